Source: an optimization exercise on an open RTL-to-GDS flow (aim: a short achievable clock period and few clock cycles). Production flows keep margins and buffers that such runs may drop.
In this exercise RTL edits were held to simulation tests only and were not proved equivalent to the original.
The runs stand in the order in which they began. Some may have run side by side, so a run need not build on the results above it, and the first need not be the original design.
Not every run is shown, and edits may drop behaviour that the tests do not exercise.
Power is estimated from default activity; no workload was simulated.

## flow/design.v

```verilog
module Registrador (
    input  wire        Clk,
    input  wire        Reset,
    input  wire        Load,
    input  wire [31:0] Entrada,
    output reg  [31:0] Saida
);
    always @(posedge Clk or posedge Reset) begin
        if (Reset)
            Saida <= 32'd0;
        else if (Load)
            Saida <= Entrada;
    end
endmodule
module Instr_Reg (
    input  wire        Clk,
    input  wire        Reset,
    input  wire        Load_ir,
    input  wire [31:0] Entrada,
    output reg  [5:0]  Instr31_26,
    output reg  [4:0]  Instr25_21,
    output reg  [4:0]  Instr20_16,
    output reg  [15:0] Instr15_0
);
    always @(posedge Clk or posedge Reset) begin
        if (Reset) begin
            Instr31_26 <= 6'd0;
            Instr25_21 <= 5'd0;
            Instr20_16 <= 5'd0;
            Instr15_0  <= 16'd0;
        end else if (Load_ir) begin
            Instr31_26 <= Entrada[31:26];
            Instr25_21 <= Entrada[25:21];
            Instr20_16 <= Entrada[20:16];
            Instr15_0  <= Entrada[15:0];
        end
    end
endmodule
module Banco_reg (
    input  wire        Clk,
    input  wire        Reset,
    input  wire        RegWrite,
    input  wire [4:0]  ReadReg1,
    input  wire [4:0]  ReadReg2,
    input  wire [4:0]  WriteReg,
    input  wire [31:0] WriteData,
    output wire [31:0] ReadData1,
    output wire [31:0] ReadData2
);
    reg [31:0] Cluster [0:31];
    integer i;
    assign ReadData1 = Cluster[ReadReg1];
    assign ReadData2 = Cluster[ReadReg2];
    always @(posedge Clk or posedge Reset) begin
        if (Reset) begin
            for (i = 0; i < 32; i = i + 1)
                Cluster[i] <= 32'd0;
        end else if (RegWrite) begin
            Cluster[WriteReg] <= WriteData;
        end
    end
endmodule
module RegDesloc (
    input  wire        Clk,
    input  wire        Reset,
    input  wire [2:0]  Shift,
    input  wire [4:0]  N,
    input  wire [31:0] Entrada,
    output wire [31:0] Saida
);
    reg [31:0] temp;
    reg [4:0]  n_shift;
    assign Saida = temp;
    always @(posedge Clk) begin
        if (Shift == 3'b001)
            n_shift <= N;
    end
    always @(posedge Clk or posedge Reset) begin
        if (Reset) begin
            temp <= 32'd0;
        end else begin
            case (Shift)
                3'b001: temp <= Entrada;
                3'b010: temp <= temp << n_shift;
                3'b011: temp <= temp >> n_shift;
                3'b100: temp <= $signed(temp) >>> n_shift;
                3'b101: temp <= (temp >> n_shift) | (temp << (6'd32 - {1'b0, n_shift}));
                3'b110: temp <= (temp << n_shift) | (temp >> (6'd32 - {1'b0, n_shift}));
                default: temp <= temp;
            endcase
        end
    end
endmodule
module ula32 (
    input  wire [31:0] A,
    input  wire [31:0] B,
    input  wire [2:0]  Seletor,
    output wire [31:0] S,
    output wire        Overflow,
    output wire        Negativo,
    output wire        z,
    output wire        Igual,
    output wire        Maior,
    output wire        Menor
);
    reg  [31:0] s_temp;
    reg  [31:0] novo_B;
    wire [31:0] soma_temp;
    wire [31:0] carry_temp;
    wire        overflow_temp;
    wire        igual_temp;
    always @(*) begin
        case (Seletor)
            3'b001:  novo_B = B;
            3'b100:  novo_B = 32'd1;
            default: novo_B = ~B;
        endcase
    end
    genvar k;
    assign soma_temp[0]  = A[0] ^ novo_B[0] ^ Seletor[1];
    assign carry_temp[0] = (Seletor[1] & (A[0] | novo_B[0])) | (A[0] & novo_B[0]);
    generate
        for (k = 1; k < 32; k = k + 1) begin : g_add
            assign soma_temp[k]  = A[k] ^ novo_B[k] ^ carry_temp[k-1];
            assign carry_temp[k] = (carry_temp[k-1] & (A[k] | novo_B[k])) | (A[k] & novo_B[k]);
        end
    endgenerate
    always @(*) begin
        case (Seletor)
            3'b000:  s_temp = A;
            3'b001:  s_temp = soma_temp;
            3'b010:  s_temp = soma_temp;
            3'b011:  s_temp = A & B;
            3'b110:  s_temp = A ^ B;
            3'b101:  s_temp = ~A;
            3'b100:  s_temp = soma_temp;
            default: s_temp = 32'd0;
        endcase
    end
    assign S             = s_temp;
    assign Negativo      = s_temp[31];
    assign z             = (s_temp == 32'd0);
    assign overflow_temp = carry_temp[31] ^ carry_temp[30];
    assign Overflow      = overflow_temp;
    assign igual_temp    = (soma_temp == 32'd0) ? ~overflow_temp : 1'b0;
    assign Igual         = igual_temp;
    assign Maior         = ((~soma_temp[31] & ~overflow_temp) | (overflow_temp & ~A[31])) & ~igual_temp;
    assign Menor         = (soma_temp[31] & ~overflow_temp) | (overflow_temp & A[31]);
endmodule
module LS_Control (input [31:0] b,
                  input [1:0] control,
                  input control2,
                  input [31:0] mdr,
                  input clock,
                  input reset,
                  output reg [31:0] out);
  always @(posedge clock)
    begin
      if(reset)
        out <= 32'b0;
      else begin
        if (control2 == 1'b1) begin
          if(control == 2'b01) begin
            out <=  {b[7:0], mdr[23:0]};  
          end    
          else if (control == 2'b10) begin
            out <= {b[15:0] , mdr[15:0]};  
          end
          else if(control == 2'b11) begin
            out <= b;  
          end
        end    
        else begin
          if(control == 2'b01) begin
            out <=  {24'b0, mdr[7:0]};
          end
          else if (control == 2'b10) begin
            out <= {16'b0, mdr[15:0]};
          end
          else if(control == 2'b11) begin
            out <= mdr;
          end
        end
      end
    end
endmodule
module mult_div (
    input wire clk,
    input wire [1:0] mult_div_control,  
    input wire reset,
    input wire [31:0] a,
    input wire [31:0] b,
    output reg [31:0] high,
    output reg [31:0] low,
    output reg div_zero
);
    reg signed [63:0] Out;
    integer counter_mult;
    reg [31:0] Q1;
    reg Qres;
    reg mult_end;
    reg [31:0] aux_a;
    reg [31:0] aux_b;
    reg [31:0] comp_b;
    reg sign_a;
    reg sign_b;
    reg div_start;
    reg div_end;
    reg [31:0] aux_result;
    reg [31:0] aux_remainder;
    reg [32:0] aux_diff;
    integer counter_div;
    always @(posedge clk)
    begin
        if (mult_div_control == 2'b00 || mult_div_control == 2'b11)
        begin
          Qres = 1'd0;
          Out = 64'd0;
          Q1 = 32'd0;
          counter_mult = 0;
          mult_end = 0;
          sign_a = 1'b0;  
          sign_b = 1'b0;  
          div_start = 1'b0;
          div_zero <= 1'b0;
          div_end = 1'b0;
          aux_result = 32'b0;
          aux_remainder = 32'b0;
          aux_diff = 33'b0;
          counter_div = 31;
          high <= 32'b0;
          low <= 32'b0;
        end
        else if (mult_div_control == 2'b01)  
        begin
            if (reset)
            begin
                Out = 64'd0;
                Q1 = 32'd0;
                Qres = 0;
                counter_mult = 0;
                mult_end = 0;
            end
            if (!mult_end) 
            begin
                case({a[counter_mult], Qres})
                    2'b01: Out[63:32] = Out[63:32] + b;
                    2'b10:
                    begin
                        Q1 = - b;
                        Out[63:32] = Out[63:32] + Q1;
                    end
                endcase
                Out = Out >>> 1;
                Qres = a[counter_mult];
                counter_mult = counter_mult + 1;
                if (counter_mult == 32)
                begin
                    if (b == 32'h8000_0000)								
                        begin
                        Out = - Out;
                    end
                    high <= Out[63:32];
                    low <= Out[31:0];
                    mult_end = 1;     
                end
            end
        end
      else if (mult_div_control == 2'b10)  
        begin
            if (reset)
            begin
                high <= 32'b0;
                low <= 32'b0;
                div_zero <= 1'b0;
                div_start = 1'b0;
                div_end = 1'b1;
                sign_a = 1'b0;
                sign_b = 1'b0;
                aux_result = 32'b0;
                aux_remainder = 32'b0;
                aux_diff = 32'b0;
                counter_div = 0;
            end
            if (!div_end)
            begin
                if (!div_start)
                begin
                    if (b == 32'b0)
                    begin
                        div_zero <= 1'b1;
                        div_end = 1'b1;
                    end
                    else
                    begin  
                        if (a[31])
                        begin
                            aux_a = (~a + 1'b1);
                            sign_a = 1'b1;
                        end
                        else
                        begin
                            aux_a = a; 
                        end
                        if (b[31])
                        begin
                            aux_b = (~b + 1'b1);
                            sign_b = 1'b1;
                        end
                        else
                        begin
                            aux_b = b; 
                        end
                    end
                    div_start = 1'b1;
                end
                if (div_start)
                begin
                    aux_remainder = aux_remainder << 1;  
                    aux_remainder[0] = aux_a[counter_div];
                    comp_b = (~aux_b + 1'b1);
                    aux_diff = aux_remainder + comp_b;  
                    if (aux_diff[32])  
                    begin
                        aux_remainder = aux_diff[31:0];
                    end
                    aux_result[counter_div] = aux_diff[32];  
                    counter_div = counter_div - 1;
                    if (counter_div == -1)
                    begin
                        if (sign_a ^ sign_b)
                        begin
                            high <= (~aux_result + 1'b1);
                        end
                        else
                        begin
                            high <= aux_result;
                        end
                        if (sign_a)
                        begin
                            low <= (~aux_remainder + 1'b1);
                        end
                        else
                        begin
                            low <= aux_remainder;
                        end
                        div_end = 1'b1;
                    end
                end
            end
        end
    end
endmodule
module mux_2to1(input wire [31:0] a,
                input wire [31:0] b,
                input wire sel,
                output reg [31:0] out
                );
  always@(*) begin
    case (sel)
      1'b0: out = a;
      1'b1: out = b;
    endcase
  end
endmodule
module mux_alusrb(input wire [31:0] reg_B,
                     input wire [31:0] instruction_15_11,
                     input wire [31:0] c,
                     input wire [1:0] sel,
                     output reg [31:0] out
                     );
  always@(*) begin
    case (sel)
      2'b00: out = reg_B; 
      2'b01: out = instruction_15_11; 
      2'b10: out = c;
      2'b11: out = 32'b100;  
    endcase
  end
endmodule
module mux_condcontrol(input wire zero,
                      input wire gt,
                      input wire [1:0] sel,
                      output reg out
                      );
  always@(*) begin
    case (sel)
      2'b00: out = ~zero;
      2'b01: out = zero;
      2'b10: out = ~gt;
      2'b11: out = gt;
    endcase
  end
endmodule
module mux_iord(input wire [31:0] PC,
                     input wire [31:0] b,
                     input wire [2:0] sel,
                     output reg [31:0] out
                     );
  always@(*) begin
    case (sel)
      3'b000: out = PC;
      3'b001: out = b;
      3'b010: out = 32'b11111101;  
      3'b011: out = 32'b11111110;  
      3'b100: out = 32'b11111111;  
      3'b101: out = 32'b0;  
      3'b110: out = 32'b0;
      3'b111: out = 32'b0;
    endcase
  end
endmodule
module mux_memtoreg(input wire [31:0] a,
                     input wire [31:0] b,
                     input wire [31:0] c,
                     input wire [31:0] d,
                     input wire [31:0] e,
                     input wire [31:0] f,
                     input wire [31:0] g,
                     input wire [2:0] sel,
                     output reg [31:0] out
                     );
  always@(*) begin
    case (sel)
      3'b000: out = a;
      3'b001: out = b;
      3'b010: out = c;
      3'b011: out = d;
      3'b100: out = e;
      3'b101: out = f;
      3'b110: out = g;
      3'b111: out = 32'd227;  
    endcase
  end
endmodule
module mux_numbershift(input wire [31:0] reg_B,
                 input wire [4:0] instruction_15_0,
                 input wire sel,
                 output reg [4:0] out
                 );
  always@(*) begin
    case (sel)
      1'b0: out = reg_B[4:0];
      1'b1: out = instruction_15_0;
    endcase
  end
endmodule
module mux_pcsource(input wire [31:0] aluResult,
                     input wire [3:0] PC_sig,
                     input wire [27:0] output_shift_left_2,
                     input wire [31:0] memData,
		                 input wire [31:0] aluOut,
                     input wire [31:0] epc,
                     input wire [2:0] sel,
                     output reg [31:0] out
                     );
  always@(*) begin
    case (sel)
      3'b000: out = aluResult;
      3'b001: out = {PC_sig, output_shift_left_2};
      3'b010: out = memData;
      3'b011: out = aluOut;
      3'b100: out = epc;
      3'b101: out = 32'b0;
      3'b110: out = 32'b0;
      3'b111: out = 32'b0;
    endcase
  end
endmodule
module mux_regdest(input wire [4:0] instruction_20_16,
                 input wire [4:0] instruction_15_11,
                 input wire [1:0] sel,
                 output reg [4:0] out
                 );
  always@(*) begin
    case (sel)
      2'b00: out = instruction_20_16;
      2'b01: out = instruction_15_11;
      2'b10: out = 5'b11101;  
      2'b11: out = 5'b11111;  
    endcase
  end
endmodule
module mux_regreadone(input wire [4:0]instrucion_25_21,
                 input wire [1:0] sel,
                 output reg [4:0] out
                 );
  always@(*) begin
    case (sel)
      2'b00: out = instrucion_25_21;
      2'b01: out = 5'b11101;  
      2'b10: out = 5'b11111;  
      2'b11: out = 5'b0;
    endcase
  end
endmodule
module shift_left_16 (
  input wire [15:0] data_in,  
  output wire [31:0] data_out  
);
  assign data_out = {data_in, 16'b0};  
endmodule
module shift_left_2 (
  input wire [31:0] data_in,  
  output wire [31:0] data_out  
);
  assign data_out = data_in << 2;  
endmodule
module shift_left_2_PC (
  input wire [25:0] data_in,  
  output wire [27:0] data_out  
);
  assign data_out = {data_in, {2{1'b0}}};  
endmodule
module sign_extend_16 (
    input wire [15:0] Data_in,
    output wire [31:0] Data_out
);
  assign Data_out = (Data_in[15]) ? {{16{1'b1}}, Data_in} : {16'b0, Data_in};
endmodule
module zero_extender_1 (
    input wire Data_in,
    output wire [31:0] Data_out
);
    assign Data_out = {31'b0, Data_in};
endmodule
module control_unit2 (
    input wire clk,
    input wire reset,
    output reg PCWrite,
    output reg PCWriteCond,
    output reg MemControl,
    output reg IRWrite,
    output reg RegWrite,
    output reg LoadA,
    output reg LoadB,
    output reg ALUSrA,
    output reg LoadALUOUT,
    output reg LoadMDR,
    output reg LoadHi,
    output reg LoadLo,
    output reg LoadEPC,
    output reg NumberShift,
    output reg InputShift,
    output reg LTout,
    output reg LSControl,
    input wire Of,
    input wire Ng,
    input wire Zr,
    input wire Eq,
    input wire Gt,
    input wire Lt,
    input wire DivZero,
    output reg [1:0] RegDST,
    output reg [1:0] ALUSrB,
    output reg [1:0] RegReadOne,
    output reg [1:0] CondControl,
    output reg [1:0] LSControlSignal,
    output reg [1:0] MultDiv,
    output reg[2:0] IordD,
    output reg[2:0] ALUOp,
    output reg[2:0] PCSource,
    output reg[2:0] MemToReg,
    output reg[2:0] ShiftControl,
    input wire [5:0] OPCode,
    input wire [5:0] Funct,
    output reg rst_out,
    input wire ext_reset
);
    reg [5:0] Counter;
    reg [5:0] State;
    parameter ST_COMMON = 6'd0;
    parameter ST_ADD = 6'd1;
    parameter ST_ADDI = 6'd2;
    parameter ST_ADDIU = 6'd3;
    parameter ST_AND = 6'd4;
    parameter ST_SUB = 6'd5;
    parameter ST_DIV = 6'd6;
    parameter ST_MULT = 6'd7;
    parameter ST_MFHI = 6'd8;
    parameter ST_MFLO = 6'd9;
    parameter ST_JR = 6'd10;
    parameter ST_RTE = 6'd11;
    parameter ST_BNE = 6'd12;
    parameter ST_BEQ = 6'd13;
    parameter ST_BLE = 6'd14;
    parameter ST_BGT = 6'd15;
    parameter ST_SLT = 6'd16;
    parameter ST_SLTI= 6'd17;
    parameter ST_LUI = 6'd18;
    parameter ST_J = 6'd19;
    parameter ST_JAL = 6'd20;
    parameter ST_SLL = 6'd21;
    parameter ST_SLLV = 6'd22;
    parameter ST_SRL = 6'd23;
    parameter ST_SRA = 6'd24;
    parameter ST_SRAV = 6'd25;
    parameter ST_SW = 6'd26;
    parameter ST_OF = 6'd27;
    parameter ST_DIVZ = 6'd28;
    parameter ST_LW = 6'd29;
    parameter ST_LH = 6'd30;
    parameter ST_LB = 6'd31;
    parameter ST_SB = 6'd34;
    parameter ST_SH = 6'd35;
    parameter ST_POP = 6'd36;
    parameter ST_PUSH = 6'd37;
    parameter ST_BREAK = 6'd32;  
    parameter ST_RESET = 6'd33;  
    parameter ST_OPN = 6'd38;
    parameter RESET = 6'b111111;
    parameter Type_R = 6'd0;
        parameter ADD = 6'h20;
        parameter SUB = 6'h22;
        parameter AND = 6'h24;
        parameter DIV = 6'h1a;
        parameter MULT = 6'h18;
        parameter JR = 6'h8;
        parameter MFHI = 6'h10;
        parameter MFLO = 6'h12;
        parameter SLL = 6'h0;
        parameter SLLV = 6'h4;
        parameter SLT = 6'h2a;
        parameter SRA = 6'h3;
        parameter SRAV = 6'h7;
        parameter SRL = 6'h2;
        parameter BREAK = 6'hd;
        parameter RTE = 6'h13;
        parameter PUSH = 6'h5;
        parameter POP = 6'h6;
    parameter ADDI = 6'h8;
    parameter ADDIU = 6'h9;
    parameter BEQ = 6'h4;
    parameter BNE = 6'h5;
    parameter BLE = 6'h6;
    parameter BGT = 6'h7;
    parameter LB = 6'h20;
    parameter LH = 6'h21;
    parameter LUI = 6'hf;
    parameter LW = 6'h23;
    parameter SB = 6'h28;
    parameter SH = 6'h29;
    parameter SLTI = 6'ha;
    parameter SW = 6'h2b;
    parameter J = 6'h2;
    parameter JAL = 6'h3;
    always @(posedge clk) begin
        if (reset == 1'b1) begin
            if (State != ST_RESET || ext_reset == 1'b1) begin
                State <= ST_RESET;
                PCWrite <= 1'b0;
                PCWriteCond <= 1'b0;
                MemControl <= 1'b0;
                IRWrite <= 1'b0;
                RegWrite <= 1'b1; 
                LoadA <= 1'b0;
                LoadB <= 1'b0;
                ALUSrA <= 1'b0;
                LoadALUOUT <= 1'b0;
                LoadMDR <= 1'b0;
                MultDiv <= 2'b00;
                LoadHi <= 1'b0;
                LoadLo <= 1'b0;
                LoadEPC <= 1'b0;
                InputShift <= 1'b0;
                NumberShift <= 1'b0;
                LTout <= 1'b0;
                LSControl <= 1'b0;
                RegDST <= 2'b10; 
                ALUSrB <= 2'b00;
                RegReadOne <= 2'b00;
                CondControl <= 2'b00;
                LSControlSignal <= 2'b00;
                IordD <= 3'b000;
                ALUOp <= 3'b000;
                PCSource <= 3'b000;
                MemToReg <= 3'b111; 
                ShiftControl <= 3'b000;
                rst_out <= 1'b1;
                Counter <= 6'd0;
            end
            else begin
                State <= ST_COMMON;
                PCWrite <= 1'b0;
                PCWriteCond <= 1'b0;
                MemControl <= 1'b0;
                IRWrite <= 1'b0;
                RegWrite <= 1'b1; 
                LoadA <= 1'b0;
                LoadB <= 1'b0;
                ALUSrA <= 1'b0;
                LoadALUOUT <= 1'b0;
                LoadMDR <= 1'b0;
                MultDiv <= 2'b00;
                LoadHi <= 1'b0;
                LoadLo <= 1'b0;
                LoadEPC <= 1'b0;
                InputShift <= 1'b0;
                NumberShift <= 1'b0;
                LTout <= 1'b0;
                LSControl <= 1'b0;
                RegDST <= 2'b10; 
                ALUSrB <= 2'b00;
                RegReadOne <= 2'b00;
                CondControl <= 2'b00;
                LSControlSignal <= 2'b00;
                IordD <= 3'b000;
                ALUOp <= 3'b000;
                PCSource <= 3'b000;
                MemToReg <= 3'b111; 
                ShiftControl <= 3'b000;
                rst_out <= 1'b0;
                Counter <= 6'd0;
            end
        end
        else begin
            case(State)
                ST_COMMON: begin
                    if (Counter == 6'd0 || Counter == 6'd1 || Counter == 6'd2) begin
                        State <= ST_COMMON;
                        PCWrite <= 1'b0;
                        PCWriteCond <= 1'b0;
                        MemControl <= 1'b0;
                        IRWrite <= 1'b0;
                        RegWrite <= 1'b0;
                        LoadA <= 1'b0;
                        LoadB <= 1'b0;
                        ALUSrA <= 1'b0;
                        LoadALUOUT <= 1'b0;
                        LoadMDR <= 1'b0;
                        MultDiv <= 2'b00;
                        LoadHi <= 1'b0;
                        LoadLo <= 1'b0;
                        LoadEPC <= 1'b0;
                        InputShift <= 1'b0;
                        NumberShift <= 1'b0;
                        LTout <= 1'b0;
                        LSControl <= 1'b0;
                        RegDST <= 2'b00;
                        ALUSrB <= 2'b11;
                        RegReadOne <= 2'b00;
                        CondControl <= 2'b00;
                        LSControlSignal <= 2'b00;
                        IordD <= 3'b000;
                        ALUOp <= 3'b001;
                        PCSource <= 3'b000;
                        MemToReg <= 3'b000;
                        ShiftControl <= 3'b000;
                        rst_out <= 1'b0;
                        Counter <= Counter + 1;
                    end
                    else if (Counter == 6'd3) begin
                        State <= ST_COMMON;
                        PCWrite <= 1'b1; 
                        PCWriteCond <= 1'b0;
                        MemControl <= 1'b0;
                        IRWrite <= 1'b1;  
                        RegWrite <= 1'b0;
                        LoadA <= 1'b0;
                        LoadB <= 1'b0;
                        ALUSrA <= 1'b0;
                        LoadALUOUT <= 1'b0; 
                        LoadMDR <= 1'b0;
                        MultDiv <= 2'b00;
                        LoadHi <= 1'b0;
                        LoadLo <= 1'b0;
                        LoadEPC <= 1'b0;
                        InputShift <= 1'b0;
                        NumberShift <= 1'b0;
                        LTout <= 1'b0;
                        LSControl <= 1'b0;
                        RegDST <= 2'b00;
                        ALUSrB <= 2'b11;  
                        RegReadOne <= 2'b00;
                        CondControl <= 2'b00;
                        LSControlSignal <= 2'b00;
                        IordD <= 3'b000;
                        ALUOp <= 3'b001;  
                        PCSource <= 3'b000;
                        MemToReg <= 3'b000;
                        ShiftControl <= 3'b000;
                        rst_out <= 1'b0;
                        Counter <= Counter + 1;
                    end
                    else if(Counter == 6'd4) begin
                        State <= ST_COMMON;
                        PCWrite <= 1'b0; 
                        PCWriteCond <= 1'b0;
                        MemControl <= 1'b0;
                        IRWrite <= 1'b0;
                        RegWrite <= 1'b0;
                        LoadA <= 1'b1;
                        LoadB <= 1'b1;
                        ALUSrA <= 1'b0;  
                        LoadALUOUT <= 1'b1;
                        LoadMDR <= 1'b0;
                        MultDiv <= 2'b00;
                        LoadHi <= 1'b0;
                        LoadLo <= 1'b0;
                        LoadEPC <= 1'b0;
                        InputShift <= 1'b0;
                        NumberShift <= 1'b0;
                        LTout <= 1'b0;
                        LSControl <= 1'b0;
                        RegDST <= 2'b00;
                        ALUSrB <= 2'b10;  
                        RegReadOne <= 2'b00;
                        CondControl <= 2'b00;
                        LSControlSignal <= 2'b00;
                        IordD <= 3'b000;
                        ALUOp <= 3'b001;  
                        PCSource <= 3'b000;
                        MemToReg <= 3'b000;
                        ShiftControl <= 3'b000;
                        rst_out <= 1'b0;
                        Counter <= Counter + 1;
                    end
                    else if(Counter == 6'd5) begin
                        case(OPCode)
                            Type_R: begin
                                case(Funct)
                                    ADD: begin
                                        State <= ST_ADD;
                                    end
                                    AND: begin
                                        State <= ST_AND;
                                    end
                                    SUB: begin
                                        State <= ST_SUB;
                                    end
                                    DIV: begin
                                        State <= ST_DIV;
                                    end
                                    MULT: begin
                                        State <= ST_MULT;
                                    end
                                    MFHI: begin
                                        State <= ST_MFHI;
                                    end
                                    MFLO: begin
                                        State <= ST_MFLO;
                                    end
                                    JR: begin
                                        State <= ST_JR;
                                    end
                                    RTE: begin
                                        State <= ST_RTE;
                                    end
                                    BREAK: begin
                                        State <= ST_BREAK;
                                    end
                                    SLL: begin
                                        State <= ST_SLL;
                                    end
                                    SLLV: begin
                                        State <= ST_SLLV;
                                    end
                                    SRL: begin
                                        State <= ST_SRL;
                                    end
                                    SRA: begin
                                        State <= ST_SRA;
                                    end
                                    SRAV: begin
                                        State <= ST_SRAV;
                                    end
                                    SLT: begin
                                        State <= ST_SLT;
                                    end
                                    PUSH: begin
                                        State <= ST_PUSH;
                                    end
                                    POP: begin
                                        State <= ST_POP;
                                    end
                                endcase
                            end
                            ADDI: begin
                                State <= ST_ADDI;
                            end
                            ADDIU: begin
                                State <= ST_ADDIU;
                            end
                            RESET: begin
                                State <= ST_RESET;
                            end
                            BNE: begin
                                State <= ST_BNE;
                            end
                            BEQ: begin
                                State <= ST_BEQ;
                            end
                            BLE: begin
                                State <= ST_BLE;
                            end
                            BGT: begin
                                State <= ST_BGT;
                            end
                            SLTI: begin
                                State <= ST_SLTI;
                            end
                            LUI: begin
                                State <= ST_LUI;
                            end
                            J: begin
                                State <= ST_J;
                            end
                            JAL: begin
                                State <= ST_JAL;
                            end
                            SW: begin
                                State <= ST_SW;
                            end
                            LW: begin
                                State <= ST_LW;
                            end
                            LB: begin
                                State <= ST_LB;
                            end
                            LH: begin
                                State <= ST_LH;
                            end
                            SB: begin
                                State <= ST_SB;
                            end
                            SH: begin
                                State <= ST_SH;
                            end
                            default:
                                State <= ST_OPN;
                        endcase
                        PCWrite <= 1'b0;   
                        PCWriteCond <= 1'b0;
                        MemControl <= 1'b0;
                        IRWrite <= 1'b0;   
                        RegWrite <= 1'b0;
                        LoadA <= 1'b0;   
                        LoadB <= 1'b0;   
                        ALUSrA <= 1'b0;
                        LoadALUOUT <= 1'b0;
                        LoadMDR <= 1'b0;
                        MultDiv <= 2'b00;
                        LoadHi <= 1'b0;
                        LoadLo <= 1'b0;
                        LoadEPC <= 1'b0;
                        InputShift <= 1'b0;
                        NumberShift <= 1'b0;
                        LTout <= 1'b0;
                        LSControl <= 1'b0;
                        RegDST <= 2'b00;
                        ALUSrB <= 2'b00;   
                        RegReadOne <= 2'b00;
                        CondControl <= 2'b00;
                        LSControlSignal <= 2'b00;
                        IordD <= 3'b000;
                        ALUOp <= 3'b000;   
                        PCSource <= 3'b000;
                        MemToReg <= 3'b000;
                        ShiftControl <= 3'b000;
                        rst_out <= 1'b0;
                        Counter <= 6'd0;
                    end
                end
                ST_ADD: begin
                    if(Counter == 6'd0) begin
                        State <= ST_ADD;
                        PCWrite <= 1'b0;   
                        PCWriteCond <= 1'b0;
                        MemControl <= 1'b0;
                        IRWrite <= 1'b0;   
                        RegWrite <= 1'b0;
                        LoadA <= 1'b0;   
                        LoadB <= 1'b0;   
                        ALUSrA <= 1'b1;
                        LoadALUOUT <= 1'b1;
                        LoadMDR <= 1'b0;
                        MultDiv <= 2'b00;
                        LoadHi <= 1'b0;
                        LoadLo <= 1'b0;
                        LoadEPC <= 1'b0;
                        InputShift <= 1'b0;
                        NumberShift <= 1'b0;
                        LTout <= 1'b0;
                        LSControl <= 1'b0;
                        RegDST <= 2'b01;   
                        ALUSrB <= 2'b00;   
                        RegReadOne <= 2'b00;
                        CondControl <= 2'b00;
                        LSControlSignal <= 2'b00;
                        IordD <= 3'b000;
                        ALUOp <= 3'b001;   
                        PCSource <= 3'b000;
                        MemToReg <= 3'b000;
                        ShiftControl <= 3'b000;
                        rst_out <= 1'b0;
                        Counter <= Counter + 1;
                    end
                    else if(Counter == 6'd1) begin
                        State <= ST_COMMON;
                        PCWrite <= 1'b0;  
                        PCWriteCond <= 1'b0;
                        MemControl <= 1'b0;
                        IRWrite <= 1'b0;   
                        RegWrite <= 1'b1;
                        LoadA <= 1'b0;   
                        LoadB <= 1'b0;   
                        ALUSrA <= 1'b1;
                        LoadALUOUT <= 1'b1;
                        LoadMDR <= 1'b0;
                        MultDiv <= 2'b00;
                        LoadHi <= 1'b0;
                        LoadLo <= 1'b0;
                        LoadEPC <= 1'b0;
                        InputShift <= 1'b0;
                        NumberShift <= 1'b0;
                        LTout <= 1'b0;
                        LSControl <= 1'b0;
                        RegDST <= 2'b01;  
                        ALUSrB <= 2'b00;   
                        RegReadOne <= 2'b00;
                        CondControl <= 2'b00;
                        LSControlSignal <= 2'b00;
                        IordD <= 3'b000;
                        ALUOp <= 3'b001;  
                        PCSource <= 3'b000;
                        MemToReg <= 3'b000;
                        ShiftControl <= 3'b000;
                        rst_out <= 1'b0;
                        Counter <= 6'd0;
                        if (Of == 1'b1) 
                        begin
                            State <= ST_OF;
                        end
                    end
                end
                ST_ADDI: begin
                    if(Counter == 6'd0) begin
                        State <= ST_ADDI;
                        PCWrite <= 1'b0;   
                        PCWriteCond <= 1'b0;
                        MemControl <= 1'b0;
                        IRWrite <= 1'b0;   
                        RegWrite <= 1'b1;
                        LoadA <= 1'b0;   
                        LoadB <= 1'b0;   
                        ALUSrA <= 1'b1;
                        LoadALUOUT <= 1'b1;
                        LoadMDR <= 1'b0;
                        MultDiv <= 2'b00;
                        LoadHi <= 1'b0;
                        LoadLo <= 1'b0;
                        LoadEPC <= 1'b0;
                        InputShift <= 1'b0;
                        NumberShift <= 1'b0;
                        LTout <= 1'b0;
                        LSControl <= 1'b0;
                        RegDST <= 2'b00;   
                        ALUSrB <= 2'b01;   
                        RegReadOne <= 2'b00;
                        CondControl <= 2'b00;
                        LSControlSignal <= 2'b00;
                        IordD <= 3'b000;
                        ALUOp <= 3'b001;   
                        PCSource <= 3'b000;
                        MemToReg <= 3'b000;
                        ShiftControl <= 3'b000;
                        rst_out <= 1'b0;
                        Counter <= Counter + 1;
                    end
                    else if(Counter == 6'd1) begin
                        State <= ST_COMMON;
                        PCWrite <= 1'b0;   
                        PCWriteCond <= 1'b0;
                        MemControl <= 1'b0;
                        IRWrite <= 1'b0;   
                        RegWrite <= 1'b1;
                        LoadA <= 1'b0;   
                        LoadB <= 1'b0;   
                        ALUSrA <= 1'b1;
                        LoadALUOUT <= 1'b1;
                        LoadMDR <= 1'b0;
                        MultDiv <= 2'b00;
                        LoadHi <= 1'b0;
                        LoadLo <= 1'b0;
                        LoadEPC <= 1'b0;
                        InputShift <= 1'b0;
                        NumberShift <= 1'b0;
                        LTout <= 1'b0;
                        LSControl <= 1'b0;
                        RegDST <= 2'b00;   
                        ALUSrB <= 2'b01;   
                        RegReadOne <= 2'b00;
                        CondControl <= 2'b00;
                        LSControlSignal <= 2'b00;
                        IordD <= 3'b000;
                        ALUOp <= 3'b001;   
                        PCSource <= 3'b000;
                        MemToReg <= 3'b000;
                        ShiftControl <= 3'b000;
                        rst_out <= 1'b0;
                        Counter <= 3'b000;
                        if (Of == 1'b1) 
                        begin
                            State <= ST_OF;
                        end
                    end
                end
                ST_OPN: begin
                    if(Counter == 6'd0) 
                    begin
                        State <= ST_OPN;
                        PCWrite <= 1'b0;
                        PCWriteCond <= 1'b0;
                        MemControl <= 1'b0;
                        IRWrite <= 1'b0;
                        RegWrite <= 1'b0;
                        LoadA <= 1'b0;
                        LoadB <= 1'b0;
                        ALUSrA <= 1'b0; 
                        LoadALUOUT <= 1'b0;
                        LoadMDR <= 1'b0;
                        MultDiv <= 2'b00;
                        LoadHi <= 1'b0;
                        LoadLo <= 1'b0;
                        LoadEPC <= 1'b1; 
                        InputShift <= 1'b0;
                        NumberShift <= 1'b0;
                        LTout <= 1'b0;
                        LSControl <= 1'b0;
                        RegDST <= 2'b00;
                        ALUSrB <= 2'b11; 
                        RegReadOne <= 2'b00;
                        CondControl <= 2'b00;
                        LSControlSignal <= 2'b00;
                        IordD <= 3'b000;
                        ALUOp <= 3'b010; 
                        PCSource <= 3'b000;
                        MemToReg <= 3'b000;
                        ShiftControl <= 3'b000;
                        rst_out <= 1'b0;
                        Counter <= Counter + 1;
                    end else if (Counter == 6'd1  || Counter == 6'd2) 
                    begin
                        State <= ST_OPN;
                        PCWrite <= 1'b0;
                        PCWriteCond <= 1'b0;
                        MemControl <= 1'b0; 
                        IRWrite <= 1'b0;
                        RegWrite <= 1'b0;
                        LoadA <= 1'b0;
                        LoadB <= 1'b0;
                        ALUSrA <= 1'b0;
                        LoadALUOUT <= 1'b0;
                        LoadMDR <= 1'b0;
                        MultDiv <= 2'b00;
                        LoadHi <= 1'b0;
                        LoadLo <= 1'b0;
                        LoadEPC <= 1'b0;
                        InputShift <= 1'b0;
                        NumberShift <= 1'b0;
                        LTout <= 1'b0;
                        LSControl <= 1'b0;
                        RegDST <= 2'b00;
                        ALUSrB <= 2'b00;
                        RegReadOne <= 2'b00;
                        CondControl <= 2'b00;
                        LSControlSignal <= 2'b00;
                        IordD <= 3'b011; 
                        ALUOp <= 3'b000;
                        PCSource <= 3'b000;
                        MemToReg <= 3'b000;
                        ShiftControl <= 3'b000;
                        rst_out <= 1'b0;
                        Counter <= Counter + 1;
                    end else if (Counter == 6'd3)
                    begin
                        State <= ST_COMMON;
                        PCWrite <= 1'b1; 
                        PCWriteCond <= 1'b0;
                        MemControl <= 1'b0;
                        IRWrite <= 1'b0;
                        RegWrite <= 1'b0;
                        LoadA <= 1'b0;
                        LoadB <= 1'b0;
                        ALUSrA <= 1'b0;
                        LoadALUOUT <= 1'b0;
                        LoadMDR <= 1'b0;
                        MultDiv <= 2'b00;
                        LoadHi <= 1'b0;
                        LoadLo <= 1'b0;
                        LoadEPC <= 1'b0;
                        InputShift <= 1'b0;
                        NumberShift <= 1'b0;
                        LTout <= 1'b0;
                        LSControl <= 1'b0;
                        RegDST <= 2'b00;
                        ALUSrB <= 2'b00;
                        RegReadOne <= 2'b00;
                        CondControl <= 2'b00;
                        LSControlSignal <= 2'b00;
                        IordD <= 3'b000;
                        ALUOp <= 3'b000;
                        PCSource <= 3'b010; 
                        MemToReg <= 3'b000;
                        ShiftControl <= 3'b000;
                        rst_out <= 1'b0;
                        Counter <= 6'd0;
                    end
                end
                ST_OF: begin
                    if(Counter == 6'd0) 
                    begin
                        State <= ST_OF;
                        PCWrite <= 1'b0;
                        PCWriteCond <= 1'b0;
                        MemControl <= 1'b0;
                        IRWrite <= 1'b0;
                        RegWrite <= 1'b0;
                        LoadA <= 1'b0;
                        LoadB <= 1'b0;
                        ALUSrA <= 1'b0; 
                        LoadALUOUT <= 1'b0;
                        LoadMDR <= 1'b0;
                        MultDiv <= 2'b00;
                        LoadHi <= 1'b0;
                        LoadLo <= 1'b0;
                        LoadEPC <= 1'b1; 
                        InputShift <= 1'b0;
                        NumberShift <= 1'b0;
                        LTout <= 1'b0;
                        LSControl <= 1'b0;
                        RegDST <= 2'b00;
                        ALUSrB <= 2'b11; 
                        RegReadOne <= 2'b00;
                        CondControl <= 2'b00;
                        LSControlSignal <= 2'b00;
                        IordD <= 3'b000;
                        ALUOp <= 3'b010; 
                        PCSource <= 3'b000;
                        MemToReg <= 3'b000;
                        ShiftControl <= 3'b000;
                        rst_out <= 1'b0;
                        Counter <= Counter + 1;
                    end else if (Counter == 6'd1  || Counter == 6'd2) 
                    begin
                        State <= ST_OF;
                        PCWrite <= 1'b0;
                        PCWriteCond <= 1'b0;
                        MemControl <= 1'b0; 
                        IRWrite <= 1'b0;
                        RegWrite <= 1'b0;
                        LoadA <= 1'b0;
                        LoadB <= 1'b0;
                        ALUSrA <= 1'b0;
                        LoadALUOUT <= 1'b0;
                        LoadMDR <= 1'b0;
                        MultDiv <= 2'b00;
                        LoadHi <= 1'b0;
                        LoadLo <= 1'b0;
                        LoadEPC <= 1'b0;
                        InputShift <= 1'b0;
                        NumberShift <= 1'b0;
                        LTout <= 1'b0;
                        LSControl <= 1'b0;
                        RegDST <= 2'b00;
                        ALUSrB <= 2'b00;
                        RegReadOne <= 2'b00;
                        CondControl <= 2'b00;
                        LSControlSignal <= 2'b00;
                        IordD <= 3'b011; 
                        ALUOp <= 3'b000;
                        PCSource <= 3'b000;
                        MemToReg <= 3'b000;
                        ShiftControl <= 3'b000;
                        rst_out <= 1'b0;
                        Counter <= Counter + 1;
                    end else if (Counter == 6'd3)
                    begin
                        State <= ST_COMMON;
                        PCWrite <= 1'b1; 
                        PCWriteCond <= 1'b0;
                        MemControl <= 1'b0;
                        IRWrite <= 1'b0;
                        RegWrite <= 1'b0;
                        LoadA <= 1'b0;
                        LoadB <= 1'b0;
                        ALUSrA <= 1'b0;
                        LoadALUOUT <= 1'b0;
                        LoadMDR <= 1'b0;
                        MultDiv <= 2'b00;
                        LoadHi <= 1'b0;
                        LoadLo <= 1'b0;
                        LoadEPC <= 1'b0;
                        InputShift <= 1'b0;
                        NumberShift <= 1'b0;
                        LTout <= 1'b0;
                        LSControl <= 1'b0;
                        RegDST <= 2'b00;
                        ALUSrB <= 2'b00;
                        RegReadOne <= 2'b00;
                        CondControl <= 2'b00;
                        LSControlSignal <= 2'b00;
                        IordD <= 3'b000;
                        ALUOp <= 3'b000;
                        PCSource <= 3'b010; 
                        MemToReg <= 3'b000;
                        ShiftControl <= 3'b000;
                        rst_out <= 1'b0;
                        Counter <= 6'd0;
                    end
                end
                ST_ADDIU: begin
                    if(Counter == 6'd0) begin
                        State <= ST_ADDIU;
                        PCWrite <= 1'b0;   
                        PCWriteCond <= 1'b0;
                        MemControl <= 1'b0;
                        IRWrite <= 1'b0;   
                        RegWrite <= 1'b1;
                        LoadA <= 1'b0;   
                        LoadB <= 1'b0;   
                        ALUSrA <= 1'b1;
                        LoadALUOUT <= 1'b1;
                        LoadMDR <= 1'b0;
                        MultDiv <= 2'b00;
                        LoadHi <= 1'b0;
                        LoadLo <= 1'b0;
                        LoadEPC <= 1'b0;
                        InputShift <= 1'b0;
                        NumberShift <= 1'b0;
                        LTout <= 1'b0;
                        LSControl <= 1'b0;
                        RegDST <= 2'b00;   
                        ALUSrB <= 2'b01;   
                        RegReadOne <= 2'b00;
                        CondControl <= 2'b00;
                        LSControlSignal <= 2'b00;
                        IordD <= 3'b000;
                        ALUOp <= 3'b001;   
                        PCSource <= 3'b000;
                        MemToReg <= 3'b000;
                        ShiftControl <= 3'b000;
                        rst_out <= 1'b0;
                        Counter <= Counter + 1;
                    end
                    else if(Counter == 6'd1) begin
                        State <= ST_COMMON;
                        PCWrite <= 1'b0;   
                        PCWriteCond <= 1'b0;
                        MemControl <= 1'b0;
                        IRWrite <= 1'b0;   
                        RegWrite <= 1'b1;
                        LoadA <= 1'b0;   
                        LoadB <= 1'b0;   
                        ALUSrA <= 1'b1;
                        LoadALUOUT <= 1'b1;
                        LoadMDR <= 1'b0;
                        MultDiv <= 2'b00;
                        LoadHi <= 1'b0;
                        LoadLo <= 1'b0;
                        LoadEPC <= 1'b0;
                        InputShift <= 1'b0;
                        NumberShift <= 1'b0;
                        LTout <= 1'b0;
                        LSControl <= 1'b0;
                        RegDST <= 2'b00;   
                        ALUSrB <= 2'b01;   
                        RegReadOne <= 2'b00;
                        CondControl <= 2'b00;
                        LSControlSignal <= 2'b00;
                        IordD <= 3'b000;
                        ALUOp <= 3'b001;   
                        PCSource <= 3'b000;
                        MemToReg <= 3'b000;
                        ShiftControl <= 3'b000;
                        rst_out <= 1'b0;
                        Counter <= 3'b000;
                    end
                end
                ST_AND: begin
                    if(Counter == 6'd0) begin
                        State <= ST_AND;
                        PCWrite <= 1'b0;   
                        PCWriteCond <= 1'b0;
                        MemControl <= 1'b0;
                        IRWrite <= 1'b0;   
                        RegWrite <= 1'b1;
                        LoadA <= 1'b0;   
                        LoadB <= 1'b0;  
                        ALUSrA <= 1'b1;
                        LoadALUOUT <= 1'b1;
                        LoadMDR <= 1'b0;
                        MultDiv <= 2'b00;
                        LoadHi <= 1'b0;
                        LoadLo <= 1'b0;
                        LoadEPC <= 1'b0;
                        InputShift <= 1'b0;
                        NumberShift <= 1'b0;
                        LTout <= 1'b0;
                        LSControl <= 1'b0;
                        RegDST <= 2'b01;  
                        ALUSrB <= 2'b00;   
                        RegReadOne <= 2'b00;
                        CondControl <= 2'b00;
                        LSControlSignal <= 2'b00;
                        IordD <= 3'b000;
                        ALUOp <= 3'b011;
                        PCSource <= 3'b000;
                        MemToReg <= 3'b000;
                        ShiftControl <= 3'b000;
                        rst_out <= 1'b0;
                        Counter <= Counter + 1;
                    end
                    else if(Counter == 6'd1) begin
                        State <= ST_COMMON;
                        PCWrite <= 1'b0;   
                        PCWriteCond <= 1'b0;
                        MemControl <= 1'b0;
                        IRWrite <= 1'b0;   
                        RegWrite <= 1'b1;
                        LoadA <= 1'b0;   
                        LoadB <= 1'b0;   
                        ALUSrA <= 1'b1;
                        LoadALUOUT <= 1'b1;
                        LoadMDR <= 1'b0;
                        MultDiv <= 2'b00;
                        LoadHi <= 1'b0;
                        LoadLo <= 1'b0;
                        LoadEPC <= 1'b0;
                        InputShift <= 1'b0;
                        NumberShift <= 1'b0;
                        LTout <= 1'b0;
                        LSControl <= 1'b0;
                        RegDST <= 2'b01;  
                        ALUSrB <= 2'b00;   
                        RegReadOne <= 2'b00;
                        CondControl <= 2'b00;
                        LSControlSignal <= 2'b00;
                        IordD <= 3'b000;
                        ALUOp <= 3'b011;
                        PCSource <= 3'b000;
                        MemToReg <= 3'b000;  
                        ShiftControl <= 3'b000;
                        rst_out <= 1'b0;
                        Counter <= 6'd0;
                    end
                end
                ST_SUB: begin
                    if(Counter == 6'd0) begin
                        State <= ST_SUB;
                        PCWrite <= 1'b0;   
                        PCWriteCond <= 1'b0;
                        MemControl <= 1'b0;
                        IRWrite <= 1'b0;   
                        RegWrite <= 1'b1;
                        LoadA <= 1'b0;   
                        LoadB <= 1'b0;   
                        ALUSrA <= 1'b1;
                        LoadALUOUT <= 1'b1;
                        LoadMDR <= 1'b0;
                        MultDiv <= 2'b00;
                        LoadHi <= 1'b0;
                        LoadLo <= 1'b0;
                        LoadEPC <= 1'b0;
                        InputShift <= 1'b0;
                        NumberShift <= 1'b0;
                        LTout <= 1'b0;
                        LSControl <= 1'b0;
                        RegDST <= 2'b01;   
                        ALUSrB <= 2'b00;
                        RegReadOne <= 2'b00;
                        CondControl <= 2'b00;
                        LSControlSignal <= 2'b00;
                        IordD <= 3'b000;
                        ALUOp <= 3'b010;
                        PCSource <= 3'b000;
                        MemToReg <= 3'b000;
                        ShiftControl <= 3'b000;  
                        rst_out <= 1'b0;
                        Counter <= Counter + 1;
                    end
                    else if(Counter == 6'd1) begin
                        State <= ST_COMMON;
                        PCWrite <= 1'b0;   
                        PCWriteCond <= 1'b0;
                        MemControl <= 1'b0;
                        IRWrite <= 1'b0;   
                        RegWrite <= 1'b1;
                        LoadA <= 1'b0;   
                        LoadB <= 1'b0;   
                        ALUSrA <= 1'b1;
                        LoadALUOUT <= 1'b1;
                        LoadMDR <= 1'b0;
                        MultDiv <= 2'b00;
                        LoadHi <= 1'b0;
                        LoadLo <= 1'b0;
                        LoadEPC <= 1'b0;
                        InputShift <= 1'b0;
                        NumberShift <= 1'b0;
                        LTout <= 1'b0;
                        LSControl <= 1'b0;
                        RegDST <= 2'b01;  
                        ALUSrB <= 2'b00;   
                        RegReadOne <= 2'b00;
                        CondControl <= 2'b00;
                        LSControlSignal <= 2'b00;
                        IordD <= 3'b000;
                        ALUOp <= 3'b010;  
                        PCSource <= 3'b000;
                        MemToReg <= 3'b000;
                        ShiftControl <= 3'b000;
                        rst_out <= 1'b0;
                        Counter <= 6'd0;
                        if (Of == 1'b1) 
                        begin
                            State <= ST_OF;
                        end
                    end
                end
                ST_DIV: begin
                    if(Counter < 6'd33) begin
                        State <= ST_DIV;
                        PCWrite <= 1'b0;  
                        PCWriteCond <= 1'b0;
                        MemControl <= 1'b0;
                        IRWrite <= 1'b0;   
                        RegWrite <= 1'b0;
                        LoadA <= 1'b0;  
                        LoadB <= 1'b0;  
                        ALUSrA <= 1'b0;
                        LoadALUOUT <= 1'b0;
                        LoadMDR <= 1'b0;
                        MultDiv <= 2'b10;
                        LoadHi <= 1'b0;
                        LoadLo <= 1'b0;
                        LoadEPC <= 1'b0;
                        InputShift <= 1'b0;
                        NumberShift <= 1'b0;
                        LTout <= 1'b0;
                        LSControl <= 1'b0;
                        RegDST <= 2'b00;   
                        ALUSrB <= 2'b00;   
                        RegReadOne <= 2'b00;
                        CondControl <= 2'b00;
                        LSControlSignal <= 2'b00;
                        IordD <= 3'b000;
                        ALUOp <= 3'b000; 
                        PCSource <= 3'b000;
                        MemToReg <= 3'b000;  
                        ShiftControl <= 3'b000;
                        rst_out <= 1'b0;
                        Counter <= Counter + 1;
                    end
                    else if(Counter == 6'd33) begin
                        State <= ST_COMMON;
                        PCWrite <= 1'b0;  
                        PCWriteCond <= 1'b0;
                        MemControl <= 1'b0;
                        IRWrite <= 1'b0;   
                        RegWrite <= 1'b0;
                        LoadA <= 1'b0;   
                        LoadB <= 1'b0;  
                        ALUSrA <= 1'b0;
                        LoadALUOUT <= 1'b0;
                        LoadMDR <= 1'b0;
                        MultDiv <= 2'b10;
                        LoadHi <= 1'b1; 
                        LoadLo <=  1'b1;
                        LoadEPC <= 1'b0;
                        InputShift <= 1'b0;
                        NumberShift <= 1'b0;
                        LTout <= 1'b0;
                        LSControl <= 1'b0;
                        RegDST <= 2'b00;   
                        ALUSrB <= 2'b00;   
                        RegReadOne <= 2'b00;
                        CondControl <= 2'b00;
                        LSControlSignal <= 2'b00;
                        IordD <= 3'b000;
                        ALUOp <= 3'b000;
                        PCSource <= 3'b000;
                        MemToReg <= 3'b000; 
                        ShiftControl <= 3'b000;  
                        rst_out <= 1'b0;
                        Counter <= 6'd0;
                        if (DivZero == 1'b1)
                        begin
                            State <= ST_DIVZ;
                        end
                    end
                end
                ST_DIVZ: begin
                    if(Counter == 6'd0) 
                    begin
                        State <= ST_DIVZ;
                        PCWrite <= 1'b0;
                        PCWriteCond <= 1'b0;
                        MemControl <= 1'b0;
                        IRWrite <= 1'b0;
                        RegWrite <= 1'b0;
                        LoadA <= 1'b0;
                        LoadB <= 1'b0;
                        ALUSrA <= 1'b0; 
                        LoadALUOUT <= 1'b0;
                        LoadMDR <= 1'b0;
                        MultDiv <= 2'b00;
                        LoadHi <= 1'b0;
                        LoadLo <= 1'b0;
                        LoadEPC <= 1'b1; 
                        InputShift <= 1'b0;
                        NumberShift <= 1'b0;
                        LTout <= 1'b0;
                        LSControl <= 1'b0;
                        RegDST <= 2'b00;
                        ALUSrB <= 2'b11; 
                        RegReadOne <= 2'b00;
                        CondControl <= 2'b00;
                        LSControlSignal <= 2'b00;
                        IordD <= 3'b000;
                        ALUOp <= 3'b010; 
                        PCSource <= 3'b000;
                        MemToReg <= 3'b000;
                        ShiftControl <= 3'b000;
                        rst_out <= 1'b0;
                        Counter <= Counter + 1;
                    end else if (Counter == 6'd1  || Counter == 6'd2) 
                    begin
                        State <= ST_DIVZ;
                        PCWrite <= 1'b0;
                        PCWriteCond <= 1'b0;
                        MemControl <= 1'b0; 
                        IRWrite <= 1'b0;
                        RegWrite <= 1'b0;
                        LoadA <= 1'b0;
                        LoadB <= 1'b0;
                        ALUSrA <= 1'b0;
                        LoadALUOUT <= 1'b0;
                        LoadMDR <= 1'b0;
                        MultDiv <= 2'b00;
                        LoadHi <= 1'b0;
                        LoadLo <= 1'b0;
                        LoadEPC <= 1'b0;
                        InputShift <= 1'b0;
                        NumberShift <= 1'b0;
                        LTout <= 1'b0;
                        LSControl <= 1'b0;
                        RegDST <= 2'b00;
                        ALUSrB <= 2'b00;
                        RegReadOne <= 2'b00;
                        CondControl <= 2'b00;
                        LSControlSignal <= 2'b00;
                        IordD <= 3'b100; 
                        ALUOp <= 3'b000;
                        PCSource <= 3'b000;
                        MemToReg <= 3'b000;
                        ShiftControl <= 3'b000;
                        rst_out <= 1'b0;
                        Counter <= Counter + 1;
                    end else if (Counter == 6'd3)
                    begin
                        State <= ST_COMMON;
                        PCWrite <= 1'b1; 
                        PCWriteCond <= 1'b0;
                        MemControl <= 1'b0;
                        IRWrite <= 1'b0;
                        RegWrite <= 1'b0;
                        LoadA <= 1'b0;
                        LoadB <= 1'b0;
                        ALUSrA <= 1'b0;
                        LoadALUOUT <= 1'b0;
                        LoadMDR <= 1'b0;
                        MultDiv <= 2'b00;
                        LoadHi <= 1'b0;
                        LoadLo <= 1'b0;
                        LoadEPC <= 1'b0;
                        InputShift <= 1'b0;
                        NumberShift <= 1'b0;
                        LTout <= 1'b0;
                        LSControl <= 1'b0;
                        RegDST <= 2'b00;
                        ALUSrB <= 2'b00;
                        RegReadOne <= 2'b00;
                        CondControl <= 2'b00;
                        LSControlSignal <= 2'b00;
                        IordD <= 3'b000;
                        ALUOp <= 3'b000;
                        PCSource <= 3'b010; 
                        MemToReg <= 3'b000;
                        ShiftControl <= 3'b000;
                        rst_out <= 1'b0;
                        Counter <= 6'd0;
                    end
                end
                ST_MULT: begin
                    if(Counter < 6'd33) begin
                        State <= ST_MULT;
                        PCWrite <= 1'b0;  
                        PCWriteCond <= 1'b0;
                        MemControl <= 1'b0;
                        IRWrite <= 1'b0;   
                        RegWrite <= 1'b0;
                        LoadA <= 1'b0;   
                        LoadB <= 1'b0;   
                        ALUSrA <= 1'b0;
                        LoadALUOUT <= 1'b0;
                        LoadMDR <= 1'b0;
                        MultDiv <= 2'b01;
                        LoadHi <= 1'b0;
                        LoadLo <= 1'b0;
                        LoadEPC <= 1'b0;
                        InputShift <= 1'b0;
                        NumberShift <= 1'b0;
                        LTout <= 1'b0;
                        LSControl <= 1'b0;
                        RegDST <= 2'b00;   
                        ALUSrB <= 2'b00;  
                        RegReadOne <= 2'b00;
                        CondControl <= 2'b00;
                        LSControlSignal <= 2'b00;
                        IordD <= 3'b000;
                        ALUOp <= 3'b000;
                        PCSource <= 3'b000;
                        MemToReg <= 3'b000;  
                        ShiftControl <= 3'b000;
                        rst_out <= 1'b0;
                        Counter <= Counter + 1;
                    end
                    else if(Counter == 6'd33) begin
                        State <= ST_COMMON;
                        PCWrite <= 1'b0;  
                        PCWriteCond <= 1'b0;
                        MemControl <= 1'b0;
                        IRWrite <= 1'b0;   
                        RegWrite <= 1'b0;
                        LoadA <= 1'b0;   
                        LoadB <= 1'b0;   
                        ALUSrA <= 1'b0;
                        LoadALUOUT <= 1'b0;
                        LoadMDR <= 1'b0;
                        MultDiv <= 2'b01;
                        LoadHi <= 1'b1; 
                        LoadLo <=  1'b1;
                        LoadEPC <= 1'b0;
                        InputShift <= 1'b0;
                        NumberShift <= 1'b0;
                        LTout <= 1'b0;
                        LSControl <= 1'b0;
                        RegDST <= 2'b00;   
                        ALUSrB <= 2'b00;   
                        RegReadOne <= 2'b00;
                        CondControl <= 2'b00;
                        LSControlSignal <= 2'b00;
                        IordD <= 3'b000;
                        ALUOp <= 3'b000;
                        PCSource <= 3'b000;
                        MemToReg <= 3'b000;   
                        ShiftControl <= 3'b000;
                        rst_out <= 1'b0;
                        Counter <= 6'd0;
                    end
                end
                ST_MFHI: begin
                    if(Counter == 6'd0) begin
                        State <= ST_MFHI;
                        PCWrite <= 1'b0; 
                        PCWriteCond <= 1'b0;
                        MemControl <= 1'b0;
                        IRWrite <= 1'b0;   
                        RegWrite <= 1'b0;
                        LoadA <= 1'b0;   
                        LoadB <= 1'b0; 
                        ALUSrA <= 1'b0;
                        LoadALUOUT <= 1'b0;
                        LoadMDR <= 1'b0;
                        MultDiv <= 2'b00;
                        LoadHi <= 1'b0;
                        LoadLo <= 1'b0;
                        LoadEPC <= 1'b0;
                        InputShift <= 1'b0;
                        NumberShift <= 1'b0;
                        LTout <= 1'b0;
                        LSControl <= 1'b0;
                        RegDST <= 2'b01;  
                        ALUSrB <= 2'b00;   
                        RegReadOne <= 2'b00;
                        CondControl <= 2'b00;
                        LSControlSignal <= 2'b00;
                        IordD <= 3'b000;
                        ALUOp <= 3'b000;
                        PCSource <= 3'b000;   
                        MemToReg <= 3'b010;
                        ShiftControl <= 3'b000;
                        rst_out <= 1'b0;
                        Counter <= Counter + 1;
                    end
                    else if(Counter == 6'd1) begin
                        State <= ST_COMMON;
                        PCWrite <= 1'b1;   
                        PCWriteCond <= 1'b0;
                        MemControl <= 1'b0;
                        IRWrite <= 1'b0;   
                        RegWrite <= 1'b1;
                        LoadA <= 1'b0;   
                        LoadB <= 1'b0;  
                        ALUSrA <= 1'b0;
                        LoadALUOUT <= 1'b0;
                        LoadMDR <= 1'b0;
                        MultDiv <= 2'b00;
                        LoadHi <= 1'b0;
                        LoadLo <=  1'b0;
                        LoadEPC <= 1'b0;
                        InputShift <= 1'b0;
                        NumberShift <= 1'b0;
                        LTout <= 1'b0;
                        LSControl <= 1'b0;
                        RegDST <= 2'b01;   
                        ALUSrB <= 2'b00;   
                        RegReadOne <= 2'b00;
                        CondControl <= 2'b00;
                        LSControlSignal <= 2'b00;
                        IordD <= 3'b000;
                        ALUOp <= 3'b000;
                        PCSource <= 3'b000;  
                        MemToReg <= 3'b010;
                        ShiftControl <= 3'b000;
                        rst_out <= 1'b0;
                        Counter <= 6'd0;
                    end
                end
                ST_MFLO: begin
                    if(Counter == 6'd0) begin
                        State <= ST_MFLO;
                        PCWrite <= 1'b0;   
                        PCWriteCond <= 1'b0;
                        MemControl <= 1'b0;
                        IRWrite <= 1'b0;   
                        RegWrite <= 1'b0;
                        LoadA <= 1'b0;   
                        LoadB <= 1'b0;   
                        ALUSrA <= 1'b0;
                        LoadALUOUT <= 1'b0;
                        LoadMDR <= 1'b0;
                        MultDiv <= 2'b00;
                        LoadHi <= 1'b0;
                        LoadLo <= 1'b0;
                        LoadEPC <= 1'b0;
                        InputShift <= 1'b0;
                        NumberShift <= 1'b0;
                        LTout <= 1'b0;
                        LSControl <= 1'b0;
                        RegDST <= 2'b01;  
                        ALUSrB <= 2'b00;  
                        RegReadOne <= 2'b00;
                        CondControl <= 2'b00;
                        LSControlSignal <= 2'b00;
                        IordD <= 3'b000;
                        ALUOp <= 3'b000;
                        PCSource <= 3'b000;  
                        MemToReg <= 3'b011;
                        ShiftControl <= 3'b000;
                        rst_out <= 1'b0;
                        Counter <= Counter + 1;
                    end
                    else if(Counter == 6'd1) begin
                        State <= ST_COMMON;
                        PCWrite <= 1'b1;   
                        PCWriteCond <= 1'b0;
                        MemControl <= 1'b0;
                        IRWrite <= 1'b0;   
                        RegWrite <= 1'b1;
                        LoadA <= 1'b0;   
                        LoadB <= 1'b0;   
                        ALUSrA <= 1'b0;
                        LoadALUOUT <= 1'b0;
                        LoadMDR <= 1'b0;
                        MultDiv <= 2'b00;
                        LoadHi <= 1'b0; 
                        LoadLo <=  1'b0; 
                        LoadEPC <= 1'b0;
                        InputShift <= 1'b0;
                        NumberShift <= 1'b0;
                        LTout <= 1'b0;
                        LSControl <= 1'b0;
                        RegDST <= 2'b01;  
                        ALUSrB <= 2'b00;   
                        RegReadOne <= 2'b00;
                        CondControl <= 2'b00;
                        LSControlSignal <= 2'b00;
                        IordD <= 3'b000;
                        ALUOp <= 3'b000;
                        PCSource <= 3'b000;  
                        MemToReg <= 3'b011;
                        ShiftControl <= 3'b000;
                        rst_out <= 1'b0;
                        Counter <= 6'd0;
                    end
                end
                ST_JR: begin
                    if(Counter == 6'd0) begin
                        State <= ST_JR; 
                        PCWrite <= 1'b1;
                        PCWriteCond <= 1'b0;
                        MemControl <= 1'b0;
                        IRWrite <= 1'b0;
                        RegWrite <= 1'b0;
                        LoadA <= 1'b0;
                        LoadB <= 1'b0;
                        ALUSrA <= 1'b1;
                        LoadALUOUT <= 1'b1;
                        LoadMDR <= 1'b0;
                        MultDiv <= 2'b00;
                        LoadHi <= 1'b0; 
                        LoadLo <=  1'b0; 
                        LoadEPC <= 1'b0;
                        InputShift <= 1'b0;
                        NumberShift <= 1'b0;
                        LTout <= 1'b0;
                        LSControl <= 1'b0;
                        RegDST <= 2'b00;
                        ALUSrB <= 2'b00;
                        RegReadOne <= 2'b00;
                        CondControl <= 2'b00;
                        LSControlSignal <= 2'b00;
                        IordD <= 3'b000;
                        ALUOp <= 3'b000;
                        PCSource <= 3'b000;
                        MemToReg <= 3'b000;
                        ShiftControl <= 3'b000;
                        rst_out <= 1'b0;
                        Counter <= Counter + 1;
                    end
                    else if(Counter == 1'd1) begin
                        State <= ST_COMMON;
                        PCWrite <= 1'b1;
                        PCWriteCond <= 1'b0;
                        MemControl <= 1'b0;
                        IRWrite <= 1'b0;
                        RegWrite <= 1'b0;
                        LoadA <= 1'b0;
                        LoadB <= 1'b0;
                        ALUSrA <= 1'b0;
                        LoadALUOUT <= 1'b1;
                        LoadMDR <= 1'b0;
                        MultDiv <= 2'b00;
                        LoadHi <= 1'b0; 
                        LoadLo <=  1'b0; 
                        LoadEPC <= 1'b0;
                        InputShift <= 1'b0;
                        NumberShift <= 1'b0;
                        LTout <= 1'b0;
                        LSControl <= 1'b0;
                        RegDST <= 2'b00;
                        ALUSrB <= 2'b00;
                        RegReadOne <= 2'b00;
                        CondControl <= 2'b00;
                        LSControlSignal <= 2'b00;
                        IordD <= 3'b000;
                        ALUOp <= 3'b000;
                        PCSource <= 3'b011;
                        MemToReg <= 3'b000;
                        ShiftControl <= 3'b000;
                        rst_out <= 1'b0;
                        Counter <= 6'd0;
                    end
                end
                ST_RTE: begin
                    if(Counter == 6'd0) begin
                        State <= ST_RTE;
                        PCWrite <= 1'b1;
                        PCWriteCond <= 1'b0;
                        MemControl <= 1'b0;
                        IRWrite <= 1'b0;
                        RegWrite <= 1'b0;
                        LoadA <= 1'b0;
                        LoadB <= 1'b0;
                        ALUSrA <= 1'b0;
                        LoadALUOUT <= 1'b0;
                        LoadMDR <= 1'b0;
                        MultDiv <= 2'b00;
                        LoadHi <= 1'b0;
                        LoadLo <= 1'b0;
                        LoadEPC <= 1'b0;
                        InputShift <= 1'b0;
                        NumberShift <= 1'b0;
                        LTout <= 1'b0;
                        LSControl <= 1'b0;
                        RegDST <= 2'b00;
                        ALUSrB <= 2'b00;
                        RegReadOne <= 2'b00;
                        CondControl <= 2'b00;
                        LSControlSignal <= 2'b00;
                        IordD <= 3'b000;
                        ALUOp <= 3'b000;
                        PCSource <= 3'b100;
                        MemToReg <= 3'b000;
                        ShiftControl <= 3'b000;
                        rst_out <= 1'b0;
                        Counter <= Counter + 1;
                    end
                    else if(Counter == 6'd1) begin
                        State <= ST_COMMON;
                        PCWrite <= 1'b1;
                        PCWriteCond <= 1'b0;
                        MemControl <= 1'b0;
                        IRWrite <= 1'b0;
                        RegWrite <= 1'b0;
                        LoadA <= 1'b0;
                        LoadB <= 1'b0;
                        ALUSrA <= 1'b0;
                        LoadALUOUT <= 1'b0;
                        LoadMDR <= 1'b0;
                        MultDiv <= 2'b00;
                        LoadHi <= 1'b0;
                        LoadLo <= 1'b0;
                        LoadEPC <= 1'b0;
                        InputShift <= 1'b0;
                        NumberShift <= 1'b0;
                        LTout <= 1'b0;
                        LSControl <= 1'b0;
                        RegDST <= 2'b00;
                        ALUSrB <= 2'b00;
                        RegReadOne <= 2'b00;
                        CondControl <= 2'b00;
                        LSControlSignal <= 2'b00;
                        IordD <= 3'b000;
                        ALUOp <= 3'b000;
                        PCSource <= 3'b100;
                        MemToReg <= 3'b000;
                        ShiftControl <= 3'b000;
                        rst_out <= 1'b0;
                        Counter <= 6'd0;
                    end
                end
                ST_BNE: begin
                    State <= ST_COMMON;
                    PCWrite <= 1'b0;
                    PCWriteCond <= 1'b1;
                    MemControl <= 1'b0;
                    IRWrite <= 1'b0;
                    RegWrite <= 1'b0;  
                    LoadA <= 1'b0;
                    LoadB <= 1'b0;
                    ALUSrA <= 1'b1;
                    LoadALUOUT <= 1'b0;
                    LoadMDR <= 1'b0;
                    MultDiv <= 2'b00;
                    LoadHi <= 1'b0; 
                    LoadLo <=  1'b0; 
                    LoadEPC <= 1'b0;
                    InputShift <= 1'b0;
                    NumberShift <= 1'b0;
                    LTout <= 1'b0;
                    LSControl <= 1'b0;
                    RegDST <= 2'b01;
                    ALUSrB <= 2'b00;
                    RegReadOne <= 2'b00;
                    CondControl <= 2'b00;
                    LSControlSignal <= 2'b00;
                    IordD <= 3'b000;
                    ALUOp <= 3'b111;
                    PCSource <= 3'b011;
                    MemToReg <= 3'b011;
                    ShiftControl <= 3'b000;
                    rst_out <= 1'b0;
                    Counter <= 6'd0;
                end
                ST_BEQ: begin
                    State <= ST_COMMON;
                    PCWrite <= 1'b0;
                    PCWriteCond <= 1'b1;
                    MemControl <= 1'b0;
                    IRWrite <= 1'b0;
                    RegWrite <= 1'b0;  
                    LoadA <= 1'b0;
                    LoadB <= 1'b0;
                    ALUSrA <= 1'b1;
                    LoadALUOUT <= 1'b0;
                    LoadMDR <= 1'b0;
                    MultDiv <= 2'b00;
                    LoadHi <= 1'b0; 
                    LoadLo <=  1'b0; 
                    LoadEPC <= 1'b0;
                    InputShift <= 1'b0;
                    NumberShift <= 1'b0;
                    LTout <= 1'b0;
                    LSControl <= 1'b0;
                    RegDST <= 2'b01;
                    ALUSrB <= 2'b00;
                    RegReadOne <= 2'b00;
                    CondControl <= 2'b01;
                    LSControlSignal <= 2'b00;
                    IordD <= 3'b000;
                    ALUOp <= 3'b111;
                    PCSource <= 3'b011;
                    MemToReg <= 3'b011;
                    ShiftControl <= 3'b000;
                    rst_out <= 1'b0;
                    Counter <= 6'd0;
                end
                ST_BLE: begin
                    State <= ST_COMMON;
                    PCWrite <= 1'b0;
                    PCWriteCond <= 1'b1;
                    MemControl <= 1'b0;
                    IRWrite <= 1'b0;
                    RegWrite <= 1'b0;  
                    LoadA <= 1'b0;
                    LoadB <= 1'b0;
                    ALUSrA <= 1'b1;
                    LoadALUOUT <= 1'b0;
                    LoadMDR <= 1'b0;
                    MultDiv <= 2'b00;
                    LoadHi <= 1'b0; 
                    LoadLo <=  1'b0; 
                    LoadEPC <= 1'b0;
                    InputShift <= 1'b0;
                    NumberShift <= 1'b0;
                    LTout <= 1'b0;
                    LSControl <= 1'b0;
                    RegDST <= 2'b01;
                    ALUSrB <= 2'b00;
                    RegReadOne <= 2'b00;
                    CondControl <= 2'b10;
                    LSControlSignal <= 2'b00;
                    IordD <= 3'b000;
                    ALUOp <= 3'b111;
                    PCSource <= 3'b011;
                    MemToReg <= 3'b011;
                    ShiftControl <= 3'b000;
                    rst_out <= 1'b0;
                    Counter <= 6'd0;
                end
                ST_BGT: begin
                    State <= ST_COMMON;
                    PCWrite <= 1'b0;
                    PCWriteCond <= 1'b1;
                    MemControl <= 1'b0;
                    IRWrite <= 1'b0;
                    RegWrite <= 1'b0;  
                    LoadA <= 1'b0;
                    LoadB <= 1'b0;
                    ALUSrA <= 1'b1;
                    LoadALUOUT <= 1'b0;
                    LoadMDR <= 1'b0;
                    MultDiv <= 2'b00;
                    LoadHi <= 1'b0; 
                    LoadLo <=  1'b0; 
                    LoadEPC <= 1'b0;
                    InputShift <= 1'b0;
                    NumberShift <= 1'b0;
                    LTout <= 1'b0;
                    LSControl <= 1'b0;
                    RegDST <= 2'b01;
                    ALUSrB <= 2'b00;
                    RegReadOne <= 2'b00;
                    CondControl <= 2'b11;
                    LSControlSignal <= 2'b00;
                    IordD <= 3'b000;
                    ALUOp <= 3'b111;
                    PCSource <= 3'b011;
                    MemToReg <= 3'b011;
                    ShiftControl <= 3'b000;
                    rst_out <= 1'b0;
                    Counter <= 6'd0;
                end
                ST_SLTI: begin
                    State <= ST_COMMON;
                    PCWrite <= 1'b0;
                    PCWriteCond <= 1'b0;
                    MemControl <= 1'b0;
                    IRWrite <= 1'b0;
                    RegWrite <= 1'b1;
                    LoadA <= 1'b0;
                    LoadB <= 1'b0;
                    ALUSrA <= 1'b1;
                    LoadALUOUT <= 1'b0;
                    LoadMDR <= 1'b0;
                    MultDiv <= 2'b00;
                    LoadHi <= 1'b0;
                    LoadLo <= 1'b0;
                    LoadEPC <= 1'b0;
                    InputShift <= 1'b0;
                    NumberShift <= 1'b0;
                    LTout <= 1'b1;
                    LSControl <= 1'b0;
                    RegDST <= 2'b00;
                    ALUSrB <= 2'b01;
                    RegReadOne <= 2'b00;
                    CondControl <= 2'b00;
                    LSControlSignal <= 2'b00;
                    IordD <= 3'b000;
                    ALUOp <= 3'b111;
                    PCSource <= 3'b000;
                    MemToReg <= 3'b000;
                    ShiftControl <= 3'b000;
                    rst_out <= 1'b0;
                    Counter <= 6'd0;
                end
                ST_LUI: begin
                    State <= ST_COMMON;
                    PCWrite <= 1'b0;
                    PCWriteCond <= 1'b0;
                    MemControl <= 1'b0;
                    IRWrite <= 1'b0;
                    RegWrite <= 1'b1;
                    LoadA <= 1'b0;
                    LoadB <= 1'b0;
                    ALUSrA <= 1'b0;
                    LoadALUOUT <= 1'b0;
                    LoadMDR <= 1'b0;
                    MultDiv <= 2'b00;
                    LoadHi <= 1'b0;
                    LoadLo <= 1'b0;
                    LoadEPC <= 1'b0;
                    InputShift <= 1'b0;
                    NumberShift <= 1'b0;
                    LTout <= 1'b0;
                    LSControl <= 1'b0;
                    RegDST <= 2'b00;
                    ALUSrB <= 2'b00;
                    RegReadOne <= 2'b00;
                    CondControl <= 2'b00;
                    LSControlSignal <= 2'b00;
                    IordD <= 3'b000;
                    ALUOp <= 3'b000;
                    PCSource <= 3'b000;
                    MemToReg <= 3'b110;
                    ShiftControl <= 3'b000;
                    rst_out <= 1'b0;
                    Counter <= 6'd0;
                end
                ST_J: begin
                    if(Counter == 6'd0) begin
                        State <= ST_J;
                        PCWrite <= 1'b1;  
                        PCWriteCond <= 1'b0;
                        MemControl <= 1'b0;
                        IRWrite <= 1'b0;
                        RegWrite <= 1'b0;
                        LoadA <= 1'b0;
                        LoadB <= 1'b0;
                        ALUSrA <= 1'b0;
                        LoadALUOUT <= 1'b0;
                        LoadMDR <= 1'b0;
                        MultDiv <= 2'b00;
                        LoadHi <= 1'b0;
                        LoadLo <= 1'b0;
                        LoadEPC <= 1'b0;
                        InputShift <= 1'b0;
                        NumberShift <= 1'b0;
                        LTout <= 1'b0;
                        LSControl <= 1'b0;
                        RegDST <= 2'b00;
                        ALUSrB <= 2'b00;
                        RegReadOne <= 2'b00;
                        CondControl <= 2'b00;
                        LSControlSignal <= 2'b00;
                        IordD <= 3'b000;
                        ALUOp <= 3'b000;
                        PCSource <= 3'b001;  
                        MemToReg <= 3'b000;
                        ShiftControl <= 3'b000;
                        rst_out <= 1'b0;
                        Counter <= Counter + 1;
                    end
                    else if(Counter == 6'd1) begin
                        State <= ST_COMMON;
                        PCWrite <= 1'b1;  
                        PCWriteCond <= 1'b0;
                        MemControl <= 1'b0;
                        IRWrite <= 1'b0;
                        RegWrite <= 1'b0;
                        LoadA <= 1'b0;
                        LoadB <= 1'b0;
                        ALUSrA <= 1'b0;
                        LoadALUOUT <= 1'b0;
                        LoadMDR <= 1'b0;
                        MultDiv <= 2'b00;
                        LoadHi <= 1'b0;
                        LoadLo <= 1'b0;
                        LoadEPC <= 1'b0;
                        InputShift <= 1'b0;
                        NumberShift <= 1'b0;
                        LTout <= 1'b0;
                        LSControl <= 1'b0;
                        RegDST <= 2'b00;
                        ALUSrB <= 2'b00;
                        RegReadOne <= 2'b00;
                        CondControl <= 2'b00;
                        LSControlSignal <= 2'b00;
                        IordD <= 3'b000;
                        ALUOp <= 3'b000;
                        PCSource <= 3'b001;  
                        MemToReg <= 3'b000;
                        ShiftControl <= 3'b000;
                        rst_out <= 1'b0;
                        Counter <= 6'd0;
                    end
                end
                ST_JAL: begin
                    if(Counter == 6'd0) begin
                        State <= ST_JAL;
                        PCWrite <= 1'b0;
                        PCWriteCond <= 1'b0;
                        MemControl <= 1'b0;
                        IRWrite <= 1'b0;
                        RegWrite <= 1'b0;
                        LoadA <= 1'b0;
                        LoadB <= 1'b0;
                        ALUSrA <= 1'b0;
                        LoadALUOUT <= 1'b1;
                        LoadMDR <= 1'b0;
                        MultDiv <= 2'b00;
                        LoadHi <= 1'b0;
                        LoadLo <= 1'b0;
                        LoadEPC <= 1'b0;
                        InputShift <= 1'b0;
                        NumberShift <= 1'b0;
                        LTout <= 1'b0;
                        LSControl <= 1'b0;
                        RegDST <= 2'b00;
                        ALUSrB <= 2'b00;
                        RegReadOne <= 2'b00;
                        CondControl <= 2'b00;
                        LSControlSignal <= 2'b00;
                        IordD <= 3'b000;
                        ALUOp <= 3'b000;
                        PCSource <= 3'b000;
                        MemToReg <= 3'b000;
                        ShiftControl <= 3'b000;
                        rst_out <= 1'b0;
                        Counter <= Counter + 1;
                    end
                    else if(Counter == 6'd1) begin
                        State <= ST_J;
                        PCWrite <= 1'b0;
                        PCWriteCond <= 1'b0;
                        MemControl <= 1'b0;
                        IRWrite <= 1'b0;
                        RegWrite <= 1'b1;
                        LoadA <= 1'b0;
                        LoadB <= 1'b0;
                        ALUSrA <= 1'b0;
                        LoadALUOUT <= 1'b0;
                        LoadMDR <= 1'b0;
                        MultDiv <= 2'b00;
                        LoadHi <= 1'b0;
                        LoadLo <= 1'b0;
                        LoadEPC <= 1'b0;
                        InputShift <= 1'b0;
                        NumberShift <= 1'b0;
                        LTout <= 1'b0;
                        LSControl <= 1'b0;
                        RegDST <= 2'b11;
                        ALUSrB <= 2'b00;
                        RegReadOne <= 2'b00;
                        CondControl <= 2'b00;
                        LSControlSignal <= 2'b00;
                        IordD <= 3'b000;
                        ALUOp <= 3'b000;
                        PCSource <= 3'b000;
                        MemToReg <= 3'b000;
                        ShiftControl <= 3'b000;
                        rst_out <= 1'b0;
                        Counter <= 6'd0;
                    end
                end
                ST_SLL: begin
                    if(Counter == 6'd0) begin
                        State <= ST_SLL;
                        PCWrite <= 1'b0;
                        PCWriteCond <= 1'b0;
                        MemControl <= 1'b0;
                        IRWrite <= 1'b0;
                        RegWrite <= 1'b0;
                        LoadA <= 1'b0;
                        LoadB <= 1'b0;
                        ALUSrA <= 1'b0;
                        LoadHi <= 1'b0;
                        LoadLo <=  1'b0;
                        LoadEPC <= 1'b0;
                        InputShift <= 1'b1;    
                        NumberShift <= 1'b1;    
                        LTout <= 1'b0;
                        LSControl <= 1'b0;
                        RegDST <= 2'b01;
                        ALUSrB <= 2'b00;
                        RegReadOne <= 2'b00;
                        CondControl <= 2'b00;
                        LSControlSignal <= 2'b00;
                        IordD <= 3'b000;
                        ALUOp <= 3'b000;
                        MemToReg <= 3'b000;
                        ShiftControl <= 3'b001;    
                        rst_out <= 1'b0;
                        Counter <= Counter + 1;
                    end
                    else if(Counter == 6'd1) begin
                        State <= ST_SLL;
                        PCWrite <= 1'b0;
                        PCWriteCond <= 1'b0;
                        MemControl <= 1'b0;
                        IRWrite <= 1'b0;
                        RegWrite <= 1'b0;
                        LoadA <= 1'b0;
                        LoadB <= 1'b0;
                        ALUSrA <= 1'b0;
                        LoadHi <= 1'b0;
                        LoadLo <=  1'b0;
                        LoadEPC <= 1'b0;
                        InputShift <= 1'b0;    
                        NumberShift <= 1'b0;    
                        LTout <= 1'b0;
                        LSControl <= 1'b0;
                        RegDST <= 2'b00;
                        ALUSrB <= 2'b00;
                        RegReadOne <= 2'b00;
                        CondControl <= 2'b00;
                        LSControlSignal <= 2'b00;
                        IordD <= 3'b000;
                        ALUOp <= 3'b000;
                        MemToReg <= 3'b000;
                        ShiftControl <= 3'b010;    
                        rst_out <= 1'b0;
                        Counter <= Counter + 1;
                    end
                    else if(Counter == 6'd2) begin
                        State <= ST_COMMON;
                        PCWrite <= 1'b0;
                        PCWriteCond <= 1'b0;
                        MemControl <= 1'b0;
                        IRWrite <= 1'b0;
                        RegWrite <= 1'b1;
                        LoadA <= 1'b0;
                        LoadB <= 1'b0;
                        ALUSrA <= 1'b0;
                        LoadHi <= 1'b0;
                        LoadLo <=  1'b0;
                        LoadEPC <= 1'b0;
                        InputShift <= 1'b0;
                        NumberShift <= 1'b0;
                        LTout <= 1'b0;
                        LSControl <= 1'b0;
                        RegDST <= 2'b01;    
                        ALUSrB <= 2'b00;
                        RegReadOne <= 2'b00;
                        CondControl <= 2'b00;
                        LSControlSignal <= 2'b00;
                        IordD <= 3'b000;
                        ALUOp <= 3'b000;
                        MemToReg <= 3'b100;    
                        ShiftControl <= 3'b000;    
                        rst_out <= 1'b0;
                        Counter <= 6'd0;    
                    end
                end
                ST_SRL: begin
                    if(Counter == 6'd0) begin
                        State <= ST_SRL;
                        PCWrite <= 1'b0;
                        PCWriteCond <= 1'b0;
                        MemControl <= 1'b0;
                        IRWrite <= 1'b0;
                        RegWrite <= 1'b0;
                        LoadA <= 1'b0;
                        LoadB <= 1'b0;
                        ALUSrA <= 1'b0;
                        LoadHi <= 1'b0;
                        LoadLo <=  1'b0;
                        LoadEPC <= 1'b0;
                        InputShift <= 1'b1;    
                        NumberShift <= 1'b1;    
                        LTout <= 1'b0;
                        LSControl <= 1'b0;
                        RegDST <= 2'b01;
                        ALUSrB <= 2'b00;
                        RegReadOne <= 2'b00;
                        CondControl <= 2'b00;
                        LSControlSignal <= 2'b00;
                        IordD <= 3'b000;
                        ALUOp <= 3'b000;
                        MemToReg <= 3'b000;
                        ShiftControl <= 3'b001;    
                        rst_out <= 1'b0;
                        Counter <= Counter + 1;
                    end
                    else if(Counter == 6'd1) begin
                        State <= ST_SRL;
                        PCWrite <= 1'b0;
                        PCWriteCond <= 1'b0;
                        MemControl <= 1'b0;
                        IRWrite <= 1'b0;
                        RegWrite <= 1'b0;
                        LoadA <= 1'b0;
                        LoadB <= 1'b0;
                        ALUSrA <= 1'b0;
                        LoadHi <= 1'b0;
                        LoadLo <=  1'b0;
                        LoadEPC <= 1'b0;
                        InputShift <= 1'b0;    
                        NumberShift <= 1'b0;    
                        LTout <= 1'b0;
                        LSControl <= 1'b0;
                        RegDST <= 2'b00;
                        ALUSrB <= 2'b00;
                        RegReadOne <= 2'b00;
                        CondControl <= 2'b00;
                        LSControlSignal <= 2'b00;
                        IordD <= 3'b000;
                        ALUOp <= 3'b000;
                        MemToReg <= 3'b000;
                        ShiftControl <= 3'b011;    
                        rst_out <= 1'b0;
                        Counter <= Counter + 1;
                    end
                    else if(Counter == 6'd2) begin
                        State <= ST_COMMON;
                        PCWrite <= 1'b0;
                        PCWriteCond <= 1'b0;
                        MemControl <= 1'b0;
                        IRWrite <= 1'b0;
                        RegWrite <= 1'b1;
                        LoadA <= 1'b0;
                        LoadB <= 1'b0;
                        ALUSrA <= 1'b0;
                        LoadHi <= 1'b0;
                        LoadLo <=  1'b0;
                        LoadEPC <= 1'b0;
                        InputShift <= 1'b0;
                        NumberShift <= 1'b0;
                        LTout <= 1'b0;
                        LSControl <= 1'b0;
                        RegDST <= 2'b01;    
                        ALUSrB <= 2'b00;
                        RegReadOne <= 2'b00;
                        CondControl <= 2'b00;
                        LSControlSignal <= 2'b00;
                        IordD <= 3'b000;
                        ALUOp <= 3'b000;
                        MemToReg <= 3'b100;    
                        ShiftControl <= 3'b000;    
                        rst_out <= 1'b0;
                        Counter <= 6'd0;    
                    end
                end
                ST_SRA: begin
                    if(Counter == 6'd0) begin
                        State <= ST_SRA;
                        PCWrite <= 1'b0;
                        PCWriteCond <= 1'b0;
                        MemControl <= 1'b0;
                        IRWrite <= 1'b0;
                        RegWrite <= 1'b0;
                        LoadA <= 1'b0;
                        LoadB <= 1'b0;
                        ALUSrA <= 1'b0;
                        LoadHi <= 1'b0;
                        LoadLo <=  1'b0;
                        LoadEPC <= 1'b0;
                        InputShift <= 1'b1;    
                        NumberShift <= 1'b1;    
                        LTout <= 1'b0;
                        LSControl <= 1'b0;
                        RegDST <= 2'b01;
                        ALUSrB <= 2'b00;
                        RegReadOne <= 2'b00;
                        CondControl <= 2'b00;
                        LSControlSignal <= 2'b00;
                        IordD <= 3'b000;
                        ALUOp <= 3'b000;
                        MemToReg <= 3'b000;
                        ShiftControl <= 3'b001;    
                        rst_out <= 1'b0;
                        Counter <= Counter + 1;
                    end
                    else if(Counter == 6'd1) begin
                        State <= ST_SRA;
                        PCWrite <= 1'b0;
                        PCWriteCond <= 1'b0;
                        MemControl <= 1'b0;
                        IRWrite <= 1'b0;
                        RegWrite <= 1'b0;
                        LoadA <= 1'b0;
                        LoadB <= 1'b0;
                        ALUSrA <= 1'b0;
                        LoadHi <= 1'b0;
                        LoadLo <=  1'b0;
                        LoadEPC <= 1'b0;
                        InputShift <= 1'b0;
                        NumberShift <= 1'b0;
                        LTout <= 1'b0;
                        LSControl <= 1'b0;
                        RegDST <= 2'b00;
                        ALUSrB <= 2'b00;
                        RegReadOne <= 2'b00;
                        CondControl <= 2'b00;
                        LSControlSignal <= 2'b00;
                        IordD <= 3'b000;
                        ALUOp <= 3'b000;
                        MemToReg <= 3'b000;
                        ShiftControl <= 3'b100;    
                        rst_out <= 1'b0;
                        Counter <= Counter + 1;
                    end
                    else if(Counter == 6'd2) begin
                        State <= ST_COMMON;
                        PCWrite <= 1'b0;
                        PCWriteCond <= 1'b0;
                        MemControl <= 1'b0;
                        IRWrite <= 1'b0;
                        RegWrite <= 1'b1;
                        LoadA <= 1'b0;
                        LoadB <= 1'b0;
                        ALUSrA <= 1'b0;
                        LoadHi <= 1'b0;
                        LoadLo <=  1'b0;
                        LoadEPC <= 1'b0;
                        InputShift <= 1'b0;
                        NumberShift <= 1'b0;
                        LTout <= 1'b0;
                        LSControl <= 1'b0;
                        RegDST <= 2'b01;    
                        ALUSrB <= 2'b00;
                        RegReadOne <= 2'b00;
                        CondControl <= 2'b00;
                        LSControlSignal <= 2'b00;
                        IordD <= 3'b000;
                        ALUOp <= 3'b000;
                        MemToReg <= 3'b100;    
                        ShiftControl <= 3'b000;    
                        rst_out <= 1'b0;
                        Counter <= 6'd0;    
                    end
                end
                ST_SLLV: begin
                    if(Counter == 6'd0) begin
                        State <= ST_SLLV;
                        PCWrite <= 1'b0;
                        PCWriteCond <= 1'b0;
                        MemControl <= 1'b0;
                        IRWrite <= 1'b0;
                        RegWrite <= 1'b0;
                        LoadA <= 1'b0;
                        LoadB <= 1'b0;
                        ALUSrA <= 1'b0;
                        LoadHi <= 1'b0;
                        LoadLo <=  1'b0;
                        LoadEPC <= 1'b0;
                        InputShift <= 1'b0;
                        NumberShift <= 1'b0;
                        LTout <= 1'b0;
                        LSControl <= 1'b0;
                        RegDST <= 2'b01;
                        ALUSrB <= 2'b00;
                        RegReadOne <= 2'b00;
                        CondControl <= 2'b00;
                        LSControlSignal <= 2'b00;
                        IordD <= 3'b000;
                        ALUOp <= 3'b000;
                        MemToReg <= 3'b000;
                        ShiftControl <= 3'b001;    
                        rst_out <= 1'b0;
                        Counter <= Counter + 1;
                    end
                    else if(Counter == 6'd1) begin
                        State <= ST_SLLV;
                        PCWrite <= 1'b0;
                        PCWriteCond <= 1'b0;
                        MemControl <= 1'b0;
                        IRWrite <= 1'b0;
                        RegWrite <= 1'b0;
                        LoadA <= 1'b0;
                        LoadB <= 1'b0;
                        ALUSrA <= 1'b0;
                        LoadHi <= 1'b0;
                        LoadLo <=  1'b0;
                        LoadEPC <= 1'b0;
                        InputShift <= 1'b0;
                        NumberShift <= 1'b0;
                        LTout <= 1'b0;
                        LSControl <= 1'b0;
                        RegDST <= 2'b00;
                        ALUSrB <= 2'b00;
                        RegReadOne <= 2'b00;
                        CondControl <= 2'b00;
                        LSControlSignal <= 2'b00;
                        IordD <= 3'b000;
                        ALUOp <= 3'b000;
                        MemToReg <= 3'b000;
                        ShiftControl <= 3'b010;    
                        rst_out <= 1'b0;
                        Counter <= Counter + 1;
                    end
                    else if(Counter == 6'd2) begin
                        State <= ST_COMMON;
                        PCWrite <= 1'b0;
                        PCWriteCond <= 1'b0;
                        MemControl <= 1'b0;
                        IRWrite <= 1'b0;
                        RegWrite <= 1'b1;
                        LoadA <= 1'b0;
                        LoadB <= 1'b0;
                        ALUSrA <= 1'b0;
                        LoadHi <= 1'b0;
                        LoadLo <=  1'b0;
                        LoadEPC <= 1'b0;
                        InputShift <= 1'b0;
                        NumberShift <= 1'b0;
                        LTout <= 1'b0;
                        LSControl <= 1'b0;
                        RegDST <= 2'b01;    
                        ALUSrB <= 2'b00;
                        RegReadOne <= 2'b00;
                        CondControl <= 2'b00;
                        LSControlSignal <= 2'b00;
                        IordD <= 3'b000;
                        ALUOp <= 3'b000;
                        MemToReg <= 3'b100;    
                        ShiftControl <= 3'b000;    
                        rst_out <= 1'b0;
                        Counter <= 6'd0;    
                    end
                end
                ST_SRAV: begin
                    if(Counter == 6'd0) begin
                        State <= ST_SRAV;
                        PCWrite <= 1'b0;
                        PCWriteCond <= 1'b0;
                        MemControl <= 1'b0;
                        IRWrite <= 1'b0;
                        RegWrite <= 1'b0;
                        LoadA <= 1'b0;
                        LoadB <= 1'b0;
                        ALUSrA <= 1'b0;
                        LoadHi <= 1'b0;
                        LoadLo <=  1'b0;
                        LoadEPC <= 1'b0;
                        InputShift <= 1'b0;
                        NumberShift <= 1'b0;
                        LTout <= 1'b0;
                        LSControl <= 1'b0;
                        RegDST <= 2'b01;
                        ALUSrB <= 2'b00;
                        RegReadOne <= 2'b00;
                        CondControl <= 2'b00;
                        LSControlSignal <= 2'b00;
                        IordD <= 3'b000;
                        ALUOp <= 3'b000;
                        MemToReg <= 3'b000;
                        ShiftControl <= 3'b001;    
                        rst_out <= 1'b0;
                        Counter <= Counter + 1;
                    end
                    else if(Counter == 6'd1) begin
                        State <= ST_SRAV;
                        PCWrite <= 1'b0;
                        PCWriteCond <= 1'b0;
                        MemControl <= 1'b0;
                        IRWrite <= 1'b0;
                        RegWrite <= 1'b0;
                        LoadA <= 1'b0;
                        LoadB <= 1'b0;
                        ALUSrA <= 1'b0;
                        LoadHi <= 1'b0;
                        LoadLo <=  1'b0;
                        LoadEPC <= 1'b0;
                        InputShift <= 1'b0;
                        NumberShift <= 1'b0;
                        LTout <= 1'b0;
                        LSControl <= 1'b0;
                        RegDST <= 2'b00;
                        ALUSrB <= 2'b00;
                        RegReadOne <= 2'b00;
                        CondControl <= 2'b00;
                        LSControlSignal <= 2'b00;
                        IordD <= 3'b000;
                        ALUOp <= 3'b000;
                        MemToReg <= 3'b000;
                        ShiftControl <= 3'b100;    
                        rst_out <= 1'b0;
                        Counter <= Counter + 1;
                    end
                    else if(Counter == 6'd2) begin
                        State <= ST_COMMON;
                        PCWrite <= 1'b0;
                        PCWriteCond <= 1'b0;
                        MemControl <= 1'b0;
                        IRWrite <= 1'b0;
                        RegWrite <= 1'b1;
                        LoadA <= 1'b0;
                        LoadB <= 1'b0;
                        ALUSrA <= 1'b0;
                        LoadHi <= 1'b0;
                        LoadLo <=  1'b0;
                        LoadEPC <= 1'b0;
                        InputShift <= 1'b0;
                        NumberShift <= 1'b0;
                        LTout <= 1'b0;
                        LSControl <= 1'b0;
                        RegDST <= 2'b01;    
                        ALUSrB <= 2'b00;
                        RegReadOne <= 2'b00;
                        CondControl <= 2'b00;
                        LSControlSignal <= 2'b00;
                        IordD <= 3'b000;
                        ALUOp <= 3'b000;
                        MemToReg <= 3'b100;    
                        ShiftControl <= 3'b000;    
                        rst_out <= 1'b0;
                        Counter <= 6'd0;    
                    end
                end
                ST_SLT: begin
                    State <= ST_COMMON;
                    PCWrite <= 1'b0;
                    PCWriteCond <= 1'b0;
                    MemControl <= 1'b0;
                    IRWrite <= 1'b0;
                    RegWrite <= 1'b1;
                    LoadA <= 1'b0;
                    LoadB <= 1'b0;
                    ALUSrA <= 1'b1;
                    LoadALUOUT <= 1'b0;
                    LoadMDR <= 1'b0;
                    MultDiv <= 2'b00;
                    LoadHi <= 1'b0;
                    LoadLo <= 1'b0;
                    LoadEPC <= 1'b0;
                    InputShift <= 1'b0;
                    NumberShift <= 1'b0;
                    LTout <= 1'b1;
                    LSControl <= 1'b0;
                    RegDST <= 2'b01;
                    ALUSrB <= 2'b00;
                    RegReadOne <= 2'b00;
                    CondControl <= 2'b00;
                    LSControlSignal <= 2'b00;
                    IordD <= 3'b000;
                    ALUOp <= 3'b111;
                    PCSource <= 3'b000;
                    MemToReg <= 3'b000;
                    ShiftControl <= 3'b000;
                    rst_out <= 1'b0;
                    Counter <= 6'd0;
                end
                 ST_SW: begin
                    if(Counter == 6'd0) begin
                        State <= ST_SW;
                        PCWrite <= 1'b0;
                        PCWriteCond <= 1'b0;
                        MemControl <= 1'b0;
                        IRWrite <= 1'b0;
                        RegWrite <= 1'b0;
                        LoadA <= 1'b0;
                        LoadB <= 1'b0;
                        ALUSrA <= 1'b1; 
                        LoadALUOUT <= 1'b1;
                        LoadMDR <= 1'b0; 
                        MultDiv <= 2'b00;
                        LoadHi <= 1'b0;
                        LoadLo <= 1'b0;
                        LoadEPC <= 1'b0;
                        InputShift <= 1'b0;
                        NumberShift <= 1'b0;
                        LTout <= 1'b0;
                        LSControl <= 1'b0;
                        RegDST <= 2'b00;
                        ALUSrB <= 2'b01; 
                        RegReadOne <= 2'b00;
                        CondControl <= 2'b00;
                        LSControlSignal <= 2'b00;
                        IordD <= 3'b000;
                        ALUOp <= 3'b001;
                        PCSource <= 3'b000;
                        MemToReg <= 3'b000;
                        ShiftControl <= 3'b000;
                        rst_out <= 1'b0;
                        Counter <= Counter + 1;
                    end
                    else if (Counter == 6'd1) begin
                        State <= ST_SW;
                        PCWrite <= 1'b0;
                        PCWriteCond <= 1'b0;
                        MemControl <= 1'b0;
                        IRWrite <= 1'b0;
                        RegWrite <= 1'b0;
                        LoadA <= 1'b0;
                        LoadB <= 1'b0;
                        ALUSrA <= 1'b0;
                        LoadALUOUT <= 1'b0;
                        LoadMDR <= 1'b0;
                        MultDiv <= 2'b00;
                        LoadHi <= 1'b0;
                        LoadLo <= 1'b0;
                        LoadEPC <= 1'b0;
                        InputShift <= 1'b0;
                        NumberShift <= 1'b0;
                        LTout <= 1'b0;
                        LSControl <= 1'b1;
                        RegDST <= 2'b00;
                        ALUSrB <= 2'b00;
                        RegReadOne <= 2'b00;
                        CondControl <= 2'b00;
                        LSControlSignal <= 2'b11;
                        IordD <= 3'b001; 
                        ALUOp <= 3'b000;
                        PCSource <= 3'b000;
                        MemToReg <= 3'b000;
                        ShiftControl <= 3'b000;
                        rst_out <= 1'b0;
                        Counter <= Counter + 1;
                    end
                    else if (Counter == 6'd2) begin
                        State <= ST_COMMON;
                        PCWrite <= 1'b0;
                        PCWriteCond <= 1'b0;
                        MemControl <= 1'b1;
                        IRWrite <= 1'b0;
                        RegWrite <= 1'b0;
                        LoadA <= 1'b0;
                        LoadB <= 1'b0;
                        ALUSrA <= 1'b0;
                        LoadALUOUT <= 1'b0;
                        LoadMDR <= 1'b0;
                        MultDiv <= 2'b00;
                        LoadHi <= 1'b0;
                        LoadLo <= 1'b0;
                        LoadEPC <= 1'b0;
                        InputShift <= 1'b0;
                        NumberShift <= 1'b0;
                        LTout <= 1'b0;
                        LSControl <= 1'b1;
                        RegDST <= 2'b00;
                        ALUSrB <= 2'b00;
                        RegReadOne <= 2'b00;
                        CondControl <= 2'b00;
                        LSControlSignal <= 2'b11;
                        IordD <= 3'b001; 
                        ALUOp <= 3'b000;
                        PCSource <= 3'b000;
                        MemToReg <= 3'b000;
                        ShiftControl <= 3'b000;
                        rst_out <= 1'b0;
                        Counter <= 0;
                    end
                end
                ST_SB: begin
                    if(Counter == 6'd0) begin
                        State <= ST_SB;
                        PCWrite <= 1'b0;
                        PCWriteCond <= 1'b0;
                        MemControl <= 1'b0;
                        IRWrite <= 1'b0;
                        RegWrite <= 1'b0;
                        LoadA <= 1'b0;
                        LoadB <= 1'b0;
                        ALUSrA <= 1'b1; 
                        LoadALUOUT <= 1'b1;
                        LoadMDR <= 1'b0; 
                        MultDiv <= 2'b00;
                        LoadHi <= 1'b0;
                        LoadLo <= 1'b0;
                        LoadEPC <= 1'b0;
                        InputShift <= 1'b0;
                        NumberShift <= 1'b0;
                        LTout <= 1'b0;
                        LSControl <= 1'b0;
                        RegDST <= 2'b00;
                        ALUSrB <= 2'b01; 
                        RegReadOne <= 2'b00;
                        CondControl <= 2'b00;
                        LSControlSignal <= 2'b00;
                        IordD <= 3'b000;
                        ALUOp <= 3'b001;
                        PCSource <= 3'b000;
                        MemToReg <= 3'b000;
                        ShiftControl <= 3'b000;
                        rst_out <= 1'b0;
                        Counter <= Counter + 1;
                    end
                    else if (Counter == 6'd1) begin
                        State <= ST_SB;
                        PCWrite <= 1'b0;
                        PCWriteCond <= 1'b0;
                        MemControl <= 1'b0;
                        IRWrite <= 1'b0;
                        RegWrite <= 1'b0;
                        LoadA <= 1'b0;
                        LoadB <= 1'b0;
                        ALUSrA <= 1'b0;
                        LoadALUOUT <= 1'b0;
                        LoadMDR <= 1'b0;
                        MultDiv <= 2'b00;
                        LoadHi <= 1'b0;
                        LoadLo <= 1'b0;
                        LoadEPC <= 1'b0;
                        InputShift <= 1'b0;
                        NumberShift <= 1'b0;
                        LTout <= 1'b0;
                        LSControl <= 1'b1;
                        RegDST <= 2'b00;
                        ALUSrB <= 2'b00;
                        RegReadOne <= 2'b00;
                        CondControl <= 2'b00;
                        LSControlSignal <= 2'b01;
                        IordD <= 3'b001; 
                        ALUOp <= 3'b000;
                        PCSource <= 3'b000;
                        MemToReg <= 3'b000;
                        ShiftControl <= 3'b000;
                        rst_out <= 1'b0;
                        Counter <= Counter + 1;
                    end
                    else if (Counter == 6'd2) begin
                        State <= ST_COMMON;
                        PCWrite <= 1'b0;
                        PCWriteCond <= 1'b0;
                        MemControl <= 1'b1;
                        IRWrite <= 1'b0;
                        RegWrite <= 1'b0;
                        LoadA <= 1'b0;
                        LoadB <= 1'b0;
                        ALUSrA <= 1'b0;
                        LoadALUOUT <= 1'b0;
                        LoadMDR <= 1'b0;
                        MultDiv <= 2'b00;
                        LoadHi <= 1'b0;
                        LoadLo <= 1'b0;
                        LoadEPC <= 1'b0;
                        InputShift <= 1'b0;
                        NumberShift <= 1'b0;
                        LTout <= 1'b0;
                        LSControl <= 1'b1;
                        RegDST <= 2'b00;
                        ALUSrB <= 2'b00;
                        RegReadOne <= 2'b00;
                        CondControl <= 2'b00;
                        LSControlSignal <= 2'b01;
                        IordD <= 3'b001; 
                        ALUOp <= 3'b000;
                        PCSource <= 3'b000;
                        MemToReg <= 3'b000;
                        ShiftControl <= 3'b000;
                        rst_out <= 1'b0;
                        Counter <= 0;
                    end
                end
                ST_SH: begin
                    if(Counter == 6'd0) begin
                        State <= ST_SH;
                        PCWrite <= 1'b0;
                        PCWriteCond <= 1'b0;
                        MemControl <= 1'b0;
                        IRWrite <= 1'b0;
                        RegWrite <= 1'b0;
                        LoadA <= 1'b0;
                        LoadB <= 1'b0;
                        ALUSrA <= 1'b1; 
                        LoadALUOUT <= 1'b1;
                        LoadMDR <= 1'b0; 
                        MultDiv <= 2'b00;
                        LoadHi <= 1'b0;
                        LoadLo <= 1'b0;
                        LoadEPC <= 1'b0;
                        InputShift <= 1'b0;
                        NumberShift <= 1'b0;
                        LTout <= 1'b0;
                        LSControl <= 1'b0;
                        RegDST <= 2'b00;
                        ALUSrB <= 2'b01; 
                        RegReadOne <= 2'b00;
                        CondControl <= 2'b00;
                        LSControlSignal <= 2'b00;
                        IordD <= 3'b000;
                        ALUOp <= 3'b001;
                        PCSource <= 3'b000;
                        MemToReg <= 3'b000;
                        ShiftControl <= 3'b000;
                        rst_out <= 1'b0;
                        Counter <= Counter + 1;
                    end
                    else if (Counter == 6'd1) begin
                        State <= ST_SH;
                        PCWrite <= 1'b0;
                        PCWriteCond <= 1'b0;
                        MemControl <= 1'b0;
                        IRWrite <= 1'b0;
                        RegWrite <= 1'b0;
                        LoadA <= 1'b0;
                        LoadB <= 1'b0;
                        ALUSrA <= 1'b0;
                        LoadALUOUT <= 1'b0;
                        LoadMDR <= 1'b0;
                        MultDiv <= 2'b00;
                        LoadHi <= 1'b0;
                        LoadLo <= 1'b0;
                        LoadEPC <= 1'b0;
                        InputShift <= 1'b0;
                        NumberShift <= 1'b0;
                        LTout <= 1'b0;
                        LSControl <= 1'b1;
                        RegDST <= 2'b00;
                        ALUSrB <= 2'b00;
                        RegReadOne <= 2'b00;
                        CondControl <= 2'b00;
                        LSControlSignal <= 2'b10;
                        IordD <= 3'b001; 
                        ALUOp <= 3'b000;
                        PCSource <= 3'b000;
                        MemToReg <= 3'b000;
                        ShiftControl <= 3'b000;
                        rst_out <= 1'b0;
                        Counter <= Counter + 1;
                    end
                    else if (Counter == 6'd2) begin
                        State <= ST_COMMON;
                        PCWrite <= 1'b0;
                        PCWriteCond <= 1'b0;
                        MemControl <= 1'b1;
                        IRWrite <= 1'b0;
                        RegWrite <= 1'b0;
                        LoadA <= 1'b0;
                        LoadB <= 1'b0;
                        ALUSrA <= 1'b0;
                        LoadALUOUT <= 1'b0;
                        LoadMDR <= 1'b0;
                        MultDiv <= 2'b00;
                        LoadHi <= 1'b0;
                        LoadLo <= 1'b0;
                        LoadEPC <= 1'b0;
                        InputShift <= 1'b0;
                        NumberShift <= 1'b0;
                        LTout <= 1'b0;
                        LSControl <= 1'b1;
                        RegDST <= 2'b00;
                        ALUSrB <= 2'b00;
                        RegReadOne <= 2'b00;
                        CondControl <= 2'b00;
                        LSControlSignal <= 2'b10;
                        IordD <= 3'b001; 
                        ALUOp <= 3'b000;
                        PCSource <= 3'b000;
                        MemToReg <= 3'b000;
                        ShiftControl <= 3'b000;
                        rst_out <= 1'b0;
                        Counter <= 0;
                    end
                end
                ST_LW: begin
                    if (Counter == 6'd0) begin
                        State <= ST_LW; 
                        PCWrite <= 1'b0;
                        PCWriteCond <= 1'b0;
                        MemControl <= 1'b0;
                        IRWrite <= 1'b0;
                        RegWrite <= 1'b0;
                        LoadA <= 1'b0;
                        LoadB <= 1'b0;
                        ALUSrA <= 1'b1;
                        LoadALUOUT <= 1'b1;
                        LoadMDR <= 1'b0;
                        MultDiv <= 2'b00;
                        LoadHi <= 1'b0;
                        LoadLo <= 1'b0;
                        LoadEPC <= 1'b0;
                        InputShift <= 1'b0;
                        NumberShift <= 1'b0;
                        LTout <= 1'b0;
                        LSControl <= 1'b0;
                        RegDST <= 2'b00;
                        ALUSrB <= 2'b01;
                        RegReadOne <= 2'b00;
                        CondControl <= 2'b00;
                        LSControlSignal <= 2'b00;
                        IordD <= 3'b000;
                        ALUOp <= 3'b001;
                        PCSource <= 3'b000;
                        MemToReg <= 3'b000;
                        ShiftControl <= 3'b000;
                        rst_out <= 1'b0;
                        Counter <= Counter + 1;
                    end
                    else if (Counter == 6'd1 || Counter == 6'd2 || Counter == 6'd3) begin
                        State <= ST_LW; 
                        PCWrite <= 1'b0;
                        PCWriteCond <= 1'b0;
                        MemControl <= 1'b0;  
                        IRWrite <= 1'b0;
                        RegWrite <= 1'b0;
                        LoadA <= 1'b0;
                        LoadB <= 1'b0;
                        ALUSrA <= 1'b0;
                        LoadALUOUT <= 1'b0;
                        LoadMDR <= 1'b1;
                        MultDiv <= 2'b00;
                        LoadHi <= 1'b0;
                        LoadLo <= 1'b0;
                        LoadEPC <= 1'b0;
                        InputShift <= 1'b0;
                        NumberShift <= 1'b0;
                        LTout <= 1'b0;
                        LSControl <= 1'b0;
                        RegDST <= 2'b00;
                        ALUSrB <= 2'b00;
                        RegReadOne <= 2'b00;
                        CondControl <= 2'b00;
                        LSControlSignal <= 2'b11;
                        IordD <= 3'b001;
                        ALUOp <= 3'b000;
                        PCSource <= 3'b000;
                        MemToReg <= 3'b101;
                        ShiftControl <= 3'b000;
                        rst_out <= 1'b0;
                        Counter <= Counter + 1;
                    end
                    else if (Counter == 6'd4) begin
                        State <= ST_LW; 
                        PCWrite <= 1'b0;
                        PCWriteCond <= 1'b0;
                        MemControl <= 1'b0;
                        IRWrite <= 1'b0;
                        RegWrite <= 1'b1;
                        LoadA <= 1'b0;
                        LoadB <= 1'b0;
                        ALUSrA <= 1'b0;
                        LoadALUOUT <= 1'b0;
                        LoadMDR <= 1'b0;
                        MultDiv <= 2'b00;
                        LoadHi <= 1'b0;
                        LoadLo <= 1'b0;
                        LoadEPC <= 1'b0;
                        InputShift <= 1'b0;
                        NumberShift <= 1'b0;
                        LTout <= 1'b0;
                        LSControl <= 1'b0;
                        RegDST <= 2'b00;
                        ALUSrB <= 2'b00;
                        RegReadOne <= 2'b00;
                        CondControl <= 2'b00;
                        LSControlSignal <= 2'b11;
                        IordD <= 3'b001;
                        ALUOp <= 3'b000;
                        PCSource <= 3'b000;
                        MemToReg <= 3'b101;
                        ShiftControl <= 3'b000;
                        rst_out <= 1'b0;
                        Counter <= Counter + 1;
                    end
                    else if (Counter == 6'd5) begin
                        State <= ST_COMMON; 
                        PCWrite <= 1'b0;
                        PCWriteCond <= 1'b0;
                        MemControl <= 1'b0;
                        IRWrite <= 1'b0;
                        RegWrite <= 1'b1;
                        LoadA <= 1'b0;
                        LoadB <= 1'b0;
                        ALUSrA <= 1'b0;
                        LoadALUOUT <= 1'b0;
                        LoadMDR <= 1'b0;
                        MultDiv <= 2'b00;
                        LoadHi <= 1'b0;
                        LoadLo <= 1'b0;
                        LoadEPC <= 1'b0;
                        InputShift <= 1'b0;
                        NumberShift <= 1'b0;
                        LTout <= 1'b0;
                        LSControl <= 1'b0;
                        RegDST <= 2'b00;
                        ALUSrB <= 2'b00;
                        RegReadOne <= 2'b00;
                        CondControl <= 2'b00;
                        LSControlSignal <= 2'b11;
                        IordD <= 3'b001;
                        ALUOp <= 3'b000;
                        PCSource <= 3'b000;
                        MemToReg <= 3'b101;
                        ShiftControl <= 3'b000;
                        rst_out <= 1'b0;
                        Counter <= 6'd0;
                    end
                end
                ST_LB: begin
                    if (Counter == 6'd0) begin
                        State <= ST_LB; 
                        PCWrite <= 1'b0;
                        PCWriteCond <= 1'b0;
                        MemControl <= 1'b0;
                        IRWrite <= 1'b0;
                        RegWrite <= 1'b0;
                        LoadA <= 1'b0;
                        LoadB <= 1'b0;
                        ALUSrA <= 1'b1;
                        LoadALUOUT <= 1'b1;
                        LoadMDR <= 1'b0;
                        MultDiv <= 2'b00;
                        LoadHi <= 1'b0;
                        LoadLo <= 1'b0;
                        LoadEPC <= 1'b0;
                        InputShift <= 1'b0;
                        NumberShift <= 1'b0;
                        LTout <= 1'b0;
                        LSControl <= 1'b0;
                        RegDST <= 2'b00;
                        ALUSrB <= 2'b01;
                        RegReadOne <= 2'b00;
                        CondControl <= 2'b00;
                        LSControlSignal <= 2'b00;
                        IordD <= 3'b000;
                        ALUOp <= 3'b001;
                        PCSource <= 3'b000;
                        MemToReg <= 3'b000;
                        ShiftControl <= 3'b000;
                        rst_out <= 1'b0;
                        Counter <= Counter + 1;
                    end
                    else if (Counter == 6'd1 || Counter == 6'd2 || Counter == 6'd3) begin
                        State <= ST_LB; 
                        PCWrite <= 1'b0;
                        PCWriteCond <= 1'b0;
                        MemControl <= 1'b0;  
                        IRWrite <= 1'b0;
                        RegWrite <= 1'b0;
                        LoadA <= 1'b0;
                        LoadB <= 1'b0;
                        ALUSrA <= 1'b0;
                        LoadALUOUT <= 1'b0;
                        LoadMDR <= 1'b1;
                        MultDiv <= 2'b00;
                        LoadHi <= 1'b0;
                        LoadLo <= 1'b0;
                        LoadEPC <= 1'b0;
                        InputShift <= 1'b0;
                        NumberShift <= 1'b0;
                        LTout <= 1'b0;
                        LSControl <= 1'b0;
                        RegDST <= 2'b00;
                        ALUSrB <= 2'b00;
                        RegReadOne <= 2'b00;
                        CondControl <= 2'b00;
                        LSControlSignal <= 2'b01;
                        IordD <= 3'b001;
                        ALUOp <= 3'b000;
                        PCSource <= 3'b000;
                        MemToReg <= 3'b101;
                        ShiftControl <= 3'b000;
                        rst_out <= 1'b0;
                        Counter <= Counter + 1;
                    end
                    else if (Counter == 6'd4) begin
                        State <= ST_LB; 
                        PCWrite <= 1'b0;
                        PCWriteCond <= 1'b0;
                        MemControl <= 1'b0;
                        IRWrite <= 1'b0;
                        RegWrite <= 1'b1;
                        LoadA <= 1'b0;
                        LoadB <= 1'b0;
                        ALUSrA <= 1'b0;
                        LoadALUOUT <= 1'b0;
                        LoadMDR <= 1'b0;
                        MultDiv <= 2'b00;
                        LoadHi <= 1'b0;
                        LoadLo <= 1'b0;
                        LoadEPC <= 1'b0;
                        InputShift <= 1'b0;
                        NumberShift <= 1'b0;
                        LTout <= 1'b0;
                        LSControl <= 1'b0;
                        RegDST <= 2'b00;
                        ALUSrB <= 2'b00;
                        RegReadOne <= 2'b00;
                        CondControl <= 2'b00;
                        LSControlSignal <= 2'b01;
                        IordD <= 3'b001;
                        ALUOp <= 3'b000;
                        PCSource <= 3'b000;
                        MemToReg <= 3'b101;
                        ShiftControl <= 3'b000;
                        rst_out <= 1'b0;
                        Counter <= Counter + 1;
                    end
                    else if (Counter == 6'd5) begin
                        State <= ST_COMMON; 
                        PCWrite <= 1'b0;
                        PCWriteCond <= 1'b0;
                        MemControl <= 1'b0;
                        IRWrite <= 1'b0;
                        RegWrite <= 1'b1;
                        LoadA <= 1'b0;
                        LoadB <= 1'b0;
                        ALUSrA <= 1'b0;
                        LoadALUOUT <= 1'b0;
                        LoadMDR <= 1'b0;
                        MultDiv <= 2'b00;
                        LoadHi <= 1'b0;
                        LoadLo <= 1'b0;
                        LoadEPC <= 1'b0;
                        InputShift <= 1'b0;
                        NumberShift <= 1'b0;
                        LTout <= 1'b0;
                        LSControl <= 1'b0;
                        RegDST <= 2'b00;
                        ALUSrB <= 2'b00;
                        RegReadOne <= 2'b00;
                        CondControl <= 2'b00;
                        LSControlSignal <= 2'b01;
                        IordD <= 3'b001;
                        ALUOp <= 3'b000;
                        PCSource <= 3'b000;
                        MemToReg <= 3'b101;
                        ShiftControl <= 3'b000;
                        rst_out <= 1'b0;
                        Counter <= 6'd0;
                    end
                end
                ST_LH: begin
                    if (Counter == 6'd0) begin
                        State <= ST_LH; 
                        PCWrite <= 1'b0;
                        PCWriteCond <= 1'b0;
                        MemControl <= 1'b0;
                        IRWrite <= 1'b0;
                        RegWrite <= 1'b0;
                        LoadA <= 1'b0;
                        LoadB <= 1'b0;
                        ALUSrA <= 1'b1;
                        LoadALUOUT <= 1'b1;
                        LoadMDR <= 1'b0;
                        MultDiv <= 2'b00;
                        LoadHi <= 1'b0;
                        LoadLo <= 1'b0;
                        LoadEPC <= 1'b0;
                        InputShift <= 1'b0;
                        NumberShift <= 1'b0;
                        LTout <= 1'b0;
                        LSControl <= 1'b0;
                        RegDST <= 2'b00;
                        ALUSrB <= 2'b01;
                        RegReadOne <= 2'b00;
                        CondControl <= 2'b00;
                        LSControlSignal <= 2'b00;
                        IordD <= 3'b000;
                        ALUOp <= 3'b001;
                        PCSource <= 3'b000;
                        MemToReg <= 3'b000;
                        ShiftControl <= 3'b000;
                        rst_out <= 1'b0;
                        Counter <= Counter + 1;
                    end
                    else if (Counter == 6'd1 || Counter == 6'd2 || Counter == 6'd3) begin
                        State <= ST_LH; 
                        PCWrite <= 1'b0;
                        PCWriteCond <= 1'b0;
                        MemControl <= 1'b0;  
                        IRWrite <= 1'b0;
                        RegWrite <= 1'b0;
                        LoadA <= 1'b0;
                        LoadB <= 1'b0;
                        ALUSrA <= 1'b0;
                        LoadALUOUT <= 1'b0;
                        LoadMDR <= 1'b1;
                        MultDiv <= 2'b00;
                        LoadHi <= 1'b0;
                        LoadLo <= 1'b0;
                        LoadEPC <= 1'b0;
                        InputShift <= 1'b0;
                        NumberShift <= 1'b0;
                        LTout <= 1'b0;
                        LSControl <= 1'b0;
                        RegDST <= 2'b00;
                        ALUSrB <= 2'b00;
                        RegReadOne <= 2'b00;
                        CondControl <= 2'b00;
                        LSControlSignal <= 2'b10;
                        IordD <= 3'b001;
                        ALUOp <= 3'b000;
                        PCSource <= 3'b000;
                        MemToReg <= 3'b101;
                        ShiftControl <= 3'b000;
                        rst_out <= 1'b0;
                        Counter <= Counter + 1;
                    end
                    else if (Counter == 6'd4) begin
                        State <= ST_LH; 
                        PCWrite <= 1'b0;
                        PCWriteCond <= 1'b0;
                        MemControl <= 1'b0;
                        IRWrite <= 1'b0;
                        RegWrite <= 1'b1;
                        LoadA <= 1'b0;
                        LoadB <= 1'b0;
                        ALUSrA <= 1'b0;
                        LoadALUOUT <= 1'b0;
                        LoadMDR <= 1'b0;
                        MultDiv <= 2'b00;
                        LoadHi <= 1'b0;
                        LoadLo <= 1'b0;
                        LoadEPC <= 1'b0;
                        InputShift <= 1'b0;
                        NumberShift <= 1'b0;
                        LTout <= 1'b0;
                        LSControl <= 1'b0;
                        RegDST <= 2'b00;
                        ALUSrB <= 2'b00;
                        RegReadOne <= 2'b00;
                        CondControl <= 2'b00;
                        LSControlSignal <= 2'b10;
                        IordD <= 3'b001;
                        ALUOp <= 3'b000;
                        PCSource <= 3'b000;
                        MemToReg <= 3'b101;
                        ShiftControl <= 3'b000;
                        rst_out <= 1'b0;
                        Counter <= Counter + 1;
                    end
                    else if (Counter == 6'd5) begin
                        State <= ST_COMMON; 
                        PCWrite <= 1'b0;
                        PCWriteCond <= 1'b0;
                        MemControl <= 1'b0;
                        IRWrite <= 1'b0;
                        RegWrite <= 1'b1;
                        LoadA <= 1'b0;
                        LoadB <= 1'b0;
                        ALUSrA <= 1'b0;
                        LoadALUOUT <= 1'b0;
                        LoadMDR <= 1'b0;
                        MultDiv <= 2'b00;
                        LoadHi <= 1'b0;
                        LoadLo <= 1'b0;
                        LoadEPC <= 1'b0;
                        InputShift <= 1'b0;
                        NumberShift <= 1'b0;
                        LTout <= 1'b0;
                        LSControl <= 1'b0;
                        RegDST <= 2'b00;
                        ALUSrB <= 2'b00;
                        RegReadOne <= 2'b00;
                        CondControl <= 2'b00;
                        LSControlSignal <= 2'b10;
                        IordD <= 3'b001;
                        ALUOp <= 3'b000;
                        PCSource <= 3'b000;
                        MemToReg <= 3'b101;
                        ShiftControl <= 3'b000;
                        rst_out <= 1'b0;
                        Counter <= 6'd0;
                    end
                end
                ST_BREAK: begin
                    State <= ST_BREAK;
                    PCWrite <= 1'b1;
                    PCWriteCond <= 1'b0;
                    MemControl <= 1'b0;
                    IRWrite <= 1'b0;
                    RegWrite <= 1'b0;
                    LoadA <= 1'b0;
                    LoadB <= 1'b0;
                    ALUSrA <= 1'b0;
                    LoadALUOUT <= 1'b0;
                    LoadMDR <= 1'b0;
                    MultDiv <= 2'b00;
                    LoadHi <= 1'b0; 
                    LoadLo <=  1'b0; 
                    LoadEPC <= 1'b0;
                    InputShift <= 1'b0;
                    NumberShift <= 1'b0;
                    LTout <= 1'b0;
                    LSControl <= 1'b0;
                    RegDST <= 2'b00;
                    ALUSrB <= 2'b00;
                    RegReadOne <= 2'b00;
                    CondControl <= 2'b00;
                    LSControlSignal <= 2'b00;
                    IordD <= 3'b000;
                    ALUOp <= 3'b000;
                    PCSource <= 3'b000;
                    MemToReg <= 3'b000;
                    ShiftControl <= 3'b000;
                    rst_out <= 1'b0;
                    Counter <= 6'd0;
                end
                ST_POP: begin
                    if (Counter == 6'd0 || Counter == 6'd1) begin
                        State <= ST_POP; 
                        PCWrite <= 1'b0;
                        PCWriteCond <= 1'b0;
                        MemControl <= 1'b0;
                        IRWrite <= 1'b0;
                        RegWrite <= 1'b0;
                        LoadA <= 1'b1; 
                        LoadB <= 1'b0;
                        ALUSrA <= 1'b1; 
                        LoadALUOUT <= 1'b1; 
                        LoadMDR <= 1'b0;
                        MultDiv <= 2'b00;
                        LoadHi <= 1'b0;
                        LoadLo <= 1'b0;
                        LoadEPC <= 1'b0;
                        InputShift <= 1'b0;
                        NumberShift <= 1'b0;
                        LTout <= 1'b0;
                        LSControl <= 1'b0;
                        RegDST <= 2'b00;
                        ALUSrB <= 2'b00;
                        RegReadOne <= 2'b01; 
                        CondControl <= 2'b00;
                        LSControlSignal <= 2'b00;
                        IordD <= 3'b000;
                        ALUOp <= 3'b000; 
                        PCSource <= 3'b000;
                        MemToReg <= 3'b000;
                        ShiftControl <= 3'b000;
                        rst_out <= 1'b0;
                        Counter <= Counter + 1;
                    end
                    else if (Counter == 6'd2 || Counter == 6'd3 || Counter == 6'd4) begin
                        State <= ST_POP; 
                        PCWrite <= 1'b0;
                        PCWriteCond <= 1'b0;
                        MemControl <= 1'b0;  
                        IRWrite <= 1'b0;
                        RegWrite <= 1'b0;
                        LoadA <= 1'b0;
                        LoadB <= 1'b0;
                        ALUSrA <= 1'b0;
                        LoadALUOUT <= 1'b0;
                        LoadMDR <= 1'b1;
                        MultDiv <= 2'b00;
                        LoadHi <= 1'b0;
                        LoadLo <= 1'b0;
                        LoadEPC <= 1'b0;
                        InputShift <= 1'b0;
                        NumberShift <= 1'b0;
                        LTout <= 1'b0;
                        LSControl <= 1'b0;
                        RegDST <= 2'b00;
                        ALUSrB <= 2'b00;
                        RegReadOne <= 2'b00;
                        CondControl <= 2'b00;
                        LSControlSignal <= 2'b00;
                        IordD <= 3'b001;
                        ALUOp <= 3'b000;
                        PCSource <= 3'b000;
                        MemToReg <= 3'b101;
                        ShiftControl <= 3'b000;
                        rst_out <= 1'b0;
                        Counter <= Counter + 1;
                    end
                    else if (Counter == 6'd5) begin
                        State <= ST_POP; 
                        PCWrite <= 1'b0;
                        PCWriteCond <= 1'b0;
                        MemControl <= 1'b0;
                        IRWrite <= 1'b0;
                        RegWrite <= 1'b1; 
                        LoadA <= 1'b0;
                        LoadB <= 1'b0;
                        ALUSrA <= 1'b0;
                        LoadALUOUT <= 1'b0;
                        LoadMDR <= 1'b0;
                        MultDiv <= 2'b00;
                        LoadHi <= 1'b0;
                        LoadLo <= 1'b0;
                        LoadEPC <= 1'b0;
                        InputShift <= 1'b0;
                        NumberShift <= 1'b0;
                        LTout <= 1'b0;
                        LSControl <= 1'b0;
                        RegDST <= 2'b00; 
                        ALUSrB <= 2'b00;
                        RegReadOne <= 2'b00;
                        CondControl <= 2'b00;
                        LSControlSignal <= 2'b00;
                        IordD <= 3'b000;
                        ALUOp <= 3'b000;
                        PCSource <= 3'b000;
                        MemToReg <= 3'b001; 
                        ShiftControl <= 3'b000;
                        rst_out <= 1'b0;
                        Counter <= Counter + 1;
                    end
                    else if(Counter == 6'd6 || Counter == 6'd7) begin
                        State <= ST_POP;
                        PCWrite <= 1'b0;
                        PCWriteCond <= 1'b0;
                        MemControl <= 1'b0;
                        IRWrite <= 1'b0;
                        RegWrite <= 1'b0;
                        LoadA <= 1'b1; 
                        LoadB <= 1'b0;
                        ALUSrA <= 1'b1; 
                        LoadALUOUT <= 1'b1; 
                        LoadMDR <= 1'b0;
                        MultDiv <= 2'b00;
                        LoadHi <= 1'b0;
                        LoadLo <= 1'b0;
                        LoadEPC <= 1'b0;
                        InputShift <= 1'b0;
                        NumberShift <= 1'b0;
                        LTout <= 1'b0;
                        LSControl <= 1'b0;
                        RegDST <= 2'b00;
                        ALUSrB <= 2'b11; 
                        RegReadOne <= 2'b01; 
                        CondControl <= 2'b00;
                        LSControlSignal <= 2'b00;
                        IordD <= 3'b000;
                        ALUOp <= 3'b001; 
                        PCSource <= 3'b000;
                        MemToReg <= 3'b000;
                        ShiftControl <= 3'b000;
                        rst_out <= 1'b0;
                        Counter <= Counter + 1; 
                    end
                    else if(Counter == 6'd8) begin
                        State <= ST_COMMON;
                        PCWrite <= 1'b0;
                        PCWriteCond <= 1'b0;
                        MemControl <= 1'b0;
                        IRWrite <= 1'b0;
                        RegWrite <= 1'b1; 
                        LoadA <= 1'b0;
                        LoadB <= 1'b0;
                        ALUSrA <= 1'b0;
                        LoadALUOUT <= 1'b0;
                        LoadMDR <= 1'b0;
                        MultDiv <= 2'b00;
                        LoadHi <= 1'b0;
                        LoadLo <= 1'b0;
                        LoadEPC <= 1'b0;
                        InputShift <= 1'b0;
                        NumberShift <= 1'b0;
                        LTout <= 1'b0; 
                        LSControl <= 1'b0;
                        RegDST <= 2'b10; 
                        ALUSrB <= 2'b00;
                        RegReadOne <= 2'b00;
                        CondControl <= 2'b00;
                        LSControlSignal <= 2'b00;
                        IordD <= 3'b000;
                        ALUOp <= 3'b000;
                        PCSource <= 3'b000;
                        MemToReg <= 3'b000; 
                        ShiftControl <= 3'b000;
                        rst_out <= 1'b0;
                        Counter <= 6'd0;
                    end
                end
                ST_PUSH: begin
                    if (Counter == 6'd0 || Counter == 6'd1) begin
                        State <= ST_PUSH; 
                        PCWrite <= 1'b0;
                        PCWriteCond <= 1'b0;
                        MemControl <= 1'b0;
                        IRWrite <= 1'b0;
                        RegWrite <= 1'b0;
                        LoadA <= 1'b1; 
                        LoadB <= 1'b0;
                        ALUSrA <= 1'b1; 
                        LoadALUOUT <= 1'b1; 
                        LoadMDR <= 1'b0;
                        MultDiv <= 2'b00;
                        LoadHi <= 1'b0;
                        LoadLo <= 1'b0;
                        LoadEPC <= 1'b0;
                        InputShift <= 1'b0;
                        NumberShift <= 1'b0;
                        LTout <= 1'b0;
                        LSControl <= 1'b0;
                        RegDST <= 2'b00;
                        ALUSrB <= 2'b11; 
                        RegReadOne <= 2'b01; 
                        CondControl <= 2'b00;
                        LSControlSignal <= 2'b00;
                        IordD <= 3'b000;
                        ALUOp <= 3'b010; 
                        PCSource <= 3'b000;
                        MemToReg <= 3'b000;
                        ShiftControl <= 3'b000;
                        rst_out <= 1'b0;
                        Counter <= Counter + 1;
                    end
                    else if(Counter == 6'd2) begin
                        State <= ST_PUSH; 
                        PCWrite <= 1'b0;
                        PCWriteCond <= 1'b0;
                        MemControl <= 1'b0;
                        IRWrite <= 1'b0;
                        RegWrite <= 1'b1; 
                        LoadA <= 1'b0;
                        LoadB <= 1'b0;
                        ALUSrA <= 1'b0;
                        LoadALUOUT <= 1'b0;
                        LoadMDR <= 1'b0;
                        MultDiv <= 2'b00;
                        LoadHi <= 1'b0;
                        LoadLo <= 1'b0;
                        LoadEPC <= 1'b0;
                        InputShift <= 1'b0;
                        NumberShift <= 1'b0;
                        LTout <= 1'b0; 
                        LSControl <= 1'b0;
                        RegDST <= 2'b10; 
                        ALUSrB <= 2'b00;
                        RegReadOne <= 2'b00;
                        CondControl <= 2'b00;
                        LSControlSignal <= 2'b00;
                        IordD <= 3'b000;
                        ALUOp <= 3'b000; 
                        PCSource <= 3'b000;
                        MemToReg <= 3'b000; 
                        ShiftControl <= 3'b000;
                        rst_out <= 1'b0;
                        Counter <= Counter + 1;
                    end
                    else if(Counter == 6'd3) begin
                        State <= ST_PUSH; 
                        PCWrite <= 1'b0;
                        PCWriteCond <= 1'b0;
                        MemControl <= 1'b0;
                        IRWrite <= 1'b0;
                        RegWrite <= 1'b0; 
                        LoadA <= 1'b1;
                        LoadB <= 1'b0;
                        ALUSrA <= 1'b1; 
                        LoadALUOUT <= 1'b1; 
                        LoadMDR <= 1'b0;
                        MultDiv <= 2'b00;
                        LoadHi <= 1'b0;
                        LoadLo <= 1'b0;
                        LoadEPC <= 1'b0;
                        InputShift <= 1'b0;
                        NumberShift <= 1'b0;
                        LTout <= 1'b0; 
                        LSControl <= 1'b0;
                        RegDST <= 2'b00; 
                        ALUSrB <= 2'b00;
                        RegReadOne <= 2'b01; 
                        CondControl <= 2'b00;
                        LSControlSignal <= 2'b00;
                        IordD <= 3'b000;
                        ALUOp <= 3'b000; 
                        PCSource <= 3'b000;
                        MemToReg <= 3'b000; 
                        ShiftControl <= 3'b000;
                        rst_out <= 1'b0;
                        Counter <= Counter + 1;
                    end
                    else if(Counter == 6'd4 || Counter == 6'd5) begin
                        State <= ST_SW;
                        PCWrite <= 1'b0;
                        PCWriteCond <= 1'b0;
                        MemControl <= 1'b0;
                        IRWrite <= 1'b0;
                        RegWrite <= 1'b0;
                        LoadA <= 1'b1; 
                        LoadB <= 1'b0;
                        ALUSrA <= 1'b1; 
                        LoadALUOUT <= 1'b1; 
                        LoadMDR <= 1'b0;
                        MultDiv <= 2'b00;
                        LoadHi <= 1'b0;
                        LoadLo <= 1'b0;
                        LoadEPC <= 1'b0;
                        InputShift <= 1'b0;
                        NumberShift <= 1'b0;
                        LTout <= 1'b0;
                        LSControl <= 1'b0;
                        RegDST <= 2'b00;
                        ALUSrB <= 2'b01; 
                        RegReadOne <= 2'b01; 
                        CondControl <= 2'b00;
                        LSControlSignal <= 2'b00;
                        IordD <= 3'b000;
                        ALUOp <= 3'b000; 
                        PCSource <= 3'b000;
                        MemToReg <= 3'b000;
                        ShiftControl <= 3'b000;
                        rst_out <= 1'b0;
                        Counter <= 6'd1;
                    end
                end
                ST_RESET: begin
                    if (Counter == 6'd0) begin
                        State <= ST_RESET; 
                        PCWrite <= 1'b0;
                        PCWriteCond <= 1'b0;
                        MemControl <= 1'b0;
                        IRWrite <= 1'b0;
                        RegWrite <= 1'b1; 
                        LoadA <= 1'b0;
                        LoadB <= 1'b0;
                        ALUSrA <= 1'b0;
                        LoadALUOUT <= 1'b0;
                        LoadMDR <= 1'b0;
                        MultDiv <= 2'b00;
                        LoadHi <= 1'b0;
                        LoadLo <= 1'b0;
                        LoadEPC <= 1'b0;
                        InputShift <= 1'b0;
                        NumberShift <= 1'b0;
                        LTout <= 1'b0;
                        LSControl <= 1'b0;
                        RegDST <= 2'b10; 
                        ALUSrB <= 2'b00;
                        RegReadOne <= 2'b00;
                        CondControl <= 2'b00;
                        LSControlSignal <= 2'b00;
                        IordD <= 3'b000;
                        ALUOp <= 3'b000;
                        PCSource <= 3'b000;
                        MemToReg <= 3'b111; 
                        ShiftControl <= 3'b000;
                        rst_out <= 1'b1;
                        Counter <= 6'd0;
                    end
                end
            endcase
        end
    end
endmodule
module cpu (
    input wire clk,
    input wire reset,
    output wire [31:0] mem_addr,
    output wire        mem_wr,
    output wire [31:0] mem_wdata,
    input  wire [31:0] mem_rdata
);
    wire PCWrite;
    wire PCWriteCond;
    wire CondControlOutput;
    wire MemControl;
    wire IRWrite;
    wire RegWrite;
    wire LoadA;
    wire LoadB;
    wire ALUSrA;
    wire LoadALUOUT;
    wire LoadMDR;
    wire LoadHi;
    wire LoadLo;
    wire LoadEPC;
    wire NumberShift;
    wire InputShift;
    wire LTout;
    wire LSControl;
    wire Of;
    wire Ng;
    wire Zr;
    wire Eq;
    wire Gt;
    wire Lt;
    wire DivZero;
    wire [1:0] RegDST;
    wire [1:0] ALUSrB;
    wire [1:0] RegReadOne;
    wire [1:0] CondControl;
    wire [1:0] LSControlSignal;
    wire [1:0] MultDiv;
    wire [2:0] IordD;
    wire [2:0] ALUOp;
    wire [2:0] PCSource;
    wire [2:0] MemToReg;
    wire [2:0] ShiftControl;
    wire [5:0] OPCode;
    wire [4:0] RS;
    wire [4:0] RT;
    wire [15:0] Immediate;
    wire [25:0] OFFSET = {RS, RT, Immediate};
    wire [27:0] OFFSET_SHIFT;
    wire [31:0] ALUOUT_Out;
    wire [31:0] PC_Out;
    wire [31:0] IordD_Out;
    wire [31:0] DataMemOut;
    wire [31:0] WriteData;
    wire [31:0] Data1Out;
    wire [31:0] Data2Out;
    wire [31:0] A_Out;
    wire [31:0] B_Out;
    wire [31:0] MuxA_Out;
    wire [31:0] ImmediateSign;
    wire [31:0] ImmediateSignShift;
    wire [31:0] MuxB_Out;
    wire [31:0] PC_in;
    wire [31:0] MDR_Out;
    wire [31:0] ALU_result;
    wire [31:0] HighIn;
    wire [31:0] LowIn;
    wire [31:0] Hi_Out;
    wire [31:0] Lo_Out;
    wire [31:0] EPC_Out;
    wire [31:0] ImmediateLui;
    wire [31:0] MuxInputShift_Out;
    wire [31:0] RegisterShift_Out;
    wire [31:0] Lt_extended;
    wire [31:0] LTout_Out;
    wire [31:0] LSControl_Out;
    wire [4:0] ReadR1Out;
    wire [4:0] MuxRDSTOut;
    wire [4:0] MuxNumberShift_Out;
    wire rst_out;
    wire sys_reset = reset | rst_out;
    wire LoadPC = ((PCWriteCond && CondControlOutput) || PCWrite);
    Registrador A(
        clk,
        sys_reset,
        LoadA,
        Data1Out,
        A_Out
    );
    Registrador B(
        clk,
        sys_reset,
        LoadB,
        Data2Out,
        B_Out
    );
    Registrador Hi(
        clk,
        sys_reset,
        LoadHi,
        HighIn,
        Hi_Out
    );
    Registrador Lo(
        clk,
        sys_reset,
        LoadLo,
        LowIn,
        Lo_Out
    );
    Registrador PC(
        clk,
        sys_reset,
        LoadPC,
        PC_in,
        PC_Out
    );
    Registrador MDR(
        clk,
        sys_reset,
        LoadMDR,
        DataMemOut,
        MDR_Out
    );
    Registrador ALUOUT(
        clk,
        sys_reset,
        LoadALUOUT,
        ALU_result,
        ALUOUT_Out
    );
    Registrador EPC(
        clk,
        sys_reset,
        LoadEPC,
        ALU_result,
        EPC_Out
    );
    mux_iord mux_Iord(
        PC_Out,
        LTout_Out,
        IordD,
        IordD_Out
    );
    mux_2to1 mux_LTout (
        ALUOUT_Out,
        Lt_extended,
        LTout,
        LTout_Out
    );
    mux_regreadone MuxRR1(
        RS,
        RegReadOne,
        ReadR1Out
    );
    mux_regdest MuxRDST(
        RT,
        Immediate[15:11],
        RegDST,
        MuxRDSTOut
    );
    mux_2to1 MuxA(
        PC_Out,
        A_Out,
        ALUSrA,
        MuxA_Out
    );
    mux_alusrb MuxB(
        B_Out,
        ImmediateSign,
        ImmediateSignShift,
        ALUSrB,
        MuxB_Out
    );
    mult_div DivMult(
        clk,
        MultDiv,
        sys_reset,
        A_Out,
        B_Out,
        HighIn,
        LowIn,
        DivZero
    );
    mux_memtoreg MuxMTR(
        LTout_Out,
        MDR_Out,
        Hi_Out,
        Lo_Out,
        RegisterShift_Out,
        LSControl_Out,
        ImmediateLui,
        MemToReg,
        WriteData
    );
    mux_pcsource MuxPCSource(
        ALU_result,
        PC_Out[31:28],
        OFFSET_SHIFT,
        DataMemOut,
        ALUOUT_Out,
        EPC_Out,
        PCSource,
        PC_in
    );
    mux_2to1 MuxInputShift(
        A_Out,
        B_Out,        
        InputShift,
        MuxInputShift_Out
    );
    mux_condcontrol MuxCondControl(
        Eq,
        Gt,
        CondControl,
        CondControlOutput
    );
    mux_numbershift MuxNumberShift(
        B_Out,
        Immediate[10:6],
        NumberShift,
        MuxNumberShift_Out
    );
    sign_extend_16 sign16(
        Immediate,
        ImmediateSign
    );
    shift_left_2 shift2(
        ImmediateSign,
        ImmediateSignShift
    );
    shift_left_16 shift16(
        Immediate,
        ImmediateLui
    );
    shift_left_2_PC ShiftLeft2PC(
        OFFSET,
        OFFSET_SHIFT
    );
    zero_extender_1 zeroExtender1(
        Lt,
        Lt_extended
    );
    LS_Control LSControlBlock (
        B_Out,
        LSControlSignal,
        LSControl,
        MDR_Out,
        clk,
        sys_reset,
        LSControl_Out
    );
    ula32 ALU(
        MuxA_Out,
        MuxB_Out,
        ALUOp,
        ALU_result,
        Of,
        Ng,
        Zr,
        Eq,
        Gt,
        Lt
    );
    control_unit2 Controle(
        clk,
        sys_reset,
        PCWrite,
        PCWriteCond,
        MemControl,
        IRWrite,
        RegWrite,
        LoadA,
        LoadB,
        ALUSrA,
        LoadALUOUT,
        LoadMDR,
        LoadHi,
        LoadLo,
        LoadEPC,
        NumberShift,
        InputShift,
        LTout,
        LSControl,
        Of,
        Ng,
        Zr,
        Eq,
        Gt,
        Lt,
        DivZero,
        RegDST,
        ALUSrB,
        RegReadOne,
        CondControl,
        LSControlSignal,
        MultDiv,
        IordD,
        ALUOp,
        PCSource,
        MemToReg,
        ShiftControl,
        OPCode,
        Immediate[5:0],
        rst_out,
        reset
    );
    RegDesloc RegisterShift(
        clk,
        sys_reset,
        ShiftControl,
        MuxNumberShift_Out,
        MuxInputShift_Out,
        RegisterShift_Out
    );
    assign mem_addr  = IordD_Out;
    assign mem_wr    = MemControl;
    assign mem_wdata = LSControl_Out;
    assign DataMemOut = mem_rdata;
    Instr_Reg Inst_(
        clk,
        sys_reset,
        IRWrite,
        DataMemOut,
        OPCode,
        RS,
        RT,
        Immediate
    );
    Banco_reg Banco(
        clk,
        sys_reset,
        RegWrite,
        ReadR1Out,
        RT,
        MuxRDSTOut,
        WriteData,
        Data1Out,
        Data2Out
    );
endmodule
```

## flow/run.sh

```bash
#!/bin/bash
# synth_recipe.tcl (not shown) runs the flow's synth.tcl, then flattens the netlist and writes it again
# the make line also repeats each setting of config.mk as NAME=value (left out here)
make -C /OpenROAD-flow-scripts/flow DESIGN_CONFIG=/design/flow/config.mk WORK_HOME=/design/flow/orfs CLKGATE_MAP_FILE= SYNTH_SCRIPT=/design/flow/synth_recipe.tcl finish
```

## flow/config.mk

```make
export PLATFORM = sky130hd
export DESIGN_NAME = cpu
export DESIGN_NICKNAME = cpu
export VERILOG_FILES = /design/flow/design.v
export SDC_FILE = /design/flow/constraint.sdc
export NUM_CORES = 4
export LEC_CHECK = 0
export CAP_MARGIN = 20
export CORE_MARGIN = 2
export CORE_UTILIZATION = 40
export SLEW_MARGIN = 20
```

## flow/constraint.sdc

```tcl
create_clock -name core_clock -period 21.0 [get_ports {clk}]
set_input_delay 4.2000 -clock core_clock [delete_from_list [all_inputs] [get_ports {clk}]]
set_output_delay 4.2000 -clock core_clock [all_outputs]
set_load 0.01 [all_outputs]
```

==> run_results.csv, run 1 <==
group,metric,value,unit
layout,fill_cells,26200,
global_routing,grtUsageMet1,0.509,
synthesis,synth_cell_types,101,
critical_path,worstSetupEndpoint,"mem_addr[0]",
synthesis,synthArstFlopShare,0.762,
clock_tree,cts_tree,"built",
timing,finalHoldViolations,0,
critical_path,critPathKind,"flip-flop to primary output",
place,port_buffers,98,
clock_tree,cts.hold.buffers_added,0,
floorplan,die_x,524,µm
timing,fin_crit,18.68,ns
timing,timing.final.crit_share,0.890,
timing,fmax,0.0535,GHz
critical_path,critPathMaxFanout,55,
timing,slew_violations,0,
clock_tree,clock-root-buffer,"clkbuf_16",
power,p_per_area,97.0,mW/mm²
place,placed_area,0.113,mm²
floorplan,die_y,524,µm
global_routing,use_met3,0.152,
global_routing,grt_use_met2,0.581,
clock_tree,clock_path_buffers,3,
route,drtPass1Iterations,9,
timing,hold_ws,0.449,ns
synthesis,syn_area_per_cell,8.23,µm²
floorplan,boundaryPins,99,
clock_tree,clk_latency,0.95,ns
timing,rsz0062_at_grt,"no",
layout,final_common_cell,"nand2_1",
status,status,"timing/DRC/antenna clean",
timing,setup_viol,0,
floorplan,rows,190,
global_routing,grt_max_degree,190,
clock_tree,clk_pin_slew,0.06,ns
route,ant_nets,0,
synthesis,netlist_area,0.108,mm²
layout,largest_reg_flops,1024,
floorplan,coreArea,0.268,mm²
layout,final_cell_mix,"nand2_1, o21ai_0, dfrtp_1, nor2_1, a21oi_1",
floorplan,design.die.area,0.275,mm²
critical_path,cpMaxStageDelayCell,"clkdlybuf4s50_1",
global_routing,grt_pass1_vias,105000,
critical_path,startpoint_type,"flip-flop",
synthesis,yosysWarnings,18,
synthesis,yosys.area.top_type,"dfrtp_1",
layout,area_growth,11.1,%
route,wl_per_cell,35.6,µm
timing,tightest_slew,1.44,ns
route,vias,114000,
synthesis,synth_area_leaders,"dfrtp_1, o21ai_0, nand2_1",
global_routing,busiest_layer,"met2",
route,route.detailed.drc,0,
clock_tree,cts_htree_levels,4,
place,dp_hpwl,379,mm
layout,regMostFlops,"Banco.Cluster",
job,drv_cap,0,
synthesis,synthFlopType,"dfrtp_1",
clock_tree,clock_sinks,1763,
global_routing,grt_usage,0.410,
synthesis,synth_edf_count,76,
critical_path,cpPeakStageDelay,0.55,ns
layout,drive_gt1_frac,0.0934,
synthesis,synth_seq_area_share,0.396,
critical_path,end_kind,"primary output",
layout,fin_nets,12800,
synthesis,synth_fp_nets,13300,
floorplan,floorplan.initialDensity,0.403,
timing,fin_skew,0.156,ns
global_routing,grt_overflow,0,
timing,timing.slew.headroom,0.0374,
critical_path,reg2reg_depth,52,
layout,fin_area,0.120,mm²
clock_tree,cts-buffers-inserted,199,
critical_path,arrival,14.48,ns
critical_path,cp_common_cell,"fa_1",
route,viasPerCell,6.96,
global_routing,grt_pass1_wl,807,mm
place,gp_congestion,1.03,
clock_tree,cts-resized-gates,0,
power,ir_drop,0.106,mV
min_path,hold_path.class,"flip-flop to flip-flop",
global_routing,antenna_found_initial,61,
route,drtIter0Drc,18500,
critical_path,required,16.80,ns
route,drt-total-wl,582,mm
critical_path,crit_start,"Controle.ALUOp[0]",
timing,fin_tns_setup,0,ns
critical_path,reg2reg_setup_slack,5.62,ns
critical_path,reg2reg_to,"PC.Saida[29]",
synthesis,ys_ff_latch,1763,
synthesis,netlist_instances,13100,
synthesis,synth_top_area_frac,0.311,
power,leakage,47.2,nW
clock_tree,cts_setup_buffers,0,
critical_path,r2r-start,"Controle.ALUOp[0]",
[report_power, final]
group          switching [mW]  leakage (nW)  total (mW)  internal, mW
sequential              0.386          21.7        4.05          3.66
clock                    1.66          3.48        3.83          2.17
combinational            2.68          22.0        3.79          1.11
total                    4.72          47.2        11.7          6.94
[how the worst min path moves through the flow]
| stage | cells past startpoint | start | endpoint | slack [ns] |
|---|---|---|---|---|
| detailed placement | 2 | DivMult.aux_remainder[4] | DivMult.aux_remainder[4] | 0.44 |
| global route | 2 | DivMult.aux_result[5] | DivMult.aux_result[5] | 0.49 |
| global placement | 2 | DivMult.aux_remainder[5] | DivMult.aux_remainder[5] | 0.43 |
| floorplan | 2 | DivMult.aux_remainder[0] | DivMult.aux_remainder[0] | 0.42 |
| CTS | 2 | DivMult.aux_remainder[4] | DivMult.aux_remainder[4] | 0.45 |
| finish | 2 | DivMult.aux_remainder[4] | DivMult.aux_remainder[4] | 0.45 |
[critical path, delay by kind of cell (launching register included)]
family	cells	cell delay, ns
adder cells (fa/ha/maj)	32	10.26
buffers and inverters	7	1.43
AO/OA/AOI/OAI	3	0.86
multiplexers	2	0.43
flip-flops	1	0.33
AND/OR/NAND/NOR	2	0.24
[layout make-up]
class,count,area (µm²),area share
Timing Repair Buffer,441,3740,0.0311
Sequential cell,1763,42800,0.356
Tap cell,3552,4440,0.0370
Multi-Input combinational cell,9937,61000,0.507
Clock inverter,92,1360,0.0113
Antenna cell,42,105,0.000874
Inverter,267,1010,0.00840
Clock buffer,283,5760,0.0479
[cell usage after synthesis, types with 22 or more instances]
cell type and number:
a22oi_1 266, nand3_1 180, buf_1 93, xor2_1 76, mux2_2 220, mux4_2 23
dfxtp_1 343, a211oi_1 140, o31ai_1 57, nor4_1 63, a221oi_1 549, o211ai_1 107
fa_1 35, nor2_1 1005, nor3b_1 24, or4_1 37, or2_2 37, nor2b_1 75
inv_1 254, a21o_1 76, o22ai_1 79, nor3_1 191, a21oi_1 715, a31o_2 22
o21ai_0 1760, and3_1 30, o221ai_1 98, a22o_1 461, nand2_1 2109, o21a_1 36
a31oi_1 93, and2_1 99, dfrtp_1 1344, edfxtp_1 76, a2111oi_0 38, or3_1 63
nand4_1 182, mux2i_1 241, ha_1 116, xnor2_1 233, nand2b_1 74, clkbuf_1 1058
[cells by family after synthesis]
logic type	synth area share
compound gates	0.287
simple gates	0.172
flops	0.396
buf+inv	0.0505
mux	0.0501
xor+xnor	0.0250
fa+ha+maj	0.0200
[layer usage]
layer  wire length, µm  share of wire
met4             53600          0.092
met2            236000           0.40
met3             80600           0.14
met1            212000           0.36
met5               572        0.00098
[stage by stage]
step / power (mW) / utilization / setup WS (ns) / cells
after global routing: 12.0 / 0.448 / 1.79 / 16300
after CTS: 11.5 / 0.447 / 2.38 / 16300
after detailed placement: 7.73 / 0.420 / 3.50 / 16000
final: 11.7 / 0.448 / 2.32 / 16400
after floorplan: 6.25 / - / 0.389 / 13100
after global placement: 7.68 / 0.420 / 3.34 / 16000
Testbench counts, summed over its fixed seeds: cycles 835,493.
==> run 2, diff against run 1 <==
==> flow/design.v (replaced) <==
module cpu (
    input  wire        clk,
    input  wire        reset,
    output wire [31:0] mem_addr,
    output wire        mem_wr,
    output wire [31:0] mem_wdata,
    input  wire [31:0] mem_rdata
);
    reg  [31:0] maddr;
    reg         mwr;
    reg  [31:0] mwdata;
    assign mem_addr  = maddr;
    assign mem_wr    = mwr;
    assign mem_wdata = mwdata;
    reg fv0, fv1, fv2;    
    reg ld0, ld1, ld2;    
    reg vc0, vc1, vc2;    
    reg [31:0] fa;        
    reg [31:0] q0, q1, q2, q3, q4;
    reg [2:0]  qn;
    reg [31:0] xpc;       
    reg [31:0] HI, LO, EPC, MDR;
    reg        halted;
    reg        vwait;     
    reg        ph;        
    reg        pend;
    reg [4:0]  pdst;
    reg [1:0]  ptyp;      
    reg        wbv;       
    wire [1023:0] rflat;
    wire        we1;
    wire [4:0]  wa1;
    wire [31:0] wd1;
    wire        we2 = wbv;
    wire [4:0]  wa2 = pdst;
    wire [31:0] wd2 = (ptyp == 2'd1) ? {24'd0, MDR[7:0]} :
                      (ptyp == 2'd2) ? {16'd0, MDR[15:0]} : MDR;
    genvar g;
    generate
        for (g = 0; g < 32; g = g + 1) begin : RF
            reg [31:0] r;
            always @(posedge clk or posedge reset) begin
                if (reset)
                    r <= (g == 29) ? 32'd227 : 32'd0;
                else if (we1 && wa1 == g)
                    r <= wd1;
                else if (we2 && wa2 == g)
                    r <= wd2;
            end
            assign rflat[g*32 +: 32] = r;
        end
    endgenerate
    wire        irv = (qn != 3'd0);
    wire [31:0] ir  = q0;
    wire [5:0]  op  = ir[31:26];
    wire [4:0]  rs  = ir[25:21];
    wire [4:0]  rt  = ir[20:16];
    wire [4:0]  rd  = ir[15:11];
    wire [4:0]  sh  = ir[10:6];
    wire [5:0]  fn  = ir[5:0];
    wire [15:0] imm = ir[15:0];
    wire [31:0] imms = {{16{imm[15]}}, imm};
    wire isR    = (op == 6'h00);
    wire iADD   = isR && fn == 6'h20;
    wire iSUB   = isR && fn == 6'h22;
    wire iAND   = isR && fn == 6'h24;
    wire iSLT   = isR && fn == 6'h2a;
    wire iSLL   = isR && fn == 6'h00;
    wire iSRL   = isR && fn == 6'h02;
    wire iSRA   = isR && fn == 6'h03;
    wire iSLLV  = isR && fn == 6'h04;
    wire iSRAV  = isR && fn == 6'h07;
    wire iMULT  = isR && fn == 6'h18;
    wire iDIV   = isR && fn == 6'h1a;
    wire iMFHI  = isR && fn == 6'h10;
    wire iMFLO  = isR && fn == 6'h12;
    wire iJR    = isR && fn == 6'h08;
    wire iRTE   = isR && fn == 6'h13;
    wire iBRK   = isR && fn == 6'h0d;
    wire iPUSH  = isR && fn == 6'h05;
    wire iPOP   = isR && fn == 6'h06;
    wire iADDI  = (op == 6'h08);
    wire iADDIU = (op == 6'h09);
    wire iSLTI  = (op == 6'h0a);
    wire iLUI   = (op == 6'h0f);
    wire iBEQ   = (op == 6'h04);
    wire iBNE   = (op == 6'h05);
    wire iBLE   = (op == 6'h06);
    wire iBGT   = (op == 6'h07);
    wire iJ     = (op == 6'h02);
    wire iJAL   = (op == 6'h03);
    wire iLW    = (op == 6'h23);
    wire iLH    = (op == 6'h21);
    wire iLB    = (op == 6'h20);
    wire iSW    = (op == 6'h2b);
    wire iSH    = (op == 6'h29);
    wire iSB    = (op == 6'h28);
    wire iSRST  = (op == 6'h3f);    
    wire iBAD   = !(isR || iADDI || iADDIU || iSLTI || iLUI || iBEQ || iBNE || iBLE ||
                    iBGT || iJ || iJAL || iLW || iLH || iLB || iSW || iSH || iSB || iSRST);
    wire iLOAD  = iLW || iLH || iLB;
    wire iSTORE = iSW || iSH || iSB;
    wire iBR    = iBEQ || iBNE || iBLE || iBGT;
    wire pop29  = iPOP && (rt == 5'd29);
    wire [31:0] A   = rflat[rs*32 +: 32];
    wire [31:0] B   = rflat[rt*32 +: 32];
    wire [31:0] R29 = rflat[29*32 +: 32];
    wire        useimm = iADDI || iADDIU || iSLTI || iLOAD || iSTORE;
    wire [31:0] opb    = useimm ? imms : B;
    wire [31:0] sum    = A + opb;
    wire [31:0] dif    = A - B;
    wire        ovf_add = (A[31] == opb[31]) && (sum[31] != A[31]);
    wire        ovf_sub = (A[31] != B[31]) && (dif[31] != A[31]);
    wire        lt     = $signed(A) < $signed(opb);
    wire        eq     = (A == B);
    wire        gt     = $signed(A) > $signed(B);
    wire        shv    = iSLLV || iSRAV;
    wire [31:0] shin   = shv ? A : B;
    wire [4:0]  shamt  = shv ? B[4:0] : sh;
    wire [31:0] shl    = shin << shamt;
    wire [32:0] shr_in = {(iSRA || iSRAV) & shin[31], shin};
    wire [32:0] shr33  = $signed(shr_in) >>> shamt;
    wire [31:0] shr    = shr33[31:0];
    wire [31:0] pc4    = xpc + 32'd4;
    wire [31:0] brtgt  = pc4 + {imms[29:0], 2'b00};
    wire [31:0] jtgt   = {pc4[31:28], ir[25:0], 2'b00};
    wire [31:0] r29m4  = R29 - 32'd4;
    wire [31:0] r29p4  = R29 + 32'd4;
    wire brtaken = (iBEQ && eq) || (iBNE && !eq) || (iBLE && !gt) || (iBGT && gt);
    reg md_busy;
    wire uses_rs = iADD || iSUB || iAND || iSLT || iSLLV || iSRAV || iMULT || iDIV || iJR ||
                   iADDI || iADDIU || iSLTI || iBR || iLOAD || iSTORE;
    wire uses_rt = iADD || iSUB || iAND || iSLT || iSLL || iSRL || iSRA || iSLLV || iSRAV ||
                   iMULT || iDIV || iBR || iSTORE || iPUSH;
    wire memop   = iLOAD || iSTORE || iPUSH || (iPOP && !ph);
    reg  [4:0]  wdst;
    reg         wen;
    always @(*) begin
        wen = 1'b0; wdst = rd;
        if (iADD || iSUB || iAND || iSLT || iSLL || iSRL || iSRA || iSLLV || iSRAV ||
            iMFHI || iMFLO) begin
            wen = 1'b1; wdst = rd;
        end else if (iADDI || iADDIU || iSLTI || iLUI) begin
            wen = 1'b1; wdst = rt;
        end else if (iJAL) begin
            wen = 1'b1; wdst = 5'd31;
        end else if (iPUSH || (iPOP && !pop29) || (pop29 && ph)) begin
            wen = 1'b1; wdst = 5'd29;
        end
    end
    wire haz_ld = pend && ((uses_rs && rs == pdst) || (uses_rt && rt == pdst) ||
                           (wen && wdst == pdst) || ((iPUSH || iPOP) && pdst == 5'd29) || memop);
    wire haz_md = md_busy && (iMULT || iDIV || iMFHI || iMFLO);
    wire go = irv && !halted && !haz_ld && !haz_md;
    wire exc_ovf = (iADD && ovf_add) || (iADDI && ovf_add) || (iSUB && ovf_sub);
    wire exc_dz  = iDIV && (B == 32'd0);
    wire exc     = go && (exc_ovf || exc_dz || iBAD);
    wire redir   = go && (brtaken || iJ || iJAL || iJR || iRTE);
    reg  [31:0] tgt;
    always @(*) begin
        if (iJ || iJAL)      tgt = jtgt;
        else if (iJR)        tgt = A;
        else if (iRTE)       tgt = EPC;
        else                 tgt = brtgt;
    end
    wire flush   = redir || exc;
    wire xbus    = go && memop;                  
    wire xload   = go && (iLOAD || (iPOP && !ph));
    wire xstore  = go && (iSTORE || iPUSH);
    wire consume = go && !(pop29 && !ph) && !iBRK;
    reg  [31:0] res;
    always @(*) begin
        res = sum;
        if (iSUB)                res = dif;
        else if (iAND)           res = A & B;
        else if (iSLT || iSLTI)  res = {31'd0, lt};
        else if (iLUI)           res = {imm, 16'd0};
        else if (iSLL || iSLLV)  res = shl;
        else if (iSRL || iSRA || iSRAV) res = shr;
        else if (iMFHI)          res = HI;
        else if (iMFLO)          res = LO;
        else if (iJAL)           res = pc4;
        else if (iPUSH)          res = r29m4;
        else if (iPOP)           res = r29p4;
    end
    assign we1 = go && wen;
    assign wa1 = wdst;
    assign wd1 = res;
    wire [31:0] daddr = iPUSH ? r29m4 : iPOP ? R29 : sum;
    wire [31:0] sdata = iSB ? {B[7:0], MDR[23:0]} : iSH ? {B[15:0], MDR[15:0]} : B;
    wire [3:0] qfill    = {1'b0, qn} + {3'b000, fv0} + {3'b000, fv1} + {3'b000, fv2};
    wire       credit   = (qfill <= 4'd4);
    wire       fissue   = !vwait && !halted && credit && !xbus && !flush && !vc2;
    wire [31:0] fa4     = fa + 32'd4;
    always @(posedge clk or posedge reset) begin
        if (reset) begin
            maddr <= 32'd0; mwr <= 1'b0; mwdata <= 32'd0;
            fa <= 32'd0;
            fv0 <= 1'b1; fv1 <= 1'b0; fv2 <= 1'b0;
            ld0 <= 1'b0; ld1 <= 1'b0; ld2 <= 1'b0;
            vc0 <= 1'b0; vc1 <= 1'b0; vc2 <= 1'b0;
        end else begin
            mwr <= xstore;
            if (xstore) mwdata <= sdata;
            ld0 <= xload; ld1 <= ld0; ld2 <= ld1;
            vc0 <= exc;   vc1 <= vc0; vc2 <= vc1;
            fv1 <= fv0 && !flush;
            fv2 <= fv1 && !flush;
            if (vc2) begin
                maddr <= mem_rdata; fa <= mem_rdata; fv0 <= 1'b1;
            end else if (exc) begin
                maddr <= exc_dz ? 32'd255 : 32'd254; fv0 <= 1'b0;
            end else if (redir) begin
                maddr <= tgt; fa <= tgt; fv0 <= 1'b1;
            end else if (xbus) begin
                maddr <= daddr; fv0 <= 1'b0;
            end else if (fissue) begin
                maddr <= fa4; fa <= fa4; fv0 <= 1'b1;
            end else begin
                fv0 <= 1'b0;
            end
        end
    end
    wire arr = fv2 && !flush;
    wire [2:0] qpos = qn - {2'b00, consume};
    always @(posedge clk or posedge reset) begin
        if (reset) begin
            qn <= 3'd0;
            q0 <= 32'd0; q1 <= 32'd0; q2 <= 32'd0; q3 <= 32'd0; q4 <= 32'd0;
        end else if (flush) begin
            qn <= 3'd0;
        end else begin
            if (consume) begin
                q0 <= q1; q1 <= q2; q2 <= q3; q3 <= q4;
            end
            if (arr) begin
                case (qpos)
                    3'd0: q0 <= mem_rdata;
                    3'd1: q1 <= mem_rdata;
                    3'd2: q2 <= mem_rdata;
                    3'd3: q3 <= mem_rdata;
                    default: q4 <= mem_rdata;
                endcase
            end
            qn <= qpos + {2'b00, arr};
        end
    end
    always @(posedge clk or posedge reset) begin
        if (reset) begin
            xpc <= 32'd0; EPC <= 32'd0; MDR <= 32'd0;
            halted <= 1'b0; vwait <= 1'b0; ph <= 1'b0;
            pend <= 1'b0; pdst <= 5'd0; ptyp <= 2'd0; wbv <= 1'b0;
        end else begin
            if (vc2) begin
                xpc <= mem_rdata; vwait <= 1'b0;
            end else if (exc) begin
                vwait <= 1'b1;
            end else if (consume) begin
                xpc <= redir ? tgt : pc4;
            end
            if (exc) EPC <= xpc;
            if (go && iBRK) halted <= 1'b1;
            if (go && pop29) ph <= !ph;
            if (ld2) MDR <= mem_rdata;
            wbv <= ld2;
            if (xload) begin
                pend <= 1'b1; pdst <= rt;
                ptyp <= iLB ? 2'd1 : iLH ? 2'd2 : 2'd0;
            end else if (wbv) begin
                pend <= 1'b0;
            end
        end
    end
    reg        md_div, md_prep, md_fix;
    reg [4:0]  md_cnt;
    reg signed [37:0] mH;
    reg [31:0] mL, mA, mB;
    reg [31:0] dQ, dR, dD;
    reg        dnq, dnr;
    wire signed [4:0]  mdig = (md_cnt[2:0] == 3'd7) ? {mA[3], mA[3:0]} : {1'b0, mA[3:0]};
    wire signed [37:0] mT   = mH + mdig * $signed(mB);
    wire signed [37:0] mHn  = mT >>> 4;
    wire [31:0]        mLn  = {mT[3:0], mL[31:4]};
    function [63:0] dstep;
        input [63:0] rq;
        input [31:0] d;
        reg [32:0] t;
        reg [31:0] r, q;
        begin
            r = rq[63:32]; q = rq[31:0];
            t = {r, q[31]} - {1'b0, d};
            if (!t[32]) begin r = t[31:0]; q = {q[30:0], 1'b1}; end
            else begin r = {r[30:0], q[31]}; q = {q[30:0], 1'b0}; end
            dstep = {r, q};
        end
    endfunction
    wire [63:0] dst1 = dstep({dR, dQ}, dD);
    wire [63:0] dst2 = dstep(dst1, dD);
    wire md_start = go && (iMULT || (iDIV && !exc_dz));
    always @(posedge clk or posedge reset) begin
        if (reset) begin
            md_busy <= 1'b0; md_div <= 1'b0; md_prep <= 1'b0; md_fix <= 1'b0;
            md_cnt <= 5'd0;
            mH <= 38'd0; mL <= 32'd0; mA <= 32'd0; mB <= 32'd0;
            dQ <= 32'd0; dR <= 32'd0; dD <= 32'd0; dnq <= 1'b0; dnr <= 1'b0;
            HI <= 32'd0; LO <= 32'd0;
        end else begin
            if (go && exc_dz) begin
                HI <= 32'd0; LO <= 32'd0;
            end
            if (md_start) begin
                md_busy <= 1'b1; md_div <= iDIV; md_prep <= iDIV; md_fix <= 1'b0;
                md_cnt <= 5'd0;
                mH <= 38'd0; mA <= A; mB <= B;
                dQ <= A; dD <= B; dR <= 32'd0;
                dnq <= A[31] ^ B[31]; dnr <= A[31];
            end else if (md_busy) begin
                if (!md_div) begin
                    mH <= mHn; mL <= mLn; mA <= {4'd0, mA[31:4]};
                    md_cnt <= md_cnt + 5'd1;
                    if (md_cnt[2:0] == 3'd7) begin
                        HI <= mHn[31:0]; LO <= mLn;
                        md_busy <= 1'b0;
                    end
                end else if (md_prep) begin
                    md_prep <= 1'b0;
                    if (dQ[31]) dQ <= -dQ;
                    if (dD[31]) dD <= -dD;
                end else if (!md_fix) begin
                    dR <= dst2[63:32]; dQ <= dst2[31:0];
                    md_cnt <= md_cnt + 5'd1;
                    if (md_cnt[3:0] == 4'd15) md_fix <= 1'b1;
                end else begin
                    HI <= dnq ? -dQ : dQ;
                    LO <= dnr ? -dR : dR;
                    md_busy <= 1'b0; md_fix <= 1'b0;
                end
            end
        end
    end
endmodule
==> run_results.csv, run 2 <==
group,metric,value,unit
status,status,"timing/DRC/antenna clean",
layout,final_common_cell,"nor2_1",
clock_tree,cts_setup_buffers,0,
synthesis,syn_area_per_cell,8.67,µm²
timing,fin_skew,0.207,ns
critical_path,crit_start,"q0[23]",
min_path,hp-start,"ld0",
synthesis,synthArstFlopShare,1.00,
layout,final_cell_mix,"nor2_1, dfrtp_1, a21oi_1, nand2_1, o21ai_0",
clock_tree,clock_path_buffers,4,
route,drtPass1Iterations,9,
route,vias,127000,
synthesis,synth_edf_count,0,
clock_tree,cts-resized-gates,0,
global_routing,grt_usage,0.393,
clock_tree,cts-buffers-inserted,203,
synthesis,netlist_area,0.128,mm²
global_routing,grt_overflow,0,
synthesis,synth_area_leaders,"dfrtp_1, mux2i_1, a21oi_1",
synthesis,synth_seq_area_share,0.333,
synthesis,synth_top_area_frac,0.332,
floorplan,die_y,569,µm
clock_tree,cts_tree,"built",
global_routing,grt_pass1_wl,913,mm
synthesis,netlist_instances,14700,
clock_tree,clock-root-buffer,"clkbuf_16",
layout,fin_area,0.139,mm²
critical_path,critPathKind,"flip-flop to flip-flop",
timing,setup_viol,0,
route,wl_per_cell,35.6,µm
synthesis,yosysMostFrequentCell,"nor2_1",
floorplan,floorplan.initialDensity,0.402,
layout,drive_gt1_frac,0.125,
timing,finalHoldViolations,0,
timing,tightest_slew,1.37,ns
timing,fmax,0.0912,GHz
floorplan,coreArea,0.318,mm²
timing,fin_crit,10.97,ns
timing,fin_tns_setup,0,ns
min_path,hold_path.class,"flip-flop to flip-flop",
place,placed_area,0.132,mm²
synthesis,ys_ff_latch,1697,
clock_tree,clk_pin_slew,0.07,ns
route,drtIter0Drc,21200,
route,drt-total-wl,657,mm
critical_path,arrival,11.87,ns
critical_path,reg2reg_setup_slack,10.03,ns
place,dp_hpwl,438,mm
route,viasPerCell,6.87,
global_routing,antenna_found_initial,51,
critical_path,required,21.90,ns
floorplan,die_x,569,µm
synthesis,synth_fa_ha_area_frac,0.0525,
floorplan,boundaryPins,99,
synthesis,synth_fp_nets,15200,
synthesis,synth_top_family_by_area,"compound AO/OA/AOI/OAI gates",
timing,slew_violations,0,
job,drv_cap,0,
synthesis,synthMuxAreaShare,0.145,
critical_path,end_kind,"flip-flop",
global_routing,grt_max_degree,158,
synthesis,yosys-top-cells-count,"nor2_1, dfrtp_1, a21oi_1",
timing,timing.slew.headroom,0.0801,
synthesis,synth_xor_area_frac,0.0246,
floorplan,design.die.area,0.323,mm²
synthesis,synth_cell_types,128,
critical_path,startpoint_type,"flip-flop",
layout,area_growth,9.39,%
layout,largest_reg_flops,1024,
timing,hold_ws,0.345,ns
clock_tree,cts.hold.buffers_added,0,
clock_tree,clock_sinks,1697,
place,gp_congestion,1.09,
timing,rsz0062_at_grt,"no",
route,route.detailed.drc,0,
floorplan,rows,207,
global_routing,grt_pass1_vias,116000,
synthesis,yosys.area.top_type,"dfrtp_1",
route,ant_nets,0,
layout,fin_nets,14500,
layout,regMostFlops,"RF.r",
critical_path,r2r-start,"q0[23]",
synthesis,synthSimpleGateAreaFrac,0.146,
clock_tree,cts_htree_levels,4,
synthesis,yosysWarnings,1,
synthesis,synth_compound_area_frac,0.237,
clock_tree,clk_latency,1.07,ns
timing,timing.final.crit_share,0.522,
synthesis,synthFlopType,"dfrtp_1",
critical_path,critPathMaxFanout,46,
place,port_buffers,98,
run 2: final cells by class:
class                   count  area, µm²
fillers                 31200     178000
multi-input cells       11200      78600
flip-flops and latches   1697      42500
clock buffers             285       5850
well taps                4180       5230
repair buffers            550       4610
inverters                 381       1440
clock inverters            87       1200
diodes                     44        110
run 2: logic make-up after synthesis:
kind of cell | after synthesis
AOI/OAI and AO/OA | 4734
and+or+nand+nor | 4262
buffers and inverters | 1793
DFF | 1697
muxes | 1420
adders and majority gates | 450
xor gates and xnor gates | 358
run 2: critical path, cell delays in order (launching register included):
cell      delay, ns
dfrtp_4        1.06
buf_4          0.75
buf_4          0.77
mux4_2         0.60
a22oi_1        0.35
and3_1         0.78
inv_1          0.37
ha_1           0.45
and3_1         0.25
a221o_1        0.21
a21oi_1        0.10
o221a_2        0.30
or3_1          0.40
a211oi_1       0.47
or3_1          0.21
o311ai_0       0.14
buf_4          0.19
a211oi_4       0.78
or2_2          0.80
buf_4          0.46
inv_2          0.34
nor3_1         0.62
o311a_1        0.22
run 2: final timing paths:
path                           endpoint  cells past startpoint
setup / recovery                  fa[6]                     22
hold / removal                      ld1                      0
setup reg to reg                  fa[6]                     22
hold reg to reg                     ld1                      0
max in group asynchronous  RF[17].r[10]                      7
min in group asynchronous        mH[36]                      2
run 2: metrics by stage:
step / worst slack [ns] / util / std cells
after detailed placement: 10.45 / 0.416 / 18000
final: 10.03 / 0.439 / 18400
after CTS: 10.44 / 0.439 / 18400
after floorplan: -6.72 / - / 14700
after global placement: 10.60 / 0.416 / 18000
after global routing: 9.70 / 0.439 / 18400
run 2: routing by layer:
layer	vias up	part of all wire	global-route usage	wire (µm)
li1	52400	-	-	-
met1	61700	0.36	0.488	238000
met2	9785	0.40	0.540	261000
met3	2759	0.14	0.154	93800
met4	28	0.098	0.312	64500
met5	-	0.00044	0.00193	287
Testbench counts for the RTL of run 2, summed over its fixed seeds: cycles 144,377.
Power of run 2 is not shown: the default activity estimate is doubtful for this run.
==> run 3, diff against run 2 <==
--- a/flow/config.mk
+++ b/flow/config.mk
@@ -6,6 +6,7 @@
 export NUM_CORES = 4
 export LEC_CHECK = 0
-export CAP_MARGIN = 20
+export ABC_CLOCK_PERIOD_IN_PS = 4000
+export CAP_MARGIN = 50
 export CORE_MARGIN = 2
 export CORE_UTILIZATION = 40
-export SLEW_MARGIN = 20
+export SLEW_MARGIN = 50
==> run_results.csv, run 3 <==
group,metric,value,unit
synthesis,synthArstFlopShare,1.00,
layout,drive_gt1_frac,0.139,
job,drv_cap,0,
route,viasPerCell,6.86,
synthesis,synth_top_area_frac,0.332,
global_routing,grt_usage,0.394,
synthesis,synth_compound_area_frac,0.237,
timing,slew_violations,0,
clock_tree,cts-buffers-inserted,204,
floorplan,die_x,569,µm
route,route.detailed.drc,0,
synthesis,synth_fa_ha_area_frac,0.0525,
layout,fin_nets,14600,
synthesis,synth_seq_area_share,0.333,
synthesis,synthMuxAreaShare,0.145,
route,ant_nets,0,
clock_tree,clock-root-buffer,"clkbuf_16",
timing,timing.slew.headroom,0.401,
timing,setup_viol,0,
timing,tightest_slew,0.899,ns
route,vias,127000,
timing,finalHoldViolations,0,
timing,fin_skew,0.119,ns
critical_path,required,21.84,ns
synthesis,synth_edf_count,0,
layout,area_growth,11.1,%
critical_path,end_kind,"flip-flop",
synthesis,synth_top_family_by_area,"compound AO/OA/AOI/OAI gates",
synthesis,netlist_instances,14700,
synthesis,synthFlopType,"dfrtp_1",
synthesis,synth_cell_types,128,
route,drt-total-wl,657,mm
floorplan,coreArea,0.318,mm²
timing,fin_crit,10.13,ns
timing,timing.final.crit_share,0.483,
synthesis,synth_area_leaders,"dfrtp_1, mux2i_1, a21oi_1",
clock_tree,cts-resized-gates,0,
layout,largest_reg_flops,1024,
layout,regMostFlops,"RF.r",
synthesis,yosysWarnings,1,
clock_tree,cts.hold.buffers_added,0,
critical_path,reg2reg_depth,25,
critical_path,arrival,10.97,ns
place,placed_area,0.134,mm²
floorplan,die_y,569,µm
timing,fmax,0.0987,GHz
critical_path,critPathKind,"flip-flop to flip-flop",
global_routing,grt_pass1_vias,116000,
synthesis,netlist_area,0.128,mm²
synthesis,yosys-top-cells-count,"nor2_1, dfrtp_1, a21oi_1",
status,status,"timing/DRC/antenna clean",
layout,final_cell_mix,"dfrtp_1, nor2_1, a21oi_1, nand2_1, o21ai_0",
floorplan,boundaryPins,99,
timing,rsz0062_at_grt,"no",
synthesis,synth_fp_nets,15200,
place,gp_congestion,1.09,
clock_tree,cts_tree,"built",
route,drtIter0Drc,20400,
synthesis,synth_xor_area_frac,0.0246,
global_routing,grt_pass1_wl,915,mm
synthesis,yosysMostFrequentCell,"nor2_1",
timing,fin_tns_setup,0,ns
critical_path,critPathMaxFanout,56,
clock_tree,clk_latency,0.99,ns
floorplan,floorplan.initialDensity,0.402,
place,port_buffers,98,
min_path,hold_path.class,"flip-flop to flip-flop",
floorplan,rows,207,
clock_tree,cts_htree_levels,4,
min_path,hold_depth,0,
synthesis,syn_area_per_cell,8.67,µm²
floorplan,design.die.area,0.323,mm²
clock_tree,clock_sinks,1697,
synthesis,ys_ff_latch,1697,
route,wl_per_cell,35.5,µm
route,drtPass1Iterations,10,
global_routing,grt_max_degree,100,
global_routing,grt_overflow,0,
layout,fin_area,0.142,mm²
critical_path,startpoint_type,"flip-flop",
place,dp_hpwl,445,mm
clock_tree,cts_setup_buffers,0,
global_routing,antenna_found_initial,47,
timing,hold_ws,0.351,ns
clock_tree,clk_pin_slew,0.07,ns
clock_tree,clock_path_buffers,4,
synthesis,synthSimpleGateAreaFrac,0.146,
synthesis,yosys.area.top_type,"dfrtp_1",
## run 3: cell counts after synthesis
Identical to the previous run, type by type.
## run 3: worst paths after layout
path	slack (ns)	end	start
min in group asynchronous	3.64	mH[36]	reset
max reg2reg	10.87	q3[29]	q0[23]
max	10.87	q3[29]	q0[23]
min reg2reg	0.35	ld1	ld0
min	0.35	ld1	ld0
max in group asynchronous	13.61	RF[1].r[10]	reset
## run 3: kinds of logic (layout without fill, tap and decap cells)
family,count (synthesis),after routing
other,0,30
muxes,1420,1420
adders and majority gates,450,450
buffers and inverters,1793,1381
AOI/OAI and AO/OA,4734,4734
DFF,1697,1697
xor gates and xnor gates,358,358
and+or+nand+nor,4262,4262
## run 3: final cells by class
| type | instances | area, µm² |
|---|---|---|
| Fill cell | 30800 | 176000 |
| Multi-Input combinational cell | 11200 | 79200 |
| Sequential cell | 1697 | 42500 |
| Timing Repair Buffer | 625 | 6160 |
| Clock buffer | 291 | 5900 |
| Tap cell | 4180 | 5230 |
| Inverter | 381 | 1440 |
| Clock inverter | 84 | 1120 |
| Antenna cell | 30 | 75.1 |
## run 3: critical path, cell delays in order (launching register included)
cell,delay (ns)
dfrtp_4,0.75
buf_12,0.30
buf_4,0.61
buf_4,0.66
mux4_2,0.40
a22o_1,0.26
a31oi_1,0.19
o311a_1,0.57
inv_1,0.38
ha_1,0.41
a211oi_1,0.33
o21ai_0,0.36
a2111o_1,0.57
nand4_1,0.14
a21oi_1,0.17
o211ai_1,0.56
a21o_1,0.28
mux2i_1,0.35
a211oi_4,0.10
buf_4,0.22
buf_4,0.19
nand3_4,0.39
clkbuf_8,0.65
buf_6,0.54
mux2i_1,0.28
a21oi_1,0.09
## run 3: through the flow
step / setup WS, ns / util / instances
floorplan: -6.72 / - / 14700
global placement: 10.60 / 0.416 / 18000
detailed placement: 11.22 / 0.422 / 18100
CTS: 11.23 / 0.444 / 18500
global route: 10.60 / 0.446 / 18500
finish: 10.87 / 0.446 / 18500
## run 3: routing by layer
metal / vias up / global-route usage / wire length (µm)
met5: - / 0.00654 / 825
met2: 9815 / 0.541 / 261000
li1: 52500 / - / -
met4: 28 / 0.317 / 65600
met1: 61900 / 0.488 / 236000
met3: 2800 / 0.153 / 93600
Power of run 3 is not shown: the default activity estimate is doubtful for this run.
==> run 4, diff against run 3 <==
--- a/flow/design.v
+++ b/flow/design.v
@@ -7,4 +7,6 @@
     input  wire [31:0] mem_rdata
 );
+    reg rr;
+    always @(posedge clk) rr <= reset;
     reg  [31:0] maddr;
     reg         mwr;
@@ -17,29 +19,34 @@
     reg vc0, vc1, vc2;    
     reg [31:0] fa;        
+    reg [31:0] fpa1, fpa2;    
     reg [31:0] q0, q1, q2, q3, q4;
+    reg        t0, t1, t2, t3, t4;    
     reg [2:0]  qn;
     reg [31:0] xpc;       
     reg [31:0] HI, LO, EPC, MDR;
+    reg        hneg, lneg;    
     reg        halted;
     reg        vwait;     
+    reg        xq;        
+    reg        xqdz;      
+    reg [31:0] lpc;       
     reg        ph;        
     reg        pend;
     reg [4:0]  pdst;
     reg [1:0]  ptyp;      
-    reg        wbv;       
     wire [1023:0] rflat;
     wire        we1;
     wire [4:0]  wa1;
     wire [31:0] wd1;
-    wire        we2 = wbv;
+    wire        we2 = ld2;
     wire [4:0]  wa2 = pdst;
-    wire [31:0] wd2 = (ptyp == 2'd1) ? {24'd0, MDR[7:0]} :
-                      (ptyp == 2'd2) ? {16'd0, MDR[15:0]} : MDR;
+    wire [31:0] wd2 = (ptyp == 2'd1) ? {24'd0, mem_rdata[7:0]} :
+                      (ptyp == 2'd2) ? {16'd0, mem_rdata[15:0]} : mem_rdata;
     genvar g;
     generate
         for (g = 0; g < 32; g = g + 1) begin : RF
             reg [31:0] r;
-            always @(posedge clk or posedge reset) begin
-                if (reset)
+            always @(posedge clk) begin
+                if (rr)
                     r <= (g == 29) ? 32'd227 : 32'd0;
                 else if (we1 && wa1 == g)
@@ -152,9 +159,11 @@
                            (wen && wdst == pdst) || ((iPUSH || iPOP) && pdst == 5'd29) || memop);
     wire haz_md = md_busy && (iMULT || iDIV || iMFHI || iMFLO);
-    wire go = irv && !halted && !haz_ld && !haz_md;
+    wire go = irv && !halted && !haz_ld && !haz_md && !xq;
     wire exc_ovf = (iADD && ovf_add) || (iADDI && ovf_add) || (iSUB && ovf_sub);
     wire exc_dz  = iDIV && (B == 32'd0);
-    wire exc     = go && (exc_ovf || exc_dz || iBAD);
-    wire redir   = go && (brtaken || iJ || iJAL || iJR || iRTE);
+    wire exc     = go && iBAD;           
+    wire excv    = exc || xq;            
+    wire jump    = brtaken || iJ || iJAL || iJR || iRTE;
+    wire redir   = go && (brtaken || ((iJ || iJAL) && !t0) || iJR || iRTE);
     reg  [31:0] tgt;
     always @(*) begin
@@ -164,5 +173,5 @@
         else                 tgt = brtgt;
     end
-    wire flush   = redir || exc;
+    wire flush   = redir || excv;
     wire xbus    = go && memop;                  
     wire xload   = go && (iLOAD || (iPOP && !ph));
@@ -178,6 +187,6 @@
         else if (iSLL || iSLLV)  res = shl;
         else if (iSRL || iSRA || iSRAV) res = shr;
-        else if (iMFHI)          res = HI;
-        else if (iMFLO)          res = LO;
+        else if (iMFHI)          res = hneg ? -HI : HI;
+        else if (iMFLO)          res = lneg ? -LO : LO;
         else if (iJAL)           res = pc4;
         else if (iPUSH)          res = r29m4;
@@ -193,9 +202,14 @@
     wire       fissue   = !vwait && !halted && credit && !xbus && !flush && !vc2;
     wire [31:0] fa4     = fa + 32'd4;
-    always @(posedge clk or posedge reset) begin
-        if (reset) begin
+    wire [31:0] apc4    = fpa2 + 32'd4;
+    wire        jpre    = fv2 && (mem_rdata[31:27] == 5'b00001);
+    wire [31:0] jpt     = {apc4[31:28], mem_rdata[25:0], 2'b00};
+    wire        jtake   = jpre && !flush && !xbus && (qn <= 3'd3);
+    always @(posedge clk) begin
+        if (rr) begin
             maddr <= 32'd0; mwr <= 1'b0; mwdata <= 32'd0;
             fa <= 32'd0;
             fv0 <= 1'b1; fv1 <= 1'b0; fv2 <= 1'b0;
+            fpa1 <= 32'd0; fpa2 <= 32'd0;
             ld0 <= 1'b0; ld1 <= 1'b0; ld2 <= 1'b0;
             vc0 <= 1'b0; vc1 <= 1'b0; vc2 <= 1'b0;
@@ -204,15 +218,18 @@
             if (xstore) mwdata <= sdata;
             ld0 <= xload; ld1 <= ld0; ld2 <= ld1;
-            vc0 <= exc;   vc1 <= vc0; vc2 <= vc1;
-            fv1 <= fv0 && !flush;
-            fv2 <= fv1 && !flush;
+            vc0 <= excv;  vc1 <= vc0; vc2 <= vc1;
+            fv1 <= fv0 && !flush && !jtake;
+            fv2 <= fv1 && !flush && !jtake;
+            fpa1 <= maddr; fpa2 <= fpa1;
             if (vc2) begin
                 maddr <= mem_rdata; fa <= mem_rdata; fv0 <= 1'b1;
-            end else if (exc) begin
-                maddr <= exc_dz ? 32'd255 : 32'd254; fv0 <= 1'b0;
+            end else if (excv) begin
+                maddr <= (xq && xqdz) ? 32'd255 : 32'd254; fv0 <= 1'b0;
             end else if (redir) begin
                 maddr <= tgt; fa <= tgt; fv0 <= 1'b1;
             end else if (xbus) begin
                 maddr <= daddr; fv0 <= 1'b0;
+            end else if (jtake) begin
+                maddr <= jpt; fa <= jpt; fv0 <= 1'b1;
             end else if (fissue) begin
                 maddr <= fa4; fa <= fa4; fv0 <= 1'b1;
@@ -224,8 +241,9 @@
     wire arr = fv2 && !flush;
     wire [2:0] qpos = qn - {2'b00, consume};
-    always @(posedge clk or posedge reset) begin
-        if (reset) begin
+    always @(posedge clk) begin
+        if (rr) begin
             qn <= 3'd0;
             q0 <= 32'd0; q1 <= 32'd0; q2 <= 32'd0; q3 <= 32'd0; q4 <= 32'd0;
+            t0 <= 1'b0; t1 <= 1'b0; t2 <= 1'b0; t3 <= 1'b0; t4 <= 1'b0;
         end else if (flush) begin
             qn <= 3'd0;
@@ -233,12 +251,13 @@
             if (consume) begin
                 q0 <= q1; q1 <= q2; q2 <= q3; q3 <= q4;
+                t0 <= t1; t1 <= t2; t2 <= t3; t3 <= t4;
             end
             if (arr) begin
                 case (qpos)
-                    3'd0: q0 <= mem_rdata;
-                    3'd1: q1 <= mem_rdata;
-                    3'd2: q2 <= mem_rdata;
-                    3'd3: q3 <= mem_rdata;
-                    default: q4 <= mem_rdata;
+                    3'd0: begin q0 <= mem_rdata; t0 <= jtake; end
+                    3'd1: begin q1 <= mem_rdata; t1 <= jtake; end
+                    3'd2: begin q2 <= mem_rdata; t2 <= jtake; end
+                    3'd3: begin q3 <= mem_rdata; t3 <= jtake; end
+                    default: begin q4 <= mem_rdata; t4 <= jtake; end
                 endcase
             end
@@ -246,31 +265,35 @@
         end
     end
-    always @(posedge clk or posedge reset) begin
-        if (reset) begin
+    always @(posedge clk) begin
+        if (rr) begin
             xpc <= 32'd0; EPC <= 32'd0; MDR <= 32'd0;
             halted <= 1'b0; vwait <= 1'b0; ph <= 1'b0;
-            pend <= 1'b0; pdst <= 5'd0; ptyp <= 2'd0; wbv <= 1'b0;
+            xq <= 1'b0; xqdz <= 1'b0; lpc <= 32'd0;
+            pend <= 1'b0; pdst <= 5'd0; ptyp <= 2'd0;
         end else begin
             if (vc2) begin
                 xpc <= mem_rdata; vwait <= 1'b0;
-            end else if (exc) begin
+            end else if (excv) begin
                 vwait <= 1'b1;
             end else if (consume) begin
-                xpc <= redir ? tgt : pc4;
+                xpc <= jump ? tgt : pc4;
             end
             if (exc) EPC <= xpc;
+            else if (xq) EPC <= lpc;
+            if (go) lpc <= xpc;
+            xq <= go && (exc_ovf || exc_dz);
+            xqdz <= exc_dz;
             if (go && iBRK) halted <= 1'b1;
             if (go && pop29) ph <= !ph;
             if (ld2) MDR <= mem_rdata;
-            wbv <= ld2;
             if (xload) begin
                 pend <= 1'b1; pdst <= rt;
                 ptyp <= iLB ? 2'd1 : iLH ? 2'd2 : 2'd0;
-            end else if (wbv) begin
+            end else if (ld2) begin
                 pend <= 1'b0;
             end
         end
     end
-    reg        md_div, md_prep, md_fix;
+    reg        md_div, md_prep;
     reg [4:0]  md_cnt;
     reg signed [37:0] mH;
@@ -297,18 +320,36 @@
     wire [63:0] dst1 = dstep({dR, dQ}, dD);
     wire [63:0] dst2 = dstep(dst1, dD);
-    wire md_start = go && (iMULT || (iDIV && !exc_dz));
-    always @(posedge clk or posedge reset) begin
-        if (reset) begin
-            md_busy <= 1'b0; md_div <= 1'b0; md_prep <= 1'b0; md_fix <= 1'b0;
+    function [5:0] clz32;
+        input [31:0] x;
+        integer i;
+        reg found;
+        begin
+            clz32 = 6'd32; found = 1'b0;
+            for (i = 31; i >= 0; i = i - 1)
+                if (!found && x[i]) begin
+                    clz32 = 31 - i; found = 1'b1;
+                end
+        end
+    endfunction
+    wire [31:0] pa   = dQ[31] ? -dQ : dQ;
+    wire [31:0] pb   = dD[31] ? -dD : dD;
+    wire [5:0]  pca  = clz32(pa);
+    wire [5:0]  pcb  = clz32(pb);
+    wire [6:0]  pt   = 7'd1 + {1'b0, pcb} - {1'b0, pca};      
+    wire [5:0]  pn   = pt[6] ? 6'd0 : pt[5:0];
+    wire [5:0]  pn2  = (pn + 6'd1) & 6'b111110;
+    wire [31:0] pR   = pa >> pn2;
+    wire [31:0] pQ   = pa << (6'd32 - pn2);
+    wire md_start = go && (iMULT || iDIV);
+    always @(posedge clk) begin
+        if (rr) begin
+            md_busy <= 1'b0; md_div <= 1'b0; md_prep <= 1'b0;
             md_cnt <= 5'd0;
             mH <= 38'd0; mL <= 32'd0; mA <= 32'd0; mB <= 32'd0;
             dQ <= 32'd0; dR <= 32'd0; dD <= 32'd0; dnq <= 1'b0; dnr <= 1'b0;
-            HI <= 32'd0; LO <= 32'd0;
+            HI <= 32'd0; LO <= 32'd0; hneg <= 1'b0; lneg <= 1'b0;
         end else begin
-            if (go && exc_dz) begin
-                HI <= 32'd0; LO <= 32'd0;
-            end
             if (md_start) begin
-                md_busy <= 1'b1; md_div <= iDIV; md_prep <= iDIV; md_fix <= 1'b0;
+                md_busy <= 1'b1; md_div <= iDIV; md_prep <= iDIV;
                 md_cnt <= 5'd0;
                 mH <= 38'd0; mA <= A; mB <= B;
@@ -320,21 +361,28 @@
                     md_cnt <= md_cnt + 5'd1;
                     if (md_cnt[2:0] == 3'd7) begin
-                        HI <= mHn[31:0]; LO <= mLn;
+                        HI <= mHn[31:0]; LO <= mLn; hneg <= 1'b0; lneg <= 1'b0;
                         md_busy <= 1'b0;
                     end
                 end else if (md_prep) begin
                     md_prep <= 1'b0;
-                    if (dQ[31]) dQ <= -dQ;
-                    if (dD[31]) dD <= -dD;
-                end else if (!md_fix) begin
-                    dR <= dst2[63:32]; dQ <= dst2[31:0];
-                    md_cnt <= md_cnt + 5'd1;
-                    if (md_cnt[3:0] == 4'd15) md_fix <= 1'b1;
+                    dQ <= pQ; dR <= pR; dD <= pb;
+                    md_cnt <= pn2[5:1];
+                    if (pn2 == 6'd0) begin
+                        HI <= 32'd0; LO <= pa; hneg <= dnq; lneg <= dnr;
+                        md_busy <= 1'b0;
+                    end
                 end else begin
-                    HI <= dnq ? -dQ : dQ;
-                    LO <= dnr ? -dR : dR;
-                    md_busy <= 1'b0; md_fix <= 1'b0;
+                    dR <= dst2[63:32]; dQ <= dst2[31:0];
+                    md_cnt <= md_cnt - 5'd1;
+                    if (md_cnt == 5'd1) begin
+                        HI <= dst2[31:0]; LO <= dst2[63:32]; hneg <= dnq; lneg <= dnr;
+                        md_busy <= 1'b0;
+                    end
                 end
             end
+            if (xq && xqdz) begin
+                md_busy <= 1'b0;
+                HI <= 32'd0; LO <= 32'd0; hneg <= 1'b0; lneg <= 1'b0;
+            end
         end
     end
==> flow/flow/run.sh (new file) <==
#!/bin/bash
set -euo pipefail
bash standard.sh SETUP_SLACK_MARGIN=14 finish > standard_make.log 2>&1
==> flow/standard.sh (new file) <==
#!/bin/bash
# synth_recipe.tcl (not shown) runs the flow's synth.tcl, then flattens the netlist and writes it again
# the make line also repeats each setting of config.mk as NAME=value (left out here)
make -C /OpenROAD-flow-scripts/flow DESIGN_CONFIG=/design/flow/config.mk WORK_HOME=/design/flow/orfs CLKGATE_MAP_FILE= SYNTH_SCRIPT=/design/flow/synth_recipe.tcl "${@:-finish}"
--- a/flow/config.mk
+++ b/flow/config.mk
@@ -6,7 +6,7 @@
 export NUM_CORES = 4
 export LEC_CHECK = 0
-export ABC_CLOCK_PERIOD_IN_PS = 4000
-export CAP_MARGIN = 50
+export ABC_CLOCK_PERIOD_IN_PS = 5000
+export CAP_MARGIN = 40
 export CORE_MARGIN = 2
 export CORE_UTILIZATION = 40
-export SLEW_MARGIN = 50
+export SLEW_MARGIN = 40
removed: flow/run.sh
==> run_results.csv, run 4 <==
group,metric,value,unit
floorplan,boundaryPins,99,
timing,slew_violations,0,
synthesis,yosysWarnings,1,
power,leakage,51.3,nW
clock_tree,clk_pin_slew,0.06,ns
timing,setup_viol,0,
timing,fin_crit,7.62,ns
route,route.detailed.drc,0,
synthesis,syn_area_per_cell,8.06,µm²
synthesis,synth_cell_types,127,
power,total_power,25.3,mW
place,dp_hpwl,441,mm
timing,fmax,0.131,GHz
synthesis,yosys-top-cells-count,"dfxtp_1, nand2_1, nor2_1",
synthesis,synth_seq_area_share,0.282,
global_routing,grt_pass1_vias,121000,
clock_tree,cts.hold.buffers_added,0,
critical_path,arrival,8.44,ns
timing,fin_skew,0.107,ns
synthesis,netlist_area,0.127,mm²
power,p_per_area,174,mW/mm²
clock_tree,cts_htree_levels,4,
floorplan,design.die.area,0.323,mm²
synthesis,ys_ff_latch,1790,
clock_tree,clock_sinks,1790,
clock_tree,clk_latency,0.97,ns
synthesis,synthArstFlopShare,0,
critical_path,path_buf_inv,5,
layout,fill_cells,31000,
clock_tree,cts-buffers-inserted,212,
critical_path,end_kind,"flip-flop",
global_routing,grt_pass1_wl,923,mm
layout,regMostFlops,"RF.r",
clock_tree,cts_tree,"built",
synthesis,synth_fp_nets,16300,
timing,timing.slew.headroom,0.287,
layout,drive_gt1_frac,0.169,
route,wl_per_cell,33.8,µm
floorplan,rows,207,
critical_path,cpMaxStageDelayCell,"fa_2",
global_routing,grt_overflow,0,
route,ant_nets,0,
layout,area_growth,14.5,%
route,drt-total-wl,663,mm
route,vias,135000,
route,drtIter0Drc,22400,
timing,rsz0062_at_grt,"yes",
layout,fin_nets,15800,
timing,finalHoldViolations,0,
critical_path,critPathKind,"flip-flop to flip-flop",
synthesis,synth_edf_count,0,
layout,largest_reg_flops,1024,
place,port_buffers,98,
layout,register_area,0.0359,mm²
power,ir_drop,0.323,mV
floorplan,die_y,568,µm
global_routing,antenna_found_initial,46,
floorplan,coreArea,0.317,mm²
critical_path,cpPeakStageDelay,0.64,ns
critical_path,critPathMaxFanout,17,
place,gp_congestion,1.07,
timing,tightest_slew,1.06,ns
clock_tree,clock_path_buffers,4,
min_path,hold_path.class,"flip-flop to flip-flop",
status,status,"timing/DRC/antenna clean",
synthesis,yosys.area.top_type,"dfxtp_1",
layout,final_cell_mix,"dfxtp_1, nand2_1, nor2_1, a211oi_1, o21ai_0",
critical_path,required,21.82,ns
route,viasPerCell,6.87,
global_routing,grt_max_degree,157,
timing,hold_ws,0.415,ns
job,drv_cap,0,
timing,timing.final.crit_share,0.363,
layout,multi_input_area,0.0868,mm²
synthesis,yosysMostFrequentCell,"dfxtp_1",
floorplan,floorplan.initialDensity,0.401,
synthesis,synth_top_area_frac,0.282,
synthesis,synthFlopType,"dfxtp_1",
synthesis,synth_area_leaders,"dfxtp_1, a211oi_1, mux4_2",
clock_tree,clock-root-buffer,"clkbuf_16",
critical_path,startpoint_type,"flip-flop",
critical_path,critPathTopFamily,"simple AND/OR/NAND/NOR gates",
timing,fin_tns_setup,0,ns
global_routing,grt_usage,0.389,
synthesis,netlist_instances,15800,
layout,final_common_cell,"dfxtp_1",
route,drtPass1Iterations,11,
floorplan,die_x,568,µm
-- run 4: kinds of logic after synthesis --
| kind of cell | synth area share |
|---|---|
| mux | 0.128 |
| compound gates | 0.266 |
| buf+inv | 0.0685 |
| fa+ha+maj | 0.0543 |
| flops | 0.282 |
| simple gates | 0.174 |
| xor+xnor | 0.0272 |
-- run 4: worst register-to-register path: cells and delay by family, from the launching register on --
family,cells,cell delay [ns]
buffers and inverters,5,0.77
adder cells (fa/ha/maj),3,0.97
flip-flops,1,0.35
XOR/XNOR,2,0.65
AO/OA/AOI/OAI,6,1.82
AND/OR/NAND/NOR,12,2.97
-- run 4: where the power goes --
group	total (mW)	internal, mW	switching [mW]
sequential	4.00	3.70	0.307
clock	4.02	2.34	1.68
combinational	17.3	4.90	12.4
-- run 4: metrics by stage --
stage | instances | instance area [µm²] | worst slack [ns] | utilization
2_1_floorplan | 15800 | 128000 | 13.60 | -
3_3_place_gp | 19000 | 131000 | 11.18 | 0.413
3_5_place_dp | 19000 | 131000 | 11.40 | 0.414
4_1_cts | 19500 | 143000 | 13.54 | 0.449
5_1_grt | 19600 | 146000 | 13.24 | 0.459
6_report | 19600 | 146000 | 13.38 | 0.459
-- run 4: layout make-up --
cell class,instances,share of cell area
Timing Repair Buffer,858,0.0606
Sequential cell,1790,0.247
Tap cell,4180,0.0359
Clock buffer,302,0.0424
Antenna cell,22,0.000378
Multi-Input combinational cell,12000,0.596
Clock inverter,74,0.00811
Inverter,381,0.0101
-- run 4: path summary, 6_finish.rpt --
kind | from | endpoint | slack (ns) | cells after the start
max | dQ[6] | dQ[26] | 13.38 | 28
min | fpa1[4] | fpa2[4] | 0.41 | 1
max reg2reg | dQ[6] | dQ[26] | 13.38 | 28
min reg2reg | fpa1[4] | fpa2[4] | 0.41 | 1
-- run 4: layer usage --
| metal | track usage | share of wire | vias up |
|---|---|---|---|
| li1 | - | - | 57400 |
| met1 | 0.510 | 0.38 | 65200 |
| met2 | 0.546 | 0.40 | 10100 |
| met3 | 0.118 | 0.14 | 2346 |
| met4 | 0.264 | 0.083 | 42 |
| met5 | 0.00238 | 0.00053 | - |
-- run 4: what timing repair did --
action	4_1_cts	5_1_grt
pin swaps	80	145
setup endpoints to repair	1427	1058
gates resized for setup	468	402
gates cloned	35	17
buffers inserted	108	100
Testbench counts for the RTL of run 4, summed over its fixed seeds: cycles 131,731.
==> run 5, diff against run 4 <==
--- a/flow/design.v
+++ b/flow/design.v
@@ -20,6 +20,13 @@
     reg [31:0] fa;        
     reg [31:0] fpa1, fpa2;    
+    reg        pt0, pt1, pt2;     
+    reg        predn;             
+    reg        btb_v;
+    reg [31:0] btb_pc, btb_tgt;
     reg [31:0] q0, q1, q2, q3, q4;
     reg        t0, t1, t2, t3, t4;    
+    reg        p0, p1, p2, p3, p4;    
+    reg [31:0] sa0, sa1, sa2, sa3, sa4;
+    reg [31:0] sb0, sb1, sb2, sb3, sb4;
     reg [2:0]  qn;
     reg [31:0] xpc;       
@@ -32,7 +39,6 @@
     reg [31:0] lpc;       
     reg        ph;        
-    reg        pend;
-    reg [4:0]  pdst;
-    reg [1:0]  ptyp;      
+    reg [4:0]  ld0d, ld1d, ld2d;
+    reg [1:0]  ld0t, ld1t, ld2t;
     wire [1023:0] rflat;
     wire        we1;
@@ -40,7 +46,7 @@
     wire [31:0] wd1;
     wire        we2 = ld2;
-    wire [4:0]  wa2 = pdst;
-    wire [31:0] wd2 = (ptyp == 2'd1) ? {24'd0, mem_rdata[7:0]} :
-                      (ptyp == 2'd2) ? {16'd0, mem_rdata[15:0]} : mem_rdata;
+    wire [4:0]  wa2 = ld2d;
+    wire [31:0] wd2 = (ld2t == 2'd1) ? {24'd0, mem_rdata[7:0]} :
+                      (ld2t == 2'd2) ? {16'd0, mem_rdata[15:0]} : mem_rdata;
     genvar g;
     generate
@@ -110,4 +116,14 @@
     wire iBR    = iBEQ || iBNE || iBLE || iBGT;
     wire pop29  = iPOP && (rt == 5'd29);
+    function [31:0] ohsel;
+        input [1023:0] f;
+        input [31:0]   oh;
+        integer i;
+        begin
+            ohsel = 32'd0;
+            for (i = 0; i < 32; i = i + 1)
+                ohsel = ohsel | (f[i*32 +: 32] & {32{oh[i]}});
+        end
+    endfunction
     wire [31:0] A   = rflat[rs*32 +: 32];
     wire [31:0] B   = rflat[rt*32 +: 32];
@@ -156,8 +172,16 @@
         end
     end
-    wire haz_ld = pend && ((uses_rs && rs == pdst) || (uses_rt && rt == pdst) ||
-                           (wen && wdst == pdst) || ((iPUSH || iPOP) && pdst == 5'd29) || memop);
+    wire hz0 = (uses_rs && rs == ld0d) || (uses_rt && rt == ld0d) || (wen && wdst == ld0d) ||
+               ((iPUSH || iPOP) && ld0d == 5'd29);
+    wire hz1 = (uses_rs && rs == ld1d) || (uses_rt && rt == ld1d) || (wen && wdst == ld1d) ||
+               ((iPUSH || iPOP) && ld1d == 5'd29);
+    wire hz2 = (uses_rs && rs == ld2d) || (uses_rt && rt == ld2d) || (wen && wdst == ld2d) ||
+               ((iPUSH || iPOP) && ld2d == 5'd29);
+    wire haz_ld = (ld0 && hz0) || (ld1 && hz1) || (ld2 && hz2) ||
+                  ((ld0 || ld1 || ld2) && (iSB || iSH));
     wire haz_md = md_busy && (iMULT || iDIV || iMFHI || iMFLO);
-    wire go = irv && !halted && !haz_ld && !haz_md && !xq;
+    wire go0 = irv && !halted && !haz_ld && !haz_md && !xq;
+    wire bad_pred = p0 && !iBR;
+    wire go  = go0 && !bad_pred;
     wire exc_ovf = (iADD && ovf_add) || (iADDI && ovf_add) || (iSUB && ovf_sub);
     wire exc_dz  = iDIV && (B == 32'd0);
@@ -165,5 +189,6 @@
     wire excv    = exc || xq;            
     wire jump    = brtaken || iJ || iJAL || iJR || iRTE;
-    wire redir   = go && (brtaken || ((iJ || iJAL) && !t0) || iJR || iRTE);
+    wire redir   = go0 && (p0 ? !(iBR && brtaken)
+                              : (brtaken || ((iJ || iJAL) && !t0) || iJR || iRTE));
     reg  [31:0] tgt;
     always @(*) begin
@@ -173,4 +198,5 @@
         else                 tgt = brtgt;
     end
+    wire [31:0] rtgt = bad_pred ? xpc : jump ? tgt : pc4;
     wire flush   = redir || excv;
     wire xbus    = go && memop;                  
@@ -178,19 +204,18 @@
     wire xstore  = go && (iSTORE || iPUSH);
     wire consume = go && !(pop29 && !ph) && !iBRK;
-    reg  [31:0] res;
-    always @(*) begin
-        res = sum;
-        if (iSUB)                res = dif;
-        else if (iAND)           res = A & B;
-        else if (iSLT || iSLTI)  res = {31'd0, lt};
-        else if (iLUI)           res = {imm, 16'd0};
-        else if (iSLL || iSLLV)  res = shl;
-        else if (iSRL || iSRA || iSRAV) res = shr;
-        else if (iMFHI)          res = hneg ? -HI : HI;
-        else if (iMFLO)          res = lneg ? -LO : LO;
-        else if (iJAL)           res = pc4;
-        else if (iPUSH)          res = r29m4;
-        else if (iPOP)           res = r29p4;
-    end
+    wire        rsum = !(iSUB || iAND || iSLT || iSLTI || iLUI || iSLL || iSLLV || iSRL ||
+                         iSRA || iSRAV || iMFHI || iMFLO || iJAL || iPUSH || iPOP);
+    wire [31:0] res  = ({32{rsum}}                   & sum) |
+                       ({32{iSUB}}                   & dif) |
+                       ({32{iAND}}                   & (A & B)) |
+                       ({32{iSLT || iSLTI}}          & {31'd0, lt}) |
+                       ({32{iLUI}}                   & {imm, 16'd0}) |
+                       ({32{iSLL || iSLLV}}          & shl) |
+                       ({32{iSRL || iSRA || iSRAV}}  & shr) |
+                       ({32{iMFHI}}                  & (hneg ? -HI : HI)) |
+                       ({32{iMFLO}}                  & (lneg ? -LO : LO)) |
+                       ({32{iJAL}}                   & pc4) |
+                       ({32{iPUSH}}                  & r29m4) |
+                       ({32{iPOP}}                   & r29p4);
     assign we1 = go && wen;
     assign wa1 = wdst;
@@ -202,4 +227,6 @@
     wire       fissue   = !vwait && !halted && credit && !xbus && !flush && !vc2;
     wire [31:0] fa4     = fa + 32'd4;
+    wire        bhit    = btb_v && (fa4 == btb_pc);
+    wire [31:0] fnext   = predn ? btb_tgt : fa4;
     wire [31:0] apc4    = fpa2 + 32'd4;
     wire        jpre    = fv2 && (mem_rdata[31:27] == 5'b00001);
@@ -212,5 +239,9 @@
             fv0 <= 1'b1; fv1 <= 1'b0; fv2 <= 1'b0;
             fpa1 <= 32'd0; fpa2 <= 32'd0;
+            pt0 <= 1'b0; pt1 <= 1'b0; pt2 <= 1'b0; predn <= 1'b0;
+            btb_v <= 1'b0; btb_pc <= 32'd0; btb_tgt <= 32'd0;
             ld0 <= 1'b0; ld1 <= 1'b0; ld2 <= 1'b0;
+            ld0d <= 5'd0; ld1d <= 5'd0; ld2d <= 5'd0;
+            ld0t <= 2'd0; ld1t <= 2'd0; ld2t <= 2'd0;
             vc0 <= 1'b0; vc1 <= 1'b0; vc2 <= 1'b0;
         end else begin
@@ -218,27 +249,48 @@
             if (xstore) mwdata <= sdata;
             ld0 <= xload; ld1 <= ld0; ld2 <= ld1;
+            ld0d <= rt; ld1d <= ld0d; ld2d <= ld1d;
+            ld0t <= iLB ? 2'd1 : iLH ? 2'd2 : 2'd0; ld1t <= ld0t; ld2t <= ld1t;
             vc0 <= excv;  vc1 <= vc0; vc2 <= vc1;
             fv1 <= fv0 && !flush && !jtake;
             fv2 <= fv1 && !flush && !jtake;
             fpa1 <= maddr; fpa2 <= fpa1;
-            if (vc2) begin
-                maddr <= mem_rdata; fa <= mem_rdata; fv0 <= 1'b1;
+            pt1 <= pt0; pt2 <= pt1;
+            pt0 <= 1'b0;
+            if (redir) begin
+                maddr <= rtgt; fa <= rtgt; fv0 <= 1'b1; predn <= 1'b0;
+            end else if (vc2) begin
+                maddr <= mem_rdata; fa <= mem_rdata; fv0 <= 1'b1; predn <= 1'b0;
             end else if (excv) begin
-                maddr <= (xq && xqdz) ? 32'd255 : 32'd254; fv0 <= 1'b0;
-            end else if (redir) begin
-                maddr <= tgt; fa <= tgt; fv0 <= 1'b1;
+                maddr <= (xq && xqdz) ? 32'd255 : 32'd254; fv0 <= 1'b0; predn <= 1'b0;
             end else if (xbus) begin
                 maddr <= daddr; fv0 <= 1'b0;
             end else if (jtake) begin
-                maddr <= jpt; fa <= jpt; fv0 <= 1'b1;
+                maddr <= jpt; fa <= jpt; fv0 <= 1'b1; predn <= 1'b0;
             end else if (fissue) begin
-                maddr <= fa4; fa <= fa4; fv0 <= 1'b1;
+                maddr <= fnext; fa <= fnext; fv0 <= 1'b1;
+                pt0 <= !predn && bhit; predn <= !predn && bhit;
             end else begin
                 fv0 <= 1'b0;
             end
+            if (go && iBR && brtaken && !p0) begin
+                btb_v <= 1'b1; btb_pc <= xpc; btb_tgt <= brtgt;
+            end
         end
     end
     wire arr = fv2 && !flush;
-    wire [2:0] qpos = qn - {2'b00, consume};
+    wire [31:0] ars = 32'd1 << mem_rdata[25:21];
+    wire [31:0] art = 32'd1 << mem_rdata[20:16];
+    localparam QW = 32 + 32 + 1 + 1 + 32;
+    wire [QW-1:0] qin = {art, ars, pt2, jtake, mem_rdata};
+    wire [QW-1:0] e0 = {sb0, sa0, p0, t0, q0};
+    wire [QW-1:0] e1 = {sb1, sa1, p1, t1, q1};
+    wire [QW-1:0] e2 = {sb2, sa2, p2, t2, q2};
+    wire [QW-1:0] e3 = {sb3, sa3, p3, t3, q3};
+    wire [QW-1:0] e4 = {sb4, sa4, p4, t4, q4};
+    wire [QW-1:0] n0 = consume ? ((fv2 && qn == 3'd1) ? qin : e1) : ((fv2 && qn == 3'd0) ? qin : e0);
+    wire [QW-1:0] n1 = consume ? ((fv2 && qn == 3'd2) ? qin : e2) : ((fv2 && qn == 3'd1) ? qin : e1);
+    wire [QW-1:0] n2 = consume ? ((fv2 && qn == 3'd3) ? qin : e3) : ((fv2 && qn == 3'd2) ? qin : e2);
+    wire [QW-1:0] n3 = consume ? ((fv2 && qn == 3'd4) ? qin : e4) : ((fv2 && qn == 3'd3) ? qin : e3);
+    wire [QW-1:0] n4 = consume ? ((fv2 && qn == 3'd5) ? qin : e4) : ((fv2 && qn >= 3'd4) ? qin : e4);
     always @(posedge clk) begin
         if (rr) begin
@@ -246,21 +298,14 @@
             q0 <= 32'd0; q1 <= 32'd0; q2 <= 32'd0; q3 <= 32'd0; q4 <= 32'd0;
             t0 <= 1'b0; t1 <= 1'b0; t2 <= 1'b0; t3 <= 1'b0; t4 <= 1'b0;
-        end else if (flush) begin
-            qn <= 3'd0;
+            p0 <= 1'b0; p1 <= 1'b0; p2 <= 1'b0; p3 <= 1'b0; p4 <= 1'b0;
+            sa0 <= 32'd1; sa1 <= 32'd1; sa2 <= 32'd1; sa3 <= 32'd1; sa4 <= 32'd1;
+            sb0 <= 32'd1; sb1 <= 32'd1; sb2 <= 32'd1; sb3 <= 32'd1; sb4 <= 32'd1;
         end else begin
-            if (consume) begin
-                q0 <= q1; q1 <= q2; q2 <= q3; q3 <= q4;
-                t0 <= t1; t1 <= t2; t2 <= t3; t3 <= t4;
-            end
-            if (arr) begin
-                case (qpos)
-                    3'd0: begin q0 <= mem_rdata; t0 <= jtake; end
-                    3'd1: begin q1 <= mem_rdata; t1 <= jtake; end
-                    3'd2: begin q2 <= mem_rdata; t2 <= jtake; end
-                    3'd3: begin q3 <= mem_rdata; t3 <= jtake; end
-                    default: begin q4 <= mem_rdata; t4 <= jtake; end
-                endcase
-            end
-            qn <= qpos + {2'b00, arr};
+            {sb0, sa0, p0, t0, q0} <= n0;
+            {sb1, sa1, p1, t1, q1} <= n1;
+            {sb2, sa2, p2, t2, q2} <= n2;
+            {sb3, sa3, p3, t3, q3} <= n3;
+            {sb4, sa4, p4, t4, q4} <= n4;
+            qn <= flush ? 3'd0 : qn - {2'b00, consume} + {2'b00, arr};
         end
     end
@@ -270,5 +315,4 @@
             halted <= 1'b0; vwait <= 1'b0; ph <= 1'b0;
             xq <= 1'b0; xqdz <= 1'b0; lpc <= 32'd0;
-            pend <= 1'b0; pdst <= 5'd0; ptyp <= 2'd0;
         end else begin
             if (vc2) begin
@@ -287,37 +331,34 @@
             if (go && pop29) ph <= !ph;
             if (ld2) MDR <= mem_rdata;
-            if (xload) begin
-                pend <= 1'b1; pdst <= rt;
-                ptyp <= iLB ? 2'd1 : iLH ? 2'd2 : 2'd0;
-            end else if (ld2) begin
-                pend <= 1'b0;
-            end
         end
     end
-    reg        md_div, md_prep;
+    reg        md_div, md_prep, md_prep2, md_prep3, mlast;
+    reg [5:0]  pn2r;
     reg [4:0]  md_cnt;
-    reg signed [37:0] mH;
+    reg signed [41:0] mH;
     reg [31:0] mL, mA, mB;
     reg [31:0] dQ, dR, dD;
+    reg [33:0] dD3;           
     reg        dnq, dnr;
-    wire signed [4:0]  mdig = (md_cnt[2:0] == 3'd7) ? {mA[3], mA[3:0]} : {1'b0, mA[3:0]};
-    wire signed [37:0] mT   = mH + mdig * $signed(mB);
-    wire signed [37:0] mHn  = mT >>> 4;
-    wire [31:0]        mLn  = {mT[3:0], mL[31:4]};
-    function [63:0] dstep;
-        input [63:0] rq;
-        input [31:0] d;
-        reg [32:0] t;
-        reg [31:0] r, q;
-        begin
-            r = rq[63:32]; q = rq[31:0];
-            t = {r, q[31]} - {1'b0, d};
-            if (!t[32]) begin r = t[31:0]; q = {q[30:0], 1'b1}; end
-            else begin r = {r[30:0], q[31]}; q = {q[30:0], 1'b0}; end
-            dstep = {r, q};
-        end
-    endfunction
-    wire [63:0] dst1 = dstep({dR, dQ}, dD);
-    wire [63:0] dst2 = dstep(dst1, dD);
+    reg  signed [40:0] mP;        
+    reg                mfin;      
+    wire signed [8:0]  mdig = mlast ? {mA[7], mA[7:0]} : {1'b0, mA[7:0]};
+    wire signed [40:0] mPn  = mdig * $signed(mB);
+    wire signed [41:0] mT   = mH + mP;
+    wire signed [41:0] mHn  = mT >>> 8;
+    wire [31:0]        mLn  = {mT[7:0], mL[31:8]};
+    wire [33:0] dx  = {dR, dQ[31:30]};
+    wire [34:0] dt1 = {1'b0, dx} - {3'b000, dD};
+    wire [34:0] dt2 = {1'b0, dx} - {2'b00, dD, 1'b0};
+    wire [34:0] dt3 = {1'b0, dx} - {1'b0, dD3};
+    reg  [31:0] dRn;
+    reg  [1:0]  dqd;
+    always @(*) begin
+        if (!dt3[34])      begin dRn = dt3[31:0]; dqd = 2'd3; end
+        else if (!dt2[34]) begin dRn = dt2[31:0]; dqd = 2'd2; end
+        else if (!dt1[34]) begin dRn = dt1[31:0]; dqd = 2'd1; end
+        else               begin dRn = dx[31:0];  dqd = 2'd0; end
+    end
+    wire [31:0] dQn = {dQ[29:0], dqd};
     function [5:0] clz32;
         input [31:0] x;
@@ -332,6 +373,8 @@
         end
     endfunction
-    wire [31:0] pa   = dQ[31] ? -dQ : dQ;
-    wire [31:0] pb   = dD[31] ? -dD : dD;
+    wire [31:0] pa0  = dQ[31] ? -dQ : dQ;
+    wire [31:0] pb0  = dD[31] ? -dD : dD;
+    wire [31:0] pa   = dQ;
+    wire [31:0] pb   = dD;
     wire [5:0]  pca  = clz32(pa);
     wire [5:0]  pcb  = clz32(pb);
@@ -339,42 +382,54 @@
     wire [5:0]  pn   = pt[6] ? 6'd0 : pt[5:0];
     wire [5:0]  pn2  = (pn + 6'd1) & 6'b111110;
-    wire [31:0] pR   = pa >> pn2;
-    wire [31:0] pQ   = pa << (6'd32 - pn2);
+    wire [31:0] pR   = pa >> pn2r;
+    wire [31:0] pQ   = pa << (6'd32 - pn2r);
     wire md_start = go && (iMULT || iDIV);
     always @(posedge clk) begin
         if (rr) begin
-            md_busy <= 1'b0; md_div <= 1'b0; md_prep <= 1'b0;
-            md_cnt <= 5'd0;
-            mH <= 38'd0; mL <= 32'd0; mA <= 32'd0; mB <= 32'd0;
-            dQ <= 32'd0; dR <= 32'd0; dD <= 32'd0; dnq <= 1'b0; dnr <= 1'b0;
+            md_busy <= 1'b0; md_div <= 1'b0; md_prep <= 1'b0; md_prep2 <= 1'b0; md_prep3 <= 1'b0;
+            pn2r <= 6'd0;
+            md_cnt <= 5'd0; mlast <= 1'b0; mfin <= 1'b0; mP <= 41'd0;
+            mH <= 42'd0; mL <= 32'd0; mA <= 32'd0; mB <= 32'd0;
+            dQ <= 32'd0; dR <= 32'd0; dD <= 32'd0; dD3 <= 34'd0; dnq <= 1'b0; dnr <= 1'b0;
             HI <= 32'd0; LO <= 32'd0; hneg <= 1'b0; lneg <= 1'b0;
         end else begin
             if (md_start) begin
-                md_busy <= 1'b1; md_div <= iDIV; md_prep <= iDIV;
-                md_cnt <= 5'd0;
-                mH <= 38'd0; mA <= A; mB <= B;
+                md_busy <= 1'b1; md_div <= iDIV; md_prep <= iDIV; md_prep2 <= 1'b0; md_prep3 <= 1'b0;
+                md_cnt <= 5'd0; mlast <= 1'b0; mfin <= 1'b0;
+                mH <= 42'd0; mA <= A; mB <= B;
                 dQ <= A; dD <= B; dR <= 32'd0;
                 dnq <= A[31] ^ B[31]; dnr <= A[31];
             end else if (md_busy) begin
                 if (!md_div) begin
-                    mH <= mHn; mL <= mLn; mA <= {4'd0, mA[31:4]};
+                    mP <= mPn; mA <= {8'd0, mA[31:8]};
+                    if (md_cnt != 5'd0) begin
+                        mH <= mHn; mL <= mLn;
+                    end
                     md_cnt <= md_cnt + 5'd1;
-                    if (md_cnt[2:0] == 3'd7) begin
+                    mlast <= (md_cnt[2:0] == 3'd2);
+                    mfin <= (md_cnt[2:0] == 3'd3);
+                    if (mfin) begin
                         HI <= mHn[31:0]; LO <= mLn; hneg <= 1'b0; lneg <= 1'b0;
                         md_busy <= 1'b0;
                     end
                 end else if (md_prep) begin
-                    md_prep <= 1'b0;
-                    dQ <= pQ; dR <= pR; dD <= pb;
-                    md_cnt <= pn2[5:1];
-                    if (pn2 == 6'd0) begin
-                        HI <= 32'd0; LO <= pa; hneg <= dnq; lneg <= dnr;
-                        md_busy <= 1'b0;
-                    end
+                    md_prep <= 1'b0; md_prep2 <= 1'b1;
+                    dQ <= pa0; dD <= pb0;
+                end else if (md_prep2) begin
+                    md_prep2 <= 1'b0; md_prep3 <= 1'b1;
+                    pn2r <= pn2;
+                    dD3 <= {2'b00, pb} + {1'b0, pb, 1'b0};
+                end else if (md_prep3) begin
+                    md_prep3 <= 1'b0;
+                    dQ <= pQ; dR <= pR;
+                    md_cnt <= pn2r[5:1];
+                end else if (md_cnt == 5'd0) begin
+                    HI <= dQ; LO <= dR; hneg <= dnq; lneg <= dnr;
+                    md_busy <= 1'b0;
                 end else begin
-                    dR <= dst2[63:32]; dQ <= dst2[31:0];
+                    dR <= dRn; dQ <= dQn;
                     md_cnt <= md_cnt - 5'd1;
                     if (md_cnt == 5'd1) begin
-                        HI <= dst2[31:0]; LO <= dst2[63:32]; hneg <= dnq; lneg <= dnr;
+                        HI <= dQn; LO <= dRn; hneg <= dnq; lneg <= dnr;
                         md_busy <= 1'b0;
                     end
==> run_results.csv, run 5 <==
group,metric,value,unit
synthesis,synth_top_area_frac,0.280,
power,switching_share,0.554,
clock_tree,clk_latency,1.06,ns
timing,finalHoldViolations,0,
global_routing,grt_pass1_wl,1070,mm
place,port_buffers,98,
synthesis,netlist_instances,17100,
clock_tree,clock_sinks,1955,
clock_tree,cts_htree_levels,4,
place,dp_hpwl,535,mm
timing,timing.slew.headroom,0.308,
synthesis,synth_area_leaders,"dfxtp_1, mux4_2, a22oi_1",
layout,final_cells,21400,
power,pwr-share-comb,0.640,
min_path,hold_depth,1,
timing,fin_crit,7.24,ns
place,numPlacedInstances,20700,
route,route.detailed.drc,0,
critical_path,critPathKind,"flip-flop to flip-flop",
layout,multi_input_area,0.0937,mm²
timing,fin_tns_setup,0,ns
floorplan,die_y,595,µm
floorplan,die_x,595,µm
place,gp_congestion,1.09,
floorplan,boundaryPins,99,
layout,regMostFlops,"RF.r",
global_routing,grt_max_degree,169,
route,drtIter0Drc,27000,
global_routing,grt_pass1_vias,135000,
layout,register_area,0.0392,mm²
synthesis,yosysMostFrequentCell,"dfxtp_1",
layout,final_common_cell,"dfxtp_1",
clock_tree,cts.hold.buffers_added,0,
synthesis,synthArstFlopShare,0,
synthesis,ys_ff_latch,1955,
critical_path,reg2reg_setup_slack,13.76,ns
route,wl_per_cell,36.5,µm
synthesis,syn_area_per_cell,8.16,µm²
power,sequentialPowerShare,0.180,
timing,fin_skew,0.169,ns
job,drv_cap,0,
power,intPower,10.7,mW
synthesis,synth_edf_count,0,
critical_path,critPathMaxFanout,23,
power,p_per_area,152,mW/mm²
route,viasPerCell,7.13,
clock_tree,clk_pin_slew,0.07,ns
route,vias,152000,
global_routing,grt_usage,0.416,
synthesis,yosysWarnings,1,
synthesis,synth_cell_types,122,
layout,fin_nets,17300,
timing,setup_viol,0,
power,ir_drop,0.188,mV
layout,fill_cells,34300,
critical_path,r2r-start,"q0[16]",
route,drt-total-wl,779,mm
critical_path,arrival,8.07,ns
floorplan,floorplan.initialDensity,0.401,
min_path,hold_end,"vc1",
synthesis,synth_seq_area_share,0.280,
synthesis,yosys.area.top_type,"dfxtp_1",
clock_tree,cts-buffers-inserted,224,
global_routing,antenna_found_initial,81,
min_path,hp-start,"vc0",
route,drtPass1Iterations,14,
route,ant_nets,0,
timing,timing.final.crit_share,0.345,
floorplan,design.die.area,0.354,mm²
floorplan,coreArea,0.349,mm²
layout,area_growth,12.7,%
status,status,"timing/DRC/antenna clean",
timing,slew_violations,0,
timing,fmax,0.138,GHz
min_path,hold_path.class,"flip-flop to flip-flop",
layout,final_cell_mix,"dfxtp_1, nand2_1, nor2_1, a21oi_1, a22oi_1",
synthesis,synth_fp_nets,17900,
power,power.switching,13.2,mW
critical_path,reg2reg_to,"maddr[19]",
synthesis,netlist_area,0.140,mm²
timing,rsz0062_at_grt,"yes",
clock_tree,clock_path_buffers,4,
floorplan,rows,217,
power,power.share.clock,0.180,
power,leakage,56.0,nW
global_routing,grt_overflow,0,
synthesis,synthFlopType,"dfxtp_1",
critical_path,startpoint_type,"flip-flop",
critical_path,reg2reg_depth,26,
clock_tree,cts_tree,"built",
clock_tree,clock-root-buffer,"clkbuf_16",
layout,largest_reg_flops,1024,
timing,tightest_slew,1.03,ns
layout,drive_gt1_frac,0.130,
critical_path,required,21.84,ns
critical_path,end_kind,"flip-flop",
synthesis,yosys-top-cells-count,"dfxtp_1, nand2_1, nor2_1",
[run 5: worst max-delay path: stages (launching register included)]
cell and delay (ns):
dfxtp_4 0.44, buf_12 0.18, buf_4 0.14, clkbuf_16 0.18
mux4_2 0.57, a22o_1 0.25, a211o_1 0.37, and2_1 0.47
inv_1 0.23, ha_1 0.30, o21ai_0 0.23, a21oi_2 0.07
a311oi_2 0.23, buf_4 0.18, o41ai_4 0.06, buf_4 0.18
a211oi_4 0.33, o211ai_1 0.27, buf_4 0.21, buf_4 0.13
and3_1 0.16, buf_4 0.25, nand2_1 0.17, o21ai_0 0.31
o21ai_0 0.61, a21oi_1 0.19, a311oi_1 0.28
[run 5: power by group through the flow]
stage          sequential, mW  clock (mW)  combinational, mW
5_1_grt                  4.33        4.41               15.2
4_1_cts                  4.29        4.27               13.9
6_report                 4.31        4.29               15.3
2_1_floorplan            4.23           0               7.56
3_5_place_dp             4.41           0               13.3
3_3_place_gp             4.41           0               13.2
[run 5: worst max path at each step]
stage / startpoint / to / slack [ns] / cells after the start
2_1_floorplan: q0[16] / qn[2] / 14.31 / 32
3_3_place_gp: q0[16] / maddr[14] / 11.36 / 22
3_5_place_dp: q0[16] / maddr[30] / 11.39 / 23
4_1_cts: q0[16] / RF[3].r[31] / 13.97 / 22
5_1_grt: q0[16] / RF[3].r[24] / 13.94 / 23
6_report: q0[16] / maddr[19] / 13.76 / 26
[run 5: layout make-up]
cell class | instances | area share
Tap cell | 4599 | 0.0365
Clock inverter | 96 | 0.00823
Inverter | 536 | 0.0130
Antenna cell | 87 | 0.00138
Clock buffer | 316 | 0.0415
Timing Repair Buffer | 864 | 0.0562
Sequential cell | 1955 | 0.249
Multi-Input combinational cell | 12900 | 0.594
[run 5: cells by family after synthesis]
| family | Yosys count | synth area share |
|---|---|---|
| compound gates | 5774 | 0.281 |
| buf+inv | 2253 | 0.0660 |
| fa+ha+maj | 717 | 0.0772 |
| xor+xnor | 466 | 0.0292 |
| flops | 1955 | 0.280 |
| mux | 1093 | 0.107 |
| simple gates | 4869 | 0.159 |
[run 5: repair_timing]
item                                   in CTS  in global routing
setup endpoints to repair                1196                363
cloned                                     16                  9
resized for setup                         209                122
pin swaps                                  17                 23
endpoints found under the hold margin       0                  0
buffers inserted                           52                 52
[run 5: layer usage]
| metal | routed length, µm | vias to the layer above | GRT usage |
|---|---|---|---|
| li1 | - | 62500 | - |
| met1 | 300000 | 73700 | 0.549 |
| met2 | 295000 | 13100 | 0.547 |
| met3 | 124000 | 2957 | 0.179 |
| met4 | 59600 | 68 | 0.260 |
| met5 | 1260 | - | 0.00906 |
[run 5: metrics by stage]
stage	hold WS (ns)	total power, mW	utilization	setup slack (ns)	cell area [µm²]
global route	0.379	23.9	0.451	13.94	157000
floorplan	0.414	11.8	-	14.31	140000
detailed placement	0.420	17.7	0.419	11.39	146000
CTS	0.360	22.5	0.447	13.97	156000
global placement	0.416	17.6	0.415	11.36	145000
finish	0.354	23.9	0.452	13.76	158000
Testbench counts for the RTL of run 5, summed over its fixed seeds: cycles 127,388.

==> afterwards: timing with drivers on the ports <==
Ports are ideal in the flow. The routed layouts listed here were re-timed in OpenROAD. Step 1 assumes that a clkbuf_16 drives the clock port and a buf_2 every other input. Step 2 times the ports against the registers' clock, not the clock port: input delays grow and output delays shrink by t, the midpoint of the rising clock arrivals with the driver on. Three values: no drivers, after step 1, after step 2; two values: the first two.
run | t, ns | setup slack, ns | hold WS [ns] | cell pins on the clock port's net
run 1 | 0.966 | 2.318 / 2.227 / 3.193 | 0.449 / 0.449 / 0.449 | 1
run 2 | 1.079 | 10.031 / 10.031 / 10.031 | 0.345 / 0.345 / 0.345 | 1
run 3 | 1.047 | 10.865 / 10.865 / 10.865 | 0.351 / 0.351 / 0.351 | 1
run 4 | 1.027 | 13.376 / 13.376 / 13.172 | 0.415 / 0.415 / 0.415 | 1
run 5 | 1.077 | 13.763 / 13.763 / 13.044 | 0.354 / 0.354 / 0.354 | 1
After both steps setup and hold are still met in every run listed. For run 5, which loses most, drivers alone change the setup slack by 0.000 ns; drivers and shift together by -0.719 ns.
